Background: an optimization exercise with open tools, aiming at small area and a short achievable clock period. Do not read the settings as production practice.
Function was checked by simulation only, so behaviour that the tests miss may differ from the original.
Runs are listed by start time; runs that overlapped did not see each other's results, and the first one shown may already differ from the original design.
Not every run is shown, and edits may drop behaviour that the tests do not exercise.
No activity file was given, so power comes from the tool's default toggle rates.

**flow/config.mk**
```make
export PLATFORM = sky130hd
export DESIGN_NAME = MIPS
export DESIGN_NICKNAME = MIPS
export VERILOG_FILES = /design/flow/design.v
export SDC_FILE = /design/flow/constraint.sdc
export NUM_CORES = 4
export LEC_CHECK = 0
export CAP_MARGIN = 20
export CORE_MARGIN = 2
export CORE_UTILIZATION = 40
export SLEW_MARGIN = 20
```
**flow/design.v**
```verilog
`timescale 1ns / 1ps
module Full_Adder( A, B, Cin, Sum, Cout);
	input  A, B, Cin;
	output Sum, Cout;	
	wire w;
	assign w = A ^ B;
	assign Sum = w ^ Cin;
	assign Cout = (A & B) | (w & Cin); 
endmodule
`timescale 1ns / 1ps
module Add( A, B, Cin, Sum, Cout);
	input  [15:0]  A, B;
	input  Cin;
	output [15:0] Sum; 
	output Cout;	
	wire[15:0] tSum, tCin;
	Full_Adder zero    (.A(A[0]), .B(B[0]), .Cin(Cin),     .Sum(tSum[0]), .Cout(tCin[1]));
	Full_Adder first   (.A(A[1]), .B(B[1]), .Cin(tCin[1]), .Sum(tSum[1]), .Cout(tCin[2]));
	Full_Adder second  (.A(A[2]), .B(B[2]), .Cin(tCin[2]), .Sum(tSum[2]), .Cout(tCin[3]));
	Full_Adder third   (.A(A[3]), .B(B[3]), .Cin(tCin[3]), .Sum(tSum[3]), .Cout(tCin[4]));
	Full_Adder fourth  (.A(A[4]), .B(B[4]), .Cin(tCin[4]), .Sum(tSum[4]), .Cout(tCin[5]));
	Full_Adder fifth   (.A(A[5]), .B(B[5]), .Cin(tCin[5]), .Sum(tSum[5]), .Cout(tCin[6]));
	Full_Adder sixth   (.A(A[6]), .B(B[6]), .Cin(tCin[6]), .Sum(tSum[6]), .Cout(tCin[7]));
	Full_Adder seventh (.A(A[7]), .B(B[7]), .Cin(tCin[7]), .Sum(tSum[7]), .Cout(tCin[8]));
	Full_Adder eighth     	(.A(A[8]),  .B(B[8]),  .Cin(tCin[8]),  .Sum(tSum[8]),  .Cout(tCin[9]));
	Full_Adder ninth   	 	(.A(A[9]),  .B(B[9]),  .Cin(tCin[9]),  .Sum(tSum[9]),  .Cout(tCin[10]));
	Full_Adder tenth  	 	(.A(A[10]), .B(B[10]), .Cin(tCin[10]), .Sum(tSum[10]), .Cout(tCin[11]));
	Full_Adder eleventh   	(.A(A[11]), .B(B[11]), .Cin(tCin[11]), .Sum(tSum[11]), .Cout(tCin[12]));
	Full_Adder twelveth   	(.A(A[12]), .B(B[12]), .Cin(tCin[12]), .Sum(tSum[12]), .Cout(tCin[13]));
	Full_Adder thirteenth 	(.A(A[13]), .B(B[13]), .Cin(tCin[13]), .Sum(tSum[13]), .Cout(tCin[14]));
	Full_Adder fourthteenth (.A(A[14]), .B(B[14]), .Cin(tCin[14]), .Sum(tSum[14]), .Cout(tCin[15]));
	Full_Adder fifthteenth  (.A(A[15]), .B(B[15]), .Cin(tCin[15]), .Sum(tSum[15]), .Cout(Cout));
	assign Sum = tSum;
endmodule
`timescale 1ns / 1ps
module two_comp(input [15:0] X, input neg, output reg[15:0] Y);
	always@*
		begin
			if(neg)
				Y <= ~X;
			else
				Y <= X;
		end
endmodule
`timescale 1ns / 1ps
module Add2Com( A, B, Cin, neg, Sum, Cout);
	input  [15:0]  A, B;
	input  Cin;
	input neg;
	output [15:0] Sum; 
	output Cout;	
	wire [15:0] B2C;
	wire	temp;
	two_comp one1( .X(B), .neg(neg),.Y(B2C));	
	Add Add1( .A(A), .B(B2C), .Cin(neg), .Sum(Sum), .Cout(temp));
	assign Cout = temp;
endmodule
`timescale 1ns / 1ps
module AND(input [15:0] X, input [15:0] Y, output [15:0] Z);
	assign Z = X & Y;
endmodule
`timescale 1ns / 1ps
module OR(input [15:0] X, input [15:0] Y, output [15:0] Z);
	assign Z = X | Y;
endmodule
`timescale 1ns / 1ps
module comparator( input X, input Y, output lt, output eq, output gt);	
	and and1(lt, ~X, Y);
	and and2(gt, X, ~Y);
	nor nor1(eq, lt, gt);
endmodule
`timescale 1ns / 1ps
module comparator16bit( input [15:0] X, input [15:0] Y, output lt, output eq, output gt);	
	wire [15:0] ltw,eqw,gtw;
	comparator com0(  .X(X[0]),  .Y(Y[0]),  .lt(ltw[0]),  .eq(eqw[0]),  .gt(gtw[0]));
	comparator com1(  .X(X[1]),  .Y(Y[1]),  .lt(ltw[1]),  .eq(eqw[1]),  .gt(gtw[1]));
	comparator com2(  .X(X[2]),  .Y(Y[2]),  .lt(ltw[2]),  .eq(eqw[2]),  .gt(gtw[2]));	
	comparator com3(  .X(X[3]),  .Y(Y[3]),  .lt(ltw[3]),  .eq(eqw[3]),  .gt(gtw[3]));
	comparator com4(  .X(X[4]),  .Y(Y[4]),  .lt(ltw[4]),  .eq(eqw[4]),  .gt(gtw[4]));
	comparator com5(  .X(X[5]),  .Y(Y[5]),  .lt(ltw[5]),  .eq(eqw[5]),  .gt(gtw[5]));
	comparator com6(  .X(X[6]),  .Y(Y[6]),  .lt(ltw[6]),  .eq(eqw[6]),  .gt(gtw[6]));
	comparator com7(  .X(X[7]),  .Y(Y[7]),  .lt(ltw[7]),  .eq(eqw[7]),  .gt(gtw[7]));
	comparator com8(  .X(X[8]),  .Y(Y[8]),  .lt(ltw[8]),  .eq(eqw[8]),  .gt(gtw[8]));
	comparator com9(  .X(X[9]),  .Y(Y[9]),  .lt(ltw[9]),  .eq(eqw[9]),  .gt(gtw[9]));
	comparator com10( .X(X[10]), .Y(Y[10]), .lt(ltw[10]), .eq(eqw[10]), .gt(gtw[10]));
	comparator com11( .X(X[11]), .Y(Y[11]), .lt(ltw[11]), .eq(eqw[11]), .gt(gtw[11]));
	comparator com12( .X(X[12]), .Y(Y[12]), .lt(ltw[12]), .eq(eqw[12]), .gt(gtw[12]));
	comparator com13( .X(X[13]), .Y(Y[13]), .lt(ltw[13]), .eq(eqw[13]), .gt(gtw[13]));
	comparator com14( .X(X[14]), .Y(Y[14]), .lt(ltw[14]), .eq(eqw[14]), .gt(gtw[14]));
	comparator com15( .X(X[15]), .Y(Y[15]), .lt(ltw[15]), .eq(eqw[15]), .gt(gtw[15]));
	assign eq = eqw[0] & eqw[1] & eqw[2]&eqw[3]&eqw[4]&eqw[5]&eqw[6]&eqw[7]&eqw[8]&eqw[9]&eqw[10]&eqw[11]&eqw[12]&eqw[13]&eqw[14]&eqw[15];
	assign lt = (ltw[15]) | (ltw[14] & eqw[15]) | (ltw[13] & eqw[14] & eqw[15]) | (ltw[12] & eqw[13]& eqw[14]& eqw[15])  | (ltw[11] & eqw[12]& eqw[13]& eqw[14]& eqw[15]) | (ltw[10] &  eqw[11]& eqw[12]& eqw[13]& eqw[14]&eqw[15]) | (ltw[9] & eqw[10]& eqw[11]& eqw[12]& eqw[13]& eqw[14]& eqw[15]) | (ltw[8] & eqw[9]& eqw[10]& eqw[11]& eqw[12]& eqw[13]& eqw[14]& eqw[15]) | (ltw[7]& eqw[8]& eqw[9]& eqw[10]& eqw[11]& eqw[12]& eqw[13]& eqw[14]& eqw[15]) | (ltw[6]& eqw[7]& eqw[8]& eqw[9]& eqw[10]& eqw[11]& eqw[12]& eqw[13]& eqw[14]& eqw[15]) | (ltw[5] & eqw[6]& eqw[7]& eqw[8]& eqw[9]& eqw[10]& eqw[11]& eqw[12]& eqw[13]& eqw[14]& eqw[15]) | (ltw[4] & eqw[5]& eqw[6]& eqw[7]& eqw[8]& eqw[9]& eqw[10]& eqw[11]& eqw[12]& eqw[13]& eqw[14]& eqw[15]) | (ltw[3] & eqw[4]& eqw[5]& eqw[6]& eqw[7]& eqw[8]& eqw[9]& eqw[10]& eqw[11]& eqw[12]& eqw[13]& eqw[14]& eqw[15]) | (ltw[2] &eqw[3]& eqw[4]& eqw[5]& eqw[6]& eqw[7]& eqw[8]& eqw[9]& eqw[10]& eqw[11]& eqw[12]& eqw[13]& eqw[14]& eqw[15]) | (ltw[1] & eqw[2]& eqw[3]& eqw[4]& eqw[5]& eqw[6]& eqw[7]& eqw[8]& eqw[9]& eqw[10]& eqw[11]& eqw[12]& eqw[13]& eqw[14]& eqw[15]) | (ltw[0] & eqw[1] & eqw[2]& eqw[3]& eqw[4]& eqw[5]& eqw[6]& eqw[7]& eqw[8]& eqw[9]& eqw[10]& eqw[11]& eqw[12]& eqw[13]& eqw[14]& eqw[15]);
	assign gt = (gtw[15]) | (gtw[14] & eqw[15]) | (gtw[13] & eqw[14] & eqw[15]) | (gtw[12] & eqw[13]& eqw[14]& eqw[15])  | (gtw[11] & eqw[12]& eqw[13]& eqw[14]& eqw[15]) | (gtw[10] & eqw[11]& eqw[12]& eqw[13]& eqw[14]& eqw[15]) | (gtw[9] & eqw[10]& eqw[11]& eqw[12]& eqw[13]& eqw[14]& eqw[15]) | (gtw[8] & eqw[9]& eqw[10]& eqw[11]& eqw[12]& eqw[13]& eqw[14]& eqw[15]) | (gtw[7]& eqw[8]& eqw[9]& eqw[10]& eqw[11]& eqw[12]& eqw[13]& eqw[14]& eqw[15]) | (gtw[6]& eqw[7]& eqw[8]& eqw[9]& eqw[10]& eqw[11]& eqw[12]& eqw[13]& eqw[14]& eqw[15]) | (gtw[5] & eqw[6]& eqw[7]& eqw[8]& eqw[9]& eqw[10]& eqw[11]& eqw[12]& eqw[13]& eqw[14]& eqw[15]) | (gtw[4] & eqw[5]& eqw[6]& eqw[7]& eqw[8]& eqw[9]& eqw[10]& eqw[11]& eqw[12]& eqw[13]& eqw[14]& eqw[15]) | (gtw[3] & eqw[4]& eqw[5]& eqw[6]& eqw[7]& eqw[8]& eqw[9]& eqw[10]& eqw[11]& eqw[12]& eqw[13]& eqw[14]& eqw[15]) | (gtw[2] & eqw[3]& eqw[4]& eqw[5]& eqw[6]& eqw[7]& eqw[8]& eqw[9]& eqw[10]& eqw[11]& eqw[12]& eqw[13]& eqw[14]& eqw[15]) | (gtw[1] & eqw[2]& eqw[3]& eqw[4]& eqw[5]& eqw[6]& eqw[7]& eqw[8]& eqw[9]& eqw[10]& eqw[11]& eqw[12]& eqw[13]& eqw[14]& eqw[15]) | (gtw[0] & eqw[1] & eqw[2]& eqw[3]& eqw[4]& eqw[5]& eqw[6]& eqw[7]& eqw[8]& eqw[9]& eqw[10]& eqw[11]& eqw[12]& eqw[13]& eqw[14]& eqw[15]);
endmodule
`timescale 1ns / 1ps
module MUX(input select, input[1:0] in, output out);
	wire [1:0] d;
	not not1(nselect, select);
	and and1(d[0], select, in[0]);
	and and2(d[1], nselect, in[1]);
	or or1(out,d[0], d[1]);
endmodule
`timescale 1ns / 1ps
module MUX_16bit(input select, input[15:0] X, input[15:0] Y, output[15:0] Z);
	MUX MUX0 (.select(select), .in({X[0], Y[0]}),  .out(Z[0]));
	MUX MUX1 (.select(select), .in({X[1], Y[1]}),  .out(Z[1]));
	MUX MUX2 (.select(select), .in({X[2], Y[2]}),  .out(Z[2]));
	MUX MUX3 (.select(select), .in({X[3], Y[3]}),  .out(Z[3]));
	MUX MUX4 (.select(select), .in({X[4], Y[4]}),  .out(Z[4]));
	MUX MUX5 (.select(select), .in({X[5], Y[5]}),  .out(Z[5]));
	MUX MUX6 (.select(select), .in({X[6], Y[6]}),  .out(Z[6]));
	MUX MUX7 (.select(select), .in({X[7], Y[7]}),  .out(Z[7]));
	MUX MUX8 (.select(select), .in({X[8], Y[8]}),  .out(Z[8]));
	MUX MUX9 (.select(select), .in({X[9], Y[9]}),  .out(Z[9]));
	MUX MUX10(.select(select), .in({X[10],Y[10]}), .out(Z[10]));
	MUX MUX11(.select(select), .in({X[11],Y[11]}), .out(Z[11]));
	MUX MUX12(.select(select), .in({X[12],Y[12]}), .out(Z[12]));
	MUX MUX13(.select(select), .in({X[13],Y[13]}), .out(Z[13]));
	MUX MUX14(.select(select), .in({X[14],Y[14]}), .out(Z[14]));
	MUX MUX15(.select(select), .in({X[15],Y[15]}), .out(Z[15]));
endmodule
`timescale 1ns / 1ps
module mux16x16x1(select, A,B,C,D,E,F,G,H,I,J,K,L,M,N,O,P, Z);
	input [3:0] select;
	input [15:0] A,B,C,D,E,F,G,H,I,J,K,L,M,N,O,P;
	output [15:0] Z;
	wire [15:0] w1,w2,w3,w4,w5,w6,w7,w8,w9,w10,w11,w12,w13,w14;
	MUX_16bit MUX1(.select(select[0]), .X(A), .Y(B), .Z(w1));
	MUX_16bit MUX2(.select(select[0]), .X(C), .Y(D), .Z(w2));
	MUX_16bit MUX3(.select(select[0]), .X(E), .Y(F), .Z(w3));
	MUX_16bit MUX4(.select(select[0]), .X(G), .Y(H), .Z(w4));
	MUX_16bit MUX5(.select(select[0]), .X(I), .Y(J), .Z(w5));
	MUX_16bit MUX6(.select(select[0]), .X(K), .Y(L), .Z(w6));
	MUX_16bit MUX7(.select(select[0]), .X(M), .Y(N), .Z(w7));
	MUX_16bit MUX8(.select(select[0]), .X(O), .Y(P), .Z(w8));
	MUX_16bit MUX9 (.select(select[1]), .X(w1), .Y(w2), .Z(w9));
	MUX_16bit MUX10(.select(select[1]), .X(w3), .Y(w4), .Z(w10));
	MUX_16bit MUX11(.select(select[1]), .X(w5), .Y(w6), .Z(w11));
	MUX_16bit MUX12(.select(select[1]), .X(w7), .Y(w8), .Z(w12));
	MUX_16bit MUX13(.select(select[2]), .X(w9), .Y(w10), .Z(w13));
	MUX_16bit MUX14(.select(select[2]), .X(w11), .Y(w12), .Z(w14));
	MUX_16bit MUX15(.select(select[3]), .X(w13), .Y(w14), .Z(Z));
endmodule
`timescale 1ns / 1ps
module dff( clk, data, reset, q );
	input clk, data, reset;
	output reg q;
	always@(posedge clk)
	begin
		q <= data;
		if(reset)
			q <= 0;
	end
endmodule
`timescale 1ns / 1ps
module register16bit( clk, reset, D, select, Q);
	input clk, reset, select;
	input  [15:0] D;
	output [15:0] Q;
	wire 	 [15:0] Z;
	MUX_16bit MUX1( .select(select), .X(Q), .Y(D), .Z(Z) );
	dff d0 ( .clk(clk), .reset(reset), .data(Z[0]),  .q(Q[0]) );
	dff d1 ( .clk(clk), .reset(reset), .data(Z[1]),  .q(Q[1]) );
	dff d2 ( .clk(clk), .reset(reset), .data(Z[2]),  .q(Q[2]) );
	dff d3 ( .clk(clk), .reset(reset), .data(Z[3]),  .q(Q[3]) );
	dff d4 ( .clk(clk), .reset(reset), .data(Z[4]),  .q(Q[4]) );
	dff d5 ( .clk(clk), .reset(reset), .data(Z[5]),  .q(Q[5]) );
	dff d6 ( .clk(clk), .reset(reset), .data(Z[6]),  .q(Q[6]) );
	dff d7 ( .clk(clk), .reset(reset), .data(Z[7]),  .q(Q[7]) );
	dff d8 ( .clk(clk), .reset(reset), .data(Z[8]),  .q(Q[8]) );	
	dff d9 ( .clk(clk), .reset(reset), .data(Z[9]),  .q(Q[9]) );
	dff d10( .clk(clk), .reset(reset), .data(Z[10]), .q(Q[10]) );	
	dff d11( .clk(clk), .reset(reset), .data(Z[11]), .q(Q[11]) );	
	dff d12( .clk(clk), .reset(reset), .data(Z[12]), .q(Q[12]) );	
	dff d13( .clk(clk), .reset(reset), .data(Z[13]), .q(Q[13]) );
	dff d14( .clk(clk), .reset(reset), .data(Z[14]), .q(Q[14]) );	
	dff d15( .clk(clk), .reset(reset), .data(Z[15]), .q(Q[15]) );
endmodule
`timescale 1ns / 1ps
module Decoder4t16(
    input E,
    input [3:0] S,
    output [15:0] D
    );
	assign D = (E) ? (1 << S) : 16'b0 ;
endmodule
`timescale 1ns / 1ps
module reg_file( A, B, C, Aaddr, Baddr, Caddr, load, clear, clk, r1, r2, r3 );
	input  load, clk, clear;
	input  [15:0] C;
	input  [3:0] Aaddr, Baddr, Caddr;
	output [15:0] A, B, r1,r2,r3;
	wire [15:0] regOut1,regOut2,regOut3,regOut4,regOut5,regOut6,regOut7,regOut8,regOut9,regOut10,regOut11,regOut12,regOut13,regOut14,regOut15,regOut16;
	wire [15:0] slt;
	Decoder4t16 dec(.E(load), .S(Caddr), .D(slt));
	register16bit reg1 ( .clk(clk), .reset(clear), .D(C), .select(slt[0]),  .Q(regOut1 ));
	register16bit reg2 ( .clk(clk), .reset(clear), .D(C), .select(slt[1]),  .Q(regOut2 ));
	register16bit reg3 ( .clk(clk), .reset(clear), .D(C), .select(slt[2]),  .Q(regOut3 ));
	register16bit reg4 ( .clk(clk), .reset(clear), .D(C), .select(slt[3]),  .Q(regOut4 ));
	register16bit reg5 ( .clk(clk), .reset(clear), .D(C), .select(slt[4]),  .Q(regOut5 ));
	register16bit reg6 ( .clk(clk), .reset(clear), .D(C), .select(slt[5]),  .Q(regOut6 ));
	register16bit reg7 ( .clk(clk), .reset(clear), .D(C), .select(slt[6]),  .Q(regOut7 ));
	register16bit reg8 ( .clk(clk), .reset(clear), .D(C), .select(slt[7]),  .Q(regOut8 ));
	register16bit reg9 ( .clk(clk), .reset(clear), .D(C), .select(slt[8]),  .Q(regOut9 ));
	register16bit reg10( .clk(clk), .reset(clear), .D(C), .select(slt[9]),  .Q(regOut10));
	register16bit reg11( .clk(clk), .reset(clear), .D(C), .select(slt[10]), .Q(regOut11));
	register16bit reg12( .clk(clk), .reset(clear), .D(C), .select(slt[11]), .Q(regOut12));
	register16bit reg13( .clk(clk), .reset(clear), .D(C), .select(slt[12]), .Q(regOut13));
	register16bit reg14( .clk(clk), .reset(clear), .D(C), .select(slt[13]), .Q(regOut14));
	register16bit reg15( .clk(clk), .reset(clear), .D(C), .select(slt[14]), .Q(regOut15));
	register16bit reg16( .clk(clk), .reset(clear), .D(C), .select(slt[15]), .Q(regOut16));
	mux16x16x1 muxA(.select(Aaddr), .A(regOut1),.B(regOut2),.C(regOut3),.D(regOut4),.E(regOut5),.F(regOut6),.G(regOut7),.H(regOut8),.I(regOut9),.J(regOut10),.K(regOut11),.L(regOut12),.M(regOut13),.N(regOut14),.O(regOut15),.P(regOut16), .Z(A));
	mux16x16x1 muxB(.select(Baddr), .A(regOut1),.B(regOut2),.C(regOut3),.D(regOut4),.E(regOut5),.F(regOut6),.G(regOut7),.H(regOut8),.I(regOut9),.J(regOut10),.K(regOut11),.L(regOut12),.M(regOut13),.N(regOut14),.O(regOut15),.P(regOut16), .Z(B));
	assign r1 = regOut2;
	assign r2 = regOut3;
	assign r3 = regOut4;
endmodule
`timescale 1ns / 1ps
module ControlUnit(
	input [3:0] controlop,
	output reg [2:0] ALUop,
	output reg jump, regdest, Regwrite, ALUsrc, branch, memread, memwrite, memtoreg
	);
	always @ (controlop)
	begin
	case (controlop)
			0:  
			begin
				ALUop = 2;
				jump = 0;
				regdest = 1;
				Regwrite = 1;
				ALUsrc = 0;
				branch=0;
				memread=0;
				memwrite=0;
				memtoreg=0;
			end
			1:  
			begin
				ALUop=3;
				jump=0;
				regdest=1;
				Regwrite=1;
				ALUsrc=0;
				branch=0;
				memread=0;
				memwrite=0;
				memtoreg=0;
			end
	2:  
			begin
				ALUop=0;
				jump=0;
				regdest=1;
				Regwrite=1;
				ALUsrc=0;
				branch=0;
				memread=0;
				memwrite=0;
				memtoreg=0;
			end
	3:  
			begin
				ALUop=0;
				jump=0;
				regdest=0;
				Regwrite=1;
				ALUsrc=1;
				branch=0;
				memread=0;
				memwrite=0;
				memtoreg=0;
			end
			6:  
			begin
				ALUop=1;
				jump=0;
				regdest=1;
				Regwrite=1;
				ALUsrc=0;
				branch=0;
				memread=0;
				memwrite=0;
				memtoreg=0;
			end
			7:  
			begin
				ALUop=4;
				jump=0;
				regdest=1;
				Regwrite=1;
				ALUsrc=0;
				branch=0;
				memread=0;
				memwrite=0;
				memtoreg=0;
			end
			8:  
			begin
				ALUop=0;
				jump=0;
				regdest=0;
				Regwrite=1;
				ALUsrc=1;
				branch=0;
				memread=1;
				memwrite=0;
				memtoreg=1;
			end
			10:  
			begin
				ALUop=0;
				jump=0;
				regdest=0;
				Regwrite=0;
				ALUsrc=1;
				branch=0;
				memread=0;
				memwrite=1;
				memtoreg=1;
			end
			14:  
			begin
				ALUop=5;
				jump=0;
				regdest=0;
				Regwrite=0;
				ALUsrc=0;
				branch=1;
				memread=0;
				memwrite=0;
				memtoreg=0;
			end
		  15:  
			begin
				ALUop=0;
				jump=1;
				regdest=0;
				Regwrite=0;
				ALUsrc=1;
				branch=0;
				memread=0;
				memwrite=0;
				memtoreg=0;
			end
			default:
			begin
				ALUop=0;
				jump=0;
				regdest=0;
				Regwrite=0;
				ALUsrc=0;
				branch=0;
				memread=0;
				memwrite=0;
				memtoreg=0;
			end
		  endcase
	end
endmodule
`timescale 1ns / 1ps
module alu(clk,X, Y, out, Cin, Cout, lt, eq, gt, V, opcod);
	input  [15:0] X, Y;
	input  [2:0] opcod;
	input  Cin,clk;
	output [15:0] out;
	output Cout, lt, eq, gt, V;
	wire [16:0] add, sub, andL, orL;
	reg [16:0] temp;
	Add2Com add1( .A(X), .B(Y), .Cin(Cin), .neg(1'b0), .Sum(add[15:0]), .Cout(add[16]));
	Add2Com sub1(.A(X), .B(Y), .Cin(1'b1), .neg(1'b1), .Sum(sub[15:0]), .Cout(sub[16]));
	OR or1(.X(X), .Y(Y), .Z(orL));
	AND and1(.X(X), .Y(Y), .Z(andL));
	comparator16bit com1( .X(X), .Y(Y), .lt(lt), .eq(eq), .gt(gt));	
	always @(*)
	begin
		case(opcod)
			0: temp = add;
			1: temp = sub;
			2: temp = andL;
			3: temp = orL;
			4: begin
				if(lt)
					temp = 1;
				else 
					temp = 0;
				end
			5: temp = 0;
			default: temp = 8;
		endcase
	end
	assign out  = temp[15:0];
	assign Cout = temp[16];
endmodule
`timescale 1ns / 1ps
module Data_Memory( clk, clear, MemWrite, MemRead, Address, WriteData, ReadData );
	input  clk, clear, MemWrite, MemRead;
	input  [15:0] WriteData;
	input  [15:0] Address;
	output reg[15:0] ReadData;
	reg[15:0]d_mm[0:15];
	always@(posedge clk)
	begin
		if(clear) begin
			d_mm[0]  <= 16'h0001;
			d_mm[1]  <= 16'h0004;
			d_mm[2]  <= 16'h0006;
			d_mm[3]  <= 16'h0004;
			d_mm[4]  <= 16'h0005;
			d_mm[5]  <= 16'h0006;
			d_mm[6]  <= 16'h0001;
			d_mm[7]  <= 16'h0001;
			d_mm[8]  <= 16'h0001;
			d_mm[9]  <= 16'h0001;
			d_mm[10] <= 16'h0001;
			d_mm[11] <= 16'h0001;
			d_mm[12] <= 16'h0001;
			d_mm[13] <= 16'h0001;
			d_mm[14] <= 16'h0001;
			d_mm[15] <= 16'h0001;
		end
		else if(MemWrite)
			d_mm[Address[3:0]] <= WriteData;
	end
	always@(*)
		ReadData = d_mm[Address[3:0]];
endmodule
`timescale 1ns / 1ps
module MIPS(
	 input clk, clear,
	 input [15:0] instr,
	 output reg [3:0] PC,
	 output[15:0] R1, R2, R3
	 );
	 wire[2:0] ALUop;
	 wire RegWrite, ALUsrc, RegDst, MemtoReg, MemWrite, MemRead, Branch, Jump,lt,eq,gt,Cout;
	 wire[15:0] instruction, Zw, Rw, Zwrite,out, memOut,A,B;
	 always@(posedge clk)
	 begin
		if(clear)
			PC <= 0;
		else if(Jump == 1'b1)
			PC <= instruction[3:0];
		else if(Branch == 1'b1 && eq == 1'b0)
			PC <= instruction[3:0];
		else
			PC <= PC + 1;
	 end
	 assign instruction = instr;
	 ControlUnit CU1(.controlop(instruction[15:12]), .ALUop(ALUop),.jump(Jump), .regdest(RegDst), .Regwrite(RegWrite), .ALUsrc(ALUsrc), .branch(Branch), .memread(MemRead), .memwrite(MemWrite), .memtoreg(MemtoReg));
	 MUX_16bit muxtop1(.select(RegDst), .X({12'b0,instruction[7:4]}), .Y({12'b0,instruction[3:0]}), .Z(Zwrite));
	 reg_file reg1( .A(A), .B(B), .C(memOut), .Aaddr(instruction[11:8]), .Baddr(instruction[7:4]), .Caddr(Zwrite[3:0]), .load(RegWrite), .clear(clear), .clk(clk), .r1(R1), .r2(R2), .r3(R3) );
	 MUX_16bit muxtop2(.select(ALUsrc), .X(B), .Y({12'b0,instruction[3:0]}), .Z(Zw));
	 alu alu1(.clk(clk), .X(A), .Y(Zw), .out(out), .Cin(1'b0), .Cout(Cout), .lt(lt), .eq(eq), .gt(gt), .V(), .opcod(ALUop));
	 Data_Memory DM1( .clk(clk), .clear(clear), .MemWrite(MemWrite), .MemRead(MemRead), .Address(out), .WriteData(B), .ReadData(Rw));
	 MUX_16bit muxtop3(.select(MemtoReg), .X(out), .Y(Rw), .Z(memOut));
endmodule
```
**flow/run.sh**
```bash
#!/bin/bash
# synth_recipe.tcl (not shown) runs the flow's synth.tcl, then flattens the netlist and writes it again
# the make line also repeats each setting of config.mk as NAME=value (left out here)
make -C /OpenROAD-flow-scripts/flow DESIGN_CONFIG=/design/flow/config.mk WORK_HOME=/design/flow/orfs CLKGATE_MAP_FILE= SYNTH_SCRIPT=/design/flow/synth_recipe.tcl finish
```
**flow/constraint.sdc**
```tcl
create_clock -name core_clock -period 9.0 [get_ports {clk}]
set_input_delay 1.8000 -clock core_clock [delete_from_list [all_inputs] [get_ports {clk}]]
set_output_delay 1.8000 -clock core_clock [all_outputs]
set_load 0.01 [all_outputs]
```
==> impl_metrics.env, run 1 <==
export IMPL_status="complete, no violations"
export IMPL_placed_cells=3430
export IMPL_nNetsFinal=2720
export IMPL_fmax_ghz=0.113
export IMPL_hold_class="flip-flop to flip-flop"
export IMPL_placed_area_sq_mm=0.0291
export IMPL_multi_input_area_sq_mm=0.0132
export IMPL_cp_start_kind="input pin"
export IMPL_crit_top_cell="fa_2"
export IMPL_htree_levels=2
export IMPL_power_density_mw_per_mm2=177
export IMPL_syn_to_final_growth_pct=12.9
export IMPL_ys_ff_latch=516
export IMPL_crit_fanout=8
export IMPL_arrival_ns=9.32
export IMPL_synth_mux_area_share_pct=13.6
export IMPL_layout_cells_non_filler=3533
export IMPL_tns_ns=0
export IMPL_cpPeakStageDelay_ns=0.53
export IMPL_drtIter0Drc=2673
export IMPL_ys_async_sr_fraction_pct=0
export IMPL_path_clk_slew_ns=0.06
export IMPL_ir_worst_vdd_mv=0.163
export IMPL_yosys_area_share_simple_pct=18.7
export IMPL_power_total_w=0.00550
export IMPL_hold_viol_final=0
export IMPL_busiest_layer="met2"
export IMPL_postRouteAntennaNets=0
export IMPL_fin_worst_skew_ns=0.0419
export IMPL_grt_pass1_vias=20400
export IMPL_via_count=21200
export IMPL_wl_per_cell_um=24.8
export IMPL_leakage_nw=10.8
export IMPL_synth_flop_cell="dfxtp_1"
export IMPL_root_buffer="clkbuf_16"
export IMPL_period_share_pct=98.0
export IMPL_clk_latency_ns=0.64
export IMPL_synthXorXnorAreaFrac_pct=0.0956
export IMPL_drt_total_wl_mm=87.8
export IMPL_ctsHoldBuffers=0
export IMPL_layout_common_cells="285 x nand2_1, 281 x nor2_1, 262 x o21ai_0"
export IMPL_synth_fa_ha_area_share_pct=4.95
export IMPL_yosysWarnings=9
export IMPL_cts_sinks=516
export IMPL_overflow=0
export IMPL_final_common_cell="nand2_1"
export IMPL_dp_hpwl_mm=57.7
export IMPL_slew_violations=0
export IMPL_seqCellArea_sq_mm=0.0129
export IMPL_cts_path_max_buffers=3
export IMPL_portBuffers=69
export IMPL_drtPass1Iterations=6
export IMPL_grt_pass1_wl_mm=131
export IMPL_fin_crit_ns=8.82
export IMPL_vias_per_cell=6.01
export IMPL_gp_congestion=0.916
export IMPL_grt_use_met1_pct=33.7
export IMPL_core_sq_mm=0.0683
export IMPL_synthDistinctLibCells=66
export IMPL_max_cap_violations=0
export IMPL_required_ns=9.50
export IMPL_nFillCells=6244
export IMPL_slew_headroom_pct=31.4
export IMPL_rsz0062_at_grt="yes"
export IMPL_synth_top_family_by_area="simple AND/OR/NAND/NOR gates"
export IMPL_setup_viol_count_final=0
export IMPL_syn_cell_area_sq_mm=0.0275
export IMPL_die_area_sq_mm=0.0708
export IMPL_synth_edff_count=256
export IMPL_die_x_um=266
export IMPL_grt_max_degree=165
export IMPL_ys_seq_area_share_pct=46.9
export IMPL_cts_tree="yes"
export IMPL_setup_worst_path_class="input pin to flip-flop"
export IMPL_synth_area_per_cell_sq_um=10.5
export IMPL_drive_gt1_share_pct=17.6
export IMPL_grt_usage_pct=24.4
export IMPL_cts_buffers=55
export IMPL_synth_compound_area_share_pct=10.1
export IMPL_end_kind="flip-flop"
export IMPL_grt_use_met3_pct=5.46
export IMPL_final_area_sq_mm=0.0310
export IMPL_antenna_found_initial=0
export IMPL_diodes=0
export IMPL_num_io_pins=70
export IMPL_final_util_pct=45.4
export IMPL_start_util_pct=40.2
export IMPL_die_y_um=266
export IMPL_tightestPinTransition_ns=1.02
export IMPL_synthCells=2625
export IMPL_num_rows=96
export IMPL_crit_slowest_cell="fa_2"
export IMPL_grtUsageMet2_pct=37.8
export IMPL_drc=0
[synthesized netlist by cell type, types with 2 or more instances]
cell,n,area (sq um)
o22a_1,3,26.3
clkbuf_1,151,567
a211o_1,2,17.5
o211a_1,3,30.0
o21ai_0,274,1370
o21bai_1,2,15.0
a31o_2,4,35.0
nand3_1,81,405
or2_2,13,81.3
o32ai_1,3,26.3
nand2_1,287,1080
o22ai_1,29,181
nor2_1,282,1060
mux2i_1,45,450
o21a_1,10,75.1
clkinv_1,3,11.3
nand3b_1,259,1940
nand2b_1,19,119
o21ai_1,26,130
buf_6,9,101
inv_1,42,158
buf_4,58,435
xor2_1,2,17.5
a211oi_1,5,37.5
fa_1,28,561
a221oi_1,3,26.3
a311oi_1,8,70.1
edfxtp_1,256,7690
or3_1,12,75.1
a211oi_2,3,37.5
o211ai_1,4,30.0
a311o_1,2,20.0
buf_1,37,139
ha_1,64,801
o221ai_1,3,26.3
a31oi_1,2,12.5
and3_1,14,87.6
nor3_1,5,25.0
nand4_1,25,156
dfxtp_1,260,5200
mux4_2,146,3290
buf_2,26,130
a21oi_1,75,375
o21ai_2,17,149
nor2_2,2,12.5
[routing by layer]
metal	up-vias	part of all wire (%)
met5	-	0
met4	0	3.6
met3	165	9.6
met2	1031	45
met1	10600	42
li1	9404	-
[cell type report]
class | count | area share, %
multi-input combinational | 1781 | 42.6
tap | 882 | 3.56
clock inverter | 20 | 0.613
inverter | 45 | 0.552
clock buffer | 78 | 4.94
timing repair buffer | 211 | 6.19
sequential | 516 | 41.5
[final timing paths]
kind / startpoint / to / slack, ns / cells past startpoint
setup / recovery: instr[4] / flip-flop / 0.18 / 29
hold / removal: flip-flop / flip-flop / 0.50 / 2
setup reg to reg: flip-flop / flip-flop / 1.12 / 28
hold reg to reg: flip-flop / flip-flop / 0.50 / 2
[cells by family after synthesis]
group | count (synthesis)
AND/OR/NAND/NOR | 1009
flip-flops | 516
AO/OA/AOI/OAI | 486
buffers and inverters | 328
multiplexers | 191
adder cells (fa/ha/maj) | 92
XOR/XNOR | 3
[critical path, delay by kind of cell]
family          cells  cell delay (ns)
buf+inv             3             0.33
simple gates        5             0.62
fa+ha+maj          15             5.42
compound gates      5             0.61
mux                 1             0.50
[timing repair]
item                                    4_1_cts  5_1_grt
gates cloned                                  0        2
pin swaps                                     1        8
resized for setup                             2       29
setup buffers                                 0        3
endpoints found under the setup margin       16       31
[through the flow]
| stage | hold WS [ns] | worst slack [ns] |
|---|---|---|
| finish | 0.499 | 0.184 |
| global route | 0.519 | -0.00664 |
| CTS | 0.499 | 0.0130 |
| detailed placement | 0.487 | -0.714 |
| global placement | 0.476 | -0.577 |
| floorplan | 0.460 | -0.377 |
[power by group]
group / internal [W] / switching, W
registers: 0.00252 / 0.0000250
logic: 0.000246 / 0.000494
clock network: 0.00124 / 0.000976
==> run 2: changes to the inputs <==
--- a/flow/design.v
+++ b/flow/design.v
@@ -428,31 +428,83 @@
 endmodule
 `timescale 1ns / 1ps
 module MIPS(
-	 input clk, clear,
-	 input [15:0] instr,
-	 output reg [3:0] PC,
-	 output[15:0] R1, R2, R3
-	 );
-	 wire[2:0] ALUop;
-	 wire RegWrite, ALUsrc, RegDst, MemtoReg, MemWrite, MemRead, Branch, Jump,lt,eq,gt,Cout;
-	 wire[15:0] instruction, Zw, Rw, Zwrite,out, memOut,A,B;
-	 always@(posedge clk)
-	 begin
-		if(clear)
-			PC <= 0;
-		else if(Jump == 1'b1)
-			PC <= instruction[3:0];
-		else if(Branch == 1'b1 && eq == 1'b0)
-			PC <= instruction[3:0];
+	input clk, clear,
+	input [15:0] instr,
+	output reg [3:0] PC,
+	output [15:0] R1, R2, R3
+	);
+	wire [3:0] op  = instr[15:12];
+	wire [3:0] rs  = instr[11:8];
+	wire [3:0] rt  = instr[7:4];
+	wire [3:0] rd  = instr[3:0];
+	wire [3:0] imm = instr[3:0];
+	wire [15:0] rq [0:15];    
+	wire [15:0] mq [0:15];    
+	wire [15:0] A = rq[rs];
+	wire [15:0] B = rq[rt];
+	wire [3:0] maddr = A[3:0] + imm;
+	wire [15:0] mrd = mq[maddr];
+	wire is_addi = (op == 4'd3);
+	wire is_lw   = (op == 4'd8);
+	wire is_sw   = (op == 4'd10);
+	wire is_bne  = (op == 4'd14);
+	wire is_j    = (op == 4'd15);
+	wire rwe = (op == 4'd0) | (op == 4'd1) | (op == 4'd2) | is_addi |
+	           (op == 4'd6) | (op == 4'd7) | is_lw;
+	wire [3:0] waddr = (is_addi | is_lw) ? rt : rd;
+	wire [15:0] sum  = A + (is_addi ? {12'b0, imm} : B);
+	wire [16:0] diff = {1'b0, A} - {1'b0, B};
+	wire lt = diff[16];
+	reg [15:0] res;
+	always @(*) begin
+		case (op)
+			4'd0: res = A & B;
+			4'd1: res = A | B;
+			4'd6: res = diff[15:0];
+			4'd7: res = {15'b0, lt};
+			4'd8: res = mrd;
+			default: res = sum;
+		endcase
+	end
+	wire [15:0] wd = clear ? 16'b0 : res;
+	wire [15:0] dz = B & {16{~clear}};
+	wire [15:0] d1 = B | {16{clear}};
+	function [15:0] dinit(input integer w);
+		case (w)
+			0: dinit = 16'h0001;
+			1: dinit = 16'h0004;
+			2: dinit = 16'h0006;
+			3: dinit = 16'h0004;
+			4: dinit = 16'h0005;
+			5: dinit = 16'h0006;
+			default: dinit = 16'h0001;
+		endcase
+	endfunction
+	genvar i;
+	generate
+		for (i = 0; i < 16; i = i + 1) begin : g
+			reg [15:0] r;
+			reg [15:0] m;
+			always @(posedge clk)
+				if (clear || (rwe && waddr == i))
+					r <= wd;
+			always @(posedge clk)
+				if (clear || (is_sw && maddr == i))
+					m <= (dinit(i) & d1) | (~dinit(i) & dz);
+			assign rq[i] = r;
+			assign mq[i] = m;
+		end
+	endgenerate
+	wire taken = is_j | (is_bne & (A != B));
+	always @(posedge clk) begin
+		if (clear)
+			PC <= 4'd0;
+		else if (taken)
+			PC <= instr[3:0];
 		else
-			PC <= PC + 1;
-	 end
-	 assign instruction = instr;
-	 ControlUnit CU1(.controlop(instruction[15:12]), .ALUop(ALUop),.jump(Jump), .regdest(RegDst), .Regwrite(RegWrite), .ALUsrc(ALUsrc), .branch(Branch), .memread(MemRead), .memwrite(MemWrite), .memtoreg(MemtoReg));
-	 MUX_16bit muxtop1(.select(RegDst), .X({12'b0,instruction[7:4]}), .Y({12'b0,instruction[3:0]}), .Z(Zwrite));
-	 reg_file reg1( .A(A), .B(B), .C(memOut), .Aaddr(instruction[11:8]), .Baddr(instruction[7:4]), .Caddr(Zwrite[3:0]), .load(RegWrite), .clear(clear), .clk(clk), .r1(R1), .r2(R2), .r3(R3) );
-	 MUX_16bit muxtop2(.select(ALUsrc), .X(B), .Y({12'b0,instruction[3:0]}), .Z(Zw));
-	 alu alu1(.clk(clk), .X(A), .Y(Zw), .out(out), .Cin(1'b0), .Cout(Cout), .lt(lt), .eq(eq), .gt(gt), .V(), .opcod(ALUop));
-	 Data_Memory DM1( .clk(clk), .clear(clear), .MemWrite(MemWrite), .MemRead(MemRead), .Address(out), .WriteData(B), .ReadData(Rw));
-	 MUX_16bit muxtop3(.select(MemtoReg), .X(out), .Y(Rw), .Z(memOut));
+			PC <= PC + 4'd1;
+	end
+	assign R1 = rq[1];
+	assign R2 = rq[2];
+	assign R3 = rq[3];
 endmodule
==> impl_metrics.env, run 2 <==
export IMPL_final_area_sq_mm=0.0274
export IMPL_placed_area_sq_mm=0.0256
export IMPL_nNetsFinal=1987
export IMPL_drt_total_wl_mm=83.8
export IMPL_cp_start_kind="input pin"
export IMPL_drtPass1Iterations=8
export IMPL_reg2reg_from="g[1].r[1]"
export IMPL_path_cells="clkdlybuf4s50_1 > nand2b_1 > nor3_2 > a22oi_1 > nand3_1 > o22a_1 > inv_1 > o21ai_0 > ha_1 > a211oi_1 > o21ai_0 > o211ai_1 > a211oi_1 > a2111oi_0 > o21bai_1 > a21oi_1 > xnor2_1 > a221oi_2 > buf_4"
export IMPL_layout_common_cells="512 x edfxtp_1, 240 x a22oi_1, 107 x nand2_1"
export IMPL_cts_sinks=516
export IMPL_yosysWarnings=1
export IMPL_synth_area_per_cell_sq_um=13.2
export IMPL_synth_edff_count=512
export IMPL_rsz0062_at_grt="no"
export IMPL_cts_buffers=52
export IMPL_final_common_cell="edfxtp_1"
export IMPL_slew_headroom_pct=18.2
export IMPL_leakage_nw=9.69
export IMPL_synth_flop_cell="edfxtp_1"
export IMPL_cpPeakStageDelay_ns=0.97
export IMPL_clk_latency_ns=0.63
export IMPL_die_area_sq_mm=0.0611
export IMPL_num_rows=89
export IMPL_switching_share_pct=32.4
export IMPL_hold_ws_ns=0.652
export IMPL_seqPwrFrac_pct=45.1
export IMPL_root_buffer="clkbuf_16"
export IMPL_dp_hpwl_mm=53.7
export IMPL_grt_usage_pct=27.0
export IMPL_antenna_found_initial=0
export IMPL_post_cts_buffers=0
export IMPL_syn_to_final_growth_pct=15.9
export IMPL_fin_crit_ns=7.69
export IMPL_hold_start="PC[0]"
export IMPL_status="complete, no violations"
export IMPL_setup_worst_path_class="input pin to flip-flop"
export IMPL_ctsHoldBuffers=0
export IMPL_cp_buffers_inverters=3
export IMPL_fmax_ghz=0.130
export IMPL_drtIter0Drc=2682
export IMPL_grt_max_degree=38
export IMPL_r2r_end="g[10].r[15]"
export IMPL_placed_cells=2616
export IMPL_end_kind="flip-flop"
export IMPL_reg2reg_setup_slack_ns=3.76
export IMPL_slew_violations=0
export IMPL_netSwitchingPower_w=0.00244
export IMPL_crit_slowest_cell="nor3_2"
export IMPL_cts_resized=0
export IMPL_postRouteAntennaNets=0
export IMPL_synth_area_leaders="edfxtp_1 65%, a22oi_1 7.6%, ha_1 3.6%"
export IMPL_synth_largest_area_cell="edfxtp_1"
export IMPL_arrival_ns=8.13
export IMPL_vias_per_cell=6.55
export IMPL_synth_top_area_share_pct=65.0
export IMPL_grt_pass1_wl_mm=118
export IMPL_hold_class="flip-flop to flip-flop"
export IMPL_synthCells=1786
export IMPL_cts_path_max_buffers=3
export IMPL_overflow=0
export IMPL_ir_worst_vdd_mv=0.189
export IMPL_layout_cells_non_filler=2714
export IMPL_setup_viol_count_final=0
export IMPL_tightestPinTransition_ns=1.22
export IMPL_htree_levels=2
export IMPL_p_comb_share_pct=25.5
export IMPL_path_clk_slew_ns=0.06
export IMPL_core_sq_mm=0.0587
export IMPL_ys_async_sr_fraction_pct=0
export IMPL_ys_ff_latch=516
export IMPL_final_util_pct=46.7
export IMPL_num_io_pins=70
export IMPL_die_x_um=247
export IMPL_wl_per_cell_um=30.9
export IMPL_via_count=17800
export IMPL_synthTopCellsByCount="512 x edfxtp_1, 240 x a22oi_1, 113 x nand2_1"
export IMPL_reg2reg_depth=17
export IMPL_reg_largest_list="g.m (256), g.r (256), PC (4)"
export IMPL_cts_tree="yes"
export IMPL_p_int_w=0.00509
export IMPL_synth_most_common_cell="edfxtp_1"
export IMPL_crit_family="compound AO/OA/AOI/OAI gates"
export IMPL_nFillCells=5133
export IMPL_drc=0
export IMPL_syn_cell_area_sq_mm=0.0236
export IMPL_diodes=0
export IMPL_power_density_mw_per_mm2=275
export IMPL_period_share_pct=85.5
export IMPL_die_y_um=247
export IMPL_synthDistinctLibCells=73
export IMPL_gp_congestion=0.970
export IMPL_hold_viol_final=0
export IMPL_holdPathEnd="PC[0]"
export IMPL_required_ns=9.44
export IMPL_start_util_pct=40.3
export IMPL_drive_gt1_share_pct=10.6
export IMPL_crit_fanout=16
export IMPL_portBuffers=69
export IMPL_tns_ns=0
export IMPL_worst_hold_path_num_cells=2
export IMPL_fin_worst_skew_ns=0.0418
export IMPL_clkPwrFrac_pct=29.3
export IMPL_ys_seq_area_share_pct=65.4
export IMPL_grt_pass1_vias=16900
export IMPL_max_cap_violations=0
run 2: changes by cell type after synthesis, moves of 146 or more:
cell | before | now
dfxtp_1 | 260 | 4
edfxtp_1 | 256 | 512
nand3b_1 | 259 | 10
a22oi_1 | 0 | 240
o21ai_0 | 274 | 37
nand2_1 | 287 | 113
nor2_1 | 282 | 108
mux4_2 | 146 | 0
run 2: power by group through the flow:
stage | combinational (W) | clock, W | sequential (W)
after floorplan | 0.00111 | 0 | 0.00336
after global placement | 0.00186 | 0 | 0.00343
after detailed placement | 0.00187 | 0 | 0.00343
after CTS | 0.00188 | 0.00222 | 0.00339
after global routing | 0.00204 | 0.00231 | 0.00342
final | 0.00192 | 0.00221 | 0.00340
run 2: worst max path at each step:
| stage | from | to | cells after the start |
|---|---|---|---|
| floorplan | instr[6] | g[0].r[14] | 20 |
| global placement | instr[6] | g[4].r[15] | 19 |
| detailed placement | instr[10] | g[13].r[13] | 21 |
| CTS | instr[6] | g[10].r[15] | 19 |
| global route | instr[6] | g[10].r[15] | 19 |
| finish | instr[6] | g[10].r[15] | 19 |
run 2: cell type report:
class                           count  area [sq um]  area share (%)
Sequential cell                   516         15500            56.4
Multi-Input combinational cell   1114          7680            28.0
Clock buffer                       68          1400            5.12
Timing Repair Buffer              157          1370            5.00
Tap cell                          773           967            3.53
Clock inverter                     29           320            1.17
Inverter                           57           214           0.781
run 2: worst min-delay path: cells and delay by family (launching register included):
kind | cells | cell delay (ns)
AO/OA/AOI/OAI | 1 | 0.06
flip-flops | 1 | 0.39
AND/OR/NAND/NOR | 1 | 0.15
run 2: routing by layer:
metal  track usage, %  vias to the layer above  wire length [um]
met3             6.94                      283             10100
li1                 -                     7395                 -
met2             41.3                     1330             37100
met4             11.3                        2              3850
met5             1.55                        -               127
met1             36.3                     8767             32600
run 2: cells by family (layout without fill, tap and decap cells):
kind of cell | after synthesis | after routing | synth area share [%]
adder cells (fa/ha/maj) | 71 | 71 | 3.85
AO/OA/AOI/OAI | 579 | 579 | 17.9
multiplexers | 12 | 12 | 0.540
flip-flops | 516 | 516 | 65.4
XOR/XNOR | 37 | 37 | 1.43
buffers and inverters | 156 | 311 | 2.59
AND/OR/NAND/NOR | 415 | 415 | 8.30
run 2: metrics by stage:
| step | setup slack [ns] | power, W |
|---|---|---|
| final | 1.31 | 0.00753 |
| after global routing | 1.08 | 0.00778 |
| after CTS | 1.54 | 0.00749 |
| after detailed placement | 0.951 | 0.00531 |
| after global placement | 0.957 | 0.00529 |
| after floorplan | 2.48 | 0.00447 |
==> run 3: changes to the inputs <==
--- a/flow/config.mk
+++ b/flow/config.mk
@@ -7,5 +7,6 @@
 export LEC_CHECK = 0
 export CAP_MARGIN = 20
 export CORE_MARGIN = 2
-export CORE_UTILIZATION = 40
+export CORE_UTILIZATION = 65
+export SETUP_SLACK_MARGIN = 3
 export SLEW_MARGIN = 20
==> impl_metrics.env, run 3 <==
export IMPL_htree_levels=2
export IMPL_crit_start="instr[8]"
export IMPL_clkPwrFrac_pct=28.6
export IMPL_synthDistinctLibCells=73
export IMPL_gp_congestion=1.01
export IMPL_synthTopCellsByCount="512 x edfxtp_1, 240 x a22oi_1, 113 x nand2_1"
export IMPL_synth_area_per_cell_sq_um=13.2
export IMPL_leakage_nw=9.97
export IMPL_via_count=18600
export IMPL_arrival_ns=6.35
export IMPL_reg2reg_depth=15
export IMPL_yosysWarnings=1
export IMPL_syn_cell_area_sq_mm=0.0236
export IMPL_wl_per_cell_um=33.5
export IMPL_required_ns=9.34
export IMPL_crit_fanout=10
export IMPL_grt_pass1_wl_mm=117
export IMPL_ir_worst_vdd_mv=0.294
export IMPL_setup_worst_path_class="input pin to flip-flop"
export IMPL_path_clk_slew_ns=0.06
export IMPL_die_y_um=195
export IMPL_slew_violations=0
export IMPL_reg_largest_list="g.m (256), g.r (256), PC (4)"
export IMPL_synth_largest_area_cell="edfxtp_1"
export IMPL_postRouteAntennaNets=0
export IMPL_layout_common_cells="512 x edfxtp_1, 239 x a22oi_1, 98 x nand2_1"
export IMPL_ys_seq_area_share_pct=65.4
export IMPL_tightestPinTransition_ns=1.15
export IMPL_grt_pass1_vias=17800
export IMPL_rsz0062_at_grt="yes"
export IMPL_reg2reg_from="g[12].r[3]"
export IMPL_drtIter0Drc=3435
export IMPL_num_rows=69
export IMPL_drive_gt1_share_pct=15.9
export IMPL_antenna_found_initial=1
export IMPL_drc=0
export IMPL_slew_headroom_pct=23.1
export IMPL_diodes=0
export IMPL_hold_start="PC[0]"
export IMPL_grt_usage_pct=42.4
export IMPL_p_int_w=0.00517
export IMPL_cts_buffers=52
export IMPL_drt_total_wl_mm=81.0
export IMPL_power_density_mw_per_mm2=275
export IMPL_num_io_pins=70
export IMPL_seqPwrFrac_pct=44.5
export IMPL_fin_crit_ns=6.01
export IMPL_fmax_ghz=0.166
export IMPL_clk_latency_ns=0.62
export IMPL_core_sq_mm=0.0357
export IMPL_netSwitchingPower_w=0.00248
export IMPL_synth_flop_cell="edfxtp_1"
export IMPL_nNetsFinal=2006
export IMPL_cp_start_kind="input pin"
export IMPL_setup_viol_count_final=0
export IMPL_syn_to_final_growth_pct=17.5
export IMPL_reg2reg_setup_slack_ns=4.21
export IMPL_worst_hold_path_num_cells=2
export IMPL_synth_edff_count=512
export IMPL_cts_sinks=516
export IMPL_die_x_um=195
export IMPL_r2r_end="g[14].r[0]"
export IMPL_switching_share_pct=32.4
export IMPL_status="complete, no violations"
export IMPL_synthCells=1786
export IMPL_ctsHoldBuffers=0
export IMPL_hold_class="flip-flop to flip-flop"
export IMPL_period_share_pct=66.8
export IMPL_overflow=0
export IMPL_final_common_cell="edfxtp_1"
export IMPL_dp_hpwl_mm=48.9
export IMPL_grt_max_degree=38
export IMPL_vias_per_cell=7.69
export IMPL_holdPathEnd="PC[0]"
export IMPL_drtPass1Iterations=9
export IMPL_cts_path_max_buffers=3
export IMPL_start_util_pct=66.3
export IMPL_ys_async_sr_fraction_pct=0
export IMPL_tns_ns=0
export IMPL_fin_worst_skew_ns=0.0279
export IMPL_hold_viol_final=0
export IMPL_end_kind="flip-flop"
export IMPL_p_comb_share_pct=26.9
export IMPL_synth_most_common_cell="edfxtp_1"
export IMPL_ys_ff_latch=516
export IMPL_die_area_sq_mm=0.0379
export IMPL_hold_ws_ns=0.618
export IMPL_root_buffer="clkbuf_16"
export IMPL_portBuffers=69
export IMPL_cts_tree="yes"
export IMPL_synth_area_leaders="edfxtp_1 65%, a22oi_1 7.6%, ha_1 3.6%"
export IMPL_max_cap_violations=0
export IMPL_synth_top_area_share_pct=65.0
[run 3: cell types whose count changed in the layout (fill, tap and decap cells not counted), moves of 6 or more]
cell             previous run  this run
nor2_4                      0         6
nor2_1                     98        89
nand2b_1                   11         3
clkdlybuf4s50_1            69        60
nand2_1                   107        98
buf_12                      0        10
nand2_2                     6        14
buf_6                       0        16
nand2b_4                    0         7
[run 3: cells by family after synthesis]
family          count (synthesis)  synth area share, %
xor+xnor                       37                 1.43
buf+inv                       156                 2.59
mux                            12                0.540
flops                         516                 65.4
simple gates                  415                 8.30
fa+ha+maj                      71                 3.85
compound gates                579                 17.9
[run 3: metrics by stage]
stage	util [%]	setup WS [ns]	total power [W]	instance area (sq um)	cells
floorplan	-	2.99	0.00449	23700	1786
global placement	70.5	1.32	0.00517	25100	2279
detailed placement	70.5	1.17	0.00521	25100	2279
CTS	76.4	3.00	0.00745	27200	2387
global route	77.9	2.96	0.00786	27800	2421
finish	77.9	2.99	0.00765	27800	2421
[run 3: critical path: stages]
cell and delay [ns]:
clkbuf_4 0.20, nand2b_4 0.20, nor2_2 0.10, a22o_1 0.24, a221oi_1 0.25, nand3_1 0.19
o22a_2 0.30, inv_1 0.17, fa_2 0.53, buf_4 0.18, and2_2 0.26, and3_4 0.22
a2111oi_4 0.33, nand3_2 0.15, mux2i_1 0.18, o31ai_1 0.08, a211o_1 0.31, a311oi_2 0.28
a211oi_2 0.13, buf_2 0.24
[run 3: per-layer routing]
metal / vias up / routed length (um) / GRT usage (%)
met5: - / 0 / 0
met4: 0 / 4280 / 19.0
met3: 390 / 13500 / 12.5
met2: 1931 / 34200 / 59.7
met1: 8859 / 29000 / 61.5
li1: 7442 / - / -
[run 3: repair_timing]
item,4_1_cts,5_1_grt
buffers inserted,11,31
gates resized for setup,100,75
pin swaps,10,20
setup endpoints to repair,512,336
cloned,0,1
[run 3: power by group through the flow]
stage / Clock, W / Sequential (W) / Combinational [W]
after CTS: 0.00218 / 0.00339 / 0.00188
final: 0.00219 / 0.00340 / 0.00206
after global placement: 0 / 0.00342 / 0.00175
after floorplan: 0 / 0.00336 / 0.00113
after detailed placement: 0 / 0.00343 / 0.00178
after global routing: 0.00227 / 0.00342 / 0.00216
[run 3: final cells by class]
cell class                      count  area (sq um)
Inverter                           57           214
Sequential cell                   516         15500
Tap cell                          461           577
Timing Repair Buffer              176          1670
Clock inverter                     35           347
Multi-Input combinational cell   1114          8160
Fill cell                        2079          7870
Clock buffer                       62          1360
[run 3: how the worst max path moves through the flow]
stage / slack [ns] / cells past startpoint / end
2_1_floorplan: 2.99 / 20 / g[0].r[0]
3_3_place_gp: 1.32 / 17 / g[5].r[13]
3_5_place_dp: 1.17 / 18 / g[1].r[13]
4_1_cts: 3.00 / 22 / g[11].r[13]
5_1_grt: 2.96 / 21 / g[15].r[13]
6_report: 2.99 / 20 / g[15].r[13]
==> run 4: changes to the inputs <==
--- a/flow/config.mk
+++ b/flow/config.mk
@@ -8,5 +8,5 @@
 export CAP_MARGIN = 20
 export CORE_MARGIN = 2
 export CORE_UTILIZATION = 65
-export SETUP_SLACK_MARGIN = 3
+export SETUP_SLACK_MARGIN = 4.2
 export SLEW_MARGIN = 20
==> impl_metrics.env, run 4 <==
export IMPL_status="complete, no violations"
export IMPL_power_density_mw_per_mm2=275
export IMPL_yosysWarnings=1
export IMPL_rsz0062_at_grt="yes"
export IMPL_cp_start_kind="input pin"
export IMPL_cts_path_max_buffers=3
export IMPL_drc=0
export IMPL_start_util_pct=66.3
export IMPL_slew_violations=0
export IMPL_path_clk_slew_ns=0.06
export IMPL_synth_mux_area_share_pct=0.540
export IMPL_ys_seq_area_share_pct=65.4
export IMPL_die_x_um=195
export IMPL_cp_buffers_inverters=5
export IMPL_hold_viol_final=0
export IMPL_gp_congestion=0.968
export IMPL_tns_ns=0
export IMPL_arrival_ns=6.46
export IMPL_root_buffer="clkbuf_16"
export IMPL_postRouteAntennaNets=0
export IMPL_reg2reg_from="g[1].r[0]"
export IMPL_seqCellArea_sq_mm=0.0155
export IMPL_ys_ff_latch=516
export IMPL_antenna_found_initial=1
export IMPL_grt_pass1_vias=19500
export IMPL_fin_ws_ns=2.99
export IMPL_die_y_um=195
export IMPL_synth_compound_area_share_pct=17.9
export IMPL_synthCells=1786
export IMPL_synth_edff_count=512
export IMPL_nNetsFinal=2172
export IMPL_tightestPinTransition_ns=1.24
export IMPL_syn_to_final_growth_pct=30.8
export IMPL_clk_latency_ns=0.62
export IMPL_holdPathEnd="PC[0]"
export IMPL_layout_common_cells="512 x edfxtp_1, 233 x a22oi_1, 172 x buf_4"
export IMPL_cts_sinks=516
export IMPL_hold_class="flip-flop to flip-flop"
export IMPL_worst_hold_path_num_cells=2
export IMPL_crit_family="simple AND/OR/NAND/NOR gates"
export IMPL_num_io_pins=70
export IMPL_synthXorXnorAreaFrac_pct=1.43
export IMPL_setup_worst_path_class="input pin to flip-flop"
export IMPL_synth_top_family_by_area="compound AO/OA/AOI/OAI gates"
export IMPL_drtIter0Drc=4840
export IMPL_vias_per_cell=8.16
export IMPL_cts_buffers=51
export IMPL_drt_total_wl_mm=96.9
export IMPL_final_common_cell="edfxtp_1"
export IMPL_r2r_end="g[0].r[13]"
export IMPL_slew_headroom_pct=16.6
export IMPL_core_sq_mm=0.0357
export IMPL_required_ns=9.45
export IMPL_cpPeakStageDelay_ns=0.68
export IMPL_fmax_ghz=0.166
export IMPL_fin_crit_ns=6.01
export IMPL_drtPass1Iterations=13
export IMPL_ys_async_sr_fraction_pct=0
export IMPL_period_share_pct=66.8
export IMPL_placed_cells=2287
export IMPL_num_rows=69
export IMPL_ctsHoldBuffers=0
export IMPL_preCtsSetupSlack_ns=1.01
export IMPL_synthDistinctLibCells=73
export IMPL_grt_max_degree=38
export IMPL_wl_per_cell_um=37.5
export IMPL_htree_levels=2
export IMPL_syn_cell_area_sq_mm=0.0236
export IMPL_reg2reg_depth=19
export IMPL_yosys_area_share_simple_pct=8.30
export IMPL_ir_worst_vdd_mv=0.242
export IMPL_crit_slowest_cell="fa_2"
export IMPL_synth_largest_area_cell="edfxtp_1"
export IMPL_multi_input_area_sq_mm=0.00947
export IMPL_layout_cells_non_filler=2585
export IMPL_drive_gt1_share_pct=29.0
export IMPL_hold_start="PC[0]"
export IMPL_synth_area_per_cell_sq_um=13.2
export IMPL_synth_flop_cell="edfxtp_1"
export IMPL_synth_top_area_share_pct=65.0
export IMPL_leakage_nw=11.2
export IMPL_diodes=0
export IMPL_reg2reg_setup_slack_ns=4.18
export IMPL_die_area_sq_mm=0.0379
export IMPL_grt_pass1_wl_mm=130
export IMPL_end_kind="flip-flop"
export IMPL_grt_usage_pct=47.5
export IMPL_setup_viol_count_final=0
export IMPL_fin_worst_skew_ns=0.0263
export IMPL_overflow=0
export IMPL_portBuffers=69
export IMPL_synth_area_leaders="edfxtp_1 65%, a22oi_1 7.6%, ha_1 3.6%"
export IMPL_synthTopCellsByCount="512 x edfxtp_1, 240 x a22oi_1, 113 x nand2_1"
export IMPL_synth_most_common_cell="edfxtp_1"
export IMPL_nFillCells=1530
export IMPL_max_cap_violations=0
export IMPL_synth_fa_ha_area_share_pct=3.85
export IMPL_path_cells="buf_12 > or2_4 > nor2_4 > a22oi_1 > nand3_1 > o22a_4 > ha_4 > inv_2 > fa_2 > buf_4 > nor2b_1 > a22oi_1 > o211ai_1 > buf_4 > nand2_1 > nor2_1 > nor4_2 > o41a_1 > a221oi_4 > buf_12"
export IMPL_crit_fanout=16
export IMPL_reg_largest_list="g.m (256), g.r (256), PC (4)"
export IMPL_dp_hpwl_mm=49.7
export IMPL_via_count=21100
export IMPL_cts_tree="yes"
==> run 4: cell count changes in the layout (fill, tap and decap cells not counted), sizes merged <==
cell / previous run / this run
buf: 115 / 265
inv: 61 / 60
bufbuf: 0 / 2
o21a: 6 / 11
dlygate4sd2: 0 / 1
nand2: 113 / 119
clkdlybuf4s50: 60 / 59
clkbuf: 63 / 65
==> run 4: power breakdown <==
part           total (W)  internal (W)  switching [W]
combinational    0.00292       0.00118        0.00174
sequential       0.00342       0.00318       0.000245
clock            0.00218       0.00123       0.000944
total            0.00852       0.00559        0.00293
==> run 4: logic make-up (layout without fill, tap and decap cells) <==
kind of cell	after synthesis	count (layout)
AO/OA/AOI/OAI	579	584
XOR/XNOR	37	37
adder cells (fa/ha/maj)	71	71
buffers and inverters	156	483
flip-flops	516	516
multiplexers	12	12
AND/OR/NAND/NOR	415	421
==> run 4: through the flow <==
stage                     power, W  utilization, %  instance area, sq um  hold slack [ns]
after global placement     0.00523            71.8                 25600            0.602
after floorplan            0.00458               -                 24400            0.632
after detailed placement   0.00527            71.8                 25600            0.610
after CTS                  0.00798            84.3                 30100            0.623
final                      0.00852            86.7                 30900            0.658
after global routing       0.00864            86.7                 30900            0.705
==> run 4: worst reg2reg max path, cell delays in order, from the launching register on <==
cell,delay (ns)
edfxtp_1,0.50
a22o_1,0.26
a221oi_2,0.18
nand3_1,0.14
o22a_4,0.24
ha_4,0.17
inv_2,0.06
fa_2,0.37
xor2_4,0.31
nor2_4,0.08
buf_12,0.17
a222oi_1,0.42
nand3_1,0.24
mux2i_1,0.23
o31ai_2,0.13
a211o_1,0.35
a311oi_2,0.34
a211oi_4,0.09
buf_6,0.17
buf_12,0.13
==> run 4: layout make-up <==
type / instances / share of cell area, %
Multi-Input combinational cell: 1125 / 30.6
Tap cell: 461 / 1.87
Clock buffer: 60 / 4.30
Sequential cell: 516 / 50.0
Clock inverter: 34 / 1.11
Inverter: 57 / 0.708
Timing Repair Buffer: 332 / 11.4
==> run 4: worst max-delay path by stage <==
stage	startpoint	to	slack (ns)	cells after the start
2_1_floorplan	instr[8]	g[0].r[13]	3.24	20
3_3_place_gp	instr[10]	g[8].r[13]	1.12	20
3_5_place_dp	instr[11]	g[2].r[13]	1.01	20
4_1_cts	instr[9]	g[14].r[13]	3.47	22
5_1_grt	instr[11]	g[14].r[13]	2.91	22
6_report	instr[9]	g[2].r[15]	2.99	20
==> run 4: layer usage <==
metal,up-vias,routed length [um],GRT usage (%)
met5,-,38,0
met4,4,8680,26.1
met3,839,18400,18.9
met2,2660,39100,66.9
met1,9787,30600,63.5
li1,7803,-,-
==> run 4: timing repair <==
action	CTS	global route
resized for setup	327	77
hold endpoints to repair	0	0
pin swaps	90	67
endpoints found under the setup margin	660	522
buffers inserted	147	33
cloned	14	9
==> run 5: changes to the inputs <==
--- a/flow/design.v
+++ b/flow/design.v
@@ -427,6 +427,42 @@
 		ReadData = d_mm[Address[3:0]];
 endmodule
 `timescale 1ns / 1ps
+module aoi222(input a0, a1, b0, b1, c0, c1, output y);
+	assign y = ~((a0 & a1) | (b0 & b1) | (c0 & c1));
+endmodule
+module nand2m(input a, b, output y);
+	assign y = ~(a & b);
+endmodule
+module and3m(input a, b, c, output y);
+	assign y = a & b & c;
+endmodule
+module nand4m(input a, b, c, d, output y);
+	assign y = ~(a & b & c & d);
+endmodule
+module mux16oh(input [15:0] d, input [15:0] s, output y);
+	wire [4:0] t;
+	wire t15, x;
+	aoi222 u0(d[0],  s[0],  d[1],  s[1],  d[2],  s[2],  t[0]);
+	aoi222 u1(d[3],  s[3],  d[4],  s[4],  d[5],  s[5],  t[1]);
+	aoi222 u2(d[6],  s[6],  d[7],  s[7],  d[8],  s[8],  t[2]);
+	aoi222 u3(d[9],  s[9],  d[10], s[10], d[11], s[11], t[3]);
+	aoi222 u4(d[12], s[12], d[13], s[13], d[14], s[14], t[4]);
+	nand2m u5(d[15], s[15], t15);
+	and3m  v0(t[0], t[1], t[2], x);
+	nand4m v1(x, t[3], t[4], t15, y);
+endmodule
+module rdport(input [255:0] q, input [15:0] s, output [15:0] y);
+	genvar b, w;
+	generate
+		for (b = 0; b < 16; b = b + 1) begin : bit_
+			wire [15:0] col;
+			for (w = 0; w < 16; w = w + 1) begin : w_
+				assign col[w] = q[16*w + b];
+			end
+			mux16oh m(.d(col), .s(s), .y(y[b]));
+		end
+	endgenerate
+endmodule
 module MIPS(
 	input clk, clear,
 	input [15:0] instr,
@@ -438,36 +474,65 @@
 	wire [3:0] rt  = instr[7:4];
 	wire [3:0] rd  = instr[3:0];
 	wire [3:0] imm = instr[3:0];
-	wire [15:0] rq [0:15];    
-	wire [15:0] mq [0:15];    
-	wire [15:0] A = rq[rs];
-	wire [15:0] B = rq[rt];
-	wire [3:0] maddr = A[3:0] + imm;
-	wire [15:0] mrd = mq[maddr];
+	wire [255:0] rq;    
+	wire [255:0] mq;    
+	wire [15:0] sA, sB, sM;
+	wire [15:0] A, B, mrd;
+	genvar i;
+	generate
+		for (i = 0; i < 16; i = i + 1) begin : dec
+			assign sA[i] = (rs == i);
+			assign sB[i] = (rt == i);
+			wire [3:0] tgt = i - imm;
+			assign sM[i] = (A[3:0] == tgt);
+		end
+	endgenerate
+	rdport pa(.q(rq), .s(sA), .y(A));
+	rdport pb(.q(rq), .s(sB), .y(B));
+	rdport pm(.q(mq), .s(sM), .y(mrd));
+	wire is_and  = (op == 4'd0);
+	wire is_or   = (op == 4'd1);
+	wire is_add  = (op == 4'd2);
 	wire is_addi = (op == 4'd3);
+	wire is_sub  = (op == 4'd6);
+	wire is_slt  = (op == 4'd7);
 	wire is_lw   = (op == 4'd8);
 	wire is_sw   = (op == 4'd10);
 	wire is_bne  = (op == 4'd14);
 	wire is_j    = (op == 4'd15);
-	wire rwe = (op == 4'd0) | (op == 4'd1) | (op == 4'd2) | is_addi |
-	           (op == 4'd6) | (op == 4'd7) | is_lw;
+	wire rwe = is_and | is_or | is_add | is_addi | is_sub | is_slt | is_lw;
 	wire [3:0] waddr = (is_addi | is_lw) ? rt : rd;
-	wire [15:0] sum  = A + (is_addi ? {12'b0, imm} : B);
-	wire [16:0] diff = {1'b0, A} - {1'b0, B};
-	wire lt = diff[16];
-	reg [15:0] res;
-	always @(*) begin
-		case (op)
-			4'd0: res = A & B;
-			4'd1: res = A | B;
-			4'd6: res = diff[15:0];
-			4'd7: res = {15'b0, lt};
-			4'd8: res = mrd;
-			default: res = sum;
-		endcase
-	end
-	wire [15:0] wd = clear ? 16'b0 : res;
-	wire [15:0] dz = B & {16{~clear}};
+	wire sub = op[2];
+	wire [15:0] Y = (is_addi ? {12'b0, imm} : B) ^ {16{sub}};
+	wire [15:0] g0 = A & Y;
+	wire [15:0] p0 = A ^ Y;
+	wire [15:0] G [0:4];
+	wire [15:0] P [0:4];
+	assign G[0] = g0 | {15'b0, p0[0] & sub};
+	assign P[0] = p0;
+	genvar l, k;
+	generate
+		for (l = 0; l < 4; l = l + 1) begin : lv
+			for (k = 0; k < 16; k = k + 1) begin : b
+				if (k >= (1 << l)) begin
+					assign G[l+1][k] = G[l][k] | (P[l][k] & G[l][k - (1 << l)]);
+					assign P[l+1][k] = P[l][k] & P[l][k - (1 << l)];
+				end else begin
+					assign G[l+1][k] = G[l][k];
+					assign P[l+1][k] = P[l][k];
+				end
+			end
+		end
+	endgenerate
+	wire [15:0] s = p0 ^ {G[4][14:0], sub};
+	wire lt = ~G[4][15];    
+	wire nc = ~clear;
+	wire [15:0] wd = ({16{is_and & nc}} & (A & B))
+	               | ({16{is_or  & nc}} & (A | B))
+	               | ({16{(is_add | is_addi | is_sub) & nc}} & s)
+	               | ({16{is_slt & nc}} & {15'b0, lt})
+	               | ({16{is_lw  & nc}} & mrd);
+	wire [15:0] dz = B & {16{nc}};
 	wire [15:0] d1 = B | {16{clear}};
 	function [15:0] dinit(input integer w);
 		case (w)
@@ -480,7 +545,6 @@
 			default: dinit = 16'h0001;
 		endcase
 	endfunction
-	genvar i;
 	generate
 		for (i = 0; i < 16; i = i + 1) begin : g
 			reg [15:0] r;
@@ -489,10 +553,10 @@
 				if (clear || (rwe && waddr == i))
 					r <= wd;
 			always @(posedge clk)
-				if (clear || (is_sw && maddr == i))
+				if (clear || (is_sw && sM[i]))
 					m <= (dinit(i) & d1) | (~dinit(i) & dz);
-			assign rq[i] = r;
-			assign mq[i] = m;
+			assign rq[16*i +: 16] = r;
+			assign mq[16*i +: 16] = m;
 		end
 	endgenerate
 	wire taken = is_j | (is_bne & (A != B));
@@ -504,7 +568,7 @@
 		else
 			PC <= PC + 4'd1;
 	end
-	assign R1 = rq[1];
-	assign R2 = rq[2];
-	assign R3 = rq[3];
+	assign R1 = rq[31:16];
+	assign R2 = rq[47:32];
+	assign R3 = rq[63:48];
 endmodule
--- a/flow/config.mk
+++ b/flow/config.mk
@@ -8,5 +8,8 @@
 export CAP_MARGIN = 20
 export CORE_MARGIN = 2
 export CORE_UTILIZATION = 65
-export SETUP_SLACK_MARGIN = 4.2
+export CTS_BUF_LIST = sky130_fd_sc_hd__clkbuf_4
+export SETUP_SLACK_MARGIN = 4
 export SLEW_MARGIN = 20
+export SYNTH_HIERARCHICAL = 1
+export SYNTH_MINIMUM_KEEP_SIZE = 0
==> impl_metrics.env, run 5 <==
export IMPL_status="complete, no violations"
export IMPL_crit_slowest_cell="a222oi_1"
export IMPL_synth_edff_count=512
export IMPL_period_share_pct=56.7
export IMPL_cp_start_kind="input pin"
export IMPL_slew_headroom_pct=28.2
export IMPL_antenna_found_initial=1
export IMPL_met3WireLength_mm=5.80
export IMPL_final_common_cell="edfxtp_1"
export IMPL_final_area_sq_mm=0.0266
export IMPL_tightestPinTransition_ns=1.08
export IMPL_drc=0
export IMPL_synthXorXnorAreaFrac_pct=1.87
export IMPL_cts_path_max_buffers=3
export IMPL_synth_flop_cell="edfxtp_1"
export IMPL_crit_top_cell="a21o_1"
export IMPL_clk_latency_ns=0.83
export IMPL_nNetsFinal=1778
export IMPL_num_io_pins=70
export IMPL_placed_area_sq_mm=0.0238
export IMPL_grt_pass1_vias=15500
export IMPL_synth_largest_area_cell="edfxtp_1"
export IMPL_fmax_ghz=0.196
export IMPL_die_y_um=188
export IMPL_cts_buffers=117
export IMPL_cpPeakStageDelay_ns=0.44
export IMPL_grt_usage_pct=33.4
export IMPL_crit_fanout=13
export IMPL_die_area_sq_mm=0.0354
export IMPL_via_count=15800
export IMPL_ys_ff_latch=516
export IMPL_core_sq_mm=0.0334
export IMPL_cts_tree="yes"
export IMPL_synth_top_area_share_pct=69.8
export IMPL_fin_worst_skew_ns=0.0593
export IMPL_max_cap_violations=0
export IMPL_synthCells=1429
export IMPL_drtPass1Iterations=9
export IMPL_yosys_area_share_simple_pct=7.89
export IMPL_holdPathEnd="PC[0]"
export IMPL_num_rows=67
export IMPL_start_util_pct=65.8
export IMPL_route_met2_wl_mm=30.7
export IMPL_synth_area_leaders="edfxtp_1 70%, a222oi_1 11%, ha_1 3.3%"
export IMPL_path_cells="buf_12 > nand2b_4 > nor2_4 > buf_4 > a222oi_1 > and3_1 > nand4_1 > xnor2_1 > nor2_1 > ha_4 > a21o_1 > a21o_1 > a21oi_2 > o211ai_4 > a221oi_2 > xor2_1 > o21ai_4 > clkbuf_16"
export IMPL_reg_largest_list="g.m (256), g.r (256), PC (4)"
export IMPL_fin_crit_ns=5.10
export IMPL_yosysWarnings=7
export IMPL_drive_gt1_share_pct=24.5
export IMPL_synth_mux_area_share_pct=0.597
export IMPL_crit_start="instr[4]"
export IMPL_r2r_end="g[12].r[15]"
export IMPL_slew_violations=0
export IMPL_required_ns=9.56
export IMPL_vias_per_cell=7.03
export IMPL_reg2reg_setup_slack_ns=4.86
export IMPL_ir_worst_vdd_mv=0.161
export IMPL_synth_area_per_cell_sq_um=15.4
export IMPL_setup_worst_path_class="input pin to flip-flop"
export IMPL_reg2reg_depth=17
export IMPL_arrival_ns=5.66
export IMPL_synth_top_family_by_area="compound AO/OA/AOI/OAI gates"
export IMPL_path_clk_slew_ns=0.07
export IMPL_wl_per_cell_um=27.0
export IMPL_ys_async_sr_fraction_pct=0
export IMPL_hold_class="flip-flop to flip-flop"
export IMPL_syn_cell_area_sq_mm=0.0220
export IMPL_grt_max_degree=59
export IMPL_power_density_mw_per_mm2=228
export IMPL_ctsHoldBuffers=0
export IMPL_postRouteAntennaNets=0
export IMPL_hold_start="PC[0]"
export IMPL_grt_pass1_wl_mm=89.1
export IMPL_nFillCells=1872
export IMPL_cp_buffers_inverters=3
export IMPL_drt_total_wl_mm=60.6
export IMPL_setup_viol_count_final=0
export IMPL_dp_hpwl_mm=38.3
export IMPL_root_buffer="clkbuf_4"
export IMPL_tns_ns=0
export IMPL_die_x_um=188
export IMPL_synth_most_common_cell="edfxtp_1"
export IMPL_portBuffers=69
export IMPL_drt_met1_wl_mm=22.0
export IMPL_drtIter0Drc=2681
export IMPL_syn_to_final_growth_pct=20.9
export IMPL_end_kind="flip-flop"
export IMPL_crit_family="compound AO/OA/AOI/OAI gates"
export IMPL_synthTopCellsByCount="512 x edfxtp_1, 241 x a222oi_1, 95 x nor2_1"
export IMPL_final_util_pct=79.5
export IMPL_leakage_nw=9.56
export IMPL_htree_levels=3
export IMPL_rsz0062_at_grt="yes"
export IMPL_overflow=0
export IMPL_synth_compound_area_share_pct=14.7
export IMPL_reg2reg_from="g[3].r[2]"
export IMPL_worst_hold_path_num_cells=1
export IMPL_hold_viol_final=0
export IMPL_layout_common_cells="512 x edfxtp_1, 241 x a222oi_1, 181 x clkbuf_4"
export IMPL_routed_top_layer="met4"
export IMPL_synthDistinctLibCells=44
export IMPL_ys_seq_area_share_pct=70.2
export IMPL_synth_fa_ha_area_share_pct=3.39
export IMPL_gp_congestion=0.949
export IMPL_cts_sinks=516
## run 5: cell count changes in the layout (fill, tap and decap cells not counted), sizes merged, moves of 41 or more
cell | previous run | this run
buf | 265 | 117
a221oi | 43 | 2
a222oi | 17 | 241
nand3 | 57 | 10
clkbuf | 65 | 182
a21oi | 96 | 25
a22oi | 240 | 14
## run 5: cell families (layout without fill, tap and decap cells)
kind of cell | after synthesis | after routing
buffers and inverters | 78 | 438
xor gates and xnor gates | 47 | 47
muxes | 13 | 13
DFF | 516 | 516
and+or+nand+nor | 353 | 356
AOI/OAI and AO/OA | 363 | 364
adders and majority gates | 59 | 59
other | 0 | 1
## run 5: how the worst max path moves through the flow
stage / slack (ns) / to / depth (start not counted)
after floorplan: 3.64 / g[0].r[15] / 17
final: 3.90 / g[12].r[15] / 18
after global placement: 1.74 / g[3].r[15] / 18
after CTS: 3.99 / g[6].r[14] / 17
after detailed placement: 1.58 / g[3].r[15] / 18
after global routing: 3.89 / g[8].r[14] / 21
## run 5: per-stage QoR
| step | instances | hold slack, ns | power, W | setup slack, ns |
|---|---|---|---|---|
| finish | 2242 | 0.535 | 0.00607 | 3.90 |
| global route | 2242 | 0.563 | 0.00632 | 3.89 |
| CTS | 2199 | 0.531 | 0.00599 | 3.99 |
| detailed placement | 1948 | 0.516 | 0.00406 | 1.58 |
| global placement | 1948 | 0.525 | 0.00403 | 1.74 |
| floorplan | 1429 | 0.531 | 0.00370 | 3.64 |
## run 5: layout make-up
class | count | area, sq um | share of cell area [%]
multi-input combinational | 839 | 7170 | 27.0
clock inverter | 30 | 206 | 0.776
tap | 448 | 561 | 2.11
inverter | 49 | 184 | 0.691
antenna | 1 | 2.50 | 0.00941
timing repair buffer | 178 | 1670 | 6.27
sequential | 516 | 15500 | 58.1
clock buffer | 181 | 1360 | 5.11
## run 5: per-layer routing
layer	vias to the layer above	GRT usage, %
li1	6834	-
met1	7698	42.6
met2	1069	56.8
met3	159	6.68
met4	0	13.4
met5	-	0
## run 5: modules after synthesis (local to each module, per instance), a selection
module / flip-flops and latches / cells inside / times used / area (sq um)
nand2m: 0 / 1 / 48 / 3.75
and3m: 0 / 1 / 48 / 6.26
nand4m: 0 / 1 / 48 / 6.26
aoi222: 0 / 1 / 240 / 10.0
MIPS: 516 / 1045 / 1 / 18800
## run 5: what timing repair did
item / in CTS / in global routing
buffers inserted: 39 / 38
resized for setup: 103 / 59
gates cloned: 1 / 4
pin swaps: 31 / 51
setup endpoints to repair: 388 / 260
## run 5: where the power goes
| group | internal (W) | total, W | leakage [nW] | switching [W] |
|---|---|---|---|---|
| Clock | 0.000999 | 0.00187 | 0.935 | 0.000873 |
| Combinational | 0.000413 | 0.00113 | 3.34 | 0.000715 |
| Sequential | 0.00296 | 0.00307 | 5.28 | 0.000115 |
| Total | 0.00437 | 0.00607 | 9.56 | 0.00170 |
==> run 6: changes to the inputs <==
--- a/flow/design.v
+++ b/flow/design.v
@@ -433,35 +433,67 @@
 module nand2m(input a, b, output y);
 	assign y = ~(a & b);
 endmodule
-module and3m(input a, b, c, output y);
-	assign y = a & b & c;
+module nand3m(input a, b, c, output y);
+	assign y = ~(a & b & c);
 endmodule
 module nand4m(input a, b, c, d, output y);
 	assign y = ~(a & b & c & d);
 endmodule
-module mux16oh(input [15:0] d, input [15:0] s, output y);
-	wire [4:0] t;
-	wire t15, x;
+module nor2m(input a, b, output y);
+	assign y = ~(a | b);
+endmodule
+module or2m(input a, b, output y);
+	assign y = a | b;
+endmodule
+module xor2m(input a, b, output y);
+	assign y = a ^ b;
+endmodule
+module nand2bm(input an, b, output y);
+	assign y = an | ~b;
+endmodule
+module nor2bm(input a, bn, output y);
+	assign y = ~a & bn;
+endmodule
+module oai21m(input a1, a2, b1, output y);
+	assign y = ~((a1 | a2) & b1);
+endmodule
+module aoi21m(input a1, a2, b1, output y);
+	assign y = ~((a1 & a2) | b1);
+endmodule
+module mux2im(input a0, a1, s, output y);
+	assign y = ~(s ? a1 : a0);
+endmodule
+module mux16t(input [15:0] d, input [15:0] s, output [5:0] t);
 	aoi222 u0(d[0],  s[0],  d[1],  s[1],  d[2],  s[2],  t[0]);
 	aoi222 u1(d[3],  s[3],  d[4],  s[4],  d[5],  s[5],  t[1]);
 	aoi222 u2(d[6],  s[6],  d[7],  s[7],  d[8],  s[8],  t[2]);
 	aoi222 u3(d[9],  s[9],  d[10], s[10], d[11], s[11], t[3]);
 	aoi222 u4(d[12], s[12], d[13], s[13], d[14], s[14], t[4]);
-	nand2m u5(d[15], s[15], t15);
-	and3m  v0(t[0], t[1], t[2], x);
-	nand4m v1(x, t[3], t[4], t15, y);
+	nand2m u5(d[15], s[15], t[5]);
 endmodule
-module rdport(input [255:0] q, input [15:0] s, output [15:0] y);
-	genvar b, w;
-	generate
-		for (b = 0; b < 16; b = b + 1) begin : bit_
-			wire [15:0] col;
-			for (w = 0; w < 16; w = w + 1) begin : w_
-				assign col[w] = q[16*w + b];
-			end
-			mux16oh m(.d(col), .s(s), .y(y[b]));
-		end
-	endgenerate
+module mux16oh(input [15:0] d, input [15:0] s, output yn);
+	wire [5:0] t;
+	wire x0, x1;
+	mux16t m(.d(d), .s(s), .t(t));
+	nand3m v0(t[0], t[1], t[2], x0);
+	nand3m v1(t[3], t[4], t[5], x1);
+	nor2m  w0(x0, x1, yn);
+endmodule
+module mux16ohx(input [15:0] d, input [15:0] s, input xn, output yn);
+	wire [5:0] t;
+	wire x0, x1;
+	mux16t m(.d(d), .s(s), .t(t));
+	nand3m v0(t[0], t[1], t[2], x0);
+	nand4m v1(t[3], t[4], t[5], xn, x1);
+	nor2m  w0(x0, x1, yn);
+endmodule
+module mux16wb(input [15:0] d, input [15:0] s, input alun, output y);
+	wire [5:0] t;
+	wire x0, x1;
+	mux16t m(.d(d), .s(s), .t(t));
+	nand3m v0(t[0], t[1], t[2], x0);
+	nand4m v1(t[3], t[4], t[5], alun, x1);
+	or2m   w0(x0, x1, y);
 endmodule
 module MIPS(
 	input clk, clear,
@@ -474,22 +506,7 @@
 	wire [3:0] rt  = instr[7:4];
 	wire [3:0] rd  = instr[3:0];
 	wire [3:0] imm = instr[3:0];
-	wire [255:0] rq;    
-	wire [255:0] mq;    
-	wire [15:0] sA, sB, sM;
-	wire [15:0] A, B, mrd;
-	genvar i;
-	generate
-		for (i = 0; i < 16; i = i + 1) begin : dec
-			assign sA[i] = (rs == i);
-			assign sB[i] = (rt == i);
-			wire [3:0] tgt = i - imm;
-			assign sM[i] = (A[3:0] == tgt);
-		end
-	endgenerate
-	rdport pa(.q(rq), .s(sA), .y(A));
-	rdport pb(.q(rq), .s(sB), .y(B));
-	rdport pm(.q(mq), .s(sM), .y(mrd));
+	wire nc = ~clear;
 	wire is_and  = (op == 4'd0);
 	wire is_or   = (op == 4'd1);
 	wire is_add  = (op == 4'd2);
@@ -502,38 +519,127 @@
 	wire is_j    = (op == 4'd15);
 	wire rwe = is_and | is_or | is_add | is_addi | is_sub | is_slt | is_lw;
 	wire [3:0] waddr = (is_addi | is_lw) ? rt : rd;
-	wire sub = op[2];
-	wire [15:0] Y = (is_addi ? {12'b0, imm} : B) ^ {16{sub}};
-	wire [15:0] g0 = A & Y;
-	wire [15:0] p0 = A ^ Y;
-	wire [15:0] G [0:4];
-	wire [15:0] P [0:4];
-	assign G[0] = g0 | {15'b0, p0[0] & sub};
-	assign P[0] = p0;
-	genvar l, k;
+	wire sub = op[2];    
+	wire [15:0] r [0:15];    
+	wire [15:0] m [0:15];    
+	wire [15:0] sA, sB, mhit, sM, An, Bn, A, Bx, wd, alun;
+	genvar i, b;
+	generate
+		for (i = 0; i < 16; i = i + 1) begin : dec
+			assign sA[i] = (rs == i);
+			assign sB[i] = (rt == i);
+			wire [3:0] tgt = i - imm;
+			assign mhit[i] = (A[3:0] == tgt);
+			assign sM[i] = mhit[i] & is_lw & nc;
+		end
+		for (b = 0; b < 16; b = b + 1) begin : rp
+			wire [15:0] rc, mc;
+			for (i = 0; i < 16; i = i + 1) begin : w_
+				assign rc[i] = r[i][b];
+				assign mc[i] = m[i][b];
+			end
+			mux16oh pa(.d(rc), .s(sA), .yn(An[b]));
+			mux16oh pb(.d(rc), .s(sB), .yn(Bn[b]));
+			mux16wb pm(.d(mc), .s(sM), .alun(alun[b]), .y(wd[b]));
+		end
+	endgenerate
+	assign A  = ~An;
+	assign Bx = ~Bn;    
+	wire [15:0] e0, e1;    
+	generate
+		for (b = 0; b < 16; b = b + 1) begin : ye
+			if (b < 4) begin : lo
+				assign e0[b] = is_addi ? ~imm[b] : sub;
+				assign e1[b] = is_addi ? ~imm[b] : ~sub;
+			end else begin : hi
+				assign e0[b] = is_addi | sub;
+				assign e1[b] = is_addi | ~sub;
+			end
+		end
+	endgenerate
+	wire [15:0] Yn, p, g0, t0;
+	wire [15:0] g1n, t1n, g2, t2, g3n, t3n, g4;
 	generate
-		for (l = 0; l < 4; l = l + 1) begin : lv
-			for (k = 0; k < 16; k = k + 1) begin : b
-				if (k >= (1 << l)) begin
-					assign G[l+1][k] = G[l][k] | (P[l][k] & G[l][k - (1 << l)]);
-					assign P[l+1][k] = P[l][k] & P[l][k - (1 << l)];
-				end else begin
-					assign G[l+1][k] = G[l][k];
-					assign P[l+1][k] = P[l][k];
+		for (b = 0; b < 16; b = b + 1) begin : l0
+			mux2im uy(~e0[b], ~e1[b], Bn[b], Yn[b]);    
+			xor2m  up(An[b], Yn[b], p[b]);              
+			if (b == 0) begin : c0
+				assign g0[0] = (~An[0] & ~Yn[0]) | ((~An[0] | ~Yn[0]) & sub);
+				assign t0[0] = 1'b0;
+			end else begin : cn
+				nor2m  ug(An[b], Yn[b], g0[b]);     
+				nand2m ut(An[b], Yn[b], t0[b]);     
+			end
+		end
+		for (b = 0; b < 16; b = b + 1) begin : l1
+			if (b >= 1) begin : c
+				aoi21m ug(t0[b], g0[b-1], g0[b], g1n[b]);
+				if (b >= 2) begin : t
+					nand2m ut(t0[b], t0[b-1], t1n[b]);
+				end else begin : tz
+					assign t1n[b] = 1'b1;
+				end
+			end else begin : p_
+				assign g1n[b] = ~g0[b];
+				assign t1n[b] = 1'b1;
+			end
+		end
+		for (b = 0; b < 16; b = b + 1) begin : l2
+			if (b >= 2) begin : c
+				oai21m ug(t1n[b], g1n[b-2], g1n[b], g2[b]);
+				if (b >= 4) begin : t
+					nor2m ut(t1n[b], t1n[b-2], t2[b]);
+				end else begin : tz
+					assign t2[b] = 1'b0;
+				end
+			end else begin : p_
+				assign g2[b] = ~g1n[b];
+				assign t2[b] = 1'b0;
+			end
+		end
+		for (b = 0; b < 16; b = b + 1) begin : l3
+			if (b >= 4) begin : c
+				aoi21m ug(t2[b], g2[b-4], g2[b], g3n[b]);
+				if (b >= 8) begin : t
+					nand2m ut(t2[b], t2[b-4], t3n[b]);
+				end else begin : tz
+					assign t3n[b] = 1'b1;
 				end
+			end else begin : p_
+				assign g3n[b] = ~g2[b];
+				assign t3n[b] = 1'b1;
+			end
+		end
+		for (b = 0; b < 16; b = b + 1) begin : l4
+			if (b >= 8) begin : c
+				oai21m ug(t3n[b], g3n[b-8], g3n[b], g4[b]);
+			end else begin : p_
+				assign g4[b] = ~g3n[b];
 			end
 		end
 	endgenerate
-	wire [15:0] s = p0 ^ {G[4][14:0], sub};
-	wire lt = ~G[4][15];    
-	wire nc = ~clear;
-	wire [15:0] wd = ({16{is_and & nc}} & (A & B))
-	               | ({16{is_or  & nc}} & (A | B))
-	               | ({16{(is_add | is_addi | is_sub) & nc}} & s)
-	               | ({16{is_slt & nc}} & {15'b0, lt})
-	               | ({16{is_lw  & nc}} & mrd);
-	wire [15:0] dz = B & {16{nc}};
-	wire [15:0] d1 = B | {16{clear}};
+	wire [15:0] c = {g4[14:0], sub};
+	wire lt = ~g4[15];    
+	wire sel_as  = (is_add | is_addi | is_sub) & nc;
+	wire sel_and = is_and & nc;
+	wire sel_or  = is_or & nc;
+	wire sel_slt = is_slt & nc;
+	wire [15:0] lg = ({16{sel_and}} & (A & Bx)) | ({16{sel_or}} & (A | Bx));
+	wire [15:0] xv = ({16{sel_as}} &  p) | lg;    
+	wire [15:0] yv = ({16{sel_as}} & ~p) | lg;    
+	wire alun0;
+	generate
+		for (b = 0; b < 16; b = b + 1) begin : fin
+			if (b == 0) begin : b0
+				mux2im um(xv[b], yv[b], c[b], alun0);
+			end else begin : bn
+				mux2im um(xv[b], yv[b], c[b], alun[b]);
+			end
+		end
+	endgenerate
+	assign alun[0] = alun0 & ~(sel_slt & lt);
+	wire [15:0] dz = Bx & {16{nc}};
+	wire [15:0] d1 = Bx | {16{clear}};
 	function [15:0] dinit(input integer w);
 		case (w)
 			0: dinit = 16'h0001;
@@ -547,19 +653,19 @@
 	endfunction
 	generate
 		for (i = 0; i < 16; i = i + 1) begin : g
-			reg [15:0] r;
-			reg [15:0] m;
+			reg [15:0] rr;
+			reg [15:0] mm;
 			always @(posedge clk)
 				if (clear || (rwe && waddr == i))
-					r <= wd;
+					rr <= wd;
 			always @(posedge clk)
-				if (clear || (is_sw && sM[i]))
-					m <= (dinit(i) & d1) | (~dinit(i) & dz);
-			assign rq[16*i +: 16] = r;
-			assign mq[16*i +: 16] = m;
+				if (clear || (is_sw && mhit[i]))
+					mm <= (dinit(i) & d1) | (~dinit(i) & dz);
+			assign r[i] = rr;
+			assign m[i] = mm;
 		end
 	endgenerate
-	wire taken = is_j | (is_bne & (A != B));
+	wire taken = is_j | (is_bne & (An != Bn));
 	always @(posedge clk) begin
 		if (clear)
 			PC <= 4'd0;
@@ -568,7 +674,7 @@
 		else
 			PC <= PC + 4'd1;
 	end
-	assign R1 = rq[31:16];
-	assign R2 = rq[47:32];
-	assign R3 = rq[63:48];
+	assign R1 = r[1];
+	assign R2 = r[2];
+	assign R3 = r[3];
 endmodule
--- a/flow/config.mk
+++ b/flow/config.mk
@@ -9,7 +9,7 @@
 export CORE_MARGIN = 2
 export CORE_UTILIZATION = 65
 export CTS_BUF_LIST = sky130_fd_sc_hd__clkbuf_4
-export SETUP_SLACK_MARGIN = 4
+export SETUP_SLACK_MARGIN = 4.5
 export SLEW_MARGIN = 20
 export SYNTH_HIERARCHICAL = 1
 export SYNTH_MINIMUM_KEEP_SIZE = 0
==> impl_metrics.env, run 6 <==
export IMPL_dp_hpwl_mm=46.0
export IMPL_crit_slowest_cell="a222oi_1"
export IMPL_htree_levels=3
export IMPL_syn_to_final_growth_pct=26.5
export IMPL_layout_common_cells="512 x edfxtp_1, 240 x a222oi_1, 179 x clkbuf_4"
export IMPL_die_area_sq_mm=0.0360
export IMPL_ys_async_sr_fraction_pct=0
export IMPL_cp_start_kind="input pin"
export IMPL_grt_max_degree=63
export IMPL_synth_area_per_cell_sq_um=14.7
export IMPL_die_x_um=190
export IMPL_setup_viol_count_final=0
export IMPL_crit_fanout=8
export IMPL_path_clk_slew_ns=0.06
export IMPL_core_sq_mm=0.0343
export IMPL_status="complete, no violations"
export IMPL_antenna_found_initial=5
export IMPL_synth_largest_area_cell="edfxtp_1"
export IMPL_vias_per_cell=7.53
export IMPL_rsz0062_at_grt="yes"
export IMPL_slew_violations=0
export IMPL_postRouteAntennaNets=0
export IMPL_via_count=18300
export IMPL_end_kind="flip-flop"
export IMPL_cts_sinks=516
export IMPL_overflow=0
export IMPL_ys_seq_area_share_pct=68.8
export IMPL_ir_worst_vdd_mv=0.182
export IMPL_synth_most_common_cell="edfxtp_1"
export IMPL_gp_congestion=0.962
export IMPL_setup_worst_path_class="input pin to flip-flop"
export IMPL_synth_flop_cell="edfxtp_1"
export IMPL_drtPass1Iterations=14
export IMPL_synth_top_area_share_pct=68.5
export IMPL_tns_ns=0
export IMPL_fin_worst_skew_ns=0.0655
export IMPL_nNetsFinal=1943
export IMPL_syn_cell_area_sq_mm=0.0225
export IMPL_synthCells=1525
export IMPL_yosysWarnings=7
export IMPL_die_y_um=190
export IMPL_power_density_mw_per_mm2=216
export IMPL_grt_pass1_wl_mm=112
export IMPL_cts_tree="yes"
export IMPL_path_cells="buf_12 > nand2b_4 > nor2_4 > a222oi_1 > nand3_1 > nor2_4 > buf_12 > xnor2_4 > xnor2_2 > nand2_2 > nor2_4 > buf_12 > a222oi_1 > nand4_1 > buf_6 > or2_4"
export IMPL_cts_buffers=119
export IMPL_synthTopCellsByCount="512 x edfxtp_1, 240 x a222oi_1, 143 x nand2_1"
export IMPL_placed_area_sq_mm=0.0243
export IMPL_fmax_ghz=0.203
export IMPL_num_rows=68
export IMPL_synth_edff_count=512
export IMPL_ys_ff_latch=516
export IMPL_slew_headroom_pct=23.2
export IMPL_drt_total_wl_mm=79.9
export IMPL_cts_path_max_buffers=3
export IMPL_max_cap_violations=0
export IMPL_cpPeakStageDelay_ns=0.68
export IMPL_root_buffer="clkbuf_4"
export IMPL_tightestPinTransition_ns=1.15
export IMPL_hold_viol_final=0
export IMPL_final_area_sq_mm=0.0284
export IMPL_hold_class="flip-flop to flip-flop"
export IMPL_grt_pass1_vias=17600
export IMPL_synthDistinctLibCells=48
export IMPL_fin_crit_ns=4.92
export IMPL_portBuffers=69
export IMPL_drive_gt1_share_pct=31.2
export IMPL_drc=0
export IMPL_reg_largest_list="g.mm (256), g.rr (256), PC (4)"
export IMPL_drtIter0Drc=3613
export IMPL_synth_area_leaders="edfxtp_1 68%, a222oi_1 11%, nand2_1 2.4%"
export IMPL_clk_latency_ns=0.89
export IMPL_wl_per_cell_um=32.8
export IMPL_final_common_cell="edfxtp_1"
export IMPL_num_io_pins=70
export IMPL_grt_usage_pct=43.1
export IMPL_required_ns=9.58
export IMPL_leakage_nw=10.6
export IMPL_arrival_ns=5.49
export IMPL_start_util_pct=65.5
export IMPL_period_share_pct=54.6
==> run 6: changes by cell type in the layout (fill, tap and decap cells not counted), moves of 21 or more <==
cell,delta
buf_12,+23
nand2_1,+54
nor2_4,+27
nand3_1,+70
and3_1,-50
a21o_1,-21
buf_4,+47
nand4_1,-33
or2_4,+22
==> run 6: stage by stage <==
step	setup slack [ns]	instances	utilization (%)	hold slack [ns]	power, W
after global placement	2.31	2031	70.7	0.593	0.00396
after global routing	4.10	2431	82.8	0.652	0.00629
after detailed placement	2.16	2032	70.8	0.612	0.00399
final	4.08	2434	82.8	0.625	0.00613
after CTS	4.49	2393	81.2	0.630	0.00598
after floorplan	4.32	1525	-	0.600	0.00364
==> run 6: per-module statistics from Yosys, one instance, submodules excluded, a selection <==
module	flip-flops and latches	times used
MIPS	516	1
nand4m	0	16
mux2im	0	32
aoi21m	0	27
nand3m	0	80
xor2m	0	16
oai21m	0	22
aoi222	0	240
nand2m	0	85
or2m	0	16
nor2m	0	59
==> run 6: kinds of logic (layout without fill, tap and decap cells) <==
kind of cell               Yosys count  count (layout)  synth area share (%)
xor gates and xnor gates            43              43                  1.78
muxes                               44              44                  2.00
other                                0               5                     0
adders and majority gates           40              40                  2.23
AOI/OAI and AO/OA                  367             367                  15.0
buffers and inverters               72             516                  1.23
DFF                                516             516                  68.8
and+or+nand+nor                    443             448                  8.88
==> run 6: area by class of cell <==
class,instances,area [sq um]
Antenna cell,5,12.5
Clock buffer,179,1340
Clock inverter,31,175
Fill cell,1751,5880
Inverter,46,176
Multi-Input combinational cell,942,8060
Sequential cell,516,15500
Tap cell,455,569
Timing Repair Buffer,260,2620
==> run 6: per-layer routing <==
layer / share of wire [%] / track usage [%] / vias up
li1: - / - / 7314
met1: 32 / 54.1 / 8657
met2: 46 / 66.8 / 1869
met3: 15 / 12.8 / 484
met4: 7.7 / 25.8 / 0
met5: 0 / 0 / -
==> run 6: final timing paths <==
path	from	endpoint	slack (ns)	depth (start not counted)
setup reg to reg	g[2].rr[3]	g[9].rr[0]	4.98	12
hold / removal	PC[0]	PC[0]	0.62	2
setup / recovery	instr[11]	g[9].rr[0]	4.08	16
hold reg to reg	PC[0]	PC[0]	0.62	2
==> run 6: worst max-delay path, delay by kind of cell <==
kind,cells,cell delay [ns]
compound gates,2,1.21
xor+xnor,2,0.32
buf+inv,4,0.58
simple gates,8,1.56
==> run 6: where the power goes <==
part | total (W) | switching (W) | leakage, nW | internal (W)
clock network | 0.00186 | 0.000901 | 0.912 | 0.000958
logic | 0.00114 | 0.000723 | 4.42 | 0.000417
registers | 0.00313 | 0.000148 | 5.29 | 0.00298
==> run 6: what timing repair did <==
item / in CTS / in global routing
endpoints found under the setup margin: 555 / 307
hold buffers: 0 / 0
setup buffers: 147 / 32
resized for setup: 193 / 35
pin swaps: 102 / 53
gates cloned: 4 / 3
==> run 7: changes to the inputs <==
--- a/flow/config.mk
+++ b/flow/config.mk
@@ -9,7 +9,7 @@
 export CORE_MARGIN = 2
 export CORE_UTILIZATION = 65
 export CTS_BUF_LIST = sky130_fd_sc_hd__clkbuf_4
-export SETUP_SLACK_MARGIN = 4.5
+export SETUP_SLACK_MARGIN = 4
 export SLEW_MARGIN = 20
 export SYNTH_HIERARCHICAL = 1
 export SYNTH_MINIMUM_KEEP_SIZE = 0
==> impl_metrics.env, run 7 <==
export IMPL_status="complete, no violations"
export IMPL_hold_viol_final=0
export IMPL_seqPwrFrac_pct=53.3
export IMPL_setup_viol_count_final=0
export IMPL_drc=0
export IMPL_ys_seq_area_share_pct=68.8
export IMPL_overflow=0
export IMPL_fin_worst_skew_ns=0.0394
export IMPL_drive_gt1_share_pct=22.3
export IMPL_slew_violations=0
export IMPL_die_x_um=190
export IMPL_num_io_pins=70
export IMPL_die_y_um=190
export IMPL_drtPass1Iterations=14
export IMPL_arrival_ns=5.59
export IMPL_max_cap_violations=0
export IMPL_ctsHoldBuffers=0
export IMPL_synth_flop_cell="edfxtp_1"
export IMPL_gp_congestion=0.961
export IMPL_routed_top_layer="met5"
export IMPL_postRouteAntennaNets=0
export IMPL_grt_pass1_wl_mm=98.4
export IMPL_ys_async_sr_fraction_pct=0
export IMPL_final_common_cell="edfxtp_1"
export IMPL_tightestPinTransition_ns=1.11
export IMPL_syn_to_final_growth_pct=17.5
export IMPL_synth_area_leaders="edfxtp_1 68%, a222oi_1 11%, nand2_1 2.4%"
export IMPL_power_density_mw_per_mm2=221
export IMPL_start_util_pct=65.5
export IMPL_nNetsFinal=1814
export IMPL_synth_edff_count=512
export IMPL_drt_total_wl_mm=66.8
export IMPL_route_met2_wl_mm=32.5
export IMPL_antenna_found_initial=2
export IMPL_cts_sinks=516
export IMPL_tns_ns=0
export IMPL_dp_hpwl_mm=43.4
export IMPL_synth_most_common_cell="edfxtp_1"
export IMPL_p_comb_share_pct=15.1
export IMPL_synth_largest_area_cell="edfxtp_1"
export IMPL_met3WireLength_mm=7.66
export IMPL_slew_headroom_pct=25.8
export IMPL_grt_usage_pct=37.3
export IMPL_hold_start="PC[0]"
export IMPL_synth_area_per_cell_sq_um=14.7
export IMPL_layout_common_cells="512 x edfxtp_1, 240 x a222oi_1, 172 x clkbuf_4"
export IMPL_reg2reg_depth=11
export IMPL_crit_fanout=16
export IMPL_worst_hold_path_num_cells=2
export IMPL_syn_cell_area_sq_mm=0.0225
export IMPL_portBuffers=69
export IMPL_ys_ff_latch=516
export IMPL_synthCells=1525
export IMPL_netSwitchingPower_w=0.00161
export IMPL_grt_pass1_vias=16000
export IMPL_layout_cells_non_filler=2305
export IMPL_cts_path_max_buffers=3
export IMPL_switching_share_pct=27.6
export IMPL_reg_largest_list="g.mm (256), g.rr (256), PC (4)"
export IMPL_path_clk_slew_ns=0.07
export IMPL_end_kind="flip-flop"
export IMPL_required_ns=9.54
export IMPL_synth_top_area_share_pct=68.5
export IMPL_fmax_ghz=0.198
export IMPL_ir_worst_vdd_mv=0.201
export IMPL_drt_met1_wl_mm=23.5
export IMPL_root_buffer="clkbuf_4"
export IMPL_die_area_sq_mm=0.0360
export IMPL_cts_buffers=119
export IMPL_synthDistinctLibCells=48
export IMPL_crit_start="instr[7]"
export IMPL_clkPwrFrac_pct=31.6
export IMPL_placed_cells=2059
export IMPL_p_int_w=0.00422
export IMPL_leakage_nw=9.65
export IMPL_core_sq_mm=0.0343
export IMPL_fin_crit_ns=5.04
export IMPL_setup_worst_path_class="input pin to flip-flop"
export IMPL_htree_levels=3
export IMPL_synthTopCellsByCount="512 x edfxtp_1, 240 x a222oi_1, 143 x nand2_1"
export IMPL_cp_start_kind="input pin"
export IMPL_rsz0062_at_grt="no"
export IMPL_grt_max_degree=63
export IMPL_vias_per_cell=7.24
export IMPL_clk_latency_ns=0.83
export IMPL_via_count=16700
export IMPL_yosysWarnings=7
export IMPL_num_rows=68
export IMPL_cts_tree="yes"
export IMPL_wl_per_cell_um=29.0
export IMPL_hold_class="flip-flop to flip-flop"
export IMPL_nFillCells=2091
export IMPL_period_share_pct=56.0
export IMPL_drtIter0Drc=2734
export IMPL_reg2reg_from="g[2].rr[2]"
## run 7: final cells by class
type	instances	area [sq um]	area share (%)
inverters	46	176	0.669
well taps	455	569	2.16
diodes	1	2.50	0.00949
flip-flops and latches	516	15500	58.6
clock buffers	172	1290	4.90
repair buffers	136	1230	4.68
multi-input cells	937	7390	28.0
clock inverters	42	250	0.949
## run 7: power groups by stage
stage | logic (W) | clock network, W | registers [W]
floorplan | 0.000476 | 0 | 0.00311
finish | 0.000880 | 0.00184 | 0.00311
global placement | 0.000764 | 0 | 0.00314
detailed placement | 0.000776 | 0 | 0.00316
global route | 0.000937 | 0.00199 | 0.00313
CTS | 0.000830 | 0.00186 | 0.00310
## run 7: worst max-delay path, cell delays in order
cell             delay, ns
clkdlybuf4s15_1       0.31
or2_4                 0.25
buf_4                 0.14
nor2_4                0.08
buf_4                 0.16
a222oi_1              0.26
nand3_1               0.30
nor2_4                0.28
mux2i_1               0.33
nand2_1               0.15
a21oi_2               0.24
inv_1                 0.13
a21oi_2               0.26
o21ai_1               0.16
mux2i_1               0.24
nand4_1               0.12
or2_4                 0.36
## run 7: kinds of logic (layout without fill, tap and decap cells)
logic type	after synthesis	after routing	synth area share, %
other cells	0	1	0
buf+inv	72	396	1.23
simple gates	443	443	8.88
flops	516	516	68.8
mux	44	44	2.00
fa+ha+maj	40	40	2.23
compound gates	367	367	15.0
xor+xnor	43	43	1.78
## run 7: per-layer routing
layer / global-route usage (%) / vias to the layer above
li1: - / 7046
met1: 47.5 / 8063
met2: 61.3 / 1346
met3: 8.47 / 229
met4: 17.9 / 2
met5: 0 / -
## run 7: final timing paths
kind,slack (ns),endpoint
worst max-delay path,3.96,g[3].rr[14]
worst min-delay path,0.62,PC[0]
worst max register to register,5.28,g[10].rr[3]
worst min register to register,0.62,PC[0]
## run 7: per-stage QoR
| step | instance area [sq um] | hold slack [ns] | worst slack [ns] | util [%] | total power, W |
|---|---|---|---|---|---|
| detailed placement | 24100 | 0.602 | 2.04 | 70.2 | 0.00393 |
| global placement | 24100 | 0.577 | 2.15 | 70.2 | 0.00391 |
| floorplan | 22600 | 0.600 | 4.01 | - | 0.00359 |
| finish | 26400 | 0.621 | 3.96 | 76.9 | 0.00584 |
| CTS | 26200 | 0.616 | 4.00 | 76.3 | 0.00579 |
| global route | 26400 | 0.650 | 3.97 | 76.9 | 0.00605 |
## run 7: Yosys stat by module (local to each module, per instance), a selection
module / cell area [sq um] / times used / cells inside / flops+latches
MIPS: 18100 / 1 / 932 / 516
aoi222: 10.0 / 240 / 1 / 0
nand4m: 6.26 / 16 / 1 / 0
nor2m: 3.75 / 59 / 1 / 0
xor2m: 8.76 / 16 / 1 / 0
mux2im: 10.0 / 32 / 1 / 0
nand2m: 3.75 / 85 / 1 / 0
aoi21m: 8.76 / 27 / 1 / 0
nand3m: 5.00 / 80 / 1 / 0
or2m: 6.26 / 16 / 1 / 0
oai21m: 5.00 / 22 / 1 / 0
## run 7: timing repair
action	4_1_cts	5_1_grt
setup endpoints to repair	450	289
setup buffers	19	12
pin swaps	13	14
gates resized for setup	113	41
cloned	0	0
==> run 8: changes to the inputs <==
--- a/flow/config.mk
+++ b/flow/config.mk
@@ -7,9 +7,11 @@
 export LEC_CHECK = 0
 export CAP_MARGIN = 20
 export CORE_MARGIN = 2
-export CORE_UTILIZATION = 65
-export CTS_BUF_LIST = sky130_fd_sc_hd__clkbuf_4
-export SETUP_SLACK_MARGIN = 4
+export CORE_UTILIZATION = 55
+export CTS_BUF_LIST = sky130_fd_sc_hd__clkbuf_8
+export CTS_CLUSTER_DIAMETER = 50
+export CTS_CLUSTER_SIZE = 16
+export SETUP_SLACK_MARGIN = 4.4
 export SLEW_MARGIN = 20
 export SYNTH_HIERARCHICAL = 1
 export SYNTH_MINIMUM_KEEP_SIZE = 0
==> impl_metrics.env, run 8 <==
export IMPL_num_rows=74
export IMPL_rsz0062_at_grt="yes"
export IMPL_synthTopCellsByCount="512 x edfxtp_1, 240 x a222oi_1, 143 x nand2_1"
export IMPL_end_kind="flip-flop"
export IMPL_synth_area_per_cell_sq_um=14.7
export IMPL_drtPass1Iterations=10
export IMPL_synthDistinctLibCells=48
export IMPL_hold_class="flip-flop to flip-flop"
export IMPL_multi_input_area_sq_mm=0.00834
export IMPL_clk_latency_ns=0.67
export IMPL_vias_per_cell=7.16
export IMPL_wl_per_cell_um=33.4
export IMPL_setup_viol_count_final=0
export IMPL_synth_flop_cell="edfxtp_1"
export IMPL_tns_ns=0
export IMPL_yosysWarnings=7
export IMPL_cp_buffers_inverters=7
export IMPL_start_util_pct=55.4
export IMPL_path_cells="buf_12 > nand2b_4 > nor3_4 > buf_12 > buf_8 > a222oi_1 > nand3_1 > nor2_4 > buf_12 > xor2_4 > buf_12 > xnor2_4 > nor3_4 > buf_12 > a222oi_1 > nand3_2 > buf_6 > or2_4"
export IMPL_nFillCells=2679
export IMPL_cts_tree="yes"
export IMPL_die_x_um=206
export IMPL_fmax_ghz=0.205
export IMPL_final_common_cell="edfxtp_1"
export IMPL_crit_slowest_cell="a222oi_1"
export IMPL_cts_sinks=516
export IMPL_root_buffer="clkbuf_8"
export IMPL_ys_async_sr_fraction_pct=0
export IMPL_path_clk_slew_ns=0.09
export IMPL_crit_fanout=8
export IMPL_reg_largest_list="g.mm (256), g.rr (256), PC (4)"
export IMPL_synth_largest_area_cell="edfxtp_1"
export IMPL_antenna_found_initial=5
export IMPL_final_util_pct=70.3
export IMPL_fin_crit_ns=4.88
export IMPL_power_density_mw_per_mm2=200
export IMPL_cts_buffers=46
export IMPL_via_count=17300
export IMPL_layout_common_cells="512 x edfxtp_1, 240 x a222oi_1, 152 x buf_4"
export IMPL_fin_worst_skew_ns=0.0310
export IMPL_slew_headroom_pct=22.6
export IMPL_setup_worst_path_class="input pin to flip-flop"
export IMPL_die_area_sq_mm=0.0425
export IMPL_hold_viol_final=0
export IMPL_cp_num_cells=18
export IMPL_portBuffers=69
export IMPL_reg2reg_depth=13
export IMPL_grt_pass1_wl_mm=112
export IMPL_synth_top_area_share_pct=68.5
export IMPL_ctsHoldBuffers=0
export IMPL_status="complete, no violations"
export IMPL_ys_seq_area_share_pct=68.8
export IMPL_arrival_ns=5.27
export IMPL_tightestPinTransition_ns=1.16
export IMPL_postRouteAntennaNets=0
export IMPL_overflow=0
export IMPL_ir_worst_vdd_mv=0.159
export IMPL_synthCells=1525
export IMPL_slew_violations=0
export IMPL_leakage_nw=10.4
export IMPL_crit_family="simple AND/OR/NAND/NOR gates"
export IMPL_nNetsFinal=1909
export IMPL_worst_hold_path_num_cells=2
export IMPL_drive_gt1_share_pct=30.3
export IMPL_drc=0
export IMPL_required_ns=9.39
export IMPL_synth_edff_count=512
export IMPL_num_io_pins=70
export IMPL_syn_to_final_growth_pct=27.0
export IMPL_grt_max_degree=63
export IMPL_fin_ws_ns=4.12
export IMPL_ys_ff_latch=516
export IMPL_synth_area_leaders="edfxtp_1 68%, a222oi_1 11%, nand2_1 2.4%"
export IMPL_synth_most_common_cell="edfxtp_1"
export IMPL_htree_levels=2
export IMPL_grt_pass1_vias=16400
export IMPL_drtIter0Drc=3223
export IMPL_cpPeakStageDelay_ns=0.61
export IMPL_preCtsSetupSlack_ns=2.21
export IMPL_core_sq_mm=0.0406
export IMPL_seqCellArea_sq_mm=0.0155
export IMPL_drt_total_wl_mm=80.6
export IMPL_die_y_um=206
export IMPL_dp_hpwl_mm=47.3
export IMPL_crit_top_cell="buf_12"
export IMPL_grt_usage_pct=37.4
export IMPL_gp_congestion=0.915
export IMPL_syn_cell_area_sq_mm=0.0225
export IMPL_cts_path_max_buffers=3
export IMPL_max_cap_violations=0
export IMPL_period_share_pct=54.2
export IMPL_cp_start_kind="input pin"
## run 8: cell types whose count changed in the layout (fill, tap and decap cells not counted), moves of 10 or more
cell | previous run | this run
buf_6 | 0 | 34
buf_4 | 61 | 152
nand2_1 | 138 | 127
clkinv_1 | 32 | 3
nor2_1 | 80 | 44
nor2_4 | 35 | 55
nor2_2 | 8 | 32
clkbuf_4 | 172 | 0
clkbuf_8 | 0 | 47
buf_12 | 6 | 34
nand2_2 | 2 | 12
## run 8: logic make-up (layout without fill, tap and decap cells)
family | after synthesis | count (layout) | share of synthesized area (%)
flip-flops | 516 | 516 | 68.8
AND/OR/NAND/NOR | 443 | 456 | 8.88
buffers and inverters | 72 | 410 | 1.23
multiplexers | 44 | 44 | 2.00
AO/OA/AOI/OAI | 367 | 367 | 15.0
XOR/XNOR | 43 | 43 | 1.78
other | 0 | 3 | 0
adder cells (fa/ha/maj) | 40 | 40 | 2.23
## run 8: per-module statistics from Yosys, one instance, submodules excluded, a selection
module / flip-flops and latches / copies in the design / area (sq um)
or2m: 0 / 16 / 6.26
nand3m: 0 / 80 / 5.00
nand4m: 0 / 16 / 6.26
MIPS: 516 / 1 / 18100
nand2m: 0 / 85 / 3.75
oai21m: 0 / 22 / 5.00
aoi21m: 0 / 27 / 8.76
aoi222: 0 / 240 / 10.0
nor2m: 0 / 59 / 3.75
xor2m: 0 / 16 / 8.76
mux2im: 0 / 32 / 10.0
## run 8: cell type report
type,count,share of cell area [%]
Tap cell,532,2.33
Clock inverter,26,0.864
Multi-Input combinational cell,950,29.2
Antenna cell,3,0.0263
Timing Repair Buffer,291,10.4
Clock buffer,47,2.27
Inverter,46,0.619
Sequential cell,516,54.2
## run 8: timing repair
item                       in CTS  in global routing
setup endpoints to repair     644                328
gates cloned                   11                  4
setup buffers                 164                 41
pin swaps                     120                 43
resized for setup             236                 62
## run 8: metrics by stage
| step | hold slack [ns] | cells | instance area (sq um) | power [W] |
|---|---|---|---|---|
| after floorplan | 0.600 | 1525 | 23000 | 0.00363 |
| after global placement | 0.583 | 2112 | 24400 | 0.00397 |
| after detailed placement | 0.591 | 2114 | 24400 | 0.00399 |
| after CTS | 0.614 | 2362 | 27700 | 0.00556 |
| after global routing | 0.651 | 2408 | 28500 | 0.00586 |
| final | 0.607 | 2411 | 28500 | 0.00570 |
## run 8: path summary, 6_finish.rpt
check | to | from | slack, ns
worst max-delay path | g[11].rr[2] | instr[10] | 4.12
worst min-delay path | PC[0] | PC[0] | 0.61
worst max register to register | g[11].rr[2] | g[3].rr[3] | 5.22
worst min register to register | PC[0] | PC[0] | 0.61
## run 8: worst register-to-register path: stages (launching register included)
cell	delay (ns)
edfxtp_1	0.49
a222oi_1	0.40
nand3_1	0.24
nor2_4	0.16
buf_12	0.14
xor2_4	0.31
buf_12	0.17
xnor2_4	0.13
nor3_4	0.08
buf_12	0.15
a222oi_1	0.62
nand3_2	0.15
buf_6	0.17
or2_4	0.29
## run 8: layer usage
layer	global-route usage (%)	wire length, um	up-vias
li1	-	-	7152
met1	47.1	28100	8629
met2	59.6	38000	1225
met3	9.59	9330	265
met4	20.6	5130	2
met5	0	13	-
## run 8: power breakdown
part	internal [W]	leakage, nW	switching, W
registers	0.00297	5.29	0.000129
logic	0.000452	4.65	0.000747
clock network	0.000569	0.454	0.000825
total	0.00399	10.4	0.00170
==> run 9: changes to the inputs <==
==> flow/flow/run.sh (new file) <==
#!/bin/bash
# Layout flow: the standard ORFS flow (standard.sh, unchanged synthesis),
# with the port buffers made from sky130_fd_sc_hd__buf_4 instead of the
# buffer ORFS picks by default (a delay cell). Every input and output port
# still gets its own buffer. The whole make output goes to standard_flow.log.
set -euo pipefail
bash standard.sh "BUFFER_PORTS_ARGS=-buffer_cell sky130_fd_sc_hd__buf_4" finish > standard_flow.log 2>&1
==> flow/standard.sh (new file) <==
#!/bin/bash
# synth_recipe.tcl (not shown) runs the flow's synth.tcl, then flattens the netlist and writes it again
# the make line also repeats each setting of config.mk as NAME=value (left out here)
make -C /OpenROAD-flow-scripts/flow DESIGN_CONFIG=/design/flow/config.mk WORK_HOME=/design/flow/orfs CLKGATE_MAP_FILE= SYNTH_SCRIPT=/design/flow/synth_recipe.tcl "${@:-finish}"
==> flow/config.mk (replaced) <==
export PLATFORM = sky130hd
export DESIGN_NAME = MIPS
export DESIGN_NICKNAME = MIPS
export VERILOG_FILES = /design/flow/design.v
export SDC_FILE = /design/flow/constraint.sdc
export NUM_CORES = 4
export LEC_CHECK = 0
export CAP_MARGIN = 20
export CORE_MARGIN = 2
export CORE_UTILIZATION = 65
export CTS_BUF_LIST = sky130_fd_sc_hd__clkbuf_4
export SETUP_SLACK_MARGIN = 4
export SLEW_MARGIN = 20
export SYNTH_HIERARCHICAL = 1
export SYNTH_MINIMUM_KEEP_SIZE = 0
removed: flow/run.sh
==> impl_metrics.env, run 9 <==
export IMPL_die_area_sq_mm=0.0360
export IMPL_switching_share_pct=27.7
export IMPL_fin_worst_skew_ns=0.0609
export IMPL_end_kind="flip-flop"
export IMPL_grt_use_met3_pct=8.98
export IMPL_placed_area_sq_mm=0.0239
export IMPL_cts_path_max_buffers=3
export IMPL_overflow=0
export IMPL_drt_total_wl_mm=67.7
export IMPL_die_x_um=190
export IMPL_cts_buffers=120
export IMPL_wl_per_cell_um=29.6
export IMPL_setup_worst_path_class="input pin to flip-flop"
export IMPL_reg_largest_list="g.mm (256), g.rr (256), PC (4)"
export IMPL_synth_edff_count=512
export IMPL_root_buffer="clkbuf_4"
export IMPL_p_comb_share_pct=14.7
export IMPL_ir_worst_vdd_mv=0.155
export IMPL_fin_crit_ns=5.08
export IMPL_num_rows=68
export IMPL_p_int_w=0.00416
export IMPL_cts_tree="yes"
export IMPL_status="complete, no violations"
export IMPL_grt_pass1_vias=16200
export IMPL_portBuffers=69
export IMPL_hold_viol_final=0
export IMPL_final_area_sq_mm=0.0259
export IMPL_netSwitchingPower_w=0.00159
export IMPL_leakage_nw=9.66
export IMPL_synth_flop_cell="edfxtp_1"
export IMPL_seqPwrFrac_pct=54.1
export IMPL_ys_async_sr_fraction_pct=0
export IMPL_drive_gt1_share_pct=23.6
export IMPL_arrival_ns=5.58
export IMPL_dp_hpwl_mm=44.5
export IMPL_die_y_um=190
export IMPL_cts_sinks=516
export IMPL_postRouteAntennaNets=0
export IMPL_busiest_layer="met2"
export IMPL_synth_area_per_cell_sq_um=14.7
export IMPL_ys_ff_latch=516
export IMPL_tns_ns=0
export IMPL_vias_per_cell=7.31
export IMPL_layout_common_cells="512 x edfxtp_1, 240 x a222oi_1, 159 x clkbuf_4"
export IMPL_grtUsageMet2_pct=60.9
export IMPL_hold_ws_ns=0.601
export IMPL_core_sq_mm=0.0343
export IMPL_hold_class="flip-flop to flip-flop"
export IMPL_fin_ws_ns=3.92
export IMPL_crit_fanout=16
export IMPL_clk_latency_ns=0.86
export IMPL_grt_use_met1_pct=48.5
export IMPL_synth_largest_area_cell="edfxtp_1"
export IMPL_syn_to_final_growth_pct=15.5
export IMPL_path_clk_slew_ns=0.06
export IMPL_power_density_mw_per_mm2=222
export IMPL_synth_top_area_share_pct=68.5
export IMPL_grt_max_degree=63
export IMPL_slew_headroom_pct=24.7
export IMPL_ctsHoldBuffers=0
export IMPL_required_ns=9.50
export IMPL_period_share_pct=56.4
export IMPL_grt_pass1_wl_mm=99.2
export IMPL_num_io_pins=70
export IMPL_fmax_ghz=0.197
export IMPL_drc=0
export IMPL_rsz0062_at_grt="no"
export IMPL_nFillCells=2098
export IMPL_cp_start_kind="input pin"
export IMPL_start_util_pct=65.5
export IMPL_grt_usage_pct=37.7
export IMPL_drtPass1Iterations=14
export IMPL_ys_seq_area_share_pct=68.8
export IMPL_synthTopCellsByCount="512 x edfxtp_1, 240 x a222oi_1, 143 x nand2_1"
export IMPL_preCtsSetupSlack_ns=2.60
export IMPL_synthDistinctLibCells=48
export IMPL_via_count=16700
export IMPL_final_common_cell="edfxtp_1"
export IMPL_gp_congestion=0.970
export IMPL_slew_violations=0
export IMPL_nNetsFinal=1812
export IMPL_syn_cell_area_sq_mm=0.0225
export IMPL_setup_viol_count_final=0
export IMPL_synth_area_leaders="edfxtp_1 68%, a222oi_1 11%, nand2_1 2.4%"
export IMPL_layout_cells_non_filler=2286
export IMPL_max_cap_violations=0
export IMPL_clkPwrFrac_pct=31.2
export IMPL_synthCells=1525
export IMPL_tightestPinTransition_ns=1.13
export IMPL_antenna_found_initial=2
export IMPL_yosysWarnings=7
export IMPL_placed_cells=2057
export IMPL_synth_most_common_cell="edfxtp_1"
export IMPL_htree_levels=3
export IMPL_drtIter0Drc=3049
run 9: cell counts after synthesis:
No cell type changed its count.
run 9: area by class of cell:
type,instances,area (sq um),area share [%]
Clock inverter,39,258,0.994
Timing Repair Buffer,133,1060,4.07
Inverter,46,173,0.666
Tap cell,455,569,2.20
Antenna cell,1,2.50,0.00965
Sequential cell,516,15500,59.6
Multi-Input combinational cell,937,7220,27.9
Clock buffer,159,1190,4.60
run 9: logic make-up after synthesis:
family	after synthesis	share of synthesized area, %
muxes	44	2.00
AOI/OAI and AO/OA	367	15.0
and+or+nand+nor	443	8.88
adders and majority gates	40	2.23
DFF	516	68.8
xor gates and xnor gates	43	1.78
buffers and inverters	72	1.23
run 9: Yosys stat by module, one instance, submodules excluded, a selection:
module	times used	area (sq um)	flops+latches	cells
nor2m	59	3.75	0	1
mux2im	32	10.0	0	1
MIPS	1	18100	516	932
aoi222	240	10.0	0	1
xor2m	16	8.76	0	1
nand3m	80	5.00	0	1
oai21m	22	5.00	0	1
nand4m	16	6.26	0	1
nand2m	85	3.75	0	1
or2m	16	6.26	0	1
aoi21m	27	8.76	0	1
run 9: power by group through the flow:
stage / logic (W) / clock network [W] / registers, W
detailed placement: 0.000766 / 0 / 0.00316
floorplan: 0.000476 / 0 / 0.00311
global placement: 0.000752 / 0 / 0.00314
CTS: 0.000781 / 0.00181 / 0.00310
global route: 0.000896 / 0.00193 / 0.00313
finish: 0.000843 / 0.00180 / 0.00311
run 9: path summary, 6_finish.rpt:
| check | slack (ns) | cells past startpoint | from | to |
|---|---|---|---|---|
| worst max-delay path | 3.92 | 16 | instr[6] | g[8].rr[14] |
| worst min-delay path | 0.60 | 2 | PC[0] | PC[0] |
| worst max register to register | 5.12 | 12 | g[3].rr[1] | g[8].rr[14] |
| worst min register to register | 0.60 | 2 | PC[0] | PC[0] |
run 9: metrics by stage:
| stage | utilization, % | total power (W) |
|---|---|---|
| floorplan | - | 0.00359 |
| global placement | 69.6 | 0.00390 |
| detailed placement | 69.6 | 0.00392 |
| finish | 75.6 | 0.00575 |
| CTS | 74.4 | 0.00570 |
| global route | 75.6 | 0.00596 |
run 9: critical path, cell delays in order:
cell and delay, ns:
buf_4 0.11, nand2b_2 0.36, nor3_4 0.10, buf_4 0.22
a222oi_1 0.33, nand3_1 0.20, nor2_2 0.28, mux2i_1 0.38
nand2_1 0.22, a21oi_2 0.22, o21ai_1 0.13, a21oi_2 0.23
o21ai_1 0.18, mux2i_1 0.23, nand4_1 0.11, or2_1 0.47
run 9: what timing repair did:
action	CTS	global route
gates resized for setup	36	47
setup buffers	5	23
endpoints found under the setup margin	256	288
pin swaps	5	11
run 9: per-layer routing:
layer | wire (um) | share of wire (%) | vias up
li1 | - | - | 7017
met1 | 23500 | 35 | 8002
met2 | 32100 | 47 | 1413
met3 | 8740 | 13 | 277
met4 | 3280 | 4.8 | 2
met5 | 13 | 0.019 | -
==> run 10: changes to the inputs <==
==> flow/flow/run.sh (replaced) <==
#!/bin/bash
# Layout flow: the standard ORFS flow (standard.sh, unchanged synthesis),
# with the port buffers made from sky130_fd_sc_hd__buf_1 (resized later where timing needs it) instead of the
# buffer ORFS picks by default (a delay cell). Every input and output port
# still gets its own buffer. The whole make output goes to standard_flow.log.
set -euo pipefail
bash standard.sh "BUFFER_PORTS_ARGS=-buffer_cell sky130_fd_sc_hd__buf_1" finish > standard_flow.log 2>&1
--- a/flow/config.mk
+++ b/flow/config.mk
@@ -8,7 +8,9 @@
 export CAP_MARGIN = 20
 export CORE_MARGIN = 2
 export CORE_UTILIZATION = 65
-export CTS_BUF_LIST = sky130_fd_sc_hd__clkbuf_4
+export CTS_BUF_LIST = sky130_fd_sc_hd__clkbuf_8
+export CTS_CLUSTER_DIAMETER = 50
+export CTS_CLUSTER_SIZE = 16
 export SETUP_SLACK_MARGIN = 4
 export SLEW_MARGIN = 20
 export SYNTH_HIERARCHICAL = 1
==> impl_metrics.env, run 10 <==
export IMPL_status="complete, no violations"
export IMPL_fin_crit_ns=5.03
export IMPL_rsz0062_at_grt="yes"
export IMPL_tightestPinTransition_ns=1.11
export IMPL_synthDistinctLibCells=48
export IMPL_htree_levels=2
export IMPL_final_area_sq_mm=0.0257
export IMPL_postRouteAntennaNets=0
export IMPL_leakage_nw=9.25
export IMPL_ir_worst_vdd_mv=0.219
export IMPL_syn_cell_area_sq_mm=0.0225
export IMPL_reg2reg_setup_slack_ns=5.23
export IMPL_grt_pass1_wl_mm=95.6
export IMPL_fmax_ghz=0.199
export IMPL_synth_area_leaders="edfxtp_1 68%, a222oi_1 11%, nand2_1 2.4%"
export IMPL_reg2reg_depth=13
export IMPL_slew_violations=0
export IMPL_drive_gt1_share_pct=19.1
export IMPL_power_density_mw_per_mm2=211
export IMPL_yosysWarnings=7
export IMPL_multi_input_area_sq_mm=0.00752
export IMPL_period_share_pct=55.9
export IMPL_end_kind="flip-flop"
export IMPL_slew_headroom_pct=25.7
export IMPL_overflow=0
export IMPL_layout_cells_non_filler=2181
export IMPL_arrival_ns=5.39
export IMPL_hold_ws_ns=0.612
export IMPL_num_io_pins=70
export IMPL_final_common_cell="edfxtp_1"
export IMPL_critPathCapture="g[4].rr[11]"
export IMPL_grt_usage_pct=36.4
export IMPL_crit_start="instr[10]"
export IMPL_hold_class="flip-flop to flip-flop"
export IMPL_crit_fanout=16
export IMPL_cts_sinks=516
export IMPL_num_rows=68
export IMPL_synth_edff_count=512
export IMPL_layout_common_cells="512 x edfxtp_1, 240 x a222oi_1, 139 x nand2_1"
export IMPL_reg_largest_list="g.mm (256), g.rr (256), PC (4)"
export IMPL_antenna_found_initial=0
export IMPL_hold_viol_final=0
export IMPL_setup_worst_path_class="input pin to flip-flop"
export IMPL_wl_per_cell_um=30.4
export IMPL_tns_ns=0
export IMPL_syn_to_final_growth_pct=14.5
export IMPL_synth_largest_area_cell="edfxtp_1"
export IMPL_synth_flop_cell="edfxtp_1"
export IMPL_ys_seq_area_share_pct=68.8
export IMPL_max_cap_violations=0
export IMPL_nNetsFinal=1760
export IMPL_drtPass1Iterations=14
export IMPL_nFillCells=2165
export IMPL_drtIter0Drc=2934
export IMPL_synth_most_common_cell="edfxtp_1"
export IMPL_reg2reg_from="g[3].rr[3]"
export IMPL_cts_path_max_buffers=3
export IMPL_cts_buffers=44
export IMPL_placed_cells=2059
export IMPL_diodes=0
export IMPL_required_ns=9.36
export IMPL_ys_ff_latch=516
export IMPL_synth_top_area_share_pct=68.5
export IMPL_synthTopCellsByCount="512 x edfxtp_1, 240 x a222oi_1, 143 x nand2_1"
export IMPL_die_area_sq_mm=0.0360
export IMPL_grt_pass1_vias=15300
export IMPL_die_x_um=190
export IMPL_die_y_um=190
export IMPL_setup_viol_count_final=0
export IMPL_clk_latency_ns=0.62
export IMPL_root_buffer="clkbuf_8"
export IMPL_drc=0
export IMPL_synthCells=1525
export IMPL_synth_area_per_cell_sq_um=14.7
export IMPL_seqCellArea_sq_mm=0.0155
export IMPL_placed_area_sq_mm=0.0236
export IMPL_cp_start_kind="input pin"
export IMPL_ys_async_sr_fraction_pct=0
export IMPL_portBuffers=69
export IMPL_start_util_pct=65.5
export IMPL_vias_per_cell=7.39
export IMPL_gp_congestion=1.03
export IMPL_r2r_end="g[4].rr[11]"
export IMPL_core_sq_mm=0.0343
export IMPL_dp_hpwl_mm=43.7
export IMPL_grt_max_degree=63
export IMPL_cts_tree="yes"
export IMPL_fin_worst_skew_ns=0.0363
export IMPL_via_count=16100
export IMPL_drt_total_wl_mm=66.4
export IMPL_path_clk_slew_ns=0.09
[run 10: worst max-delay path: stages]
cell and delay, ns:
buf_6 0.13, nand2b_4 0.18, buf_4 0.16, nor2_4 0.44, a222oi_1 0.15, nand3_1 0.18, nor2_4 0.05, buf_12 0.14
xor2_4 0.20, buf_4 0.20, buf_4 0.13, xnor2_1 0.20, nor2_1 0.08, buf_4 0.22, a222oi_1 0.44, nand4_1 0.29
or2_4 0.36
[run 10: logic make-up after synthesis]
logic type	Yosys count	share of synthesized area (%)
simple gates	443	8.88
buf+inv	72	1.23
mux	44	2.00
flops	516	68.8
xor+xnor	43	1.78
fa+ha+maj	40	2.23
compound gates	367	15.0
[run 10: final cells by class]
class                   instances  share of cell area (%)
clock buffers                  45                    2.41
clock inverters                25                    1.24
well taps                     455                    2.21
flip-flops and latches        516                    60.1
multi-input cells             938                    29.3
inverters                      46                   0.671
repair buffers                156                    4.11
[run 10: per-module statistics from Yosys (local to each module, per instance), excerpt]
module  cells inside  flops+latches  cell area (sq um)  times used
MIPS             932            516              18100           1
aoi222             1              0               10.0         240
nand3m             1              0               5.00          80
nor2m              1              0               3.75          59
or2m               1              0               6.26          16
xor2m              1              0               8.76          16
[run 10: worst min-delay path by stage]
stage | from | end | slack (ns) | depth (start not counted)
finish | PC[0] | PC[0] | 0.61 | 2
detailed placement | PC[0] | PC[0] | 0.59 | 2
CTS | PC[0] | PC[0] | 0.61 | 2
floorplan | PC[0] | PC[0] | 0.60 | 2
global placement | PC[0] | PC[0] | 0.58 | 2
global route | PC[0] | PC[0] | 0.66 | 2
[run 10: power by group]
group | total [W] | switching [W] | internal [W] | leakage, nW
Combinational | 0.000898 | 0.000624 | 0.000273 | 3.48
Sequential | 0.00310 | 0.000125 | 0.00297 | 5.29
Clock | 0.00142 | 0.000769 | 0.000655 | 0.483
[run 10: what timing repair did]
action                                  in CTS  in global routing
setup buffers                               27                 24
endpoints found under the setup margin     417                355
gates resized for setup                    109                 69
cloned                                       0                  1
pin swaps                                   11                 25
hold buffers                                 0                  0
[run 10: metrics by stage]
step | setup slack, ns | util [%] | total power [W]
CTS | 4.02 | 73.6 | 0.00533
global placement | 2.49 | 68.9 | 0.00387
global route | 3.94 | 75.0 | 0.00559
finish | 3.97 | 75.0 | 0.00542
detailed placement | 2.33 | 68.9 | 0.00389
floorplan | 4.01 | - | 0.00359
[run 10: layer usage]
metal | GRT usage (%) | routed length, um | share of wire (%)
met1 | 46.7 | 23700 | 36
met2 | 59.3 | 31700 | 48
met3 | 9.13 | 7980 | 12
met4 | 16.2 | 2990 | 4.5
met5 | 0 | 0 | 0
==> run 11: changes to the inputs <==
--- a/flow/config.mk
+++ b/flow/config.mk
@@ -11,7 +11,8 @@
 export CTS_BUF_LIST = sky130_fd_sc_hd__clkbuf_8
 export CTS_CLUSTER_DIAMETER = 50
 export CTS_CLUSTER_SIZE = 16
-export SETUP_SLACK_MARGIN = 4
+export SETUP_SLACK_MARGIN = 4.2
 export SLEW_MARGIN = 20
 export SYNTH_HIERARCHICAL = 1
 export SYNTH_MINIMUM_KEEP_SIZE = 0
+export TNS_END_PERCENT = 10
==> impl_metrics.env, run 11 <==
export IMPL_synth_edff_count=512
export IMPL_grt_pass1_vias=16600
export IMPL_worst_hold_path_num_cells=2
export IMPL_hold_class="flip-flop to flip-flop"
export IMPL_cts_sinks=516
export IMPL_multi_input_area_sq_mm=0.00807
export IMPL_seqCellArea_sq_mm=0.0155
export IMPL_tightestPinTransition_ns=1.23
export IMPL_leakage_nw=9.95
export IMPL_overflow=0
export IMPL_vias_per_cell=7.90
export IMPL_nFillCells=1894
export IMPL_tns_ns=0
export IMPL_ys_ff_latch=516
export IMPL_via_count=18000
export IMPL_wl_per_cell_um=35.6
export IMPL_path_clk_slew_ns=0.10
export IMPL_period_share_pct=59.9
export IMPL_gp_congestion=1.01
export IMPL_cts_tree="yes"
export IMPL_start_util_pct=65.5
export IMPL_arrival_ns=5.72
export IMPL_clk_latency_ns=0.67
export IMPL_reg_largest_list="g.mm (256), g.rr (256), PC (4)"
export IMPL_synth_flop_cell="edfxtp_1"
export IMPL_clkPwrFrac_pct=24.9
export IMPL_ctsHoldBuffers=0
export IMPL_setup_viol_count_final=0
export IMPL_hold_start="PC[0]"
export IMPL_placed_cells=2043
export IMPL_placed_area_sq_mm=0.0237
export IMPL_seqPwrFrac_pct=55.8
export IMPL_switching_share_pct=30.0
export IMPL_reg2reg_depth=12
export IMPL_grt_max_degree=63
export IMPL_die_area_sq_mm=0.0360
export IMPL_final_util_pct=79.5
export IMPL_drive_gt1_share_pct=26.3
export IMPL_synth_largest_area_cell="edfxtp_1"
export IMPL_die_x_um=190
export IMPL_num_rows=68
export IMPL_fin_worst_skew_ns=0.0556
export IMPL_rsz0062_at_grt="yes"
export IMPL_root_buffer="clkbuf_8"
export IMPL_antenna_found_initial=8
export IMPL_drt_total_wl_mm=81.2
export IMPL_max_cap_violations=0
export IMPL_p_comb_share_pct=19.4
export IMPL_grt_pass1_wl_mm=107
export IMPL_drtIter0Drc=4515
export IMPL_core_sq_mm=0.0343
export IMPL_crit_fanout=16
export IMPL_syn_to_final_growth_pct=21.4
export IMPL_synthCells=1525
export IMPL_holdPathEnd="PC[0]"
export IMPL_setup_worst_path_class="input pin to flip-flop"
export IMPL_final_area_sq_mm=0.0272
export IMPL_end_kind="flip-flop"
export IMPL_ir_worst_vdd_mv=0.172
export IMPL_layout_cells_non_filler=2279
export IMPL_yosysWarnings=7
export IMPL_postRouteAntennaNets=0
export IMPL_reg2reg_from="g[6].rr[12]"
export IMPL_portBuffers=69
export IMPL_power_density_mw_per_mm2=205
export IMPL_ys_async_sr_fraction_pct=0
export IMPL_cp_start_kind="input pin"
export IMPL_p_int_w=0.00391
export IMPL_final_common_cell="edfxtp_1"
export IMPL_drc=0
export IMPL_status="complete, no violations"
export IMPL_synthDistinctLibCells=48
export IMPL_layout_common_cells="512 x edfxtp_1, 240 x a222oi_1, 137 x buf_4"
export IMPL_cts_path_max_buffers=3
export IMPL_htree_levels=2
export IMPL_ys_seq_area_share_pct=68.8
export IMPL_cts_buffers=43
export IMPL_fmax_ghz=0.186
export IMPL_syn_cell_area_sq_mm=0.0225
export IMPL_required_ns=9.33
export IMPL_synthTopCellsByCount="512 x edfxtp_1, 240 x a222oi_1, 143 x nand2_1"
export IMPL_dp_hpwl_mm=45.4
export IMPL_num_io_pins=70
export IMPL_grt_usage_pct=42.0
export IMPL_r2r_end="g[10].rr[13]"
export IMPL_drtPass1Iterations=16
export IMPL_synth_most_common_cell="edfxtp_1"
export IMPL_die_y_um=190
export IMPL_slew_headroom_pct=18.3
export IMPL_slew_violations=0
export IMPL_nNetsFinal=1854
export IMPL_synth_area_leaders="edfxtp_1 68%, a222oi_1 11%, nand2_1 2.4%"
export IMPL_netSwitchingPower_w=0.00167
export IMPL_fin_crit_ns=5.39
export IMPL_synth_area_per_cell_sq_um=14.7
export IMPL_reg2reg_setup_slack_ns=4.99
export IMPL_hold_viol_final=0
export IMPL_synth_top_area_share_pct=68.5
run 11: cell counts after synthesis:
No cell type changed its count.
run 11: cell families (layout without fill, tap and decap cells):
group	after synthesis	count (layout)	synth area share [%]
multiplexers	44	44	2.00
AO/OA/AOI/OAI	367	367	15.0
adder cells (fa/ha/maj)	40	40	2.23
XOR/XNOR	43	43	1.78
AND/OR/NAND/NOR	443	447	8.88
other	0	5	0
flip-flops	516	516	68.8
buffers and inverters	72	362	1.23
run 11: per-module statistics from Yosys (local to each module, per instance), excerpt:
| module | cells | times used |
|---|---|---|
| nand4m | 1 | 16 |
| MIPS | 932 | 1 |
| nand2m | 1 | 85 |
| mux2im | 1 | 32 |
| aoi21m | 1 | 27 |
| nand3m | 1 | 80 |
| xor2m | 1 | 16 |
| aoi222 | 1 | 240 |
| nor2m | 1 | 59 |
| or2m | 1 | 16 |
| oai21m | 1 | 22 |
run 11: how the worst max path moves through the flow:
stage | start | endpoint | cells past startpoint
detailed placement | instr[8] | g[3].rr[7] | 13
CTS | instr[11] | g[6].rr[12] | 18
global placement | instr[9] | g[1].rr[7] | 14
finish | instr[4] | g[10].rr[13] | 16
floorplan | instr[9] | g[0].mm[0] | 10
global route | instr[4] | g[10].rr[13] | 16
run 11: routing by layer:
layer / track usage [%] / up-vias / share of wire, %
met5: 0 / - / 0.032
met4: 26.0 / 4 / 8.0
met3: 12.7 / 472 / 16
met2: 64.7 / 1860 / 45
met1: 52.6 / 8655 / 31
li1: - / 7020 / -
run 11: area by class of cell:
type | count | share of cell area (%)
tap | 455 | 2.09
timing repair buffer | 248 | 7.75
clock inverter | 24 | 0.927
inverter | 46 | 0.647
multi-input combinational | 941 | 29.6
antenna | 5 | 0.0459
clock buffer | 44 | 2.22
sequential | 516 | 56.7
run 11: power by group through the flow:
stage                     logic [W]  registers (W)  clock network [W]
after floorplan            0.000493        0.00311                  0
after global placement     0.000764        0.00314                  0
after detailed placement   0.000781        0.00315                  0
after CTS                  0.000899        0.00310            0.00137
after global routing        0.00112        0.00313            0.00145
final                       0.00108        0.00312            0.00139
run 11: metrics by stage:
step / setup WS, ns / hold slack [ns] / total power (W)
6_report: 3.61 / 0.632 / 0.00559
5_1_grt: 3.67 / 0.662 / 0.00570
4_1_cts: 4.10 / 0.608 / 0.00536
3_3_place_gp: 2.13 / 0.577 / 0.00390
2_1_floorplan: 4.17 / 0.600 / 0.00361
3_5_place_dp: 1.87 / 0.588 / 0.00393
run 11: timing repair:
item                                    4_1_cts  5_1_grt
resized for setup                           131      123
cloned                                        1        4
endpoints found under the setup margin      516      276
pin swaps                                    58       69
buffers inserted                            104       53
run 11: critical path: stages:
cell and delay (ns):
buf_8 0.16, nand2b_4 0.25, nor2_4 0.08, buf_12 0.16, a222oi_1 0.80, nand3_2 0.37
nor2_4 0.27, mux2i_1 0.32, nand2_1 0.17, a21oi_2 0.20, o21ai_1 0.13, a21oi_2 0.12
o21ai_1 0.08, mux2i_1 0.17, nand4_1 0.11, or2_2 0.50
==> run 12: changes to the inputs <==
--- a/flow/design.v
+++ b/flow/design.v
@@ -487,13 +487,16 @@
 	nand4m v1(t[3], t[4], t[5], xn, x1);
 	nor2m  w0(x0, x1, yn);
 endmodule
-module mux16wb(input [15:0] d, input [15:0] s, input alun, output y);
+module wbbit(input [15:0] d, input [15:0] s, input xhn, yhn, c, output y);
 	wire [5:0] t;
-	wire x0, x1;
+	wire u1, ux, uy, xn, yn;
 	mux16t m(.d(d), .s(s), .t(t));
-	nand3m v0(t[0], t[1], t[2], x0);
-	nand4m v1(t[3], t[4], t[5], alun, x1);
-	or2m   w0(x0, x1, y);
+	nand3m v1(t[0], t[1], t[2], u1);
+	nand4m v2(t[3], t[4], t[5], xhn, ux);
+	nand4m v3(t[3], t[4], t[5], yhn, uy);
+	nor2m  w1(u1, ux, xn);
+	nor2m  w2(u1, uy, yn);
+	mux2im m2(xn, yn, c, y);    
 endmodule
 module MIPS(
 	input clk, clear,
@@ -522,7 +525,7 @@
 	wire sub = op[2];    
 	wire [15:0] r [0:15];    
 	wire [15:0] m [0:15];    
-	wire [15:0] sA, sB, mhit, sM, An, Bn, A, Bx, wd, alun;
+	wire [15:0] sA, sB, mhit, sM, An, Bn, A, Bx, wd, xh, yh, csel;
 	genvar i, b;
 	generate
 		for (i = 0; i < 16; i = i + 1) begin : dec
@@ -540,7 +543,7 @@
 			end
 			mux16oh pa(.d(rc), .s(sA), .yn(An[b]));
 			mux16oh pb(.d(rc), .s(sB), .yn(Bn[b]));
-			mux16wb pm(.d(mc), .s(sM), .alun(alun[b]), .y(wd[b]));
+			wbbit pm(.d(mc), .s(sM), .xhn(~xh[b]), .yhn(~yh[b]), .c(csel[b]), .y(wd[b]));
 		end
 	endgenerate
 	assign A  = ~An;
@@ -625,19 +628,10 @@
 	wire sel_or  = is_or & nc;
 	wire sel_slt = is_slt & nc;
 	wire [15:0] lg = ({16{sel_and}} & (A & Bx)) | ({16{sel_or}} & (A | Bx));
-	wire [15:0] xv = ({16{sel_as}} &  p) | lg;    
-	wire [15:0] yv = ({16{sel_as}} & ~p) | lg;    
-	wire alun0;
-	generate
-		for (b = 0; b < 16; b = b + 1) begin : fin
-			if (b == 0) begin : b0
-				mux2im um(xv[b], yv[b], c[b], alun0);
-			end else begin : bn
-				mux2im um(xv[b], yv[b], c[b], alun[b]);
-			end
-		end
-	endgenerate
-	assign alun[0] = alun0 & ~(sel_slt & lt);
+	wire arith0 = sel_as & (p[0] ^ sub);
+	assign xh = {({15{sel_as}} &  p[15:1]) | lg[15:1], arith0 | lg[0]};
+	assign yh = {({15{sel_as}} & ~p[15:1]) | lg[15:1], arith0 | lg[0] | sel_slt};
+	assign csel = {c[15:1], lt};
 	wire [15:0] dz = Bx & {16{nc}};
 	wire [15:0] d1 = Bx | {16{clear}};
 	function [15:0] dinit(input integer w);
--- a/flow/config.mk
+++ b/flow/config.mk
@@ -11,8 +11,7 @@
 export CTS_BUF_LIST = sky130_fd_sc_hd__clkbuf_8
 export CTS_CLUSTER_DIAMETER = 50
 export CTS_CLUSTER_SIZE = 16
-export SETUP_SLACK_MARGIN = 4.2
+export SETUP_SLACK_MARGIN = 4
 export SLEW_MARGIN = 20
 export SYNTH_HIERARCHICAL = 1
 export SYNTH_MINIMUM_KEEP_SIZE = 0
-export TNS_END_PERCENT = 10
==> impl_metrics.env, run 12 <==
export IMPL_status="complete, no violations"
export IMPL_die_area_sq_mm=0.0362
export IMPL_tightestPinTransition_ns=1.18
export IMPL_die_x_um=190
export IMPL_synth_flop_cell="edfxtp_1"
export IMPL_antenna_found_initial=0
export IMPL_drc=0
export IMPL_synth_largest_area_cell="edfxtp_1"
export IMPL_fin_worst_skew_ns=0.0407
export IMPL_wl_per_cell_um=31.7
export IMPL_num_rows=68
export IMPL_final_area_sq_mm=0.0265
export IMPL_root_buffer="clkbuf_8"
export IMPL_drive_gt1_share_pct=22.0
export IMPL_synthTopCellsByCount="512 x edfxtp_1, 240 x a222oi_1, 186 x nor2_1"
export IMPL_synthDistinctLibCells=51
export IMPL_drt_total_wl_mm=71.6
export IMPL_required_ns=9.42
export IMPL_htree_levels=2
export IMPL_clk_latency_ns=0.67
export IMPL_cts_tree="yes"
export IMPL_slew_violations=0
export IMPL_ys_ff_latch=516
export IMPL_nNetsFinal=1832
export IMPL_gp_congestion=0.980
export IMPL_synthCells=1556
export IMPL_overflow=0
export IMPL_max_cap_violations=0
export IMPL_grt_pass1_vias=16200
export IMPL_end_kind="flip-flop"
export IMPL_synth_most_common_cell="edfxtp_1"
export IMPL_crit_top_cell="nand3_1"
export IMPL_postRouteAntennaNets=0
export IMPL_layout_common_cells="512 x edfxtp_1, 240 x a222oi_1, 121 x nor2_1"
export IMPL_nFillCells=2035
export IMPL_grt_max_degree=46
export IMPL_ys_async_sr_fraction_pct=0
export IMPL_ys_seq_area_share_pct=68.6
export IMPL_hold_class="flip-flop to flip-flop"
export IMPL_num_io_pins=70
export IMPL_period_share_pct=56.1
export IMPL_synth_area_per_cell_sq_um=14.5
export IMPL_via_count=17300
export IMPL_ctsHoldBuffers=0
export IMPL_setup_viol_count_final=0
export IMPL_synth_area_leaders="edfxtp_1 68%, a222oi_1 11%, nor2_1 3.1%"
export IMPL_power_density_mw_per_mm2=212
export IMPL_path_cells="clkbuf_4 > nand2b_4 > nor2_4 > buf_4 > a222oi_1 > nand3_1 > nor2_4 > xnor2_1 > and2_1 > nand3_1 > nor2_1 > buf_6 > a222oi_1 > nand3_1 > nor2_2 > mux2i_4 > buf_12"
export IMPL_hold_viol_final=0
export IMPL_rsz0062_at_grt="yes"
export IMPL_dp_hpwl_mm=44.3
export IMPL_ir_worst_vdd_mv=0.180
export IMPL_synth_edff_count=512
export IMPL_reg2reg_depth=13
export IMPL_reg_largest_list="g.mm (256), g.rr (256), PC (4)"
export IMPL_vias_per_cell=7.65
export IMPL_crit_slowest_cell="a222oi_1"
export IMPL_grt_pass1_wl_mm=101
export IMPL_cts_sinks=516
export IMPL_layout_cells_non_filler=2258
export IMPL_start_util_pct=65.5
export IMPL_path_clk_slew_ns=0.09
export IMPL_drtPass1Iterations=12
export IMPL_final_common_cell="edfxtp_1"
export IMPL_syn_cell_area_sq_mm=0.0225
export IMPL_worst_hold_path_num_cells=3
export IMPL_diodes=0
export IMPL_cp_start_kind="input pin"
export IMPL_die_y_um=190
export IMPL_syn_to_final_growth_pct=17.9
export IMPL_drtIter0Drc=3588
export IMPL_grt_usage_pct=38.7
export IMPL_cts_buffers=46
export IMPL_cpPeakStageDelay_ns=0.41
export IMPL_setup_worst_path_class="input pin to flip-flop"
export IMPL_portBuffers=69
export IMPL_preCtsSetupSlack_ns=2.01
export IMPL_fin_ws_ns=3.95
export IMPL_crit_fanout=16
export IMPL_synth_top_area_share_pct=68.3
export IMPL_yosysWarnings=7
export IMPL_fmax_ghz=0.198
export IMPL_placed_area_sq_mm=0.0238
export IMPL_cts_path_max_buffers=3
export IMPL_leakage_nw=9.66
export IMPL_slew_headroom_pct=21.4
export IMPL_tns_ns=0
export IMPL_placed_cells=2092
export IMPL_arrival_ns=5.47
export IMPL_core_sq_mm=0.0344
export IMPL_fin_crit_ns=5.05
run 12: kinds of logic (layout without fill, tap and decap cells):
kind of cell	Yosys count	after routing	synth area share [%]
flops	516	516	68.6
fa+ha+maj	40	40	2.22
mux	44	44	1.97
simple gates	477	478	9.41
buf+inv	72	317	1.26
compound gates	364	364	14.7
xor+xnor	43	44	1.82
run 12: metrics by stage:
step / total power [W] / hold slack (ns) / util [%]
finish: 0.00563 / 0.608 / 77.2
global route: 0.00576 / 0.663 / 77.2
CTS: 0.00550 / 0.604 / 75.3
detailed placement: 0.00396 / 0.581 / 69.2
global placement: 0.00393 / 0.564 / 69.2
floorplan: 0.00364 / 0.600 / -
run 12: power by group:
group / switching, W / leakage [nW] / internal [W]
Clock: 0.000829 / 0.489 / 0.000640
Sequential: 0.000132 / 5.29 / 0.00299
Combinational: 0.000692 / 3.88 / 0.000344
run 12: worst max-delay path: cells and delay by family:
kind                      cells  cell delay, ns
and+or+nand+nor               9            1.88
AOI/OAI and AO/OA             2            0.72
buffers and inverters         4            0.71
xor gates and xnor gates      1            0.21
muxes                         1            0.09
run 12: final timing paths:
check | endpoint | slack, ns | from
setup / recovery | g[14].rr[12] | 3.95 | instr[11]
hold / removal | PC[3] | 0.61 | PC[3]
setup reg to reg | g[14].rr[12] | 5.30 | g[3].rr[0]
hold reg to reg | PC[3] | 0.61 | PC[3]
run 12: per-module statistics from Yosys (local to each module, per instance), excerpt:
module / copies in the design / area, sq um / cells
nand3m: 80 / 5.00 / 1
MIPS: 1 / 18100 / 931
mux2im: 32 / 10.0 / 1
aoi222: 240 / 10.0 / 1
nor2m: 91 / 3.75 / 1
nand2m: 85 / 3.75 / 1
aoi21m: 27 / 8.76 / 1
xor2m: 16 / 8.76 / 1
nand4m: 32 / 6.26 / 1
run 12: what timing repair did:
action / 4_1_cts / 5_1_grt
gates resized for setup: 76 / 88
pin swaps: 25 / 40
gates cloned: 2 / 0
buffers inserted: 55 / 31
endpoints found under the setup margin: 329 / 256
run 12: area by class of cell:
cell class	count	area, sq um	share of cell area [%]
inverter	48	180	0.679
tap	455	569	2.14
multi-input combinational	970	7800	29.4
clock inverter	28	294	1.11
clock buffer	49	674	2.54
timing repair buffer	192	1570	5.92
sequential	516	15500	58.2
run 12: routing by layer:
layer	GRT usage [%]	routed length (um)
met1	56.0	25800
met2	57.8	31500
met3	9.41	11000
met4	14.5	3230
met5	0	0
==> run 13: changes to the inputs <==
--- a/flow/design.v
+++ b/flow/design.v
@@ -487,16 +487,13 @@
 	nand4m v1(t[3], t[4], t[5], xn, x1);
 	nor2m  w0(x0, x1, yn);
 endmodule
-module wbbit(input [15:0] d, input [15:0] s, input xhn, yhn, c, output y);
+module mux16wb(input [15:0] d, input [15:0] s, input alun, output y);
 	wire [5:0] t;
-	wire u1, ux, uy, xn, yn;
+	wire x0, x1;
 	mux16t m(.d(d), .s(s), .t(t));
-	nand3m v1(t[0], t[1], t[2], u1);
-	nand4m v2(t[3], t[4], t[5], xhn, ux);
-	nand4m v3(t[3], t[4], t[5], yhn, uy);
-	nor2m  w1(u1, ux, xn);
-	nor2m  w2(u1, uy, yn);
-	mux2im m2(xn, yn, c, y);    
+	nand3m v0(t[0], t[1], t[2], x0);
+	nand4m v1(t[3], t[4], t[5], alun, x1);
+	or2m   w0(x0, x1, y);
 endmodule
 module MIPS(
 	input clk, clear,
@@ -525,7 +522,7 @@
 	wire sub = op[2];    
 	wire [15:0] r [0:15];    
 	wire [15:0] m [0:15];    
-	wire [15:0] sA, sB, mhit, sM, An, Bn, A, Bx, wd, xh, yh, csel;
+	wire [15:0] sA, sB, mhit, sM, An, Bn, A, Bx, wd, alun;
 	genvar i, b;
 	generate
 		for (i = 0; i < 16; i = i + 1) begin : dec
@@ -543,7 +540,7 @@
 			end
 			mux16oh pa(.d(rc), .s(sA), .yn(An[b]));
 			mux16oh pb(.d(rc), .s(sB), .yn(Bn[b]));
-			wbbit pm(.d(mc), .s(sM), .xhn(~xh[b]), .yhn(~yh[b]), .c(csel[b]), .y(wd[b]));
+			mux16wb pm(.d(mc), .s(sM), .alun(alun[b]), .y(wd[b]));
 		end
 	endgenerate
 	assign A  = ~An;
@@ -628,10 +625,19 @@
 	wire sel_or  = is_or & nc;
 	wire sel_slt = is_slt & nc;
 	wire [15:0] lg = ({16{sel_and}} & (A & Bx)) | ({16{sel_or}} & (A | Bx));
-	wire arith0 = sel_as & (p[0] ^ sub);
-	assign xh = {({15{sel_as}} &  p[15:1]) | lg[15:1], arith0 | lg[0]};
-	assign yh = {({15{sel_as}} & ~p[15:1]) | lg[15:1], arith0 | lg[0] | sel_slt};
-	assign csel = {c[15:1], lt};
+	wire [15:0] xv = ({16{sel_as}} &  p) | lg;    
+	wire [15:0] yv = ({16{sel_as}} & ~p) | lg;    
+	wire alun0;
+	generate
+		for (b = 0; b < 16; b = b + 1) begin : fin
+			if (b == 0) begin : b0
+				mux2im um(xv[b], yv[b], c[b], alun0);
+			end else begin : bn
+				mux2im um(xv[b], yv[b], c[b], alun[b]);
+			end
+		end
+	endgenerate
+	assign alun[0] = alun0 & ~(sel_slt & lt);
 	wire [15:0] dz = Bx & {16{nc}};
 	wire [15:0] d1 = Bx | {16{clear}};
 	function [15:0] dinit(input integer w);
--- a/flow/config.mk
+++ b/flow/config.mk
@@ -8,9 +8,9 @@
 export CAP_MARGIN = 20
 export CORE_MARGIN = 2
 export CORE_UTILIZATION = 65
-export CTS_BUF_LIST = sky130_fd_sc_hd__clkbuf_8
-export CTS_CLUSTER_DIAMETER = 50
-export CTS_CLUSTER_SIZE = 16
+export CTS_BUF_LIST = sky130_fd_sc_hd__clkbuf_16
+export CTS_CLUSTER_DIAMETER = 60
+export CTS_CLUSTER_SIZE = 24
 export SETUP_SLACK_MARGIN = 4
 export SLEW_MARGIN = 20
 export SYNTH_HIERARCHICAL = 1
==> impl_metrics.env, run 13 <==
export IMPL_end_kind="flip-flop"
export IMPL_netSwitchingPower_w=0.00157
export IMPL_setup_viol_count_final=0
export IMPL_power_density_mw_per_mm2=215
export IMPL_placed_cells=2059
export IMPL_layout_cells_non_filler=2166
export IMPL_cts_buffers=31
export IMPL_synth_area_per_cell_sq_um=14.7
export IMPL_seqPwrFrac_pct=55.7
export IMPL_final_common_cell="edfxtp_1"
export IMPL_nNetsFinal=1747
export IMPL_grt_use_met1_pct=47.1
export IMPL_cp_start_kind="input pin"
export IMPL_fin_worst_skew_ns=0.0235
export IMPL_grtUsageMet2_pct=60.0
export IMPL_grt_pass1_vias=15400
export IMPL_synth_most_common_cell="edfxtp_1"
export IMPL_ys_async_sr_fraction_pct=0
export IMPL_dp_hpwl_mm=43.7
export IMPL_crit_fanout=9
export IMPL_path_cells="clkbuf_4 > nand2b_4 > nor2_4 > buf_4 > a222oi_1 > nand3_2 > nor2_4 > mux2i_4 > nand2_1 > a21oi_4 > inv_1 > a21oi_2 > o21ai_1 > mux2i_1 > nand4_1 > or2_4"
export IMPL_layout_common_cells="512 x edfxtp_1, 240 x a222oi_1, 138 x nand2_1"
export IMPL_synthCells=1525
export IMPL_switching_share_pct=28.2
export IMPL_core_sq_mm=0.0343
export IMPL_slew_violations=0
export IMPL_status="complete, no violations"
export IMPL_drc=0
export IMPL_nFillCells=2118
export IMPL_syn_to_final_growth_pct=15.2
export IMPL_synth_edff_count=512
export IMPL_synth_top_area_share_pct=68.5
export IMPL_ctsHoldBuffers=0
export IMPL_p_int_w=0.00400
export IMPL_drive_gt1_share_pct=18.5
export IMPL_synth_flop_cell="edfxtp_1"
export IMPL_drt_total_wl_mm=66.7
export IMPL_fmax_ghz=0.199
export IMPL_leakage_nw=9.29
export IMPL_tightestPinTransition_ns=1.09
export IMPL_die_area_sq_mm=0.0360
export IMPL_hold_viol_final=0
export IMPL_p_comb_share_pct=16.2
export IMPL_rsz0062_at_grt="yes"
export IMPL_ys_seq_area_share_pct=68.8
export IMPL_antenna_found_initial=2
export IMPL_tns_ns=0
export IMPL_grt_usage_pct=36.6
export IMPL_overflow=0
export IMPL_ir_worst_vdd_mv=0.247
export IMPL_synthDistinctLibCells=48
export IMPL_cts_sinks=516
export IMPL_gp_congestion=1.03
export IMPL_start_util_pct=65.5
export IMPL_crit_top_cell="nor2_4"
export IMPL_portBuffers=69
export IMPL_synth_area_leaders="edfxtp_1 68%, a222oi_1 11%, nand2_1 2.4%"
export IMPL_max_cap_violations=0
export IMPL_crit_slowest_cell="a222oi_1"
export IMPL_reg2reg_setup_slack_ns=5.31
export IMPL_final_util_pct=75.4
export IMPL_setup_worst_path_class="input pin to flip-flop"
export IMPL_fin_ws_ns=3.97
export IMPL_wl_per_cell_um=30.8
export IMPL_syn_cell_area_sq_mm=0.0225
export IMPL_htree_levels=1
export IMPL_synth_largest_area_cell="edfxtp_1"
export IMPL_cts_path_max_buffers=3
export IMPL_busiest_layer="met2"
export IMPL_die_x_um=190
export IMPL_hold_ws_ns=0.611
export IMPL_preCtsSetupSlack_ns=2.33
export IMPL_cpPeakStageDelay_ns=0.40
export IMPL_clk_latency_ns=0.61
export IMPL_root_buffer="clkbuf_16"
export IMPL_grt_pass1_wl_mm=96.7
export IMPL_period_share_pct=55.8
export IMPL_drtPass1Iterations=17
export IMPL_synthTopCellsByCount="512 x edfxtp_1, 240 x a222oi_1, 143 x nand2_1"
export IMPL_hold_class="flip-flop to flip-flop"
export IMPL_die_y_um=190
export IMPL_grt_use_met3_pct=8.02
export IMPL_ys_ff_latch=516
export IMPL_postRouteAntennaNets=0
export IMPL_num_io_pins=70
export IMPL_slew_headroom_pct=27.1
export IMPL_fin_crit_ns=5.03
export IMPL_clkPwrFrac_pct=28.1
export IMPL_required_ns=9.34
export IMPL_drtIter0Drc=3008
export IMPL_grt_max_degree=63
export IMPL_cts_tree="yes"
export IMPL_reg_largest_list="g.mm (256), g.rr (256), PC (4)"
export IMPL_num_rows=68
export IMPL_vias_per_cell=7.42
export IMPL_via_count=16100
export IMPL_arrival_ns=5.37
export IMPL_path_clk_slew_ns=0.08
export IMPL_yosysWarnings=7
==> run 13: worst paths after layout <==
kind / startpoint / cells after the start / to
min: PC[0] / 2 / PC[0]
max: instr[4] / 16 / g[1].rr[14]
min reg2reg: PC[0] / 2 / PC[0]
max reg2reg: g[3].rr[3] / 12 / g[1].rr[14]
==> run 13: metrics by stage <==
step / total power (W) / cell area (sq um)
2_1_floorplan: 0.00359 / 22600
3_3_place_gp: 0.00387 / 23600
3_5_place_dp: 0.00389 / 23600
4_1_cts: 0.00547 / 25300
5_1_grt: 0.00573 / 25900
6_report: 0.00557 / 25900
==> run 13: critical path: cells and delay by family <==
family | cells | cell delay [ns]
AOI/OAI and AO/OA | 4 | 1.05
muxes | 2 | 0.51
and+or+nand+nor | 7 | 1.53
buffers and inverters | 3 | 0.47
==> run 13: logic make-up after synthesis <==
group                      count (synthesis)  synth area share, %
DFF                                      516                 68.8
and+or+nand+nor                          443                 8.88
AOI/OAI and AO/OA                        367                 15.0
adders and majority gates                 40                 2.23
xor gates and xnor gates                  43                 1.78
muxes                                     44                 2.00
buffers and inverters                     72                 1.23
==> run 13: repair_timing <==
item / in CTS / in global routing
setup endpoints to repair: 419 / 358
pin swaps: 12 / 32
cloned: 1 / 1
hold endpoints to repair: 0 / 0
gates resized for setup: 97 / 81
setup buffers: 25 / 23
==> run 13: layout make-up <==
cell class,instances,area [sq um],share of cell area (%)
Clock inverter,22,282,1.09
Multi-Input combinational cell,939,7550,29.2
Inverter,46,176,0.682
Clock buffer,31,776,3.00
Sequential cell,516,15500,59.8
Timing Repair Buffer,155,1040,4.04
Antenna cell,2,5.00,0.0194
Tap cell,455,569,2.20
==> run 13: modules after synthesis, one instance, submodules excluded, a selection <==
module,cells,copies in the design,cell area [sq um]
nand4m,1,16,6.26
or2m,1,16,6.26
oai21m,1,22,5.00
nand3m,1,80,5.00
aoi21m,1,27,8.76
mux2im,1,32,10.0
MIPS,932,1,18100
nand2m,1,85,3.75
nor2m,1,59,3.75
aoi222,1,240,10.0
xor2m,1,16,8.76
==> run 13: metal layers <==
| layer | up-vias | routed length (um) |
|---|---|---|
| met5 | - | 42 |
| met3 | 231 | 8000 |
| met1 | 7841 | 23500 |
| li1 | 6801 | - |
| met4 | 2 | 3270 |
| met2 | 1207 | 32000 |
==> run 13: power by group through the flow <==
stage / registers [W] / logic [W] / clock network, W
finish: 0.00310 / 0.000901 / 0.00156
global route: 0.00312 / 0.000956 / 0.00165
CTS: 0.00309 / 0.000803 / 0.00157
detailed placement: 0.00315 / 0.000746 / 0
global placement: 0.00314 / 0.000737 / 0
floorplan: 0.00311 / 0.000476 / 0
==> run 14: changes to the inputs <==
--- a/flow/config.mk
+++ b/flow/config.mk
@@ -7,10 +7,10 @@
 export LEC_CHECK = 0
 export CAP_MARGIN = 20
 export CORE_MARGIN = 2
-export CORE_UTILIZATION = 65
-export CTS_BUF_LIST = sky130_fd_sc_hd__clkbuf_16
-export CTS_CLUSTER_DIAMETER = 60
-export CTS_CLUSTER_SIZE = 24
+export CORE_UTILIZATION = 60
+export CTS_BUF_LIST = sky130_fd_sc_hd__clkbuf_8
+export CTS_CLUSTER_DIAMETER = 50
+export CTS_CLUSTER_SIZE = 16
 export SETUP_SLACK_MARGIN = 4
 export SLEW_MARGIN = 20
 export SYNTH_HIERARCHICAL = 1
==> impl_metrics.env, run 14 <==
export IMPL_ys_seq_area_share_pct=68.8
export IMPL_synthTopCellsByCount="512 x edfxtp_1, 240 x a222oi_1, 143 x nand2_1"
export IMPL_setup_viol_count_final=0
export IMPL_grt_usage_pct=36.1
export IMPL_die_y_um=197
export IMPL_overflow=0
export IMPL_antenna_found_initial=1
export IMPL_die_area_sq_mm=0.0390
export IMPL_fin_crit_ns=5.13
export IMPL_hold_ws_ns=0.618
export IMPL_nNetsFinal=1789
export IMPL_drive_gt1_share_pct=22.3
export IMPL_synth_area_per_cell_sq_um=14.7
export IMPL_hold_viol_final=0
export IMPL_start_util_pct=61.2
export IMPL_drt_total_wl_mm=72.0
export IMPL_grt_pass1_wl_mm=101
export IMPL_ctsHoldBuffers=0
export IMPL_cts_path_max_buffers=3
export IMPL_synth_flop_cell="edfxtp_1"
export IMPL_crit_fanout=16
export IMPL_period_share_pct=57.0
export IMPL_ys_ff_latch=516
export IMPL_rsz0062_at_grt="yes"
export IMPL_root_buffer="clkbuf_8"
export IMPL_layout_common_cells="512 x edfxtp_1, 240 x a222oi_1, 138 x nand2_1"
export IMPL_clk_latency_ns=0.65
export IMPL_core_sq_mm=0.0367
export IMPL_cpPeakStageDelay_ns=0.43
export IMPL_dp_hpwl_mm=45.4
export IMPL_via_count=16700
export IMPL_synthCells=1525
export IMPL_arrival_ns=5.49
export IMPL_path_cells="clkbuf_4 > nand2_2 > nor3_2 > buf_6 > a222oi_1 > nand3_1 > nor2_4 > buf_4 > xor2_4 > buf_12 > buf_4 > xnor2_1 > nor2_1 > buf_6 > a222oi_1 > nand3_2 > or2_4"
export IMPL_drc=0
export IMPL_tns_ns=0
export IMPL_portBuffers=69
export IMPL_reg_largest_list="g.mm (256), g.rr (256), PC (4)"
export IMPL_grt_pass1_vias=15300
export IMPL_synth_top_area_share_pct=68.5
export IMPL_leakage_nw=9.39
export IMPL_setup_worst_path_class="input pin to flip-flop"
export IMPL_grt_max_degree=63
export IMPL_final_common_cell="edfxtp_1"
export IMPL_required_ns=9.37
export IMPL_vias_per_cell=7.52
export IMPL_gp_congestion=0.914
export IMPL_synthDistinctLibCells=48
export IMPL_num_io_pins=70
export IMPL_synth_largest_area_cell="edfxtp_1"
export IMPL_power_density_mw_per_mm2=208
export IMPL_syn_cell_area_sq_mm=0.0225
export IMPL_slew_violations=0
export IMPL_postRouteAntennaNets=0
export IMPL_htree_levels=2
export IMPL_crit_slowest_cell="a222oi_1"
export IMPL_max_cap_violations=0
export IMPL_ys_async_sr_fraction_pct=0
export IMPL_fmax_ghz=0.195
export IMPL_drtIter0Drc=3604
export IMPL_path_clk_slew_ns=0.09
export IMPL_end_kind="flip-flop"
export IMPL_wl_per_cell_um=32.4
export IMPL_synth_area_leaders="edfxtp_1 68%, a222oi_1 11%, nand2_1 2.4%"
export IMPL_tightestPinTransition_ns=1.19
export IMPL_cts_buffers=46
export IMPL_cts_tree="yes"
export IMPL_drtPass1Iterations=13
export IMPL_diodes=0
export IMPL_synth_most_common_cell="edfxtp_1"
export IMPL_synth_edff_count=512
export IMPL_power_total_w=0.00541
export IMPL_hold_class="flip-flop to flip-flop"
export IMPL_final_util_pct=71.0
export IMPL_die_x_um=197
export IMPL_cp_start_kind="input pin"
export IMPL_cts_sinks=516
export IMPL_status="complete, no violations"
export IMPL_ir_worst_vdd_mv=0.156
export IMPL_fin_worst_skew_ns=0.0321
export IMPL_slew_headroom_pct=20.8
export IMPL_num_rows=70
export IMPL_syn_to_final_growth_pct=16.0
export IMPL_yosysWarnings=7
==> run 14: per-layer routing <==
layer | track usage [%] | part of all wire (%)
met1 | 55.4 | 38
met2 | 52.0 | 44
met3 | 7.00 | 14
met4 | 12.4 | 4.0
met5 | 0 | 0
==> run 14: layout make-up <==
cell class,instances,area [sq um]
sequential,516,15500
fill,2471,10700
multi-input combinational,942,7690
timing repair buffer,179,1290
clock buffer,47,647
tap,468,586
clock inverter,27,204
inverter,46,176
==> run 14: critical path, delay by kind of cell <==
kind / cells / cell delay [ns]
AO/OA/AOI/OAI: 2 / 0.83
XOR/XNOR: 2 / 0.35
buffers and inverters: 6 / 1.02
AND/OR/NAND/NOR: 7 / 1.47
==> run 14: path summary, 6_finish.rpt <==
kind	cells after the start	to	startpoint	slack (ns)
setup / recovery	17	g[14].rr[15]	instr[11]	3.87
hold reg to reg	2	PC[0]	PC[0]	0.62
setup reg to reg	13	g[14].rr[15]	g[12].rr[3]	5.16
hold / removal	2	PC[0]	PC[0]	0.62
==> run 14: cells by family (layout without fill, tap and decap cells) <==
kind of cell	after synthesis	in the layout	synth area share, %
XOR/XNOR	43	43	1.78
flip-flops	516	516	68.8
multiplexers	44	44	2.00
adder cells (fa/ha/maj)	40	40	2.23
buffers and inverters	72	299	1.23
AND/OR/NAND/NOR	443	448	8.88
AO/OA/AOI/OAI	367	367	15.0
==> run 14: power by group <==
part,leakage (nW),switching [W],internal [W]
Sequential,5.29,0.000123,0.00297
Clock,0.424,0.000823,0.000513
Combinational,3.68,0.000659,0.000314
Total,9.39,0.00160,0.00380
==> run 14: timing repair <==
item	CTS	global route
setup endpoints to repair	510	259
pin swaps	9	50
buffers inserted	19	45
resized for setup	109	104
cloned	0	5
==> run 14: per-module statistics from Yosys (local to each module, per instance), excerpt <==
module	copies in the design	cells	cell area, sq um
aoi222	240	1	10.0
or2m	16	1	6.26
oai21m	22	1	5.00
xor2m	16	1	8.76
aoi21m	27	1	8.76
nand3m	80	1	5.00
nand2m	85	1	3.75
mux2im	32	1	10.0
nand4m	16	1	6.26
MIPS	1	932	18100
nor2m	59	1	3.75
==> run 14: stage by stage <==
step	area [sq um]	instances	setup WS, ns
finish	26000	2225	3.87
global route	26000	2225	3.88
CTS	25200	2173	3.92
detailed placement	23800	2080	2.13
global placement	23700	2079	2.22
floorplan	22600	1525	4.01
==> run 15: changes to the inputs <==
--- a/flow/design.v
+++ b/flow/design.v
@@ -442,6 +442,9 @@
 module nor2m(input a, b, output y);
 	assign y = ~(a | b);
 endmodule
+module and2m(input a, b, output y);
+	assign y = a & b;
+endmodule
 module or2m(input a, b, output y);
 	assign y = a | b;
 endmodule
@@ -522,15 +525,28 @@
 	wire sub = op[2];    
 	wire [15:0] r [0:15];    
 	wire [15:0] m [0:15];    
-	wire [15:0] sA, sB, mhit, sM, An, Bn, A, Bx, wd, alun;
+	wire [15:0] mhit, An, Bn, A, Bx, wd, alun;
+	wire [15:0] sA [0:1];
+	wire [15:0] sB [0:1];
+	wire [15:0] sM [0:1];
+	wire [3:0] pAl, pAh, pBl, pBh;
+	wire lwnc = is_lw & nc;
 	genvar i, b;
 	generate
+		for (i = 0; i < 4; i = i + 1) begin : pre
+			assign pAl[i] = ~(rs[1:0] == i);
+			assign pAh[i] = ~(rs[3:2] == i);
+			assign pBl[i] = ~(rt[1:0] == i);
+			assign pBh[i] = ~(rt[3:2] == i);
+		end
 		for (i = 0; i < 16; i = i + 1) begin : dec
-			assign sA[i] = (rs == i);
-			assign sB[i] = (rt == i);
+			for (b = 0; b < 2; b = b + 1) begin : cp
+				nor2m ua(pAl[i % 4], pAh[i / 4], sA[b][i]);
+				nor2m ub(pBl[i % 4], pBh[i / 4], sB[b][i]);
+				and2m um(mhit[i], lwnc, sM[b][i]);
+			end
 			wire [3:0] tgt = i - imm;
 			assign mhit[i] = (A[3:0] == tgt);
-			assign sM[i] = mhit[i] & is_lw & nc;
 		end
 		for (b = 0; b < 16; b = b + 1) begin : rp
 			wire [15:0] rc, mc;
@@ -538,9 +554,9 @@
 				assign rc[i] = r[i][b];
 				assign mc[i] = m[i][b];
 			end
-			mux16oh pa(.d(rc), .s(sA), .yn(An[b]));
-			mux16oh pb(.d(rc), .s(sB), .yn(Bn[b]));
-			mux16wb pm(.d(mc), .s(sM), .alun(alun[b]), .y(wd[b]));
+			mux16oh pa(.d(rc), .s(sA[b / 8]), .yn(An[b]));
+			mux16oh pb(.d(rc), .s(sB[b / 8]), .yn(Bn[b]));
+			mux16wb pm(.d(mc), .s(sM[b / 8]), .alun(alun[b]), .y(wd[b]));
 		end
 	endgenerate
 	assign A  = ~An;
--- a/flow/config.mk
+++ b/flow/config.mk
@@ -7,7 +7,7 @@
 export LEC_CHECK = 0
 export CAP_MARGIN = 20
 export CORE_MARGIN = 2
-export CORE_UTILIZATION = 60
+export CORE_UTILIZATION = 65
 export CTS_BUF_LIST = sky130_fd_sc_hd__clkbuf_8
 export CTS_CLUSTER_DIAMETER = 50
 export CTS_CLUSTER_SIZE = 16
==> impl_metrics.env, run 15 <==
export IMPL_drc=0
export IMPL_synth_top_area_share_pct=67.2
export IMPL_final_common_cell="edfxtp_1"
export IMPL_postRouteAntennaNets=0
export IMPL_yosysWarnings=7
export IMPL_portBuffers=69
export IMPL_fin_crit_ns=4.92
export IMPL_synth_flop_cell="edfxtp_1"
export IMPL_slew_headroom_pct=22.6
export IMPL_tns_ns=0
export IMPL_fmax_ghz=0.203
export IMPL_grt_pass1_vias=15800
export IMPL_grt_pass1_wl_mm=91.6
export IMPL_hold_ws_ns=0.535
export IMPL_synth_largest_area_cell="edfxtp_1"
export IMPL_core_sq_mm=0.0346
export IMPL_status="complete, no violations"
export IMPL_crit_fanout=16
export IMPL_drive_gt1_share_pct=16.0
export IMPL_hold_class="flip-flop to flip-flop"
export IMPL_nNetsFinal=1827
export IMPL_max_cap_violations=0
export IMPL_tightestPinTransition_ns=1.16
export IMPL_ys_seq_area_share_pct=67.5
export IMPL_via_count=16400
export IMPL_synthDistinctLibCells=56
export IMPL_synth_area_leaders="edfxtp_1 67%, a222oi_1 10%, nor2_1 2.9%"
export IMPL_cts_sinks=516
export IMPL_num_io_pins=70
export IMPL_grt_max_degree=34
export IMPL_placed_area_sq_mm=0.0237
export IMPL_grt_usage_pct=33.7
export IMPL_busiest_layer="met2"
export IMPL_grt_use_met1_pct=44.1
export IMPL_clk_latency_ns=0.65
export IMPL_slew_violations=0
export IMPL_ir_worst_vdd_mv=0.186
export IMPL_reg_largest_list="g.mm (256), g.rr (256), PC (4)"
export IMPL_num_rows=68
export IMPL_dp_hpwl_mm=43.9
export IMPL_period_share_pct=54.7
export IMPL_cts_path_max_buffers=3
export IMPL_nFillCells=2220
export IMPL_hold_viol_final=0
export IMPL_drtIter0Drc=2984
export IMPL_ctsHoldBuffers=0
export IMPL_fin_worst_skew_ns=0.0351
export IMPL_htree_levels=2
export IMPL_rsz0062_at_grt="yes"
export IMPL_layout_common_cells="512 x edfxtp_1, 240 x a222oi_1, 154 x nand2_1"
export IMPL_start_util_pct=66.1
export IMPL_drt_total_wl_mm=62.6
export IMPL_vias_per_cell=7.31
export IMPL_root_buffer="clkbuf_8"
export IMPL_synth_edff_count=512
export IMPL_end_kind="flip-flop"
export IMPL_drtPass1Iterations=14
export IMPL_ys_async_sr_fraction_pct=0
export IMPL_setup_worst_path_class="input pin to flip-flop"
export IMPL_die_y_um=192
export IMPL_syn_to_final_growth_pct=11.6
export IMPL_cts_tree="yes"
export IMPL_setup_viol_count_final=0
export IMPL_final_area_sq_mm=0.0255
export IMPL_gp_congestion=0.975
export IMPL_diodes=0
export IMPL_arrival_ns=5.28
export IMPL_wl_per_cell_um=27.8
export IMPL_syn_cell_area_sq_mm=0.0229
export IMPL_cts_buffers=46
export IMPL_synth_most_common_cell="edfxtp_1"
export IMPL_ys_ff_latch=516
export IMPL_grt_use_met3_pct=5.28
export IMPL_die_x_um=192
export IMPL_cp_start_kind="input pin"
export IMPL_die_area_sq_mm=0.0367
export IMPL_required_ns=9.36
export IMPL_power_density_mw_per_mm2=210
export IMPL_synthTopCellsByCount="512 x edfxtp_1, 240 x a222oi_1, 174 x nor2_1"
export IMPL_overflow=0
export IMPL_path_clk_slew_ns=0.09
export IMPL_grtUsageMet2_pct=57.0
export IMPL_synthCells=1628
export IMPL_synth_area_per_cell_sq_um=14.1
export IMPL_antenna_found_initial=1
export IMPL_leakage_nw=9.32
export IMPL_power_total_w=0.00535
-- run 15: changes by cell type after synthesis, sizes merged, moves of 6 or more --
cell    before  now
nor2       123  174
o21ai       23   51
a211oi       0    7
and2         0   33
a31o        17    4
nand2      143  158
o221ai      16    3
nor3        19    0
o211ai      16    7
mux2i       40   33
nand2b      21   15
a21o         5   22
buf          7   14
-- run 15: repair_timing --
| action | CTS | global route |
|---|---|---|
| endpoints found under the hold margin | 0 | 0 |
| setup endpoints to repair | 260 | 260 |
| resized for setup | 89 | 100 |
| gates cloned | 1 | 1 |
| setup buffers | 5 | 30 |
| pin swaps | 8 | 30 |
-- run 15: Yosys stat by module (local to each module, per instance), a selection --
module  cells inside  copies in the design  cell area [sq um]  flip-flops and latches
MIPS             939                     1              18100                     516
and2m              1                    32               6.26                       0
aoi21m             1                    27               8.76                       0
aoi222             1                   240               10.0                       0
mux2im             1                    32               10.0                       0
nand2m             1                    85               3.75                       0
nand3m             1                    80               5.00                       0
nand4m             1                    16               6.26                       0
nor2m              1                   123               3.75                       0
oai21m             1                    22               5.00                       0
or2m               1                    16               6.26                       0
xor2m              1                    16               8.76                       0
-- run 15: where the power goes --
| group | switching [W] | internal, W |
|---|---|---|
| registers | 0.000126 | 0.00298 |
| clock network | 0.000792 | 0.000597 |
| logic | 0.000596 | 0.000267 |
| total | 0.00151 | 0.00384 |
-- run 15: worst paths after layout --
kind              cells after the start        from  slack, ns           to
hold reg to reg                       1       PC[0]       0.54        PC[0]
setup / recovery                     16    instr[4]       4.08   g[7].rr[6]
hold / removal                        1       PC[0]       0.54        PC[0]
setup reg to reg                     13  g[3].rr[2]       5.26  g[13].rr[7]
-- run 15: cell families after synthesis --
kind of cell / synth area share [%]
AO/OA/AOI/OAI: 15.2
XOR/XNOR: 1.60
adder cells (fa/ha/maj): 2.19
buffers and inverters: 1.42
flip-flops: 67.5
multiplexers: 1.44
AND/OR/NAND/NOR: 10.7
-- run 15: per-stage QoR --
| stage | worst slack (ns) | utilization, % | cells |
|---|---|---|---|
| 2_1_floorplan | 4.01 | - | 1628 |
| 3_3_place_gp | 2.83 | 68.5 | 2139 |
| 3_5_place_dp | 2.75 | 68.5 | 2139 |
| 4_1_cts | 3.98 | 72.1 | 2219 |
| 5_1_grt | 3.96 | 73.7 | 2250 |
| 6_report | 4.08 | 73.7 | 2250 |
-- run 15: cell type report --
cell class / count / area (sq um) / share of cell area, %
inverter: 49 / 188 / 0.735
timing repair buffer: 120 / 723 / 2.83
clock buffer: 50 / 688 / 2.70
timing repair inverter: 1 / 5.00 / 0.0196
tap: 455 / 569 / 2.23
sequential: 516 / 15500 / 60.5
clock inverter: 24 / 244 / 0.956
multi-input combinational: 1035 / 7660 / 30.0
-- run 15: worst max-delay path, stage by stage --
cell	delay [ns]
buf_2	0.23
or2_4	0.26
nor2_2	0.12
a222oi_1	0.40
nand3_1	0.24
nor2_4	0.23
mux2i_2	0.30
nor2b_2	0.23
a21oi_4	0.07
a21oi_2	0.20
inv_1	0.13
a21oi_2	0.23
inv_1	0.09
mux2i_2	0.25
nand4_1	0.12
or2_4	0.36
-- run 15: layer usage --
| layer | wire (um) | up-vias |
|---|---|---|
| met5 | 0 | - |
| met4 | 2370 | 0 |
| met3 | 6550 | 215 |
| met1 | 22900 | 8000 |
| met2 | 30800 | 1202 |
| li1 | - | 7025 |
==> run 16: changes to the inputs <==
--- a/flow/config.mk
+++ b/flow/config.mk
@@ -7,7 +7,7 @@
 export LEC_CHECK = 0
 export CAP_MARGIN = 20
 export CORE_MARGIN = 2
-export CORE_UTILIZATION = 65
+export CORE_UTILIZATION = 70
 export CTS_BUF_LIST = sky130_fd_sc_hd__clkbuf_8
 export CTS_CLUSTER_DIAMETER = 50
 export CTS_CLUSTER_SIZE = 16
==> impl_metrics.env, run 16 <==
export IMPL_hold_start="PC[0]"
export IMPL_htree_levels=2
export IMPL_cts_sinks=516
export IMPL_holdPathEnd="PC[0]"
export IMPL_clk_latency_ns=0.62
export IMPL_grt_max_degree=61
export IMPL_leakage_nw=9.33
export IMPL_synth_edff_count=512
export IMPL_synth_flop_cell="edfxtp_1"
export IMPL_crit_fanout=8
export IMPL_yosysWarnings=7
export IMPL_nNetsFinal=1825
export IMPL_ctsHoldBuffers=0
export IMPL_power_density_mw_per_mm2=209
export IMPL_num_io_pins=70
export IMPL_drtPass1Iterations=15
export IMPL_via_count=16400
export IMPL_cp_start_kind="input pin"
export IMPL_placed_area_sq_mm=0.0237
export IMPL_drtIter0Drc=2698
export IMPL_start_util_pct=70.7
export IMPL_gp_congestion=1.01
export IMPL_ys_ff_latch=516
export IMPL_synth_area_leaders="edfxtp_1 67%, a222oi_1 10%, nor2_1 2.9%"
export IMPL_ys_async_sr_fraction_pct=0
export IMPL_wl_per_cell_um=27.3
export IMPL_cp_buffers_inverters=4
export IMPL_grt_pass1_wl_mm=90.2
export IMPL_setup_worst_path_class="input pin to flip-flop"
export IMPL_vias_per_cell=7.36
export IMPL_reg_largest_list="g.mm (256), g.rr (256), PC (4)"
export IMPL_fin_crit_ns=5.01
export IMPL_fin_ws_ns=3.99
export IMPL_layout_common_cells="512 x edfxtp_1, 240 x a222oi_1, 153 x nand2_1"
export IMPL_fin_worst_skew_ns=0.0361
export IMPL_setup_viol_count_final=0
export IMPL_arrival_ns=5.37
export IMPL_tightestPinTransition_ns=1.15
export IMPL_ir_worst_vdd_mv=0.192
export IMPL_num_rows=66
export IMPL_syn_to_final_growth_pct=11.2
export IMPL_root_buffer="clkbuf_8"
export IMPL_dp_hpwl_mm=42.5
export IMPL_drive_gt1_share_pct=16.2
export IMPL_cpPeakStageDelay_ns=0.52
export IMPL_overflow=0
export IMPL_synthTopCellsByCount="512 x edfxtp_1, 240 x a222oi_1, 174 x nor2_1"
export IMPL_max_cap_violations=0
export IMPL_crit_family="simple AND/OR/NAND/NOR gates"
export IMPL_final_area_sq_mm=0.0255
export IMPL_path_cells="buf_4 > or2_4 > nor2_4 > a222oi_1 > nand3_1 > nor2_4 > buf_6 > xnor2_4 > xor2_2 > inv_2 > nand2_2 > nor2_1 > and2_4 > a222oi_1 > nand4_1 > buf_4 > or2_4"
export IMPL_path_clk_slew_ns=0.09
export IMPL_slew_violations=0
export IMPL_drt_total_wl_mm=61.0
export IMPL_fmax_ghz=0.200
export IMPL_hold_class="flip-flop to flip-flop"
export IMPL_r2r_end="g[7].rr[0]"
export IMPL_end_kind="flip-flop"
export IMPL_tns_ns=0
export IMPL_slew_headroom_pct=23.3
export IMPL_rsz0062_at_grt="yes"
export IMPL_reg2reg_setup_slack_ns=5.16
export IMPL_diodes=0
export IMPL_portBuffers=69
export IMPL_core_sq_mm=0.0324
export IMPL_die_x_um=185
export IMPL_synthCells=1628
export IMPL_nFillCells=1915
export IMPL_postRouteAntennaNets=0
export IMPL_reg2reg_from="g[2].rr[2]"
export IMPL_cts_tree="yes"
export IMPL_preCtsSetupSlack_ns=2.76
export IMPL_die_y_um=185
export IMPL_final_common_cell="edfxtp_1"
export IMPL_drc=0
export IMPL_reg2reg_depth=14
export IMPL_grt_usage_pct=35.3
export IMPL_synthDistinctLibCells=56
export IMPL_synth_area_per_cell_sq_um=14.1
export IMPL_status="complete, no violations"
export IMPL_cts_path_max_buffers=3
export IMPL_required_ns=9.36
export IMPL_synth_most_common_cell="edfxtp_1"
export IMPL_synth_top_area_share_pct=67.2
export IMPL_antenna_found_initial=0
export IMPL_hold_viol_final=0
export IMPL_crit_slowest_cell="a222oi_1"
export IMPL_ys_seq_area_share_pct=67.5
export IMPL_cts_buffers=44
export IMPL_power_total_w=0.00533
export IMPL_die_area_sq_mm=0.0342
export IMPL_worst_hold_path_num_cells=1
export IMPL_synth_largest_area_cell="edfxtp_1"
export IMPL_period_share_pct=55.7
export IMPL_grt_pass1_vias=15800
export IMPL_syn_cell_area_sq_mm=0.0229
==> run 16: cell counts after synthesis <==
No cell type changed its count.
==> run 16: Yosys stat by module, one instance, submodules excluded, excerpt <==
module	cell area, sq um	times used	flip-flops and latches
MIPS	18100	1	516
aoi222	10.0	240	0
mux2im	10.0	32	0
aoi21m	8.76	27	0
xor2m	8.76	16	0
and2m	6.26	32	0
nand4m	6.26	16	0
or2m	6.26	16	0
nand3m	5.00	80	0
oai21m	5.00	22	0
nand2m	3.75	85	0
nor2m	3.75	123	0
==> run 16: report_power, final <==
| part | total (W) | internal, W | switching, W | leakage (nW) |
|---|---|---|---|---|
| registers | 0.00310 | 0.00298 | 0.000125 | 5.28 |
| clock network | 0.00136 | 0.000596 | 0.000767 | 0.466 |
| logic | 0.000864 | 0.000268 | 0.000595 | 3.58 |
==> run 16: worst max path at each step <==
stage | start | end | slack [ns] | depth (start not counted)
CTS | instr[7] | g[8].rr[10] | 3.95 | 15
finish | instr[9] | g[7].rr[0] | 3.99 | 17
detailed placement | instr[9] | g[1].rr[0] | 2.76 | 13
floorplan | instr[4] | g[0].rr[12] | 4.01 | 16
global placement | instr[8] | g[0].rr[0] | 2.96 | 13
global route | instr[9] | g[4].rr[0] | 3.96 | 17
==> run 16: cells by family (layout without fill, tap and decap cells) <==
family | count (synthesis) | count (layout) | synth area share (%)
AOI/OAI and AO/OA | 392 | 392 | 15.2
muxes | 33 | 33 | 1.44
and+or+nand+nor | 531 | 534 | 10.7
xor gates and xnor gates | 38 | 38 | 1.60
adders and majority gates | 40 | 40 | 2.19
DFF | 516 | 516 | 67.5
buffers and inverters | 78 | 237 | 1.42
==> run 16: per-stage QoR <==
stage | util, % | hold slack, ns | instances
2_1_floorplan | - | 0.530 | 1628
3_3_place_gp | 73.2 | 0.482 | 2125
3_5_place_dp | 73.2 | 0.501 | 2125
4_1_cts | 76.8 | 0.518 | 2201
5_1_grt | 78.6 | 0.550 | 2232
6_report | 78.6 | 0.519 | 2232
==> run 16: area by class of cell <==
class                   count  area [sq um]  share of cell area [%]
flip-flops and latches    516         15500                    60.7
clock inverters            24           259                    1.02
multi-input cells        1037          7680                    30.2
well taps                 442           553                    2.17
repair buffers            119           699                    2.75
inverters                  49           184                   0.723
clock buffers              45           619                    2.43
==> run 16: routing by layer <==
| layer | vias to the layer above | GRT usage, % | routed length, um |
|---|---|---|---|
| li1 | 7023 | - | - |
| met4 | 0 | 15.3 | 2500 |
| met5 | - | 0 | 0 |
| met2 | 1194 | 60.3 | 29800 |
| met3 | 216 | 6.23 | 6870 |
| met1 | 8000 | 44.7 | 21800 |
==> run 16: repair_timing <==
| action | 4_1_cts | 5_1_grt |
|---|---|---|
| setup endpoints to repair | 256 | 256 |
| hold endpoints to repair | 0 | 0 |
| gates cloned | 0 | 4 |
| buffers inserted | 7 | 27 |
| resized for setup | 83 | 120 |
| pin swaps | 8 | 32 |
==> run 17: changes to the inputs <==
--- a/flow/config.mk
+++ b/flow/config.mk
@@ -7,11 +7,11 @@
 export LEC_CHECK = 0
 export CAP_MARGIN = 20
 export CORE_MARGIN = 2
-export CORE_UTILIZATION = 70
+export CORE_UTILIZATION = 65
 export CTS_BUF_LIST = sky130_fd_sc_hd__clkbuf_8
 export CTS_CLUSTER_DIAMETER = 50
 export CTS_CLUSTER_SIZE = 16
-export SETUP_SLACK_MARGIN = 4
+export SETUP_SLACK_MARGIN = 3.9
 export SLEW_MARGIN = 20
 export SYNTH_HIERARCHICAL = 1
 export SYNTH_MINIMUM_KEEP_SIZE = 0
==> impl_metrics.env, run 17 <==
export IMPL_wl_per_cell_um=27.4
export IMPL_gp_congestion=0.955
export IMPL_synthDistinctLibCells=56
export IMPL_die_x_um=192
export IMPL_synth_edff_count=512
export IMPL_cp_start_kind="input pin"
export IMPL_root_buffer="clkbuf_8"
export IMPL_status="complete, no violations"
export IMPL_num_rows=68
export IMPL_synthCells=1628
export IMPL_synth_largest_area_cell="edfxtp_1"
export IMPL_setup_viol_count_final=0
export IMPL_drtIter0Drc=2722
export IMPL_nFillCells=2228
export IMPL_netSwitchingPower_w=0.00151
export IMPL_path_clk_slew_ns=0.09
export IMPL_required_ns=9.39
export IMPL_hold_class="flip-flop to flip-flop"
export IMPL_layout_common_cells="512 x edfxtp_1, 240 x a222oi_1, 155 x nand2_1"
export IMPL_fmax_ghz=0.194
export IMPL_cts_path_max_buffers=3
export IMPL_crit_slowest_cell="a222oi_1"
export IMPL_tightestPinTransition_ns=1.19
export IMPL_dp_hpwl_mm=43.7
export IMPL_overflow=0
export IMPL_fin_crit_ns=5.15
export IMPL_crit_fanout=8
export IMPL_slew_headroom_pct=20.3
export IMPL_portBuffers=69
export IMPL_slew_violations=0
export IMPL_crit_family="simple AND/OR/NAND/NOR gates"
export IMPL_drc=0
export IMPL_diodes=0
export IMPL_fin_worst_skew_ns=0.0461
export IMPL_antenna_found_initial=0
export IMPL_switching_share_pct=28.2
export IMPL_grt_max_degree=61
export IMPL_cp_buffers_inverters=2
export IMPL_grt_pass1_wl_mm=90.8
export IMPL_yosysWarnings=7
export IMPL_path_cells="clkbuf_4 > or2_4 > buf_12 > nor2_4 > a222oi_1 > nand3_1 > nor2_4 > xnor2_4 > nor2b_4 > and3_1 > and2_4 > a222oi_1 > nand4_1 > or2_4"
export IMPL_drt_total_wl_mm=61.6
export IMPL_htree_levels=2
export IMPL_start_util_pct=66.1
export IMPL_syn_cell_area_sq_mm=0.0229
export IMPL_synth_area_leaders="edfxtp_1 67%, a222oi_1 10%, nor2_1 2.9%"
export IMPL_cts_sinks=516
export IMPL_clkPwrFrac_pct=26.5
export IMPL_reg_largest_list="g.mm (256), g.rr (256), PC (4)"
export IMPL_num_io_pins=70
export IMPL_ys_ff_latch=516
export IMPL_postRouteAntennaNets=0
export IMPL_period_share_pct=57.2
export IMPL_ys_seq_area_share_pct=67.5
export IMPL_synth_flop_cell="edfxtp_1"
export IMPL_clk_latency_ns=0.66
export IMPL_power_total_w=0.00537
export IMPL_drtPass1Iterations=15
export IMPL_synth_most_common_cell="edfxtp_1"
export IMPL_die_area_sq_mm=0.0367
export IMPL_max_cap_violations=0
export IMPL_grt_pass1_vias=15600
export IMPL_ys_async_sr_fraction_pct=0
export IMPL_end_kind="flip-flop"
export IMPL_core_sq_mm=0.0346
export IMPL_rsz0062_at_grt="yes"
export IMPL_synth_area_per_cell_sq_um=14.1
export IMPL_final_common_cell="edfxtp_1"
export IMPL_via_count=16200
export IMPL_nNetsFinal=1824
export IMPL_vias_per_cell=7.20
export IMPL_synth_top_area_share_pct=67.2
export IMPL_cts_tree="yes"
export IMPL_arrival_ns=5.54
export IMPL_tns_ns=0
export IMPL_setup_worst_path_class="input pin to flip-flop"
export IMPL_syn_to_final_growth_pct=10.9
export IMPL_cts_buffers=46
export IMPL_drive_gt1_share_pct=14.9
export IMPL_power_density_mw_per_mm2=211
export IMPL_p_int_w=0.00385
export IMPL_cpPeakStageDelay_ns=0.74
export IMPL_die_y_um=192
export IMPL_seqPwrFrac_pct=57.7
export IMPL_ir_worst_vdd_mv=0.189
export IMPL_leakage_nw=9.29
export IMPL_p_comb_share_pct=15.8
export IMPL_synthTopCellsByCount="512 x edfxtp_1, 240 x a222oi_1, 174 x nor2_1"
export IMPL_hold_viol_final=0
export IMPL_grt_usage_pct=33.4
-- run 17: changes by cell type in the layout (fill, tap and decap cells not counted), sizes merged --
cell,before,now
buf,115,114
or2,24,22
bufinv,4,3
clkbuf,49,53
clkinvlp,1,2
-- run 17: per-layer routing --
metal | routed length, um | part of all wire [%] | up-vias | global-route usage, %
met5 | 0 | 0 | - | 0
met4 | 2100 | 3.4 | 0 | 12.8
met3 | 6250 | 10 | 177 | 4.88
met2 | 30700 | 50 | 1104 | 57.5
met1 | 22600 | 37 | 7869 | 43.2
li1 | - | - | 7022 | -
-- run 17: cells by family after synthesis --
family | share of synthesized area (%)
xor gates and xnor gates | 1.60
adders and majority gates | 2.19
AOI/OAI and AO/OA | 15.2
buffers and inverters | 1.42
muxes | 1.44
DFF | 67.5
and+or+nand+nor | 10.7
-- run 17: layout make-up --
cell class	count	area [sq um]	share of cell area (%)
Sequential cell	516	15500	60.9
Multi-Input combinational cell	1035	7550	29.8
Clock buffer	49	674	2.66
Timing Repair Buffer	118	667	2.63
Tap cell	455	569	2.24
Clock inverter	24	275	1.08
Inverter	49	184	0.725
-- run 17: through the flow --
step           area [sq um]  hold slack (ns)  instances  setup WS (ns)  util (%)
6_report              25400            0.549       2246           3.85      73.3
5_1_grt               25400            0.570       2246           3.81      73.3
4_1_cts               25000            0.534       2226           3.90      72.1
3_5_place_dp          23700            0.505       2145           2.61      68.6
3_3_place_gp          23700            0.517       2145           2.63      68.6
2_1_floorplan         22900            0.530       1628           3.94         -
-- run 17: final timing paths --
check             startpoint     endpoint  slack [ns]  cells past startpoint
setup / recovery    instr[8]  g[7].rr[15]        3.85                     14
hold / removal         PC[0]        PC[0]        0.55                      1
setup reg to reg  g[3].rr[3]  g[7].rr[15]        5.09                     11
hold reg to reg        PC[0]        PC[0]        0.55                      1
-- run 17: power by group through the flow --
stage               Clock, W  Combinational [W]  Sequential, W
global placement           0           0.000734        0.00313
detailed placement         0           0.000748        0.00315
global route         0.00150           0.000912        0.00312
finish               0.00142           0.000850        0.00309
floorplan                  0           0.000485        0.00311
CTS                  0.00143           0.000775        0.00309
-- run 17: worst reg2reg max path, stage by stage, from the launching register on --
cell and delay, ns:
edfxtp_1 0.46, a222oi_1 0.39, nand3_1 0.19, nor2_2 0.20
buf_6 0.18, xnor2_4 0.13, xnor2_1 0.21, and3_1 0.20
and2_4 0.21, a222oi_1 0.74, nand4_1 0.36, or2_4 0.38
-- run 17: repair_timing --
item	CTS	global route
pin swaps	6	29
hold buffers	0	0
buffers inserted	8	19
gates resized for setup	79	78
cloned	0	1
endpoints found under the setup margin	273	260
-- run 17: Yosys stat by module (local to each module, per instance), excerpt --
module | cells | times used | area (sq um) | flops+latches
oai21m | 1 | 22 | 5.00 | 0
MIPS | 939 | 1 | 18100 | 516
nor2m | 1 | 123 | 3.75 | 0
nand3m | 1 | 80 | 5.00 | 0
aoi222 | 1 | 240 | 10.0 | 0
nand4m | 1 | 16 | 6.26 | 0
mux2im | 1 | 32 | 10.0 | 0
xor2m | 1 | 16 | 8.76 | 0
and2m | 1 | 32 | 6.26 | 0
nand2m | 1 | 85 | 3.75 | 0
==> run 18: changes to the inputs <==
--- a/flow/config.mk
+++ b/flow/config.mk
@@ -11,7 +11,7 @@
 export CTS_BUF_LIST = sky130_fd_sc_hd__clkbuf_8
 export CTS_CLUSTER_DIAMETER = 50
 export CTS_CLUSTER_SIZE = 16
-export SETUP_SLACK_MARGIN = 3.9
+export SETUP_SLACK_MARGIN = 4.15
 export SLEW_MARGIN = 20
 export SYNTH_HIERARCHICAL = 1
 export SYNTH_MINIMUM_KEEP_SIZE = 0
==> impl_metrics.env, run 18 <==
export IMPL_tightestPinTransition_ns=1.20
export IMPL_via_count=16400
export IMPL_crit_fanout=8
export IMPL_fmax_ghz=0.205
export IMPL_clk_latency_ns=0.64
export IMPL_synth_most_common_cell="edfxtp_1"
export IMPL_cts_path_max_buffers=3
export IMPL_r2r_end="g[5].rr[6]"
export IMPL_final_area_sq_mm=0.0261
export IMPL_end_kind="flip-flop"
export IMPL_critPathCapture="g[5].rr[6]"
export IMPL_slew_violations=0
export IMPL_yosys_area_share_simple_pct=10.7
export IMPL_hold_ws_ns=0.539
export IMPL_drc=0
export IMPL_htree_levels=2
export IMPL_cp_start_kind="input pin"
export IMPL_drtIter0Drc=2774
export IMPL_rsz0062_at_grt="yes"
export IMPL_synth_mux_area_share_pct=1.44
export IMPL_required_ns=9.36
export IMPL_gp_congestion=0.942
export IMPL_placed_area_sq_mm=0.0238
export IMPL_final_common_cell="edfxtp_1"
export IMPL_reg2reg_setup_slack_ns=5.27
export IMPL_ir_worst_vdd_mv=0.165
export IMPL_synth_largest_area_cell="edfxtp_1"
export IMPL_synth_flop_cell="edfxtp_1"
export IMPL_core_sq_mm=0.0346
export IMPL_synthDistinctLibCells=56
export IMPL_grt_pass1_wl_mm=91.9
export IMPL_synthCells=1628
export IMPL_hold_viol_final=0
export IMPL_die_x_um=192
export IMPL_fin_worst_skew_ns=0.0365
export IMPL_max_cap_violations=0
export IMPL_num_io_pins=70
export IMPL_start_util_pct=66.1
export IMPL_diodes=0
export IMPL_setup_worst_path_class="input pin to flip-flop"
export IMPL_synth_top_area_share_pct=67.2
export IMPL_reg2reg_depth=13
export IMPL_drive_gt1_share_pct=20.7
export IMPL_power_total_w=0.00540
export IMPL_syn_cell_area_sq_mm=0.0229
export IMPL_drtPass1Iterations=13
export IMPL_period_share_pct=54.2
export IMPL_ys_ff_latch=516
export IMPL_leakage_nw=9.56
export IMPL_setup_viol_count_final=0
export IMPL_arrival_ns=5.24
export IMPL_synth_area_per_cell_sq_um=14.1
export IMPL_cts_tree="yes"
export IMPL_postRouteAntennaNets=0
export IMPL_synth_area_leaders="edfxtp_1 67%, a222oi_1 10%, nor2_1 2.9%"
export IMPL_grt_usage_pct=33.5
export IMPL_cts_buffers=45
export IMPL_die_y_um=192
export IMPL_fin_crit_ns=4.88
export IMPL_synthXorXnorAreaFrac_pct=1.60
export IMPL_grt_max_degree=61
export IMPL_antenna_found_initial=0
export IMPL_vias_per_cell=7.20
export IMPL_tns_ns=0
export IMPL_num_rows=68
export IMPL_reg2reg_from="g[2].rr[2]"
export IMPL_dp_hpwl_mm=43.9
export IMPL_synth_edff_count=512
export IMPL_root_buffer="clkbuf_8"
export IMPL_ys_async_sr_fraction_pct=0
export IMPL_crit_start="instr[9]"
export IMPL_grt_pass1_vias=15700
export IMPL_nNetsFinal=1864
export IMPL_drt_total_wl_mm=63.0
export IMPL_layout_common_cells="512 x edfxtp_1, 240 x a222oi_1, 147 x nand2_1"
export IMPL_status="complete, no violations"
export IMPL_synthTopCellsByCount="512 x edfxtp_1, 240 x a222oi_1, 174 x nor2_1"
export IMPL_power_density_mw_per_mm2=207
export IMPL_hold_class="flip-flop to flip-flop"
export IMPL_reg_largest_list="g.mm (256), g.rr (256), PC (4)"
export IMPL_die_area_sq_mm=0.0367
export IMPL_synth_top_family_by_area="compound AO/OA/AOI/OAI gates"
export IMPL_portBuffers=69
export IMPL_path_clk_slew_ns=0.09
export IMPL_syn_to_final_growth_pct=14.1
export IMPL_synth_fa_ha_area_share_pct=2.19
export IMPL_ys_seq_area_share_pct=67.5
export IMPL_overflow=0
export IMPL_synth_compound_area_share_pct=15.2
export IMPL_cts_sinks=516
export IMPL_slew_headroom_pct=20.0
export IMPL_yosysWarnings=7
export IMPL_wl_per_cell_um=27.6
## run 18: changes by cell type in the layout (fill, tap and decap cells not counted), sizes merged
cell | previous run | this run
clkdlybuf4s15 | 0 | 1
clkinvlp | 2 | 5
inv | 57 | 55
clkbuf | 53 | 47
or2 | 22 | 24
buf | 114 | 153
## run 18: layout make-up
class,count,area [sq um]
Timing Repair inverter,1,5.00
Tap cell,455,569
Clock inverter,24,249
Timing Repair Buffer,156,1050
Sequential cell,516,15500
Clock buffer,45,619
Multi-Input combinational cell,1037,7980
Inverter,49,188
Fill cell,2153,8520
## run 18: worst min-delay path by stage
stage	start	end	slack, ns	cells after the start
finish	PC[0]	PC[0]	0.54	1
global route	PC[0]	PC[0]	0.59	1
global placement	PC[0]	PC[0]	0.51	1
floorplan	PC[0]	PC[0]	0.53	1
CTS	PC[0]	PC[0]	0.55	1
detailed placement	PC[0]	PC[0]	0.53	1
## run 18: logic make-up after synthesis
group                    Yosys count
AND/OR/NAND/NOR                  531
flip-flops                       516
AO/OA/AOI/OAI                    392
buffers and inverters             78
adder cells (fa/ha/maj)           40
XOR/XNOR                          38
multiplexers                      33
## run 18: Yosys stat by module, one instance, submodules excluded, a selection
| module | area, sq um | flops+latches | copies in the design | cells |
|---|---|---|---|---|
| xor2m | 8.76 | 0 | 16 | 1 |
| mux2im | 10.0 | 0 | 32 | 1 |
| nor2m | 3.75 | 0 | 123 | 1 |
| or2m | 6.26 | 0 | 16 | 1 |
| aoi21m | 8.76 | 0 | 27 | 1 |
| nand4m | 6.26 | 0 | 16 | 1 |
| nand3m | 5.00 | 0 | 80 | 1 |
| nand2m | 3.75 | 0 | 85 | 1 |
| oai21m | 5.00 | 0 | 22 | 1 |
| and2m | 6.26 | 0 | 32 | 1 |
| aoi222 | 10.0 | 0 | 240 | 1 |
| MIPS | 18100 | 516 | 1 | 939 |
## run 18: repair_timing
action,in CTS,in global routing
hold endpoints to repair,0,0
gates cloned,0,4
pin swaps,11,81
setup endpoints to repair,292,268
resized for setup,104,176
buffers inserted,14,56
hold buffers,0,0
## run 18: stage by stage
| stage | util, % | std cells | setup WS (ns) |
|---|---|---|---|
| after CTS | 72.4 | 2223 | 4.07 |
| after global placement | 68.6 | 2139 | 2.74 |
| after floorplan | - | 1628 | 4.16 |
| after detailed placement | 68.6 | 2140 | 2.69 |
| final | 75.4 | 2283 | 4.12 |
| after global routing | 75.4 | 2283 | 4.05 |
## run 18: per-layer routing
layer | vias up | track usage, % | wire length (um)
met5 | - | 0 | 0
met4 | 0 | 13.1 | 2040
met3 | 175 | 4.44 | 6320
met2 | 1114 | 57.0 | 31100
met1 | 8054 | 44.3 | 23500
li1 | 7102 | - | -
## run 18: worst max-delay path, cell delays in order
cell	delay, ns
buf_6	0.11
or2_4	0.31
buf_6	0.14
nor2_4	0.21
a222oi_1	0.13
nand3_1	0.19
nor2_4	0.07
buf_12	0.13
xnor2_4	0.24
xor2_2	0.26
inv_1	0.11
nand2_2	0.11
nor2_4	0.05
and2_2	0.27
a222oi_1	0.43
nand4_1	0.28
or2_4	0.38
## run 18: where the power goes
| part | total, W | switching [W] | internal (W) |
|---|---|---|---|
| clock network | 0.00136 | 0.000784 | 0.000573 |
| registers | 0.00310 | 0.000123 | 0.00297 |
| logic | 0.000950 | 0.000631 | 0.000320 |
==> run 19: changes to the inputs <==
--- a/flow/config.mk
+++ b/flow/config.mk
@@ -11,7 +11,8 @@
 export CTS_BUF_LIST = sky130_fd_sc_hd__clkbuf_8
 export CTS_CLUSTER_DIAMETER = 50
 export CTS_CLUSTER_SIZE = 16
-export SETUP_SLACK_MARGIN = 4.15
+export PLACE_DENSITY = 0.75
+export SETUP_SLACK_MARGIN = 4
 export SLEW_MARGIN = 20
 export SYNTH_HIERARCHICAL = 1
 export SYNTH_MINIMUM_KEEP_SIZE = 0
==> impl_metrics.env, run 19 <==
export IMPL_status="complete, no violations"
export IMPL_diodes=0
export IMPL_crit_fanout=8
export IMPL_reg2reg_setup_slack_ns=5.22
export IMPL_cp_buffers_inverters=1
export IMPL_setup_viol_count_final=0
export IMPL_final_common_cell="edfxtp_1"
export IMPL_syn_to_final_growth_pct=10.0
export IMPL_layout_cells_non_filler=2241
export IMPL_num_io_pins=70
export IMPL_via_count=16300
export IMPL_gp_congestion=1.02
export IMPL_synth_top_area_share_pct=67.2
export IMPL_root_buffer="clkbuf_8"
export IMPL_nNetsFinal=1812
export IMPL_power_total_w=0.00525
export IMPL_multi_input_area_sq_mm=0.00750
export IMPL_synth_area_per_cell_sq_um=14.1
export IMPL_drc=0
export IMPL_hold_start="PC[0]"
export IMPL_path_clk_slew_ns=0.08
export IMPL_die_area_sq_mm=0.0367
export IMPL_start_util_pct=66.1
export IMPL_end_kind="flip-flop"
export IMPL_htree_levels=2
export IMPL_slew_headroom_pct=24.8
export IMPL_power_density_mw_per_mm2=209
export IMPL_grtUsageMet2_pct=55.7
export IMPL_path_cells="clkbuf_2 > or2_4 > nor2_4 > a222oi_1 > nand3_1 > nor2_4 > xnor2_2 > nor2b_1 > nand2_1 > nor2_1 > and2_2 > a222oi_1 > nand3_2 > or2_4"
export IMPL_period_share_pct=55.8
export IMPL_synthCells=1628
export IMPL_layout_common_cells="512 x edfxtp_1, 240 x a222oi_1, 155 x nand2_1"
export IMPL_nFillCells=2288
export IMPL_ir_worst_vdd_mv=0.207
export IMPL_slew_violations=0
export IMPL_cts_tree="yes"
export IMPL_hold_class="flip-flop to flip-flop"
export IMPL_die_x_um=192
export IMPL_cpPeakStageDelay_ns=0.56
export IMPL_cts_buffers=46
export IMPL_cts_sinks=516
export IMPL_placed_cells=2139
export IMPL_ys_seq_area_share_pct=67.5
export IMPL_vias_per_cell=7.26
export IMPL_synthDistinctLibCells=56
export IMPL_seqCellArea_sq_mm=0.0155
export IMPL_yosysWarnings=7
export IMPL_synthTopCellsByCount="512 x edfxtp_1, 240 x a222oi_1, 174 x nor2_1"
export IMPL_reg2reg_from="g[3].rr[3]"
export IMPL_dp_hpwl_mm=43.1
export IMPL_rsz0062_at_grt="yes"
export IMPL_tightestPinTransition_ns=1.13
export IMPL_grt_pass1_vias=15300
export IMPL_grt_max_degree=61
export IMPL_drive_gt1_share_pct=14.2
export IMPL_cts_path_max_buffers=3
export IMPL_num_rows=68
export IMPL_tns_ns=0
export IMPL_crit_slowest_cell="a222oi_1"
export IMPL_grt_use_met3_pct=5.68
export IMPL_drt_total_wl_mm=60.8
export IMPL_grt_use_met1_pct=43.7
export IMPL_antenna_found_initial=0
export IMPL_cp_start_kind="input pin"
export IMPL_synth_area_leaders="edfxtp_1 67%, a222oi_1 10%, nor2_1 2.9%"
export IMPL_r2r_end="g[9].rr[11]"
export IMPL_wl_per_cell_um=27.1
export IMPL_drtPass1Iterations=15
export IMPL_reg_largest_list="g.mm (256), g.rr (256), PC (4)"
export IMPL_hold_viol_final=0
export IMPL_fmax_ghz=0.199
export IMPL_drtIter0Drc=2956
export IMPL_ys_ff_latch=516
export IMPL_synth_edff_count=512
export IMPL_required_ns=9.37
export IMPL_syn_cell_area_sq_mm=0.0229
export IMPL_die_y_um=192
export IMPL_synth_flop_cell="edfxtp_1"
export IMPL_grt_usage_pct=32.9
export IMPL_holdPathEnd="PC[0]"
export IMPL_fin_ws_ns=3.97
export IMPL_grt_pass1_wl_mm=89.9
export IMPL_preCtsSetupSlack_ns=2.80
export IMPL_leakage_nw=9.22
export IMPL_clk_latency_ns=0.65
export IMPL_worst_hold_path_num_cells=1
export IMPL_busiest_layer="met2"
export IMPL_crit_family="simple AND/OR/NAND/NOR gates"
export IMPL_postRouteAntennaNets=0
export IMPL_setup_worst_path_class="input pin to flip-flop"
export IMPL_synth_most_common_cell="edfxtp_1"
export IMPL_arrival_ns=5.40
export IMPL_fin_crit_ns=5.03
export IMPL_reg2reg_depth=12
export IMPL_synth_largest_area_cell="edfxtp_1"
export IMPL_overflow=0
export IMPL_core_sq_mm=0.0346
export IMPL_ys_async_sr_fraction_pct=0
export IMPL_fin_worst_skew_ns=0.0372
export IMPL_max_cap_violations=0
export IMPL_portBuffers=69
run 19: layer usage:
layer | wire length [um] | part of all wire [%] | vias up
met5 | 0 | 0 | -
met4 | 1770 | 2.9 | 0
met3 | 6660 | 11 | 184
met2 | 29700 | 49 | 1221
met1 | 22700 | 37 | 7843
li1 | - | - | 7012
run 19: worst max path at each step:
| stage | end | start | depth (start not counted) | slack (ns) |
|---|---|---|---|---|
| finish | g[9].rr[11] | instr[11] | 14 | 3.97 |
| global route | g[9].rr[11] | instr[5] | 16 | 3.96 |
| CTS | g[15].rr[5] | instr[9] | 16 | 3.96 |
| detailed placement | g[0].rr[0] | instr[4] | 15 | 2.80 |
| global placement | g[1].rr[15] | instr[8] | 13 | 2.84 |
| floorplan | g[0].rr[12] | instr[4] | 16 | 4.01 |
run 19: layout make-up:
type	count	share of cell area [%]
inverter	49	0.745
clock inverter	31	0.880
clock buffer	49	2.68
sequential	516	61.4
tap	455	2.26
multi-input combinational	1035	29.8
timing repair inverter	1	0.0199
timing repair buffer	105	2.24
run 19: kinds of logic (layout without fill, tap and decap cells):
kind of cell / count (synthesis) / count (layout) / share of synthesized area, %
and+or+nand+nor: 531 / 532 / 10.7
muxes: 33 / 33 / 1.44
buffers and inverters: 78 / 235 / 1.42
DFF: 516 / 516 / 67.5
xor gates and xnor gates: 38 / 38 / 1.60
adders and majority gates: 40 / 40 / 2.19
AOI/OAI and AO/OA: 392 / 392 / 15.2
run 19: modules after synthesis (local to each module, per instance), a selection:
| module | flip-flops and latches | copies in the design | cells |
|---|---|---|---|
| nand3m | 0 | 80 | 1 |
| or2m | 0 | 16 | 1 |
| xor2m | 0 | 16 | 1 |
| aoi222 | 0 | 240 | 1 |
| nand4m | 0 | 16 | 1 |
| MIPS | 516 | 1 | 939 |
| nand2m | 0 | 85 | 1 |
| and2m | 0 | 32 | 1 |
| mux2im | 0 | 32 | 1 |
| oai21m | 0 | 22 | 1 |
| nor2m | 0 | 123 | 1 |
| aoi21m | 0 | 27 | 1 |
run 19: where the power goes:
part | switching [W] | internal [W]
combinational | 0.000579 | 0.000245
sequential | 0.000122 | 0.00298
clock | 0.000799 | 0.000534
run 19: timing repair:
action / in CTS / in global routing
hold buffers: 0 / 0
gates cloned: 0 / 2
gates resized for setup: 76 / 71
buffers inserted: 2 / 18
pin swaps: 2 / 28
setup endpoints to repair: 257 / 260
hold endpoints to repair: 0 / 0
run 19: stage by stage:
stage / hold WS [ns] / area (sq um) / util [%]
2_1_floorplan: 0.530 / 22900 / -
3_3_place_gp: 0.508 / 23700 / 68.5
3_5_place_dp: 0.534 / 23700 / 68.5
4_1_cts: 0.553 / 24800 / 71.8
6_report: 0.548 / 25200 / 72.7
5_1_grt: 0.577 / 25200 / 72.7
==> run 20: changes to the inputs <==
--- a/flow/config.mk
+++ b/flow/config.mk
@@ -11,7 +11,7 @@
 export CTS_BUF_LIST = sky130_fd_sc_hd__clkbuf_8
 export CTS_CLUSTER_DIAMETER = 50
 export CTS_CLUSTER_SIZE = 16
-export PLACE_DENSITY = 0.75
+export GPL_ROUTABILITY_DRIVEN = 0
 export SETUP_SLACK_MARGIN = 4
 export SLEW_MARGIN = 20
 export SYNTH_HIERARCHICAL = 1
==> impl_metrics.env, run 20 <==
export IMPL_ys_seq_area_share_pct=67.5
export IMPL_fmax_ghz=0.201
export IMPL_seqCellArea_sq_mm=0.0155
export IMPL_drive_gt1_share_pct=14.2
export IMPL_rsz0062_at_grt="yes"
export IMPL_met3WireLength_mm=6.20
export IMPL_yosysWarnings=7
export IMPL_setup_worst_path_class="input pin to flip-flop"
export IMPL_fin_worst_skew_ns=0.0404
export IMPL_multi_input_area_sq_mm=0.00757
export IMPL_required_ns=9.38
export IMPL_crit_fanout=8
export IMPL_root_buffer="clkbuf_8"
export IMPL_die_area_sq_mm=0.0367
export IMPL_crit_family="simple AND/OR/NAND/NOR gates"
export IMPL_synth_largest_area_cell="edfxtp_1"
export IMPL_yosys_area_share_simple_pct=10.7
export IMPL_path_cells="clkbuf_2 > nand2b_4 > nor2_2 > a222oi_1 > nand3_1 > nor2_4 > xnor2_2 > nor2b_1 > and3_1 > and2_1 > a222oi_1 > nand4_1 > buf_4 > or2_4"
export IMPL_synth_compound_area_share_pct=15.2
export IMPL_num_rows=68
export IMPL_slew_violations=0
export IMPL_dp_hpwl_mm=43.5
export IMPL_postRouteAntennaNets=0
export IMPL_drt_total_wl_mm=60.9
export IMPL_layout_common_cells="512 x edfxtp_1, 240 x a222oi_1, 154 x nand2_1"
export IMPL_clk_latency_ns=0.66
export IMPL_path_clk_slew_ns=0.09
export IMPL_cts_buffers=45
export IMPL_synth_top_family_by_area="compound AO/OA/AOI/OAI gates"
export IMPL_power_density_mw_per_mm2=209
export IMPL_htree_levels=2
export IMPL_cts_path_max_buffers=3
export IMPL_cp_buffers_inverters=2
export IMPL_antenna_found_initial=0
export IMPL_die_y_um=192
export IMPL_via_count=16100
export IMPL_die_x_um=192
export IMPL_ys_async_sr_fraction_pct=0
export IMPL_grt_usage_pct=33.3
export IMPL_layout_cells_non_filler=2232
export IMPL_cts_tree="yes"
export IMPL_num_io_pins=70
export IMPL_status="complete, no violations"
export IMPL_slew_headroom_pct=24.9
export IMPL_grt_max_degree=61
export IMPL_cts_sinks=516
export IMPL_tightestPinTransition_ns=1.12
export IMPL_reg_largest_list="g.mm (256), g.rr (256), PC (4)"
export IMPL_fin_crit_ns=4.98
export IMPL_synthTopCellsByCount="512 x edfxtp_1, 240 x a222oi_1, 174 x nor2_1"
export IMPL_nFillCells=2244
export IMPL_synth_flop_cell="edfxtp_1"
export IMPL_final_area_sq_mm=0.0252
export IMPL_period_share_pct=55.4
export IMPL_routed_top_layer="met4"
export IMPL_synthDistinctLibCells=56
export IMPL_hold_class="flip-flop to flip-flop"
export IMPL_drc=0
export IMPL_synth_top_area_share_pct=67.2
export IMPL_ctsHoldBuffers=0
export IMPL_setup_viol_count_final=0
export IMPL_drtIter0Drc=2681
export IMPL_synthCells=1628
export IMPL_drtPass1Iterations=17
export IMPL_crit_top_cell="a222oi_1"
export IMPL_final_util_pct=72.7
export IMPL_cp_start_kind="input pin"
export IMPL_synth_most_common_cell="edfxtp_1"
export IMPL_synth_area_leaders="edfxtp_1 67%, a222oi_1 10%, nor2_1 2.9%"
export IMPL_synth_edff_count=512
export IMPL_end_kind="flip-flop"
export IMPL_grt_pass1_wl_mm=91.3
export IMPL_max_cap_violations=0
export IMPL_synth_fa_ha_area_share_pct=2.19
export IMPL_hold_viol_final=0
export IMPL_portBuffers=69
export IMPL_start_util_pct=66.1
export IMPL_syn_cell_area_sq_mm=0.0229
export IMPL_grt_pass1_vias=15700
export IMPL_tns_ns=0
export IMPL_ys_ff_latch=516
export IMPL_synthXorXnorAreaFrac_pct=1.60
export IMPL_placed_cells=2137
export IMPL_vias_per_cell=7.19
export IMPL_arrival_ns=5.36
export IMPL_crit_slowest_cell="a222oi_1"
export IMPL_nNetsFinal=1808
export IMPL_drt_met1_wl_mm=22.8
export IMPL_overflow=0
export IMPL_ir_worst_vdd_mv=0.150
export IMPL_leakage_nw=9.18
export IMPL_placed_area_sq_mm=0.0237
export IMPL_route_met2_wl_mm=29.9
export IMPL_syn_to_final_growth_pct=10.1
export IMPL_core_sq_mm=0.0346
export IMPL_synth_area_per_cell_sq_um=14.1
export IMPL_cpPeakStageDelay_ns=0.56
export IMPL_wl_per_cell_um=27.3
export IMPL_final_common_cell="edfxtp_1"
export IMPL_synth_mux_area_share_pct=1.44
-- run 20: cell families (layout without fill, tap and decap cells) --
logic type,count (synthesis),count (layout)
AOI/OAI and AO/OA,392,392
other,0,1
and+or+nand+nor,531,532
muxes,33,33
adders and majority gates,40,40
buffers and inverters,78,225
xor gates and xnor gates,38,38
DFF,516,516
-- run 20: worst reg2reg max path, stage by stage, from the launching register on --
cell      delay, ns
edfxtp_1       0.47
a222oi_1       0.45
nand3_1        0.25
nor2_4         0.28
xnor2_2        0.15
nor2b_1        0.24
and3_1         0.22
and2_1         0.28
a222oi_1       0.57
nand4_1        0.16
buf_4          0.19
or2_4          0.30
-- run 20: layer usage --
layer / vias to the layer above / GRT usage [%]
met2: 1086 / 56.5
met1: 7813 / 43.2
met5: - / 0
li1: 6987 / -
met4: 0 / 13.1
met3: 166 / 5.79
-- run 20: per-module statistics from Yosys, one instance, submodules excluded, a selection --
module  cells inside  copies in the design  flip-flops and latches
aoi222             1                   240                       0
xor2m              1                    16                       0
mux2im             1                    32                       0
nand2m             1                    85                       0
and2m              1                    32                       0
MIPS             939                     1                     516
nor2m              1                   123                       0
oai21m             1                    22                       0
nand3m             1                    80                       0
aoi21m             1                    27                       0
nand4m             1                    16                       0
or2m               1                    16                       0
-- run 20: layout make-up --
type                    instances  share of cell area, %
clock inverters                28                  0.978
repair buffers                103                   2.16
well taps                     455                   2.26
flip-flops and latches        516                   61.3
multi-input cells            1035                   30.1
inverters                      49                  0.730
clock buffers                  45                   2.46
diodes                          1                0.00993
-- run 20: metrics by stage --
| step | hold WS, ns | worst slack (ns) | power (W) |
|---|---|---|---|
| after global placement | 0.501 | 2.87 | 0.00386 |
| final | 0.586 | 4.02 | 0.00526 |
| after global routing | 0.593 | 3.94 | 0.00545 |
| after floorplan | 0.530 | 4.01 | 0.00360 |
| after detailed placement | 0.548 | 2.80 | 0.00389 |
| after CTS | 0.565 | 4.00 | 0.00520 |
-- run 20: power by group --
part | switching (W) | internal [W]
Combinational | 0.000580 | 0.000251
Sequential | 0.000125 | 0.00298
Clock | 0.000785 | 0.000547
Total | 0.00149 | 0.00377
-- run 20: path summary, 6_finish.rpt --
path,to,from,slack [ns],cells after the start
setup / recovery,g[1].rr[14],instr[8],4.02,14
hold / removal,PC[0],PC[0],0.59,1
setup reg to reg,g[1].rr[14],g[3].rr[0],5.17,11
hold reg to reg,PC[0],PC[0],0.59,1
-- run 20: what timing repair did --
action	CTS	global route
pin swaps	8	22
setup endpoints to repair	258	260
hold endpoints to repair	0	0
cloned	0	1
gates resized for setup	84	70
setup buffers	2	17
==> run 21: changes to the inputs <==
--- a/flow/config.mk
+++ b/flow/config.mk
@@ -12,6 +12,7 @@
 export CTS_CLUSTER_DIAMETER = 50
 export CTS_CLUSTER_SIZE = 16
 export GPL_ROUTABILITY_DRIVEN = 0
+export PLACE_DENSITY = 0.75
 export SETUP_SLACK_MARGIN = 4
 export SLEW_MARGIN = 20
 export SYNTH_HIERARCHICAL = 1
==> impl_metrics.env, run 21 <==
export IMPL_status="complete, no violations"
export IMPL_syn_to_final_growth_pct=11.6
export IMPL_portBuffers=69
export IMPL_nFillCells=2153
export IMPL_busiest_layer="met2"
export IMPL_path_clk_slew_ns=0.09
export IMPL_drtIter0Drc=3076
export IMPL_drtPass1Iterations=22
export IMPL_fin_crit_ns=5.05
export IMPL_ys_ff_latch=516
export IMPL_clk_latency_ns=0.64
export IMPL_arrival_ns=5.43
export IMPL_drive_gt1_share_pct=16.3
export IMPL_grtUsageMet2_pct=52.4
export IMPL_power_density_mw_per_mm2=208
export IMPL_path_cells="clkbuf_2 > nand2b_4 > nor2_2 > a222oi_1 > nand3_1 > nor2_4 > buf_12 > xor2_4 > buf_4 > xnor2_1 > nor2_1 > and2_1 > a222oi_1 > nand4_1 > or2_4"
export IMPL_slew_headroom_pct=24.7
export IMPL_cts_path_max_buffers=3
export IMPL_tightestPinTransition_ns=1.13
export IMPL_root_buffer="clkbuf_8"
export IMPL_slew_violations=0
export IMPL_cts_sinks=516
export IMPL_setup_worst_path_class="input pin to flip-flop"
export IMPL_layout_common_cells="512 x edfxtp_1, 240 x a222oi_1, 153 x nand2_1"
export IMPL_cts_tree="yes"
export IMPL_die_area_sq_mm=0.0367
export IMPL_synthCells=1628
export IMPL_num_io_pins=70
export IMPL_synth_largest_area_cell="edfxtp_1"
export IMPL_required_ns=9.38
export IMPL_leakage_nw=9.33
export IMPL_end_kind="flip-flop"
export IMPL_crit_start="instr[11]"
export IMPL_cpPeakStageDelay_ns=0.41
export IMPL_start_util_pct=66.1
export IMPL_postRouteAntennaNets=0
export IMPL_grt_max_degree=61
export IMPL_final_area_sq_mm=0.0255
export IMPL_fin_worst_skew_ns=0.0342
export IMPL_htree_levels=2
export IMPL_die_x_um=192
export IMPL_syn_cell_area_sq_mm=0.0229
export IMPL_overflow=0
export IMPL_period_share_pct=56.1
export IMPL_via_count=16600
export IMPL_reg_largest_list="g.mm (256), g.rr (256), PC (4)"
export IMPL_crit_slowest_cell="a222oi_1"
export IMPL_die_y_um=192
export IMPL_ys_async_sr_fraction_pct=0
export IMPL_wl_per_cell_um=27.4
export IMPL_grt_pass1_wl_mm=88.0
export IMPL_placed_area_sq_mm=0.0237
export IMPL_synth_flop_cell="edfxtp_1"
export IMPL_hold_class="flip-flop to flip-flop"
export IMPL_ir_worst_vdd_mv=0.151
export IMPL_hold_viol_final=0
export IMPL_synth_edff_count=512
export IMPL_crit_fanout=8
export IMPL_grt_use_met3_pct=6.58
export IMPL_max_cap_violations=0
export IMPL_grt_pass1_vias=15200
export IMPL_vias_per_cell=7.37
export IMPL_synth_top_area_share_pct=67.2
export IMPL_hold_start="PC[0]"
export IMPL_synth_area_per_cell_sq_um=14.1
export IMPL_seqCellArea_sq_mm=0.0155
export IMPL_crit_top_cell="a222oi_1"
export IMPL_multi_input_area_sq_mm=0.00772
export IMPL_setup_viol_count_final=0
export IMPL_cts_buffers=44
export IMPL_fmax_ghz=0.198
export IMPL_grt_usage_pct=32.2
export IMPL_rsz0062_at_grt="yes"
export IMPL_final_common_cell="edfxtp_1"
export IMPL_drt_total_wl_mm=61.9
export IMPL_reg2reg_from="g[8].rr[3]"
export IMPL_num_rows=68
export IMPL_tns_ns=0
export IMPL_yosysWarnings=7
export IMPL_synthDistinctLibCells=56
export IMPL_ys_seq_area_share_pct=67.5
export IMPL_nNetsFinal=1831
export IMPL_drc=0
export IMPL_core_sq_mm=0.0346
export IMPL_cp_start_kind="input pin"
export IMPL_synthTopCellsByCount="512 x edfxtp_1, 240 x a222oi_1, 174 x nor2_1"
export IMPL_synth_area_leaders="edfxtp_1 67%, a222oi_1 10%, nor2_1 2.9%"
export IMPL_grt_use_met1_pct=43.7
export IMPL_antenna_found_initial=2
export IMPL_synth_most_common_cell="edfxtp_1"
export IMPL_dp_hpwl_mm=42.6
[run 21: cell counts after synthesis]
No cell type changed its count.
[run 21: kinds of logic after synthesis]
group / synth area share [%]
AO/OA/AOI/OAI: 15.2
XOR/XNOR: 1.60
adder cells (fa/ha/maj): 2.19
buffers and inverters: 1.42
flip-flops: 67.5
multiplexers: 1.44
AND/OR/NAND/NOR: 10.7
[run 21: critical path: cells and delay by family]
kind / cells / cell delay (ns)
xor gates and xnor gates: 2 / 0.41
buffers and inverters: 3 / 0.51
and+or+nand+nor: 8 / 1.88
AOI/OAI and AO/OA: 2 / 0.80
[run 21: report_power, final]
part	total [W]	internal (W)	switching (W)
registers	0.00310	0.00298	0.000127
logic	0.000866	0.000270	0.000596
clock network	0.00135	0.000572	0.000778
[run 21: worst paths after layout]
check               end  depth (start not counted)  slack [ns]
min reg2reg       PC[0]                          1        0.53
max reg2reg  g[4].rr[3]                         12        5.20
min               PC[0]                          1        0.53
max          g[4].rr[3]                         15        3.95
[run 21: modules after synthesis, one instance, submodules excluded, a selection]
module  times used  cell area (sq um)  cells  flip-flops and latches
mux2im          32               10.0      1                       0
nand4m          16               6.26      1                       0
or2m            16               6.26      1                       0
aoi222         240               10.0      1                       0
and2m           32               6.26      1                       0
nand3m          80               5.00      1                       0
aoi21m          27               8.76      1                       0
nand2m          85               3.75      1                       0
nor2m          123               3.75      1                       0
[run 21: layer usage]
metal | wire length, um | up-vias
met1 | 22200 | 8000
met3 | 7880 | 262
met4 | 2510 | 2
met2 | 29300 | 1329
met5 | 26 | -
li1 | - | 7047
[run 21: through the flow]
step           power, W  hold slack, ns  std cells  setup WS (ns)  util [%]
6_report        0.00532           0.526       2259           3.95      73.8
5_1_grt         0.00549           0.566       2259           3.75      73.8
4_1_cts         0.00522           0.522       2221           4.00      71.9
3_5_place_dp    0.00388           0.503       2138           2.66      68.4
3_3_place_gp    0.00385           0.504       2138           2.84      68.4
2_1_floorplan   0.00360           0.530       1628           4.01         -
[run 21: cell type report]
| type | count | share of cell area (%) |
|---|---|---|
| Antenna cell | 2 | 0.0196 |
| Clock buffer | 45 | 2.42 |
| Clock inverter | 30 | 1.01 |
| Inverter | 49 | 0.735 |
| Multi-Input combinational cell | 1037 | 30.2 |
| Sequential cell | 516 | 60.5 |
| Tap cell | 455 | 2.23 |
| Timing Repair Buffer | 124 | 2.84 |
| Timing Repair inverter | 1 | 0.0196 |
[run 21: timing repair]
action | 4_1_cts | 5_1_grt
resized for setup | 92 | 112
cloned | 0 | 4
hold buffers | 0 | 0
endpoints found under the setup margin | 259 | 260
pin swaps | 9 | 29
setup buffers | 8 | 32
==> run 22: changes to the inputs <==
--- a/flow/config.mk
+++ b/flow/config.mk
@@ -12,7 +12,7 @@
 export CTS_CLUSTER_DIAMETER = 50
 export CTS_CLUSTER_SIZE = 16
 export GPL_ROUTABILITY_DRIVEN = 0
-export PLACE_DENSITY = 0.75
+export PLACE_DENSITY = 0.85
 export SETUP_SLACK_MARGIN = 4
 export SLEW_MARGIN = 20
 export SYNTH_HIERARCHICAL = 1
==> impl_metrics.env, run 22 <==
export IMPL_hold_start="PC[0]"
export IMPL_clkPwrFrac_pct=24.6
export IMPL_placed_cells=2137
export IMPL_synth_edff_count=512
export IMPL_ys_seq_area_share_pct=67.5
export IMPL_slew_headroom_pct=27.8
export IMPL_cts_buffers=42
export IMPL_reg2reg_depth=13
export IMPL_fin_ws_ns=3.91
export IMPL_drt_total_wl_mm=61.6
export IMPL_leakage_nw=9.15
export IMPL_fin_worst_skew_ns=0.0344
export IMPL_dp_hpwl_mm=42.8
export IMPL_holdPathEnd="PC[0]"
export IMPL_cp_num_cells=14
export IMPL_fin_crit_ns=5.09
export IMPL_grt_pass1_vias=16200
export IMPL_vias_per_cell=7.55
export IMPL_cpPeakStageDelay_ns=0.66
export IMPL_cp_start_kind="input pin"
export IMPL_synth_flop_cell="edfxtp_1"
export IMPL_die_y_um=192
export IMPL_synthXorXnorAreaFrac_pct=1.60
export IMPL_layout_cells_non_filler=2224
export IMPL_synth_most_common_cell="edfxtp_1"
export IMPL_tns_ns=0
export IMPL_syn_to_final_growth_pct=9.87
export IMPL_preCtsSetupSlack_ns=2.64
export IMPL_reg_largest_list="g.mm (256), g.rr (256), PC (4)"
export IMPL_period_share_pct=56.5
export IMPL_tightestPinTransition_ns=1.08
export IMPL_drtIter0Drc=3623
export IMPL_synth_top_family_by_area="compound AO/OA/AOI/OAI gates"
export IMPL_synth_fa_ha_area_share_pct=2.19
export IMPL_status="complete, no violations"
export IMPL_crit_slowest_cell="nor2_1"
export IMPL_p_comb_share_pct=16.1
export IMPL_overflow=0
export IMPL_htree_levels=2
export IMPL_slew_violations=0
export IMPL_grt_usage_pct=33.2
export IMPL_placed_area_sq_mm=0.0237
export IMPL_core_sq_mm=0.0346
export IMPL_synth_top_area_share_pct=67.2
export IMPL_grt_max_degree=61
export IMPL_ys_async_sr_fraction_pct=0
export IMPL_ir_worst_vdd_mv=0.124
export IMPL_postRouteAntennaNets=0
export IMPL_synthCells=1628
export IMPL_syn_cell_area_sq_mm=0.0229
export IMPL_grt_pass1_wl_mm=91.6
export IMPL_hold_class="flip-flop to flip-flop"
export IMPL_cp_buffers_inverters=3
export IMPL_fmax_ghz=0.197
export IMPL_cts_path_max_buffers=3
export IMPL_root_buffer="clkbuf_8"
export IMPL_setup_viol_count_final=0
export IMPL_crit_fanout=8
export IMPL_synth_area_leaders="edfxtp_1 67%, a222oi_1 10%, nor2_1 2.9%"
export IMPL_r2r_end="g[7].rr[6]"
export IMPL_p_int_w=0.00378
export IMPL_synth_compound_area_share_pct=15.2
export IMPL_num_io_pins=70
export IMPL_start_util_pct=66.1
export IMPL_ctsHoldBuffers=0
export IMPL_reg2reg_setup_slack_ns=5.20
export IMPL_required_ns=9.51
export IMPL_cts_tree="yes"
export IMPL_antenna_found_initial=0
export IMPL_via_count=16800
export IMPL_ys_ff_latch=516
export IMPL_cts_sinks=516
export IMPL_path_cells="clkbuf_2 > or2_4 > buf_4 > nor2_1 > a222oi_1 > nand3_1 > nor2_1 > inv_1 > ha_1 > nor4_1 > nand4_1 > o2111ai_4 > nor2_1 > a211oi_1"
export IMPL_yosys_area_share_simple_pct=10.7
export IMPL_end_kind="flip-flop"
export IMPL_final_common_cell="edfxtp_1"
export IMPL_busiest_layer="met2"
export IMPL_portBuffers=69
export IMPL_synth_largest_area_cell="edfxtp_1"
export IMPL_drtPass1Iterations=15
export IMPL_setup_worst_path_class="input pin to flip-flop"
export IMPL_grt_use_met1_pct=42.0
export IMPL_seqPwrFrac_pct=59.3
export IMPL_switching_share_pct=28.0
export IMPL_clk_latency_ns=0.61
export IMPL_path_clk_slew_ns=0.09
export IMPL_die_x_um=192
export IMPL_diodes=0
export IMPL_grt_use_met3_pct=6.50
export IMPL_rsz0062_at_grt="yes"
export IMPL_synthDistinctLibCells=56
export IMPL_layout_common_cells="512 x edfxtp_1, 240 x a222oi_1, 154 x nand2_1"
export IMPL_die_area_sq_mm=0.0367
export IMPL_hold_viol_final=0
export IMPL_max_cap_violations=0
export IMPL_arrival_ns=5.59
export IMPL_worst_hold_path_num_cells=1
export IMPL_crit_family="simple AND/OR/NAND/NOR gates"
export IMPL_reg2reg_from="g[0].rr[2]"
export IMPL_synth_area_per_cell_sq_um=14.1
export IMPL_synth_mux_area_share_pct=1.44
export IMPL_synthTopCellsByCount="512 x edfxtp_1, 240 x a222oi_1, 174 x nor2_1"
export IMPL_nFillCells=2129
export IMPL_nNetsFinal=1802
export IMPL_wl_per_cell_um=27.7
export IMPL_grtUsageMet2_pct=56.1
export IMPL_power_total_w=0.00525
export IMPL_netSwitchingPower_w=0.00147
export IMPL_drc=0
export IMPL_drive_gt1_share_pct=13.6
export IMPL_yosysWarnings=7
export IMPL_crit_top_cell="nor2_1"
export IMPL_num_rows=68
export IMPL_final_area_sq_mm=0.0251
export IMPL_power_density_mw_per_mm2=209
[run 22: cell counts after synthesis]
No cell type changed its count.
[run 22: power by group through the flow]
stage / Combinational (W) / Sequential (W) / Clock, W
2_1_floorplan: 0.000487 / 0.00311 / 0
3_3_place_gp: 0.000706 / 0.00314 / 0
3_5_place_dp: 0.000734 / 0.00316 / 0
4_1_cts: 0.000770 / 0.00310 / 0.00130
5_1_grt: 0.000901 / 0.00313 / 0.00139
6_report: 0.000845 / 0.00311 / 0.00129
[run 22: final cells by class]
class	count	area, sq um	share of cell area (%)
Timing Repair Buffer	101	533	2.12
Clock inverter	22	184	0.732
Sequential cell	516	15500	61.5
Tap cell	455	569	2.26
Inverter	49	184	0.732
Clock buffer	47	647	2.57
Multi-Input combinational cell	1034	7570	30.1
[run 22: logic make-up (layout without fill, tap and decap cells)]
group                    Yosys count  count (layout)
flip-flops                       516             516
multiplexers                      33              33
buffers and inverters             78             219
AND/OR/NAND/NOR                  531             531
adder cells (fa/ha/maj)           40              40
XOR/XNOR                          38              38
AO/OA/AOI/OAI                    392             392
[run 22: per-module statistics from Yosys, one instance, submodules excluded, excerpt]
| module | cell area, sq um | flip-flops and latches | cells |
|---|---|---|---|
| or2m | 6.26 | 0 | 1 |
| and2m | 6.26 | 0 | 1 |
| oai21m | 5.00 | 0 | 1 |
| nand4m | 6.26 | 0 | 1 |
| aoi222 | 10.0 | 0 | 1 |
| mux2im | 10.0 | 0 | 1 |
| MIPS | 18100 | 516 | 939 |
[run 22: worst max-delay path by stage]
stage / from / to
5_1_grt: instr[10] / g[10].rr[6]
3_3_place_gp: instr[4] / g[0].rr[0]
6_report: instr[10] / PC[2]
4_1_cts: instr[4] / g[10].rr[14]
2_1_floorplan: instr[4] / g[0].rr[12]
3_5_place_dp: instr[4] / g[1].rr[0]
[run 22: what timing repair did]
action | 4_1_cts | 5_1_grt
pin swaps | 6 | 23
setup buffers | 3 | 13
gates resized for setup | 82 | 68
setup endpoints to repair | 260 | 260
[run 22: through the flow]
stage	hold slack (ns)	util, %
after floorplan	0.530	-
after global placement	0.499	68.4
after detailed placement	0.513	68.4
after CTS	0.530	71.6
after global routing	0.538	72.6
final	0.532	72.6
[run 22: per-layer routing]
metal | wire [um] | up-vias
met2 | 30000 | 1560
met3 | 7370 | 278
met1 | 21500 | 7987
li1 | - | 6976
met4 | 2680 | 0
met5 | 0 | -
==> run 23: changes to the inputs <==
--- a/flow/design.v
+++ b/flow/design.v
@@ -482,6 +482,18 @@
 	nand3m v1(t[3], t[4], t[5], x1);
 	nor2m  w0(x0, x1, yn);
 endmodule
+module mux16oh2(input [15:0] d, input [15:0] s, output y, yn);
+	wire [5:0] t;
+	wire x0, x1;
+	mux16t m(.d(d), .s(s), .t(t));
+	nand3m v0(t[0], t[1], t[2], x0);
+	nand3m v1(t[3], t[4], t[5], x1);
+	nor2m  w0(x0, x1, yn);
+	or2m   w1(x0, x1, y);
+endmodule
+module aoi221(input a1, a2, b1, b2, c1, output y);
+	assign y = ~((a1 & a2) | (b1 & b2) | c1);
+endmodule
 module mux16ohx(input [15:0] d, input [15:0] s, input xn, output yn);
 	wire [5:0] t;
 	wire x0, x1;
@@ -555,29 +567,19 @@
 				assign mc[i] = m[i][b];
 			end
 			mux16oh pa(.d(rc), .s(sA[b / 8]), .yn(An[b]));
-			mux16oh pb(.d(rc), .s(sB[b / 8]), .yn(Bn[b]));
+			mux16oh2 pb(.d(rc), .s(sB[b / 8]), .y(Bx[b]), .yn(Bn[b]));
 			mux16wb pm(.d(mc), .s(sM[b / 8]), .alun(alun[b]), .y(wd[b]));
 		end
 	endgenerate
 	assign A  = ~An;
-	assign Bx = ~Bn;    
-	wire [15:0] e0, e1;    
-	generate
-		for (b = 0; b < 16; b = b + 1) begin : ye
-			if (b < 4) begin : lo
-				assign e0[b] = is_addi ? ~imm[b] : sub;
-				assign e1[b] = is_addi ? ~imm[b] : ~sub;
-			end else begin : hi
-				assign e0[b] = is_addi | sub;
-				assign e1[b] = is_addi | ~sub;
-			end
-		end
-	endgenerate
+	wire selB  = ~is_addi & ~sub;
+	wire selBn = ~is_addi & sub;
+	wire [15:0] immb = {12'b0, imm & {4{is_addi}}};
 	wire [15:0] Yn, p, g0, t0;
 	wire [15:0] g1n, t1n, g2, t2, g3n, t3n, g4;
 	generate
 		for (b = 0; b < 16; b = b + 1) begin : l0
-			mux2im uy(~e0[b], ~e1[b], Bn[b], Yn[b]);    
+			aoi221 uy(selB, Bx[b], selBn, Bn[b], immb[b], Yn[b]);
 			xor2m  up(An[b], Yn[b], p[b]);              
 			if (b == 0) begin : c0
 				assign g0[0] = (~An[0] & ~Yn[0]) | ((~An[0] | ~Yn[0]) & sub);
--- a/flow/config.mk
+++ b/flow/config.mk
@@ -12,7 +12,6 @@
 export CTS_CLUSTER_DIAMETER = 50
 export CTS_CLUSTER_SIZE = 16
 export GPL_ROUTABILITY_DRIVEN = 0
-export PLACE_DENSITY = 0.85
 export SETUP_SLACK_MARGIN = 4
 export SLEW_MARGIN = 20
 export SYNTH_HIERARCHICAL = 1
==> impl_metrics.env, run 23 <==
export IMPL_root_buffer="clkbuf_8"
export IMPL_htree_levels=2
export IMPL_nNetsFinal=1831
export IMPL_rsz0062_at_grt="yes"
export IMPL_grt_max_degree=62
export IMPL_wl_per_cell_um=27.5
export IMPL_syn_to_final_growth_pct=13.3
export IMPL_tns_ns=0
export IMPL_num_rows=68
export IMPL_period_share_pct=55.6
export IMPL_ir_worst_vdd_mv=0.159
export IMPL_final_area_sq_mm=0.0258
export IMPL_grt_pass1_vias=15500
export IMPL_cts_path_max_buffers=3
export IMPL_ys_async_sr_fraction_pct=0
export IMPL_crit_start="instr[4]"
export IMPL_required_ns=9.36
export IMPL_setup_viol_count_final=0
export IMPL_nFillCells=2233
export IMPL_drtIter0Drc=3581
export IMPL_synth_area_leaders="edfxtp_1 67%, a222oi_1 11%, nand2_1 2.5%"
export IMPL_status="complete, no violations"
export IMPL_antenna_found_initial=0
export IMPL_synth_flop_cell="edfxtp_1"
export IMPL_p_comb_share_pct=17.4
export IMPL_placed_area_sq_mm=0.0238
export IMPL_vias_per_cell=7.36
export IMPL_drt_total_wl_mm=63.0
export IMPL_layout_common_cells="512 x edfxtp_1, 240 x a222oi_1, 145 x nand2_1"
export IMPL_core_sq_mm=0.0345
export IMPL_reg_largest_list="g.mm (256), g.rr (256), PC (4)"
export IMPL_die_area_sq_mm=0.0366
export IMPL_reg2reg_from="g[3].rr[0]"
export IMPL_drive_gt1_share_pct=18.4
export IMPL_r2r_end="g[13].rr[6]"
export IMPL_clkPwrFrac_pct=25.4
export IMPL_drtPass1Iterations=13
export IMPL_multi_input_area_sq_mm=0.00781
export IMPL_crit_top_cell="or2_4"
export IMPL_hold_class="flip-flop to flip-flop"
export IMPL_seqCellArea_sq_mm=0.0155
export IMPL_end_kind="flip-flop"
export IMPL_crit_slowest_cell="a221oi_2"
export IMPL_crit_fanout=16
export IMPL_cts_buffers=46
export IMPL_syn_cell_area_sq_mm=0.0228
export IMPL_seqPwrFrac_pct=57.1
export IMPL_slew_headroom_pct=29.7
export IMPL_cts_sinks=516
export IMPL_tightestPinTransition_ns=1.05
export IMPL_setup_worst_path_class="input pin to flip-flop"
export IMPL_netSwitchingPower_w=0.00155
export IMPL_fin_crit_ns=5.00
export IMPL_path_cells="buf_2 > or2_4 > buf_12 > nor2_4 > a222oi_1 > nand3_1 > or2_4 > a221oi_2 > nand2_1 > nand2_1 > o21ai_2 > a21oi_2 > inv_1 > a21oi_2 > inv_1 > mux2i_1 > nand4_1 > or2_4"
export IMPL_hold_viol_final=0
export IMPL_final_common_cell="edfxtp_1"
export IMPL_synth_area_per_cell_sq_um=14.1
export IMPL_cp_num_cells=18
export IMPL_synth_largest_area_cell="edfxtp_1"
export IMPL_clk_latency_ns=0.65
export IMPL_fin_worst_skew_ns=0.0462
export IMPL_reg2reg_depth=14
export IMPL_synth_top_area_share_pct=67.5
export IMPL_synthDistinctLibCells=54
export IMPL_postRouteAntennaNets=0
export IMPL_leakage_nw=9.25
export IMPL_synthCells=1621
export IMPL_synth_most_common_cell="edfxtp_1"
export IMPL_grt_usage_pct=34.2
export IMPL_cpPeakStageDelay_ns=0.40
export IMPL_path_clk_slew_ns=0.09
export IMPL_diodes=0
export IMPL_start_util_pct=66.0
export IMPL_dp_hpwl_mm=43.3
export IMPL_yosysWarnings=7
export IMPL_cts_tree="yes"
export IMPL_switching_share_pct=28.6
export IMPL_cp_start_kind="input pin"
export IMPL_power_density_mw_per_mm2=210
export IMPL_drc=0
export IMPL_synthTopCellsByCount="512 x edfxtp_1, 240 x a222oi_1, 151 x nand2_1, 151 x nor2_1, 88 x nand3_1"
export IMPL_crit_family="simple AND/OR/NAND/NOR gates"
export IMPL_arrival_ns=5.36
export IMPL_critPathCapture="g[13].rr[6]"
export IMPL_reg2reg_setup_slack_ns=5.22
export IMPL_fmax_ghz=0.200
export IMPL_via_count=16900
export IMPL_ys_ff_latch=516
export IMPL_die_y_um=191
export IMPL_ys_seq_area_share_pct=67.8
export IMPL_portBuffers=69
export IMPL_p_int_w=0.00387
export IMPL_cp_buffers_inverters=4
export IMPL_max_cap_violations=0
export IMPL_die_x_um=191
export IMPL_num_io_pins=70
export IMPL_synth_edff_count=512
export IMPL_slew_violations=0
export IMPL_overflow=0
export IMPL_grt_pass1_wl_mm=93.0
run 23: changes by cell type after synthesis, sizes merged, moves of 9 or more:
cell,change
ha,-32
o21ai,+26
nor2,-23
or2,+19
inv,-18
a221oi,+15
mux2i,-15
nor2b,+14
nor3,+11
xnor2,+9
run 23: power groups by stage:
stage	Sequential [W]	Clock (W)	Combinational, W
after floorplan	0.00312	0	0.000528
after CTS	0.00310	0.00139	0.000837
after global placement	0.00314	0	0.000783
after detailed placement	0.00315	0	0.000796
after global routing	0.00312	0.00149	0.00101
final	0.00310	0.00138	0.000946
run 23: worst min-delay path by stage:
| stage | from | end | slack (ns) | depth (start not counted) |
|---|---|---|---|---|
| floorplan | PC[0] | PC[0] | 0.54 | 1 |
| global placement | PC[0] | PC[0] | 0.52 | 1 |
| detailed placement | PC[0] | PC[0] | 0.52 | 1 |
| CTS | PC[0] | PC[0] | 0.53 | 1 |
| global route | PC[0] | PC[0] | 0.57 | 1 |
| finish | PC[0] | PC[0] | 0.53 | 1 |
run 23: logic make-up after synthesis:
kind of cell | Yosys count | synth area share, %
buffers and inverters | 55 | 0.961
muxes | 18 | 0.791
and+or+nand+nor | 551 | 11.5
adders and majority gates | 9 | 0.483
xor gates and xnor gates | 55 | 2.18
DFF | 516 | 67.8
AOI/OAI and AO/OA | 416 | 16.3
other | 1 | 0.0165
run 23: stage by stage:
stage	util, %	std cells	worst slack, ns	hold WS, ns	power [W]
after floorplan	-	1632	4.01	0.544	0.00365
after global placement	68.8	2156	2.80	0.516	0.00392
after detailed placement	68.8	2156	2.69	0.516	0.00395
final	74.7	2290	4.00	0.526	0.00543
after CTS	72.7	2242	3.95	0.529	0.00533
after global routing	74.7	2290	3.90	0.565	0.00562
run 23: worst reg2reg max path: stages (launching register included):
cell and delay (ns):
edfxtp_1 0.44, a222oi_1 0.41, nand3_1 0.22, or2_4 0.31, a221oi_2 0.40, nand2_1 0.09, nand2_1 0.09, o21ai_2 0.13
a21oi_2 0.27, inv_1 0.14, a21oi_2 0.17, inv_1 0.09, mux2i_1 0.24, nand4_1 0.15, or2_4 0.35
run 23: metal layers:
layer / routed length [um] / vias up / global-route usage, %
li1: - / 7144 / -
met5: 0 / - / 0
met1: 24700 / 8181 / 51.2
met3: 7220 / 200 / 5.20
met4: 2590 / 0 / 12.9
met2: 28500 / 1326 / 51.5
run 23: layout make-up:
type	instances	share of cell area [%]
clock buffers	49	2.61
well taps	455	2.21
inverters	31	0.451
repair buffers	146	3.57
multi-input cells	1064	30.3
clock inverters	29	1.02
flip-flops and latches	516	59.9
run 23: per-module statistics from Yosys (local to each module, per instance), a selection:
module  cells  cell area [sq um]  flops+latches
aoi221      1               15.0              0
mux2im      1               10.0              0
aoi222      1               10.0              0
nand2m      1               3.75              0
oai21m      1               5.00              0
and2m       1               6.26              0
aoi21m      1               8.76              0
or2m        1               6.26              0
MIPS      916              17800            516
nor2m       1               3.75              0
nand4m      1               6.26              0
xor2m       1               8.76              0
nand3m      1               5.00              0
run 23: what timing repair did:
| action | CTS | global route |
|---|---|---|
| buffers inserted | 8 | 44 |
| pin swaps | 7 | 31 |
| gates cloned | 0 | 3 |
| gates resized for setup | 106 | 72 |
| endpoints found under the setup margin | 256 | 256 |
| hold buffers | 0 | 0 |
==> run 24: changes to the inputs <==
--- a/flow/design.v
+++ b/flow/design.v
@@ -482,18 +482,6 @@
 	nand3m v1(t[3], t[4], t[5], x1);
 	nor2m  w0(x0, x1, yn);
 endmodule
-module mux16oh2(input [15:0] d, input [15:0] s, output y, yn);
-	wire [5:0] t;
-	wire x0, x1;
-	mux16t m(.d(d), .s(s), .t(t));
-	nand3m v0(t[0], t[1], t[2], x0);
-	nand3m v1(t[3], t[4], t[5], x1);
-	nor2m  w0(x0, x1, yn);
-	or2m   w1(x0, x1, y);
-endmodule
-module aoi221(input a1, a2, b1, b2, c1, output y);
-	assign y = ~((a1 & a2) | (b1 & b2) | c1);
-endmodule
 module mux16ohx(input [15:0] d, input [15:0] s, input xn, output yn);
 	wire [5:0] t;
 	wire x0, x1;
@@ -567,19 +555,29 @@
 				assign mc[i] = m[i][b];
 			end
 			mux16oh pa(.d(rc), .s(sA[b / 8]), .yn(An[b]));
-			mux16oh2 pb(.d(rc), .s(sB[b / 8]), .y(Bx[b]), .yn(Bn[b]));
+			mux16oh pb(.d(rc), .s(sB[b / 8]), .yn(Bn[b]));
 			mux16wb pm(.d(mc), .s(sM[b / 8]), .alun(alun[b]), .y(wd[b]));
 		end
 	endgenerate
 	assign A  = ~An;
-	wire selB  = ~is_addi & ~sub;
-	wire selBn = ~is_addi & sub;
-	wire [15:0] immb = {12'b0, imm & {4{is_addi}}};
+	assign Bx = ~Bn;    
+	wire [15:0] e0, e1;    
+	generate
+		for (b = 0; b < 16; b = b + 1) begin : ye
+			if (b < 4) begin : lo
+				assign e0[b] = is_addi ? ~imm[b] : sub;
+				assign e1[b] = is_addi ? ~imm[b] : ~sub;
+			end else begin : hi
+				assign e0[b] = is_addi | sub;
+				assign e1[b] = is_addi | ~sub;
+			end
+		end
+	endgenerate
 	wire [15:0] Yn, p, g0, t0;
 	wire [15:0] g1n, t1n, g2, t2, g3n, t3n, g4;
 	generate
 		for (b = 0; b < 16; b = b + 1) begin : l0
-			aoi221 uy(selB, Bx[b], selBn, Bn[b], immb[b], Yn[b]);
+			mux2im uy(~e0[b], ~e1[b], Bn[b], Yn[b]);    
 			xor2m  up(An[b], Yn[b], p[b]);              
 			if (b == 0) begin : c0
 				assign g0[0] = (~An[0] & ~Yn[0]) | ((~An[0] | ~Yn[0]) & sub);
--- a/flow/config.mk
+++ b/flow/config.mk
@@ -8,9 +8,9 @@
 export CAP_MARGIN = 20
 export CORE_MARGIN = 2
 export CORE_UTILIZATION = 65
-export CTS_BUF_LIST = sky130_fd_sc_hd__clkbuf_8
-export CTS_CLUSTER_DIAMETER = 50
-export CTS_CLUSTER_SIZE = 16
+export CTS_BUF_LIST = sky130_fd_sc_hd__clkbuf_16
+export CTS_CLUSTER_DIAMETER = 60
+export CTS_CLUSTER_SIZE = 24
 export GPL_ROUTABILITY_DRIVEN = 0
 export SETUP_SLACK_MARGIN = 4
 export SLEW_MARGIN = 20
==> impl_metrics.env, run 24 <==
export IMPL_synth_area_leaders="edfxtp_1 67%, a222oi_1 10%, nor2_1 2.9%"
export IMPL_tightestPinTransition_ns=1.13
export IMPL_drtIter0Drc=3210
export IMPL_htree_levels=2
export IMPL_arrival_ns=5.32
export IMPL_crit_fanout=8
export IMPL_critPathCapture="g[9].rr[14]"
export IMPL_slew_violations=0
export IMPL_drt_total_wl_mm=62.4
export IMPL_syn_to_final_growth_pct=14.1
export IMPL_synth_area_per_cell_sq_um=14.1
export IMPL_portBuffers=69
export IMPL_reg2reg_from="g[2].rr[3]"
export IMPL_fin_ws_ns=3.96
export IMPL_start_util_pct=66.1
export IMPL_antenna_found_initial=0
export IMPL_syn_cell_area_sq_mm=0.0229
export IMPL_drtPass1Iterations=15
export IMPL_max_cap_violations=0
export IMPL_setup_viol_count_final=0
export IMPL_die_area_sq_mm=0.0367
export IMPL_cts_sinks=516
export IMPL_drc=0
export IMPL_ir_worst_vdd_mv=0.257
export IMPL_tns_ns=0
export IMPL_required_ns=9.28
export IMPL_synth_most_common_cell="edfxtp_1"
export IMPL_via_count=16400
export IMPL_multi_input_area_sq_mm=0.00780
export IMPL_num_rows=68
export IMPL_slew_headroom_pct=24.3
export IMPL_drive_gt1_share_pct=17.9
export IMPL_power_density_mw_per_mm2=220
export IMPL_r2r_end="g[9].rr[14]"
export IMPL_layout_common_cells="512 x edfxtp_1, 240 x a222oi_1, 153 x nand2_1"
export IMPL_nFillCells=2086
export IMPL_cts_buffers=35
export IMPL_synth_top_area_share_pct=67.2
export IMPL_core_sq_mm=0.0346
export IMPL_ys_async_sr_fraction_pct=0
export IMPL_reg2reg_setup_slack_ns=5.19
export IMPL_clk_latency_ns=0.56
export IMPL_synthDistinctLibCells=56
export IMPL_fin_worst_skew_ns=0.0325
export IMPL_die_y_um=192
export IMPL_vias_per_cell=7.29
export IMPL_synth_edff_count=512
export IMPL_ys_seq_area_share_pct=67.5
export IMPL_seqCellArea_sq_mm=0.0155
export IMPL_grt_pass1_vias=15700
export IMPL_fmax_ghz=0.198
export IMPL_postRouteAntennaNets=0
export IMPL_hold_class="flip-flop to flip-flop"
export IMPL_end_kind="flip-flop"
export IMPL_die_x_um=192
export IMPL_fin_crit_ns=5.04
export IMPL_crit_start="instr[9]"
export IMPL_reg_largest_list="g.mm (256), g.rr (256), PC (4)"
export IMPL_cts_path_max_buffers=3
export IMPL_final_common_cell="edfxtp_1"
export IMPL_synth_flop_cell="edfxtp_1"
export IMPL_grt_pass1_wl_mm=91.6
export IMPL_cts_tree="yes"
export IMPL_hold_viol_final=0
export IMPL_wl_per_cell_um=27.7
export IMPL_ys_ff_latch=516
export IMPL_reg2reg_depth=13
export IMPL_root_buffer="clkbuf_16"
export IMPL_rsz0062_at_grt="yes"
export IMPL_yosysWarnings=7
export IMPL_num_io_pins=70
export IMPL_grt_max_degree=61
export IMPL_overflow=0
export IMPL_period_share_pct=56.0
export IMPL_status="complete, no violations"
export IMPL_leakage_nw=9.60
export IMPL_synthCells=1628
export IMPL_dp_hpwl_mm=43.5
export IMPL_path_clk_slew_ns=0.08
export IMPL_grt_usage_pct=33.3
export IMPL_synth_largest_area_cell="edfxtp_1"
export IMPL_synthTopCellsByCount="512 x edfxtp_1, 240 x a222oi_1, 174 x nor2_1"
export IMPL_nNetsFinal=1832
export IMPL_preCtsSetupSlack_ns=2.80
export IMPL_setup_worst_path_class="input pin to flip-flop"
export IMPL_cp_start_kind="input pin"
[run 24: cells by family (layout without fill, tap and decap cells)]
family / after synthesis / in the layout / synth area share (%)
muxes: 33 / 33 / 1.44
DFF: 516 / 516 / 67.5
adders and majority gates: 40 / 40 / 2.19
buffers and inverters: 78 / 246 / 1.42
and+or+nand+nor: 531 / 533 / 10.7
AOI/OAI and AO/OA: 392 / 392 / 15.2
other: 0 / 1 / 0
xor gates and xnor gates: 38 / 38 / 1.60
[run 24: worst min-delay path by stage]
stage	from	end	cells after the start
after global placement	PC[0]	PC[0]	1
after global routing	PC[0]	PC[0]	1
final	PC[0]	PC[0]	1
after CTS	PC[0]	PC[0]	1
after floorplan	PC[0]	PC[0]	1
after detailed placement	PC[0]	PC[0]	1
[run 24: cell type report]
| class | instances | share of cell area [%] |
|---|---|---|
| Timing Repair Buffer | 136 | 3.25 |
| Clock inverter | 24 | 1.29 |
| Clock buffer | 37 | 3.55 |
| Antenna cell | 1 | 0.00958 |
| Sequential cell | 516 | 59.2 |
| Tap cell | 455 | 2.18 |
| Multi-Input combinational cell | 1036 | 29.9 |
| Inverter | 49 | 0.704 |
[run 24: modules after synthesis (local to each module, per instance), a selection]
module,flip-flops and latches,cells
MIPS,516,939
aoi222,0,1
mux2im,0,1
xor2m,0,1
aoi21m,0,1
or2m,0,1
nand4m,0,1
and2m,0,1
oai21m,0,1
nor2m,0,1
nand2m,0,1
[run 24: layer usage]
| metal | vias up | track usage, % | wire (um) |
|---|---|---|---|
| met3 | 183 | 5.13 | 6680 |
| met2 | 1209 | 56.7 | 30700 |
| met5 | - | 0 | 0 |
| met4 | 0 | 12.5 | 2210 |
| li1 | 7054 | - | - |
| met1 | 7995 | 43.6 | 22800 |
[run 24: critical path, cell delays in order]
cell and delay [ns]:
buf_6 0.11, or2_4 0.30, buf_4 0.16, nor2_4 0.21, a222oi_1 0.17, nand3_1 0.16, nor2_4 0.05, buf_12 0.14
xor2_4 0.19, buf_4 0.19, buf_4 0.12, xnor2_1 0.21, nor2_1 0.11, and2_2 0.28, a222oi_1 0.35, nand4_1 0.33
or2_4 0.40
[run 24: power breakdown]
part / internal, W / switching [W]
sequential: 0.00298 / 0.000126
clock: 0.000884 / 0.000864
combinational: 0.000288 / 0.000607
total: 0.00415 / 0.00160
[run 24: stage by stage]
step           hold WS (ns)  utilization (%)  total power [W]  instances  instance area, sq um
2_1_floorplan         0.530                -          0.00360       1628                 22900
3_3_place_gp          0.501             68.4          0.00386       2137                 23700
3_5_place_dp          0.548             68.4          0.00389       2137                 23700
4_1_cts               0.563             73.2          0.00564       2210                 25300
5_1_grt               0.588             75.4          0.00592       2253                 26100
6_report              0.573             75.4          0.00574       2254                 26100
[run 24: what timing repair did]
| item | 4_1_cts | 5_1_grt |
|---|---|---|
| buffers inserted | 12 | 40 |
| hold buffers | 0 | 0 |
| resized for setup | 105 | 127 |
| gates cloned | 0 | 2 |
| setup endpoints to repair | 356 | 260 |
| pin swaps | 20 | 55 |

## separate check: timing with driven ports
How much do the figures lean on ideal ports? The routed layouts below were timed once more, with nothing changed but the port constraints. Step 1: set_driving_cell puts a clkbuf_16 on clk and a buf_2 on each other input, an assumption about the parent block. Step 2, shift: input delay + t, output delay - t, t = (earliest + latest rising clock arrival at the registers) / 2. This alone moves slack from input paths to output paths. Three values: ideal ports, drivers, drivers and shift; two values: the first two.
run	t (ns)	setup WS [ns]	clock arrival spread, ns
run 1	0.676	0.184 / 0.180 / -0.496	0.042 / 0.042
run 2	0.661	1.308 / 1.309 / 0.647	0.042 / 0.043
run 3	0.659	2.992 / 3.020 / 2.361	0.028 / 0.028
run 4	0.665	2.989 / 3.001 / 2.336	0.027 / 0.027
run 5	0.851	3.900 / 3.860 / 3.009	0.060 / 0.060
run 6	0.907	4.085 / 4.062 / 3.155	0.072 / 0.072
run 7	0.861	3.956 / 3.941 / 3.080	0.041 / 0.041
run 8	0.706	4.118 / 3.987 / 3.281	0.035 / 0.034
run 9	0.880	3.923 / 3.931 / 3.051	0.063 / 0.064
run 10	0.657	3.973 / 3.989 / 3.332	0.037 / 0.036
run 11	0.691	3.613 / 3.583 / 2.892	0.056 / 0.056
run 12	0.700	3.951 / 3.980 / 3.280	0.041 / 0.041
run 13	0.653	3.974 / 3.973 / 3.319	0.024 / 0.023
run 14	0.690	3.871 / 3.903 / 3.213	0.032 / 0.032
run 15	0.688	4.077 / 4.104 / 3.416	0.035 / 0.035
run 16	0.646	3.990 / 4.009 / 3.363	0.036 / 0.036
run 17	0.687	3.848 / 3.860 / 3.173	0.046 / 0.046
run 18	0.672	4.124 / 4.137 / 3.464	0.048 / 0.047
run 19	0.678	3.974 / 3.990 / 3.312	0.038 / 0.038
run 20	0.688	4.015 / 4.043 / 3.355	0.040 / 0.040
run 21	0.676	3.950 / 3.976 / 3.300	0.034 / 0.034
run 22	0.645	3.913 / 3.936 / 3.291	0.034 / 0.034
run 23	0.675	3.999 / 4.019 / 3.344	0.048 / 0.048
run 24	0.601	3.961 / 3.936 / 3.335	0.032 / 0.033
Met with ideal ports but missed after step 2: setup timing in run 1. For run 6, which loses most, drivers alone change the setup slack by -0.023 ns; drivers and shift together by -0.930 ns.
